This is an optimization exercise on Yosys and OpenROAD, whose aim is small area, not a production implementation.
At most, simulation tests tie the RTL to the original design; equivalence was not proved.
The runs stand in the order in which they began. Some may have run side by side, so a run need not build on the results above it, and the first need not be the original design.
The series may have gaps, and a smaller design here may also do less where the tests do not look.
Function not checked in runs 4 to 10, 12, 13, 15, 17 and 18: the RTL went through the layout flow alone.
In runs 14 to 19 the design's own scripts or RTL, not TritonCTS, make the clock network.
No driver is modelled on the clock port, so clock power and skew are understated where the tree is cut down; a real chip needs a root buffer or a tree.

==> flow/design.v <==
`timescale 1ns / 1ps
module cam_read #(
		parameter AW = 15  
		)(
		input pclk,
		input rst,
		input vsync,
		input href,
		input [7:0] px_data,
		input init,
		output reg done,
		output reg error,
		output reg [AW-1:0] mem_px_addr,
		output reg [7:0]  mem_px_data,
		output reg px_wr
   );
reg countData;
reg [1:0]start;
reg init_old;
reg vsync_old;
reg [14:0]count;
always @(posedge pclk)begin
	if (rst)begin
		countData <= 0;
		mem_px_addr <= 15'h7fff;
		start <= 0;
		done <= 0;
		error <= 0;
		count <= 0;
		px_wr <= 0;
		init_old <= 0;
		vsync_old <= 0;
	end else begin
		if(init && !init_old)begin
			start <= 1;
			done <= 0;
		end
		if(start>0 && (!vsync && vsync_old))begin
			start <=2;
		end
		if(start == 2 && (vsync && !vsync_old))begin
			mem_px_addr <= 15'h7fff;
			px_wr <= 0;
			start <= 0;
			if(count >= 19200)begin
				done <= 1;
				error <= 0;
			end else begin
				error <= 1;
				done <= 0;
			end
		end
			if(start==2)begin
				if(href)begin
					if(countData == 0)begin
						mem_px_data[7:2] <= {px_data[7:5],px_data[2:0]} ;
						countData <= 1;
						px_wr <= 0;
					end
					if(countData == 1)begin
						mem_px_data[1:0] <= {px_data[4:3]} ;
						mem_px_addr <= mem_px_addr + 1;
						px_wr <= 1;
						countData <= 0;
						count <= count+1;
					end
				end else begin
					px_wr <= 0;
				end
			end
		init_old <= init;
		vsync_old <= vsync;
	end
end
endmodule
`timescale 1ns / 1ps
module Analyzer(
	input [7:0]data,
	input clk,
	input rst,
	input init,
	output reg [14:0]addr,
	output reg done,
	output reg [2:0]res
    );
reg init_old;
reg start;
reg [14:0]count;
reg [17:0]sumaR;
reg [17:0]sumaG;
reg [17:0]sumaB;
wire [2:0]dataR;
wire [2:0]dataG;
wire [2:0]dataB;
assign dataR = data[7:5];
assign dataG = data[4:2];
assign dataB = {data[2:0],1'b0};
always @(posedge clk)begin
	if(rst)begin
		init_old <= 0;
		start <= 0;
		addr <= 15'h7fff;
		done <= 0;
		count <= 0;
		sumaR <= 0;
		sumaG <= 0;
		sumaB <= 0;
	end else begin
		if(init && !init_old)begin
			start <= 1;
			done <= 0;
			sumaR <= 0;
			sumaG <= 0;
			sumaB <= 0;
		end
		if(start)begin
			if(count >= 19200)begin
				start <= 0;
				count <= 0;
				addr <= 15'h7fff;
				done <= 1;
				if((sumaR > sumaG) && (sumaR > sumaB))begin
					res <= 3'b100;
				end else begin
					if((sumaG > sumaR) && (sumaG > sumaB))begin
					res <= 3'b010;
					end else begin
						if((sumaB > sumaR) && (sumaB > sumaG))begin
							res <= 3'b001;
						end else begin
							res <= 3'b111;  
						end
					end
				end
			end else begin
				addr <= addr+1;
				count <= count+1;
				sumaR <= sumaR+dataR;
				sumaG <= sumaG+dataG;
				sumaB <= sumaB+dataB;
				done <= 0;
			end
		end
		init_old <= init;
	end
end
endmodule
`timescale 1ns / 1ps
module cam_color(
	input wire clk,
	input wire rst,
	input wire CAM_vsync,
	input wire CAM_href,
	input wire [7:0] CAM_px_data,
	input wire init,
	output wire error,
	output wire done_read,
	output wire done,
	output wire [2:0] res,
	output wire [14:0] wr_addr,
	output wire [7:0] wr_data,
	output wire wr_en,
	output wire [14:0] rd_addr,
	input wire [7:0] rd_data
	);
cam_read #(15) cam_read(
		.pclk(clk),
		.rst(rst),
		.vsync(CAM_vsync),
		.href(CAM_href),
		.px_data(CAM_px_data),
		.init(init),
		.done(done_read),
		.error(error),
		.mem_px_addr(wr_addr),
		.mem_px_data(wr_data),
		.px_wr(wr_en)
   );
Analyzer Analyzer(
	.data(rd_data),
	.clk(clk),
	.rst(rst),
	.init(done_read),
	.addr(rd_addr),
	.done(done),
	.res(res)
    );
endmodule
==> flow/run.sh <==
#!/bin/bash
# synth_recipe.tcl (not shown) runs the flow's synth.tcl, then flattens the netlist and writes it again
# the make line also repeats each setting of config.mk as NAME=value (left out here)
make -C /OpenROAD-flow-scripts/flow DESIGN_CONFIG=/design/flow/config.mk WORK_HOME=/design/flow/orfs CLKGATE_MAP_FILE= SYNTH_SCRIPT=/design/flow/synth_recipe.tcl finish
==> flow/config.mk <==
export PLATFORM = sky130hd
export DESIGN_NAME = cam_color
export DESIGN_NICKNAME = cam_color
export VERILOG_FILES = /design/flow/design.v
export SDC_FILE = /design/flow/constraint.sdc
export NUM_CORES = 4
export LEC_CHECK = 0
export CAP_MARGIN = 20
export CORE_MARGIN = 2
export CORE_UTILIZATION = 40
export SLEW_MARGIN = 20
==> flow/constraint.sdc <==
create_clock -name core_clock -period 6.0 [get_ports {clk}]
set_input_delay 1.2000 -clock core_clock [delete_from_list [all_inputs] [get_ports {clk}]]
set_output_delay 1.2000 -clock core_clock [all_outputs]
set_load 0.01 [all_outputs]
==> flow_summary.ini, run 1 <==
[route]
drc_errors = 0
vias = 6318
drt-total-wl_um = 17890
viasPerCell = 5.377
first_pass_iters = 6
final_antenna_net_count = 0
drt-initial-drc-count = 358
routedWlPerCell_um = 15.22

[critical_path]
required_ns = 6.34
cp_max_fo = 3
cp.depth = 10
end_kind = register
worstPathArrival_ns = 3.29
timing.critical_path.buf_inv = 2
cp_common_cell = nor2_1
cp_slowest_stage_delay_ns = 0.46
critPathLaunchType = input pin
crit_path_cell_trace = clkdlybuf4s50_1 -> ha_1 -> inv_1 -> fa_1 -> nor2b_1 -> nor2_1 -> nor2_1 -> nand3_1 -> nor3_1 -> mux2i_1
slowest_stage = clkdlybuf4s50_1
r2r_slack_ns = 3.29
worstSetupPathType = in -> reg
critPathTopFamily = simple AND/OR/NAND/NOR gates
ff2ff_path_depth = 5

[logic_synthesis]
synthesis.instances = 870
synth_edf_count = 11
ys_warn_count = 2
yosys_register_bits = 136
synth_nets = 962
syn_area_sq_mm = 0.007393
avgSynthCellArea_sq_um = 8.498
async_flop_share_pct = 0
synth_flop_cell = dfxtp_1
ys_seq_area_share_pct = 38.31
yosysUniqueCellTypes = 55

[floorplanning]
core_area_sq_mm = 0.01802
dieArea_sq_mm = 0.01959
die_y_um = 140.0
rows = 49
io_pins = 66
start_util_pct = 41.02
die_w_um = 140.0

[global_route]
first_global_vias = 5865
grt_max_degree = 55
grt.total_usage_pct = 18.60
antenna_found_initial = 0
grt_pass1_wl_um = 29860
grt_overflow_total = 0

[clock_network]
post_cts_buffers = 0
path_clk_slew_ns = 0.06
cts_tree = done
clkLatencyLatePin_ns = 0.42
cts.sinks = 136
cts_buffer_depth = 2
htree_levels = 4
cts_root_buf = clkbuf_16
hold_buffers = 0
post_cts_resized = 0
tritoncts.num_buffers = 17

[placed_design]
gp_congestion = 0.8003
place_hpwl_um = 12940
port_buffers = 65

[worst_hold_path]
hold_path.class = reg -> reg
holdPathStages = 1

[sta]
fin_skew_ns = 0.009556
worstMarginPinSlew_ns = 0.9275
timing.final.crit_share_pct = 49.15
relSlewSlack_pct = 38.02
tns_ns = 0
max_freq_mhz = 339.1
period_minus_slack_ns = 2.949
setup-violations-final = 0
hold_viol_final = 0
slew_violations = 0
rsz0062_at_grt = false

[run_status]
outcome = complete, no violations

[cells_and_area]
drive_gt1_share_pct = 5.285
syn_to_final_growth_pct = 19.78
num_antenna_cells = 0
nets = 1026

[run]
max-cap-violations = 0
registers in the layout, indices dropped and copies added (netlist names), 2 cells and up:
name                  count
Analyzer.addr            15
Analyzer.sumaR           18
cam_read.count           15
Analyzer.count           15
Analyzer.res              3
cam_read.mem_px_data      8
Analyzer.sumaB           18
Analyzer.sumaG           18
cam_read.start            2
cam_read.mem_px_addr     15
per-stage QoR:
stage	instance area (sq um)	cells	utilization (%)	hold WS, ns	setup WS (ns)
4_1_cts	8843	1174	49.06	0.4687	3.060
3_5_place_dp	8248	1143	45.76	0.4541	2.610
6_report	8856	1175	49.13	0.4572	3.051
5_1_grt	8856	1175	49.13	0.4836	2.844
3_3_place_gp	8248	1143	45.76	0.4455	2.656
2_1_floorplan	7393	870	-	0.4365	3.323
worst paths after layout:
check                 start                  to
max              rd_data[2]  Analyzer.sumaG[12]
max reg2reg  Analyzer.start  Analyzer.sumaR[11]
min reg2reg   Analyzer.done       Analyzer.done
min           Analyzer.done       Analyzer.done
layer usage:
layer / up-vias / share of wire [%] / global-route usage [%] / routed length [um]
li1: 3250 / - / - / -
met1: 2950 / 50 / 25.72 / 8979
met2: 104 / 46 / 30.19 / 8166
met3: 14 / 3.2 / 3.795 / 574
met4: 0 / 0.92 / 4.000 / 165
met5: - / 0 / 0 / 0
Yosys cell counts (11+ instances only):
| master | n | area, sq um |
|---|---|---|
| ha_1 | 68 | 850.8 |
| nor2b_1 | 11 | 68.82 |
| inv_1 | 51 | 191.4 |
| edfxtp_1 | 11 | 330.3 |
| or3_1 | 12 | 75.07 |
| xnor2_1 | 20 | 175.2 |
| a21o_1 | 16 | 120.1 |
| o31ai_1 | 22 | 165.2 |
| a21oi_1 | 44 | 220.2 |
| dfxtp_1 | 125 | 2502 |
| nand4_1 | 32 | 200.2 |
| nand3_1 | 64 | 320.3 |
| nor2_1 | 83 | 311.6 |
| and3_1 | 15 | 93.84 |
| xor2_1 | 24 | 210.2 |
| clkbuf_1 | 18 | 67.56 |
| nand2_1 | 90 | 337.8 |
| nor3_1 | 23 | 115.1 |
| o21ai_0 | 45 | 225.2 |
area by class of cell:
cell class,instances,area (sq um)
Timing Repair Buffer,70,683.2
Clock inverter,14,170.2
Inverter,52,195.2
Fill cell,1730,9169
Sequential cell,136,2833
Tap cell,229,286.5
Clock buffer,17,425.4
Multi-Input combinational cell,657,4263
cells by family after synthesis:
kind of cell               synth area share, %
xor gates and xnor gates                 5.212
buffers and inverters                    4.095
DFF                                      38.31
AOI/OAI and AO/OA                        15.23
adders and majority gates                12.46
muxes                                   0.2708
and+or+nand+nor                          24.42
cell usage in the layout, fill, tap and decap left out, types with 12 or more instances in the layout:
cell             instances
a21o_1                  16
a21oi_1                 44
and3_1                  15
clkbuf_16               17
clkdlybuf4s50_1         64
dfxtp_1                125
ha_1                    68
inv_1                   51
nand2_1                 90
nand3_1                 64
nand4_1                 32
nor2_1                  83
nor3_1                  22
o21ai_0                 45
o31ai_1                 22
or3_1                   12
xnor2_1                 20
xor2_1                  24
Power of run 1 is not shown: the default activity estimate is doubtful for this run.
==> run 2, diff against run 1 <==
==> flow/design.v (replaced) <==
`timescale 1ns / 1ps
module cam_read #(
		parameter AW = 15  
		)(
		input pclk,
		input rst,
		input vsync,
		input href,
		input [7:0] px_data,
		input init,
		output reg done,
		output reg error,
		output reg [AW-1:0] mem_px_addr,
		output reg [7:0]  mem_px_data,
		output reg px_wr
   );
reg countData;
reg armed;
reg cap;
reg init_old;
reg vsync_old;
reg [14:0]count;
wire init_rise = init & ~init_old;
wire vs_fall = ~vsync & vsync_old;
wire vs_rise = vsync & ~vsync_old;
wire fin = cap & vs_rise;            
wire second = cap & href & countData;  
wire enough = (count >= 19200);
always @(posedge pclk)begin
	if (rst)begin
		countData <= 0;
		mem_px_addr <= 15'h7fff;
		armed <= 0;
		cap <= 0;
		done <= 0;
		error <= 0;
		count <= 0;
		px_wr <= 0;
		init_old <= 0;
		vsync_old <= 0;
	end else begin
		if (fin) begin
			armed <= 0;
			cap <= 0;
		end else if ((armed | cap) & vs_fall) begin
			armed <= 0;
			cap <= 1;
		end else if (init_rise) begin
			armed <= 1;
			cap <= 0;
		end
		if (fin) begin
			done <= enough;
			error <= ~enough;
		end else if (init_rise) begin
			done <= 0;
		end
		if (second)
			mem_px_addr <= mem_px_addr + 1'b1;
		else if (fin)
			mem_px_addr <= 15'h7fff;
		if (second)
			count <= count + 1'b1;
		if (cap & href)
			countData <= ~countData;
		if (cap)
			px_wr <= href & countData;
		init_old <= init;
		vsync_old <= vsync;
	end
end
always @(posedge pclk)begin
	if (cap & ~countData)
		mem_px_data[7:2] <= {px_data[7:5],px_data[2:0]};
	if (cap)
		mem_px_data[1:0] <= px_data[4:3];
end
endmodule
`timescale 1ns / 1ps
module Analyzer(
	input [7:0]data,
	input clk,
	input rst,
	input init,
	output reg [14:0]addr,
	output reg done,
	output [2:0]res
    );
localparam [17:0] SIXN = 18'd115200;
reg init_old;
reg start;
reg [17:0]sx;
reg [17:0]sy;
reg [1:0]rq;    
wire [3:0] w = {~data[1:0], 1'b0};
wire [3:0] dx = data[7:5] + w;
wire [3:0] dy = data[4:2] + w;
wire init_rise = init & ~init_old;
wire last = start & addr[14] & ~addr[13] & addr[11] & addr[9] & (&addr[7:0]);
wire r_gt = (sx > sy) & (sx > SIXN);
wire g_gt = (sy > sx) & (sy > SIXN);
wire b_gt = (sx < SIXN) & (sy < SIXN);
assign res = {rq[1], rq[0], rq[1] ~^ rq[0]};
always @(posedge clk)begin
	if(rst)begin
		init_old <= 0;
		start <= 0;
		done <= 0;
	end else begin
		init_old <= init;
		if (last) begin
			start <= 0;
			done <= 1;
		end else if (init_rise) begin
			start <= 1;
			done <= 0;
		end
	end
end
always @(posedge clk)begin
	if (rst | ~start | last)
		addr <= 15'h7fff;
	else
		addr <= addr + 1'b1;
end
always @(posedge clk)begin
	if (start) begin
		sx <= sx + dx;
		sy <= sy + dy;
	end else begin
		sx <= 0;
		sy <= 0;
	end
end
always @(posedge clk)begin
	if (last) begin
		if (r_gt) rq <= 2'b10;
		else if (g_gt) rq <= 2'b01;
		else if (b_gt) rq <= 2'b00;
		else rq <= 2'b11;
	end
end
endmodule
`timescale 1ns / 1ps
module cam_color(
	input wire clk,
	input wire rst,
	input wire CAM_vsync,
	input wire CAM_href,
	input wire [7:0] CAM_px_data,
	input wire init,
	output wire error,
	output wire done_read,
	output wire done,
	output wire [2:0] res,
	output wire [14:0] wr_addr,
	output wire [7:0] wr_data,
	output wire wr_en,
	output wire [14:0] rd_addr,
	input wire [7:0] rd_data
	);
cam_read #(15) cam_read(
		.pclk(clk),
		.rst(rst),
		.vsync(CAM_vsync),
		.href(CAM_href),
		.px_data(CAM_px_data),
		.init(init),
		.done(done_read),
		.error(error),
		.mem_px_addr(wr_addr),
		.mem_px_data(wr_data),
		.px_wr(wr_en)
   );
Analyzer Analyzer(
	.data(rd_data),
	.clk(clk),
	.rst(rst),
	.init(done_read),
	.addr(rd_addr),
	.done(done),
	.res(res)
    );
endmodule
==> run 2 against run 1 <==
Net effect:
- still clean
- die area decreased by 30%
- first-iteration DRC count decreased by 53%
- clock skew fell by 0.0010 ns
- via count fell by 36%
- worst setup slack got worse by 0.67 ns
- non-clock buffer count decreased by 3
- routed wire length shrank 40%
- flip-flop and latch count shrank 34
- core utilization grew 0.39 points
- hold slack lost 0.028 ns
- count of clock-buffer cells in the layout decreased by 5
- synthesized cell count down 36%
- critical path type unchanged
==> flow_summary.ini, run 2 <==
[critical_path]
required_ns = 6.24
critPathLaunchType = input pin
r2r_slack_ns = 3.36
cp_max_fo = 9
worstSetupPathType = in -> reg
worstPathArrival_ns = 3.86
end_kind = register

[route]
drt-initial-drc-count = 167
drc_errors = 0
vias = 4019
final_antenna_net_count = 0
viasPerCell = 5.017
routedWlPerCell_um = 13.31
first_pass_iters = 4
drt-total-wl_um = 10660

[logic_synthesis]
synthesis.instances = 559
async_flop_share_pct = 0
yosys_register_bits = 102
yosysMostFrequentCell = dfxtp_1
yosys.area.top_type = dfxtp_1
synth_nets = 616
avgSynthCellArea_sq_um = 9.099
ys_top_cells_by_area = dfxtp_1 36%, ha_1 7.4%, edfxtp_1 5.9%
netlist.area_leader.share_pct = 36.21
synth_edf_count = 10
synth_commonest_cells = 92 x dfxtp_1, 52 x nand2_1, 48 x inv_1
ys_seq_area_share_pct = 42.12
yosysUniqueCellTypes = 49
syn_area_sq_mm = 0.005086
synth_flop_cell = dfxtp_1
ys_warn_count = 2

[cells_and_area]
drive_gt1_share_pct = 3.657
nets = 682
final_cell_mix = 92 x dfxtp_1, 65 x clkdlybuf4s50_1, 52 x nand2_1
top_regs = Analyzer.sx x18, Analyzer.sy x18
num_antenna_cells = 0
syn_to_final_growth_pct = 21.87
utilization_pct = 49.52
fill_cells = 1211
final_common_cell = dfxtp_1

[run]
max-cap-violations = 0

[global_route]
grt_max_degree = 40
grt_overflow_total = 0
first_global_vias = 3758
grt.total_usage_pct = 16.53
grt_pass1_wl_um = 17910
antenna_found_initial = 0

[placed_design]
gp_congestion = 0.7859
port_buffers = 65
place_hpwl_um = 7718

[floorplanning]
io_pins = 66
die_y_um = 116.8
die_w_um = 116.8
start_util_pct = 40.63
dieArea_sq_mm = 0.01363
rows = 41
core_area_sq_mm = 0.01252

[sta]
hold_viol_final = 0
rsz0062_at_grt = false
tns_ns = 0
setup-violations-final = 0
relSlewSlack_pct = 36.81
slew_violations = 0
worstMarginPinSlew_ns = 0.9436
max_freq_mhz = 276.1
fin_skew_ns = 0.008542
timing.final.crit_share_pct = 60.36
period_minus_slack_ns = 3.621

[clock_network]
post_cts_buffers = 0
cts_tree = done
path_clk_slew_ns = 0.07
hold_buffers = 0
cts.sinks = 102
cts_root_buf = clkbuf_16
cts_buffer_depth = 2
clkLatencyLatePin_ns = 0.35
tritoncts.num_buffers = 9
post_cts_resized = 0
htree_levels = 3

[worst_hold_path]
hold_path.class = reg -> reg

[run_status]
outcome = complete, no violations
run 2: path summary, 6_finish.rpt:
kind                                        from          endpoint  cells after the start
worst max-delay path                  rd_data[1]    Analyzer.sx[6]                      9
worst min-delay path            Analyzer.addr[0]  Analyzer.addr[0]                      1
worst max register to register    Analyzer.sy[1]   Analyzer.sy[13]                     10
worst min register to register  Analyzer.addr[0]  Analyzer.addr[0]                      1
run 2: cell families (layout without fill, tap and decap cells):
logic type               Yosys count  after routing  synth area share, %
AO/OA/AOI/OAI                     69             69                8.389
XOR/XNOR                          54             54                9.299
adder cells (fa/ha/maj)           37             37                9.939
buffers and inverters             60            130                4.551
flip-flops                       102            102                42.12
AND/OR/NAND/NOR                  237            237                25.71
run 2: metal layers:
| layer | GRT usage [%] | up-vias | wire length [um] |
|---|---|---|---|
| met5 | 0 | - | 0 |
| met2 | 27.17 | 58 | 5101 |
| met1 | 20.93 | 1900 | 4998 |
| li1 | - | 2055 | - |
| met3 | 4.463 | 6 | 477 |
| met4 | 5.882 | 0 | 82 |
run 2: final cells by class:
class / count / area, sq um / share of cell area [%]
repair buffers: 67 / 665.6 / 10.74
flip-flops and latches: 102 / 2142 / 34.56
clock buffers: 12 / 256.5 / 4.138
well taps: 172 / 215.2 / 3.472
clock inverters: 3 / 26.28 / 0.4239
inverters: 48 / 180.2 / 2.907
multi-input cells: 397 / 2713 / 43.76
run 2: stage by stage:
stage	setup WS, ns	hold slack, ns	instances	area, sq um
after floorplan	2.768	0.4357	559	5086
after global placement	2.074	0.4104	786	5916
after detailed placement	2.007	0.4148	786	5916
after CTS	2.384	0.4340	801	6198
after global routing	2.153	0.4569	801	6198
final	2.379	0.4296	801	6198
run 2: critical path, stage by stage:
cell,delay (ns)
clkdlybuf4s50_1,0.49
fa_1,0.63
inv_1,0.07
ha_1,0.28
a21o_1,0.18
a21oi_1,0.58
nor3_1,0.13
xnor2_1,0.15
and2_1,0.16
Power of run 2 is not shown: the default activity estimate is doubtful for this run.
==> run 3, diff against run 2 <==
--- a/flow/config.mk
+++ b/flow/config.mk
@@ -5,6 +5,7 @@
 export SDC_FILE = /design/flow/constraint.sdc
 export NUM_CORES = 4
 export LEC_CHECK = 0
+export ABC_AREA = 1
 export CAP_MARGIN = 20
 export CORE_MARGIN = 2
 export CORE_UTILIZATION = 40
==> run 3 against run 2 <==
Net effect:
- synthesized area is 7.9% higher
- highest routed layer unchanged
- critical path depth is 4 higher
- register-to-register slack better by 0.07 ns
- global-route usage is 1.8 points higher
- sequential share of layout area is 2.1 points lower
- die area is 7.6% higher
- final cell count is 27% higher
- maximum frequency is 1.6% higher
- hold slack better by 0.0065 ns
- clock skew is 0.0010 ns higher
==> flow_summary.ini, run 3 <==
[clock_network]
clkLatencyLatePin_ns = 0.35
post_cts_buffers = 0
tritoncts.num_buffers = 9
cts.sinks = 102
cts_tree = done
htree_levels = 3
path_clk_slew_ns = 0.07
post_cts_resized = 0
hold_buffers = 0
cts_root_buf = clkbuf_16
cts_buffer_depth = 2

[route]
drc_errors = 0
drt-initial-drc-count = 364
routedWlPerCell_um = 12.38
top_layer_used = met4
drt-total-wl_um = 12620
first_pass_iters = 5
dr_wl_met3_um = 556
final_antenna_net_count = 0
wl_met1_um = 5845
wl_met2_um = 6006
vias = 5007
viasPerCell = 4.914

[critical_path]
worstSetupPathType = in -> reg
slowest_stage = fa_1
cp_common_cell = inv_1
cp_slowest_stage_delay_ns = 0.48
critPathTopFamily = adder cells
required_ns = 6.27
timing.critical_path.buf_inv = 4
cp_max_fo = 6
worstPathArrival_ns = 3.84
critPathLaunchType = input pin
end_kind = register
r2r_slack_ns = 3.43
crit_path_cell_trace = clkdlybuf4s50_1 -> fa_1 -> inv_1 -> ha_1 -> inv_1 -> fa_1 -> inv_1 -> nand2_1 -> a21oi_4 -> nand2_1 -> nor2_1 -> nand3_1 -> a21oi_1

[run_status]
outcome = complete, no violations

[logic_synthesis]
ys_warn_count = 2
yosys_register_bits = 102
ys_top_cells_by_area = dfxtp_1 34%, nand2_1 12%, inv_1 8.8%
synth_nets = 831
synth_edf_count = 10
async_flop_share_pct = 0
netlist.area_leader.share_pct = 33.57
synth_commonest_cells = 176 x nand2_1, 129 x inv_1, 100 x nor2_1
yosysUniqueCellTypes = 38
yosys.area.top_type = dfxtp_1
yosysMostFrequentCell = nand2_1
synth_flop_cell = dfxtp_1
avgSynthCellArea_sq_um = 7.089
synthesis.instances = 774
syn_area_sq_mm = 0.005487
ys_seq_area_share_pct = 39.04

[sta]
period_minus_slack_ns = 3.566
slew_violations = 0
max_freq_mhz = 280.5
fin_skew_ns = 0.009547
rsz0062_at_grt = false
whs_ns = 0.4361
worstMarginPinSlew_ns = 0.8667
timing.final.crit_share_pct = 59.43
relSlewSlack_pct = 42.14
hold_viol_final = 0
tns_ns = 0
setup-violations-final = 0

[cells_and_area]
syn_to_final_growth_pct = 20.23
final_cell_mix = 176 x nand2_1, 129 x inv_1, 100 x nor2_1
top_regs = Analyzer.sx x18, Analyzer.sy x18
drive_gt1_share_pct = 4.152
nets = 895
num_antenna_cells = 0
fill_cells = 1346
final_common_cell = nand2_1

[floorplanning]
die_y_um = 121.1
core_area_sq_mm = 0.01330
io_pins = 66
start_util_pct = 41.27
dieArea_sq_mm = 0.01467
rows = 42
die_w_um = 121.1

[global_route]
grt.total_usage_pct = 18.28
grt_pass1_wl_um = 21760
grt_max_degree = 25
antenna_found_initial = 0
first_global_vias = 4832
grt_overflow_total = 0

[placed_design]
port_buffers = 65
gp_congestion = 0.8686
place_hpwl_um = 9551

[run]
max-cap-violations = 0

[worst_hold_path]
hold_path.class = reg -> reg
run 3: layout make-up:
class / instances / area, sq um / share of cell area [%]
Multi-Input combinational cell: 529 / 2793 / 42.34
Sequential cell: 102 / 2142 / 32.47
Timing Repair Buffer: 65 / 650.6 / 9.863
Inverter: 131 / 491.7 / 7.454
Clock buffer: 11 / 242.7 / 3.680
Tap cell: 176 / 220.2 / 3.338
Clock inverter: 5 / 56.30 / 0.8536
run 3: path summary, 6_finish.rpt:
path,start,to,depth (start not counted)
worst max-delay path,rd_data[0],Analyzer.sy[15],13
worst min register to register,Analyzer.addr[0],Analyzer.addr[0],1
worst min-delay path,Analyzer.addr[0],Analyzer.addr[0],1
worst max register to register,Analyzer.sy[1],Analyzer.sy[15],13
run 3: metrics by stage:
stage	setup WS (ns)	cell area, sq um	utilization (%)	instances
final	2.434	6596	49.61	1019
after global routing	2.229	6596	49.61	1019
after CTS	2.449	6596	49.61	1019
after detailed placement	2.096	6297	47.37	1003
after global placement	2.137	6297	47.37	1003
after floorplan	2.814	5487	-	774
run 3: routing by layer:
layer	GRT usage [%]	vias to the layer above
met3	4.887	21
li1	-	2591
met5	0	-
met1	22.82	2295
met4	5.669	0
met2	30.72	100
run 3: worst reg2reg max path, delay by kind of cell, from the launching register on:
| family | cells | cell delay (ns) |
|---|---|---|
| flops | 1 | 0.33 |
| fa+ha+maj | 3 | 0.97 |
| buf+inv | 4 | 0.26 |
| compound gates | 2 | 0.37 |
| simple gates | 4 | 0.57 |
run 3: kinds of logic (layout without fill, tap and decap cells):
group	after synthesis	after routing	share of synthesized area (%)
and+or+nand+nor	386	386	30.81
buffers and inverters	143	212	10.06
DFF	102	102	39.04
AOI/OAI and AO/OA	98	98	9.624
adders and majority gates	36	36	9.031
xor gates and xnor gates	9	9	1.437
Power of run 3 is not shown: the default activity estimate is doubtful for this run.
==> run 4, diff against run 3 <==
--- a/flow/design.v
+++ b/flow/design.v
@@ -55,12 +55,11 @@
 		end else if (init_rise) begin
 			done <= 0;
 		end
-		if (second)
-			mem_px_addr <= mem_px_addr + 1'b1;
-		else if (fin)
+		if (fin & ~second)
 			mem_px_addr <= 15'h7fff;
-		if (second)
-			count <= count + 1'b1;
+		else
+			mem_px_addr <= mem_px_addr + second;
+		count <= count + second;
 		if (cap & href)
 			countData <= ~countData;
 		if (cap)
==> flow/flow/run.sh (new file) <==
#!/bin/bash
# Standard layout, with single-drive-strength buffers on the ports.
set -euo pipefail
export BUFFER_PORTS_ARGS="-buffer_cell sky130_fd_sc_hd__buf_1"
bash standard.sh finish > standard.log 2>&1
==> flow/standard.sh (new file) <==
#!/bin/bash
# synth_recipe.tcl (not shown) runs the flow's synth.tcl, then flattens the netlist and writes it again
# the make line also repeats each setting of config.mk as NAME=value (left out here)
make -C /OpenROAD-flow-scripts/flow DESIGN_CONFIG=/design/flow/config.mk WORK_HOME=/design/flow/orfs CLKGATE_MAP_FILE= SYNTH_SCRIPT=/design/flow/synth_recipe.tcl "${@:-finish}"
--- a/flow/config.mk
+++ b/flow/config.mk
@@ -5,7 +5,6 @@
 export SDC_FILE = /design/flow/constraint.sdc
 export NUM_CORES = 4
 export LEC_CHECK = 0
-export ABC_AREA = 1
 export CAP_MARGIN = 20
 export CORE_MARGIN = 2
 export CORE_UTILIZATION = 40
removed: flow/run.sh
==> run 4 against run 3 <==
Net effect:
- register-to-register slack about the same
- synthesized cell count decreased by 32%
- maximum frequency rose by 14%
- synthesized area down 11%
- design area shrank 16%
- global-route usage fell by 2.7 points
- still clean on timing, DRC and antenna
- flip-flop and latch count did not move
- hold slack improved by 0.018 ns
- core utilization decreased by 3.0 points
- clock skew up 0.00081 ns
- critical path depth is 4 lower
==> flow_summary.ini, run 4 <==
[run_status]
outcome = complete, no violations

[cells_and_area]
final_cell_mix = 92 x dfxtp_1, 65 x buf_1, 48 x nor2_1
final_common_cell = dfxtp_1
top_regs = Analyzer.sx x18, Analyzer.sy x18
drive_gt1_share_pct = 4.858
nets = 650
utilization_pct = 46.59
final_area_sq_mm = 0.005573
num_antenna_cells = 0
syn_to_final_growth_pct = 14.12

[route]
final_antenna_net_count = 0
vias = 3766
drt-initial-drc-count = 150
routedWlPerCell_um = 13.01
drc_errors = 0
first_pass_iters = 4
drt-total-wl_um = 9683
viasPerCell = 5.062

[logic_synthesis]
synth_flop_cell = dfxtp_1
synthesis.instances = 524
netlist.area_leader.share_pct = 37.71
yosys.area.top_type = dfxtp_1
ys_top_cells_by_area = dfxtp_1 38%, ha_1 7.9%, xnor2_1 6.8%
ys_warn_count = 2
yosysUniqueCellTypes = 45
yosysMostFrequentCell = dfxtp_1
async_flop_share_pct = 0
yosys_register_bits = 102
synth_commonest_cells = 92 x dfxtp_1, 48 x nor2_1, 44 x nand2_1
syn_area_sq_mm = 0.004883
avgSynthCellArea_sq_um = 9.320
synth_edf_count = 10
synth_nets = 582
ys_seq_area_share_pct = 43.86

[floorplanning]
die_y_um = 114.5
io_pins = 66
start_util_pct = 40.83
dieArea_sq_mm = 0.01311
rows = 40
die_w_um = 114.5
core_area_sq_mm = 0.01196

[critical_path]
ff2ff_path_depth = 9
timing.rr.start = Analyzer.sy[2]
cp_max_fo = 8
critPathLaunchType = input pin
slowest_stage = a21oi_1
cp_slowest_stage_delay_ns = 0.55
r2r_end = Analyzer.sy[8]
worstPathArrival_ns = 3.33
crit_path_cell_trace = buf_1 -> fa_1 -> inv_1 -> ha_1 -> a21o_1 -> a21oi_1 -> nor3b_1 -> xnor2_1 -> nor2_1
r2r_slack_ns = 3.44
critPathTopFamily = adder cells
end_kind = register
timing.critical_path.buf_inv = 2
worstSetupPathType = in -> reg
required_ns = 6.22

[sta]
tns_ns = 0
max_freq_mhz = 321.1
worstMarginPinSlew_ns = 0.8765
setup_ws_ns = 2.885
relSlewSlack_pct = 41.25
timing.final.crit_share_pct = 51.91
period_minus_slack_ns = 3.115
fin_skew_ns = 0.01035
hold_viol_final = 0
rsz0062_at_grt = false
setup-violations-final = 0
slew_violations = 0

[placed_design]
gp_congestion = 0.8041
place_area_sq_mm = 0.005278
place_hpwl_um = 7194
port_buffers = 65
dp_slack_ns = 2.512

[clock_network]
cts_buffer_depth = 2
cts_tree = done
hold_buffers = 0
tritoncts.num_buffers = 9
clkLatencyLatePin_ns = 0.36
post_cts_buffers = 0
cts_root_buf = clkbuf_16
cts.sinks = 102
htree_levels = 3
post_cts_resized = 0
path_clk_slew_ns = 0.08

[global_route]
first_global_vias = 3659
grt_max_degree = 28
antenna_found_initial = 0
grt_overflow_total = 0
grt_pass1_wl_um = 16440
grt.total_usage_pct = 15.58

[worst_hold_path]
holdPathStages = 1
hold_path.class = reg -> reg
hold_start = Analyzer.addr[0]
min_to = Analyzer.addr[0]

[run]
max-cap-violations = 0
[run 4: cells by family after synthesis]
family / after synthesis / share of synthesized area (%)
flip-flops: 102 / 43.86
AO/OA/AOI/OAI: 49 / 5.893
AND/OR/NAND/NOR: 222 / 24.24
XOR/XNOR: 64 / 11.48
adder cells (fa/ha/maj): 38 / 10.61
buffers and inverters: 49 / 3.920
[run 4: layer usage]
metal	track usage (%)	vias up	wire (um)
met1	19.58	1782	4583
met5	0	-	0
li1	-	1911	-
met2	26.07	59	4634
met3	3.970	14	305
met4	5.203	0	160
[run 4: worst max path at each step]
stage	start	end	slack, ns	cells past startpoint
after global routing	rd_data[0]	Analyzer.sy[17]	2.75	10
after global placement	rd_data[0]	Analyzer.sy[17]	2.53	10
after CTS	rd_data[0]	Analyzer.sy[17]	2.89	10
after detailed placement	rd_data[0]	Analyzer.sy[17]	2.51	10
final	rd_data[1]	Analyzer.sy[8]	2.89	9
after floorplan	rd_data[3]	Analyzer.sy[9]	2.89	10
[run 4: cell type report]
| class | count | area [sq um] |
|---|---|---|
| clock buffers | 11 | 242.7 |
| clock inverters | 5 | 48.80 |
| fillers | 1187 | 6389 |
| inverters | 40 | 150.1 |
| multi-input cells | 373 | 2554 |
| flip-flops and latches | 102 | 2142 |
| well taps | 147 | 183.9 |
| repair buffers | 66 | 251.5 |
[run 4: stage by stage]
step                      cells  hold slack [ns]
after floorplan             524           0.4472
after global placement      728           0.4342
after detailed placement    728           0.4350
after CTS                   744           0.4554
after global routing        744           0.4822
final                       744           0.4540
[run 4: worst register-to-register path: cells and delay by family (launching register included)]
kind / cells / cell delay [ns]
adders and majority gates: 2 / 0.76
AOI/OAI and AO/OA: 2 / 0.73
DFF: 1 / 0.41
and+or+nand+nor: 2 / 0.21
xor gates and xnor gates: 1 / 0.18
buffers and inverters: 2 / 0.14
Power of run 4 is not shown: the default activity estimate is doubtful for this run.
==> run 5, diff against run 4 <==
==> flow/run.sh (new file) <==
#!/bin/bash
# synth_recipe.tcl (not shown) runs the flow's synth.tcl, then flattens the netlist and writes it again
# the make line also repeats each setting of config.mk as NAME=value (left out here)
make -C /OpenROAD-flow-scripts/flow DESIGN_CONFIG=/design/flow/config.mk WORK_HOME=/design/flow/orfs CLKGATE_MAP_FILE= SYNTH_SCRIPT=/design/flow/synth_recipe.tcl finish
--- a/flow/config.mk
+++ b/flow/config.mk
@@ -8,4 +8,6 @@
 export CAP_MARGIN = 20
 export CORE_MARGIN = 2
 export CORE_UTILIZATION = 40
+export CTS_CLUSTER_DIAMETER = 200
+export CTS_CLUSTER_SIZE = 50
 export SLEW_MARGIN = 20
removed: flow/flow/run.sh
removed: flow/standard.sh
==> run 5 against run 4 <==
Net effect:
- still clean on timing, DRC and antenna
- register-to-register slack about the same
- clock skew shrank 0.0026 ns
- synthesized area stayed put
- global-route usage is 0.36 points higher
- worst setup slack worse by 0.37 ns
- design area rose by 7.0%
- sequential share of layout area decreased by 2.5 points
- hold slack got worse by 0.0026 ns
- count of clock-buffer cells in the layout down 1
- via count shrank 1.5%
- non-clock buffer count did not move
- maximum frequency decreased by 11%
- largest cell class unchanged
==> flow_summary.ini, run 5 <==
[global_route]
antenna_found_initial = 0
first_global_vias = 3641
grt_max_degree = 28
grt_pass1_wl_um = 16830
grt.total_usage_pct = 15.95
grt_overflow_total = 0

[logic_synthesis]
synth_flop_cell = dfxtp_1
netlist.area_leader.share_pct = 37.71
synth_edf_count = 10
yosys.area.top_type = dfxtp_1
ys_top_cells_by_area = dfxtp_1 38%, ha_1 7.9%, xnor2_1 6.8%
syn_area_sq_mm = 0.004883
ys_seq_area_share_pct = 43.86
async_flop_share_pct = 0
synthesis.instances = 524
synth_nets = 582
ys_warn_count = 2
yosysMostFrequentCell = dfxtp_1
yosys_register_bits = 102
synth_commonest_cells = 92 x dfxtp_1, 48 x nor2_1, 44 x nand2_1
yosysUniqueCellTypes = 45
avgSynthCellArea_sq_um = 9.320

[sta]
period_minus_slack_ns = 3.489
fin_skew_ns = 0.007719
hold_viol_final = 0
relSlewSlack_pct = 31.20
slew_violations = 0
rsz0062_at_grt = false
timing.final.crit_share_pct = 58.15
tns_ns = 0
worstMarginPinSlew_ns = 1.032
max_freq_mhz = 286.6
setup-violations-final = 0

[cells_and_area]
final_common_cell = dfxtp_1
fill_cells = 1135
final_area_sq_mm = 0.005966
seq_area_sq_mm = 0.002142
num_antenna_cells = 0
multi_input_area_sq_mm = 0.002550
final_cell_mix = 92 x dfxtp_1, 65 x clkdlybuf4s50_1, 48 x nor2_1
top_regs = Analyzer.sx x18, Analyzer.sy x18
syn_to_final_growth_pct = 22.16
instances_no_fill = 744
drive_gt1_share_pct = 4.690
nets = 650

[route]
final_antenna_net_count = 0
routedWlPerCell_um = 13.23
vias = 3708
drt-initial-drc-count = 123
drc_errors = 0
first_pass_iters = 4
viasPerCell = 4.984
drt-total-wl_um = 9845

[floorplanning]
rows = 40
dieArea_sq_mm = 0.01311
die_y_um = 114.5
die_w_um = 114.5
io_pins = 66
core_area_sq_mm = 0.01196
start_util_pct = 40.83

[clock_network]
path_clk_slew_ns = 0.07
clkLatencyLatePin_ns = 0.35
cts_tree = done
cts_root_buf = clkbuf_16
htree_levels = 3
tritoncts.num_buffers = 9
post_cts_buffers = 0
cts.sinks = 102
cts_buffer_depth = 2
post_cts_resized = 0
hold_buffers = 0

[critical_path]
required_ns = 6.21
worstPathArrival_ns = 3.70
r2r_slack_ns = 3.43
cp_max_fo = 4
worstSetupPathType = in -> reg
critPathLaunchType = input pin
end_kind = register

[placed_design]
dp_cells = 728
gp_congestion = 0.7264
place_area_sq_mm = 0.005684
port_buffers = 65
place_hpwl_um = 7326

[run_status]
outcome = complete, no violations

[run]
max-cap-violations = 0

[worst_hold_path]
hold_path.class = reg -> reg
run 5: cell types whose count changed in the layout (fill, tap and decap cells not counted):
cell	before	now
clkbuf_8	1	0
a21oi_2	1	0
a21oi_1	22	23
inv_4	1	0
clkinvlp_4	0	1
buf_1	65	0
inv_8	3	2
clkdlybuf4s50_1	0	65
inv_6	1	2
clkinv_2	0	1
run 5: cell type report:
class	count	area share, %
multi-input cells	373	42.74
clock buffers	10	3.838
repair buffers	66	11.03
inverters	40	2.517
well taps	147	3.083
flip-flops and latches	102	35.91
clock inverters	6	0.8809
run 5: worst max-delay path, stage by stage:
cell and delay [ns]:
clkdlybuf4s50_1 0.48, fa_1 0.55, inv_1 0.04, ha_1 0.22, fa_1 0.42, a21oi_1 0.33, nor3_2 0.13, nand3_1 0.12
xor2_1 0.16, nor2_1 0.05
run 5: cell families (layout without fill, tap and decap cells):
| kind of cell | Yosys count | in the layout | synth area share [%] |
|---|---|---|---|
| AOI/OAI and AO/OA | 49 | 49 | 5.893 |
| xor gates and xnor gates | 64 | 64 | 11.48 |
| adders and majority gates | 38 | 38 | 10.61 |
| buffers and inverters | 49 | 122 | 3.920 |
| DFF | 102 | 102 | 43.86 |
| and+or+nand+nor | 222 | 222 | 24.24 |
run 5: final timing paths:
check	startpoint	to	cells past startpoint
hold reg to reg	Analyzer.addr[0]	Analyzer.addr[0]	1
setup / recovery	rd_data[0]	Analyzer.sy[17]	10
setup reg to reg	Analyzer.start	Analyzer.addr[5]	3
hold / removal	Analyzer.addr[0]	Analyzer.addr[0]	1
run 5: metrics by stage:
step	worst slack [ns]	utilization (%)	hold WS [ns]
6_report	2.511	49.87	0.4514
5_1_grt	2.282	49.87	0.5059
4_1_cts	2.498	49.87	0.4570
3_5_place_dp	2.118	47.52	0.4374
3_3_place_gp	2.159	47.52	0.4396
2_1_floorplan	2.889	-	0.4472
run 5: routing by layer:
layer | vias to the layer above | routed length (um) | GRT usage [%]
met4 | 0 | 161 | 5.691
met5 | - | 0 | 0
li1 | 1908 | - | -
met3 | 14 | 289 | 4.288
met2 | 41 | 4791 | 26.47
met1 | 1745 | 4602 | 19.92
Power of run 5 is not shown: the default activity estimate is doubtful for this run.
==> run 6, diff against run 5 <==
==> flow/flow/run.sh (new file) <==
#!/bin/bash
# Standard layout, with single-drive-strength buffers on the ports and a
# smaller clock tree (no dummy loads).
set -euo pipefail
export BUFFER_PORTS_ARGS="-buffer_cell sky130_fd_sc_hd__buf_1"
export CTS_ARGS="-sink_clustering_enable -repair_clock_nets -dont_use_dummy_load -root_buf sky130_fd_sc_hd__clkbuf_8 -buf_list sky130_fd_sc_hd__clkbuf_8 -sink_clustering_size 30 -sink_clustering_max_diameter 200"
bash standard.sh finish > standard.log 2>&1
==> flow/standard.sh (new file) <==
#!/bin/bash
# synth_recipe.tcl (not shown) runs the flow's synth.tcl, then flattens the netlist and writes it again
# the make line also repeats each setting of config.mk as NAME=value (left out here)
make -C /OpenROAD-flow-scripts/flow DESIGN_CONFIG=/design/flow/config.mk WORK_HOME=/design/flow/orfs CLKGATE_MAP_FILE= SYNTH_SCRIPT=/design/flow/synth_recipe.tcl "${@:-finish}"
--- a/flow/config.mk
+++ b/flow/config.mk
@@ -8,6 +8,4 @@
 export CAP_MARGIN = 20
 export CORE_MARGIN = 2
 export CORE_UTILIZATION = 40
-export CTS_CLUSTER_DIAMETER = 200
-export CTS_CLUSTER_SIZE = 50
 export SLEW_MARGIN = 20
removed: flow/run.sh
==> run 6 against run 5 <==
Net effect:
- global-route usage shrank 0.44 points
- synthesized cell count is the same
- routed wire length shrank 2.6%
- via count shrank 0.35%
- sequential share of layout area grew 3.7 points
- critical endpoint is now Analyzer.sy[8]
- largest cell class unchanged
==> flow_summary.ini, run 6 <==
[logic_synthesis]
avgSynthCellArea_sq_um = 9.320
ys_seq_area_share_pct = 43.86
yosysMostFrequentCell = dfxtp_1
ys_warn_count = 2
synth_commonest_cells = 92 x dfxtp_1, 48 x nor2_1, 44 x nand2_1
syn_area_sq_mm = 0.004883
ys_top_cells_by_area = dfxtp_1 38%, ha_1 7.9%, xnor2_1 6.8%
yosys_register_bits = 102
synth_flop_cell = dfxtp_1
synth_nets = 582
yosysUniqueCellTypes = 45
synth_edf_count = 10
yosys.area.top_type = dfxtp_1
async_flop_share_pct = 0
netlist.area_leader.share_pct = 37.71
synthesis.instances = 524

[global_route]
grt_max_degree = 28
antenna_found_initial = 0
grt.total_usage_pct = 15.51
grt_overflow_total = 0
grt_pass1_wl_um = 16330
first_global_vias = 3631

[clock_network]
post_cts_buffers = 0
clkLatencyLatePin_ns = 0.38
cts.sinks = 102
tritoncts.num_buffers = 9
cts_root_buf = clkbuf_8
hold_buffers = 0
post_cts_resized = 0
htree_levels = 3
cts_buffer_depth = 2
path_clk_slew_ns = 0.10
cts_tree = done

[critical_path]
required_ns = 6.22
cp_max_fo = 8
end_kind = register
worstPathArrival_ns = 3.33
worstSetupPathType = in -> reg
critPathLaunchType = input pin

[placed_design]
port_buffers = 65
dp_cells = 728
gp_congestion = 0.8041
dp_slack_ns = 2.512
place_hpwl_um = 7194

[run]
max-cap-violations = 0

[cells_and_area]
drive_gt1_share_pct = 3.898
final_cell_mix = 92 x dfxtp_1, 65 x buf_1, 48 x nor2_1
instances_no_fill = 737
top_regs = Analyzer.sx x18, Analyzer.sy x18
syn_to_final_growth_pct = 10.68
num_antenna_cells = 0
final_common_cell = dfxtp_1
nets = 650

[floorplanning]
io_pins = 66
rows = 40
dieArea_sq_mm = 0.01311
die_w_um = 114.5
core_area_sq_mm = 0.01196
start_util_pct = 40.83
die_y_um = 114.5

[sta]
fin_skew_ns = 0.03066
timing.final.crit_share_pct = 51.80
setup_ws_ns = 2.892
slew_violations = 0
setup-violations-final = 0
hold_viol_final = 0
period_minus_slack_ns = 3.108
worstMarginPinSlew_ns = 0.8845
rsz0062_at_grt = false
max_freq_mhz = 321.8
tns_ns = 0
relSlewSlack_pct = 40.71

[route]
vias = 3695
drt-total-wl_um = 9592
final_antenna_net_count = 0
drc_errors = 0
viasPerCell = 5.014
routedWlPerCell_um = 13.01
drt-initial-drc-count = 175
first_pass_iters = 4

[worst_hold_path]
hold_path.class = reg -> reg

[run_status]
outcome = complete, no violations
run 6: cell count changes in the layout (fill, tap and decap cells not counted):
cell,delta
clkbuf_1,-1
clkdlybuf4s50_1,-65
inv_6,-2
clkinvlp_4,-1
inv_8,-2
clkbuf_8,+9
clkinv_2,-1
clkbuf_16,-9
buf_1,+65
a21oi_2,+1
a21oi_1,-1
run 6: final timing paths:
path,start,to,slack [ns],depth (start not counted)
worst max-delay path,rd_data[1],Analyzer.sy[8],2.89,9
worst min-delay path,Analyzer.addr[0],Analyzer.addr[0],0.46,1
worst max register to register,Analyzer.sy[2],Analyzer.sy[8],3.44,9
worst min register to register,Analyzer.addr[0],Analyzer.addr[0],0.46,1
run 6: cell families after synthesis:
logic type	Yosys count	synth area share, %
XOR/XNOR	64	11.48
AO/OA/AOI/OAI	49	5.893
flip-flops	102	43.86
AND/OR/NAND/NOR	222	24.24
adder cells (fa/ha/maj)	38	10.61
buffers and inverters	49	3.920
run 6: layout make-up:
class	instances	area (sq um)
Inverter	40	150.1
Timing Repair Buffer	66	251.5
Sequential cell	102	2142
Tap cell	147	183.9
Multi-Input combinational cell	373	2554
Clock buffer	9	123.9
Fill cell	1207	6556
run 6: per-stage QoR:
step	utilization (%)	hold WS [ns]	instance area (sq um)
global placement	44.12	0.4342	5278
detailed placement	44.12	0.4350	5278
CTS	45.16	0.4627	5401
global route	45.19	0.4892	5405
floorplan	-	0.4472	4883
finish	45.19	0.4617	5405
run 6: worst max-delay path, stage by stage:
cell	delay, ns
buf_1	0.12
fa_1	0.54
inv_1	0.07
ha_1	0.29
a21o_1	0.18
a21oi_1	0.55
nor3b_1	0.15
xnor2_1	0.18
nor2_1	0.05
run 6: metal layers:
metal / part of all wire (%) / GRT usage, % / up-vias
met5: 0 / 0 / -
met4: 1.4 / 4.797 / 0
met3: 3.1 / 4.500 / 12
met2: 48 / 25.80 / 41
met1: 48 / 19.42 / 1738
li1: - / - / 1904
Power of run 6 is not shown: the default activity estimate is doubtful for this run.
==> run 7, diff against run 6 <==
==> flow/flow/run.sh (replaced) <==
#!/bin/bash
# Standard layout, with single-drive-strength buffers on the ports and a
# smaller clock tree (no dummy loads).
set -euo pipefail
export BUFFER_PORTS_ARGS="-buffer_cell sky130_fd_sc_hd__buf_1"
export CTS_ARGS="-repair_clock_nets -dont_use_dummy_load -root_buf sky130_fd_sc_hd__clkbuf_8 -buf_list sky130_fd_sc_hd__clkbuf_8"
bash standard.sh finish > standard.log 2>&1
==> run 7 against run 6 <==
Net effect:
- still clean
- synthesized cell count is the same
- register-to-register slack is essentially flat
- final cell count is the same
- worst setup slack is the same
- sequential share of layout area is the same
- global-route usage is the same
- first-iteration DRC count is the same
- synthesized area is the same
- highest routed layer unchanged
==> flow_summary.ini, run 7 <==
[route]
first_pass_iters = 4
drt-total-wl_um = 9592
drt-initial-drc-count = 175
final_antenna_net_count = 0
vias = 3695
viasPerCell = 5.014
routedWlPerCell_um = 13.01
drc_errors = 0

[critical_path]
r2r_slack_ns = 3.44
worstPathArrival_ns = 3.33
cp_max_fo = 8
critPathLaunchType = input pin
end_kind = register
worstSetupPathType = in -> reg
required_ns = 6.22

[cells_and_area]
nets = 650
syn_to_final_growth_pct = 10.68
final_cell_mix = 92 x dfxtp_1, 65 x buf_1, 48 x nor2_1
drive_gt1_share_pct = 3.898
final_common_cell = dfxtp_1
top_regs = Analyzer.sx x18, Analyzer.sy x18
num_antenna_cells = 0

[clock_network]
cts_tree = done
clkLatencyLatePin_ns = 0.38
cts_buffer_depth = 2
post_cts_resized = 0
hold_buffers = 0
htree_levels = 3
path_clk_slew_ns = 0.10
cts.sinks = 102
post_cts_buffers = 0
cts_root_buf = clkbuf_8
tritoncts.num_buffers = 9

[floorplanning]
die_y_um = 114.5
core_area_sq_mm = 0.01196
die_w_um = 114.5
io_pins = 66
rows = 40
dieArea_sq_mm = 0.01311
start_util_pct = 40.83

[logic_synthesis]
yosys.area.top_type = dfxtp_1
synth_edf_count = 10
ys_warn_count = 2
synthesis.instances = 524
synth_commonest_cells = 92 x dfxtp_1, 48 x nor2_1, 44 x nand2_1
yosys.area_share.simple_pct = 24.24
synth-compound-area-share_pct = 5.893
avgSynthCellArea_sq_um = 9.320
async_flop_share_pct = 0
yosysMostFrequentCell = dfxtp_1
syn_area_sq_mm = 0.004883
ys_top_cells_by_area = dfxtp_1 38%, ha_1 7.9%, xnor2_1 6.8%
ys_seq_area_share_pct = 43.86
synth_mux_area_share_pct = 0
synth_flop_cell = dfxtp_1
synth_nets = 582
synth_adder_area_share_pct = 10.61
yosys.area_share.xor_xnor_pct = 11.48
synth_top_family_by_area = simple AND/OR/NAND/NOR gates
yosys_register_bits = 102
netlist.area_leader.share_pct = 37.71
yosysUniqueCellTypes = 45

[sta]
fin_skew_ns = 0.03066
worstMarginPinSlew_ns = 0.8845
relSlewSlack_pct = 40.71
slew_violations = 0
setup-violations-final = 0
timing.final.crit_share_pct = 51.80
rsz0062_at_grt = false
max_freq_mhz = 321.8
hold_viol_final = 0
period_minus_slack_ns = 3.108
tns_ns = 0
setup_ws_ns = 2.892

[placed_design]
dp_slack_ns = 2.512
place_hpwl_um = 7194
port_buffers = 65
gp_congestion = 0.8041

[global_route]
grt_overflow_total = 0
grt_max_degree = 28
grt_pass1_wl_um = 16330
antenna_found_initial = 0
grt.total_usage_pct = 15.51
first_global_vias = 3631

[worst_hold_path]
hold_path.class = reg -> reg

[run]
max-cap-violations = 0

[run_status]
outcome = complete, no violations
## run 7: critical path, cell delays in order
cell and delay [ns]:
buf_1 0.12, fa_1 0.54, inv_1 0.07, ha_1 0.29, a21o_1 0.18, a21oi_1 0.55, nor3b_1 0.15, xnor2_1 0.18
nor2_1 0.05
## run 7: cell type report
| cell class | instances | area (sq um) |
|---|---|---|
| clock buffer | 9 | 123.9 |
| sequential | 102 | 2142 |
| fill | 1207 | 6556 |
| timing repair buffer | 66 | 251.5 |
| multi-input combinational | 373 | 2554 |
| inverter | 40 | 150.1 |
| tap | 147 | 183.9 |
## run 7: final timing paths
check / to / startpoint / cells past startpoint
worst min-delay path: Analyzer.addr[0] / Analyzer.addr[0] / 1
worst max register to register: Analyzer.sy[8] / Analyzer.sy[2] / 9
worst max-delay path: Analyzer.sy[8] / rd_data[1] / 9
worst min register to register: Analyzer.addr[0] / Analyzer.addr[0] / 1
## run 7: kinds of logic after synthesis
| family | count (synthesis) |
|---|---|
| AO/OA/AOI/OAI | 49 |
| XOR/XNOR | 64 |
| buffers and inverters | 49 |
| flip-flops | 102 |
| AND/OR/NAND/NOR | 222 |
| adder cells (fa/ha/maj) | 38 |
## run 7: routing by layer
layer	GRT usage, %	wire, um
met5	0	0
met4	4.797	133
met2	25.80	4580
met3	4.500	294
met1	19.42	4583
## run 7: stage by stage
step           std cells  utilization, %  hold WS (ns)  cell area (sq um)
6_report             737           45.19        0.4617               5405
2_1_floorplan        524               -        0.4472               4883
5_1_grt              737           45.19        0.4892               5405
3_3_place_gp         728           44.12        0.4342               5278
3_5_place_dp         728           44.12        0.4350               5278
4_1_cts              737           45.16        0.4627               5401
Power of run 7 is not shown: the default activity estimate is doubtful for this run.
==> run 8, diff against run 7 <==
==> flow/flow/run.sh (replaced) <==
#!/bin/bash
# Standard layout, with single-drive-strength buffers on the ports and a
# smaller clock tree (no dummy loads).
set -euo pipefail
export BUFFER_PORTS_ARGS="-buffer_cell sky130_fd_sc_hd__buf_1"
export CTS_ARGS="-sink_clustering_enable -repair_clock_nets -dont_use_dummy_load -root_buf sky130_fd_sc_hd__clkbuf_8 -buf_list sky130_fd_sc_hd__clkbuf_8 -sink_clustering_size 40 -sink_clustering_max_diameter 500 -sink_clustering_levels 1"
bash standard.sh finish > standard.log 2>&1
==> run 8 against run 7 <==
Net effect:
- still clean on timing, DRC and antenna
- core utilization unchanged
- first-iteration DRC count unchanged
- maximum frequency is the same
- flip-flop and latch count is the same
- sequential share of layout area is the same
- non-clock buffer count stayed put
- via count unchanged
- design area is the same
- hold slack unchanged
- clock skew did not move
- synthesized area unchanged
- largest cell class unchanged
==> flow_summary.ini, run 8 <==
[worst_hold_path]
hold_path.class = reg -> reg

[clock_network]
path_clk_slew_ns = 0.10
cts_tree = done
clkLatencyLatePin_ns = 0.38
htree_levels = 3
cts_buffer_depth = 2
post_cts_resized = 0
cts.sinks = 102
cts_root_buf = clkbuf_8
post_cts_buffers = 0
hold_buffers = 0
tritoncts.num_buffers = 9

[critical_path]
slowest_stage = a21oi_1
critPathLaunchType = input pin
crit_path_cell_trace = buf_1 -> fa_1 -> inv_1 -> ha_1 -> a21o_1 -> a21oi_1 -> nor3b_1 -> xnor2_1 -> nor2_1
cp_slowest_stage_delay_ns = 0.55
critPathTopFamily = adder cells
worstPathArrival_ns = 3.33
end_kind = register
cp_max_fo = 8
required_ns = 6.22
timing.critical_path.buf_inv = 2
worstSetupPathType = in -> reg

[sta]
whs_ns = 0.4617
setup-violations-final = 0
slew_violations = 0
period_minus_slack_ns = 3.108
hold_viol_final = 0
worstMarginPinSlew_ns = 0.8845
fin_skew_ns = 0.03066
rsz0062_at_grt = false
setup_ws_ns = 2.892
relSlewSlack_pct = 40.71
timing.final.crit_share_pct = 51.80
max_freq_mhz = 321.8
tns_ns = 0

[cells_and_area]
multi_input_area_sq_mm = 0.002554
nets = 650
fill_cells = 1207
final_cell_mix = 92 x dfxtp_1, 65 x buf_1, 48 x nor2_1
syn_to_final_growth_pct = 10.68
num_antenna_cells = 0
seq_area_sq_mm = 0.002142
final_common_cell = dfxtp_1
drive_gt1_share_pct = 3.898
utilization_pct = 45.19
top_regs = Analyzer.sx x18, Analyzer.sy x18

[route]
vias = 3695
drt-initial-drc-count = 175
viasPerCell = 5.014
drc_errors = 0
routedWlPerCell_um = 13.01
drt-total-wl_um = 9592
first_pass_iters = 4
final_antenna_net_count = 0

[logic_synthesis]
ys_top_cells_by_area = dfxtp_1 38%, ha_1 7.9%, xnor2_1 6.8%
avgSynthCellArea_sq_um = 9.320
ys_seq_area_share_pct = 43.86
synth_nets = 582
yosysUniqueCellTypes = 45
synth_commonest_cells = 92 x dfxtp_1, 48 x nor2_1, 44 x nand2_1
yosys.area_share.simple_pct = 24.24
yosys_register_bits = 102
synth_adder_area_share_pct = 10.61
yosysMostFrequentCell = dfxtp_1
synth_flop_cell = dfxtp_1
synth_mux_area_share_pct = 0
yosys.area.top_type = dfxtp_1
synthesis.instances = 524
synth_top_family_by_area = simple AND/OR/NAND/NOR gates
ys_warn_count = 2
syn_area_sq_mm = 0.004883
yosys.area_share.xor_xnor_pct = 11.48
synth-compound-area-share_pct = 5.893
netlist.area_leader.share_pct = 37.71
async_flop_share_pct = 0
synth_edf_count = 10

[run_status]
outcome = complete, no violations

[floorplanning]
rows = 40
start_util_pct = 40.83
dieArea_sq_mm = 0.01311
core_area_sq_mm = 0.01196
die_y_um = 114.5
die_w_um = 114.5
io_pins = 66

[placed_design]
dp_slack_ns = 2.512
gp_congestion = 0.8041
port_buffers = 65
place_hpwl_um = 7194

[global_route]
grt_max_degree = 28
grt_overflow_total = 0
antenna_found_initial = 0
grt.total_usage_pct = 15.51
grt_pass1_wl_um = 16330
first_global_vias = 3631

[run]
max-cap-violations = 0
run 8: cell counts after synthesis:
Identical to the previous run, type by type.
run 8: worst register-to-register path, delay by kind of cell (launching register included):
| kind | cells | cell delay (ns) |
|---|---|---|
| AOI/OAI and AO/OA | 2 | 0.73 |
| DFF | 1 | 0.41 |
| buffers and inverters | 2 | 0.14 |
| adders and majority gates | 2 | 0.76 |
| and+or+nand+nor | 2 | 0.20 |
| xor gates and xnor gates | 1 | 0.18 |
run 8: cells by family (layout without fill, tap and decap cells):
family	count (synthesis)	after routing
AO/OA/AOI/OAI	49	49
buffers and inverters	49	115
adder cells (fa/ha/maj)	38	38
flip-flops	102	102
AND/OR/NAND/NOR	222	222
XOR/XNOR	64	64
run 8: layer usage:
layer | routed length (um) | vias to the layer above | track usage (%)
met2 | 4580 | 41 | 25.80
met5 | 0 | - | 0
met4 | 133 | 0 | 4.797
met1 | 4583 | 1738 | 19.42
li1 | - | 1904 | -
met3 | 294 | 12 | 4.500
run 8: final cells by class:
type                       count  share of cell area, %
clock buffer                   9                  2.292
inverter                      40                  2.778
multi-input combinational    373                  47.25
sequential                   102                  39.63
tap                          147                  3.403
timing repair buffer          66                  4.653
run 8: final timing paths:
kind	start	endpoint	slack (ns)	cells after the start
max reg2reg	Analyzer.sy[2]	Analyzer.sy[8]	3.44	9
max	rd_data[1]	Analyzer.sy[8]	2.89	9
min reg2reg	Analyzer.addr[0]	Analyzer.addr[0]	0.46	1
min	Analyzer.addr[0]	Analyzer.addr[0]	0.46	1
run 8: stage by stage:
| stage | instance area (sq um) | std cells |
|---|---|---|
| after global placement | 5278 | 728 |
| final | 5405 | 737 |
| after detailed placement | 5278 | 728 |
| after global routing | 5405 | 737 |
| after CTS | 5401 | 737 |
| after floorplan | 4883 | 524 |
Power of run 8 is not shown: the default activity estimate is doubtful for this run.
==> run 9, diff against run 8 <==
==> flow/flow/run.sh (replaced) <==
#!/bin/bash
# Standard layout, with single-drive-strength buffers on the ports and a
# smaller clock tree (no dummy loads).
set -euo pipefail
export BUFFER_PORTS_ARGS="-buffer_cell sky130_fd_sc_hd__buf_1"
export CTS_ARGS="-sink_clustering_enable -repair_clock_nets -dont_use_dummy_load -root_buf sky130_fd_sc_hd__clkbuf_8 -buf_list sky130_fd_sc_hd__clkbuf_8 -sink_buffer_max_cap_derate 1.0"
bash standard.sh finish > standard.log 2>&1
==> run 9 against run 8 <==
Net effect:
- critical endpoint unchanged
- largest cell class unchanged
- clock skew is the same
- synthesized cell count unchanged
- final cell count stayed put
- sequential share of layout area unchanged
==> flow_summary.ini, run 9 <==
[run_status]
outcome = complete, no violations

[clock_network]
tritoncts.num_buffers = 9
cts.sinks = 102
post_cts_resized = 0
cts_buffer_depth = 2
cts_root_buf = clkbuf_8
post_cts_buffers = 0
cts_tree = done
path_clk_slew_ns = 0.10
htree_levels = 3
clkLatencyLatePin_ns = 0.38
hold_buffers = 0

[logic_synthesis]
ys_top_cells_by_area = dfxtp_1 38%, ha_1 7.9%, xnor2_1 6.8%
ys_seq_area_share_pct = 43.86
yosys_register_bits = 102
ys_warn_count = 2
syn_area_sq_mm = 0.004883
yosysMostFrequentCell = dfxtp_1
yosys.area.top_type = dfxtp_1
synth_edf_count = 10
synthesis.instances = 524
synth_flop_cell = dfxtp_1
synth_commonest_cells = 92 x dfxtp_1, 48 x nor2_1, 44 x nand2_1
netlist.area_leader.share_pct = 37.71
avgSynthCellArea_sq_um = 9.320
yosysUniqueCellTypes = 45
async_flop_share_pct = 0
synth_nets = 582

[floorplanning]
io_pins = 66
dieArea_sq_mm = 0.01311
rows = 40
die_w_um = 114.5
core_area_sq_mm = 0.01196
die_y_um = 114.5
start_util_pct = 40.83

[global_route]
grt.total_usage_pct = 15.51
grt_pass1_wl_um = 16330
grt_max_degree = 28
grt_overflow_total = 0
first_global_vias = 3631
antenna_found_initial = 0

[critical_path]
critPathLaunchType = input pin
slowest_stage = a21oi_1
ff2ff_path_depth = 9
worstSetupPathType = in -> reg
required_ns = 6.22
cp_max_fo = 8
cp_slowest_stage_delay_ns = 0.55
crit_path_cell_trace = buf_1 -> fa_1 -> inv_1 -> ha_1 -> a21o_1 -> a21oi_1 -> nor3b_1 -> xnor2_1 -> nor2_1
end_kind = register
worstPathArrival_ns = 3.33

[run]
max-cap-violations = 0

[placed_design]
place_area_sq_mm = 0.005278
port_buffers = 65
gp_congestion = 0.8041
dp_slack_ns = 2.512
place_hpwl_um = 7194

[cells_and_area]
multi_input_area_sq_mm = 0.002554
top_regs = Analyzer.sx x18, Analyzer.sy x18
fill_cells = 1207
final_common_cell = dfxtp_1
syn_to_final_growth_pct = 10.68
drive_gt1_share_pct = 3.898
num_antenna_cells = 0
seq_area_sq_mm = 0.002142
utilization_pct = 45.19
final_cell_mix = 92 x dfxtp_1, 65 x buf_1, 48 x nor2_1
final_area_sq_mm = 0.005405
nets = 650

[route]
final_antenna_net_count = 0
drc_errors = 0
vias = 3695
drt-total-wl_um = 9592
first_pass_iters = 4
drt-initial-drc-count = 175
viasPerCell = 5.014
routedWlPerCell_um = 13.01

[worst_hold_path]
holdPathStages = 1
hold_path.class = reg -> reg

[sta]
hold_viol_final = 0
max_freq_mhz = 321.8
slew_violations = 0
relSlewSlack_pct = 40.71
setup_ws_ns = 2.892
fin_skew_ns = 0.03066
timing.final.crit_share_pct = 51.80
rsz0062_at_grt = false
tns_ns = 0
worstMarginPinSlew_ns = 0.8845
period_minus_slack_ns = 3.108
setup-violations-final = 0
## run 9: cell counts in the layout (fill, tap and decap cells not counted)
Identical to the previous run, type by type.
## run 9: worst max-delay path: cells and delay by family
family	cells	cell delay [ns]
AOI/OAI and AO/OA	2	0.73
xor gates and xnor gates	1	0.18
adders and majority gates	2	0.83
buffers and inverters	2	0.19
and+or+nand+nor	2	0.20
## run 9: worst paths after layout
path                     from          endpoint  slack (ns)
max                rd_data[1]    Analyzer.sy[8]        2.89
min          Analyzer.addr[0]  Analyzer.addr[0]        0.46
max reg2reg    Analyzer.sy[2]    Analyzer.sy[8]        3.44
min reg2reg  Analyzer.addr[0]  Analyzer.addr[0]        0.46
## run 9: through the flow
step,hold slack (ns),std cells
3_3_place_gp,0.4342,728
6_report,0.4617,737
3_5_place_dp,0.4350,728
4_1_cts,0.4627,737
2_1_floorplan,0.4472,524
5_1_grt,0.4892,737
## run 9: metal layers
metal / share of wire, % / vias to the layer above / wire length (um) / track usage, %
met5: 0 / - / 0 / 0
met4: 1.4 / 0 / 133 / 4.797
met3: 3.1 / 12 / 294 / 4.500
met2: 48 / 41 / 4580 / 25.80
met1: 48 / 1738 / 4583 / 19.42
li1: - / 1904 / - / -
## run 9: cells by family (layout without fill, tap and decap cells)
group	after synthesis	count (layout)	synth area share [%]
compound gates	49	49	5.893
xor+xnor	64	64	11.48
fa+ha+maj	38	38	10.61
simple gates	222	222	24.24
buf+inv	49	115	3.920
flops	102	102	43.86
## run 9: final cells by class
class | count | share of cell area, %
tap | 147 | 3.403
inverter | 40 | 2.778
sequential | 102 | 39.63
timing repair buffer | 66 | 4.653
multi-input combinational | 373 | 47.25
clock buffer | 9 | 2.292
Power of run 9 is not shown: the default activity estimate is doubtful for this run.
==> run 10, diff against run 9 <==
==> flow/flow/run.sh (replaced) <==
#!/bin/bash
# Standard layout, with single-drive-strength buffers on the ports and a
# smaller clock tree (no dummy loads).
set -euo pipefail
export BUFFER_PORTS_ARGS="-buffer_cell sky130_fd_sc_hd__buf_1"
export CTS_ARGS="-sink_clustering_enable -repair_clock_nets -dont_use_dummy_load -root_buf sky130_fd_sc_hd__clkbuf_8 -buf_list sky130_fd_sc_hd__clkbuf_8 -sink_buffer_max_cap_derate 1.0 -sink_clustering_size 30 -sink_clustering_max_diameter 150 -wire_unit 50"
bash standard.sh finish > standard.log 2>&1
==> run 10 against run 9 <==
Net effect:
- die area unchanged
- maximum frequency up 2.2%
- hold slack better by 0.00058 ns
- synthesized cell count unchanged
- sequential share of layout area down 0.40 points
- via count up 0.41%
- core utilization up 0.46 points
==> flow_summary.ini, run 10 <==
[sta]
setup-violations-final = 0
fin_skew_ns = 0.03184
tns_ns = 0
period_minus_slack_ns = 3.042
max_freq_mhz = 328.7
whs_ns = 0.4623
rsz0062_at_grt = false
worstMarginPinSlew_ns = 0.8841
relSlewSlack_pct = 40.74
slew_violations = 0
hold_viol_final = 0
timing.final.crit_share_pct = 50.70

[critical_path]
end_kind = register
worstPathArrival_ns = 3.33
r2r_end = Analyzer.sy[8]
timing.rr.start = Analyzer.sy[2]
ff2ff_path_depth = 9
r2r_slack_ns = 3.44
required_ns = 6.29
cp_max_fo = 8
worstSetupPathType = in -> reg
critPathLaunchType = input pin

[route]
final_antenna_net_count = 0
first_pass_iters = 4
routedWlPerCell_um = 13.01
viasPerCell = 5.007
drc_errors = 0
drt-initial-drc-count = 147
vias = 3710
drt-total-wl_um = 9639

[clock_network]
cts.sinks = 102
htree_levels = 3
post_cts_resized = 0
path_clk_slew_ns = 0.10
hold_buffers = 0
post_cts_buffers = 0
cts_root_buf = clkbuf_8
cts_tree = done
clkLatencyLatePin_ns = 0.45
tritoncts.num_buffers = 13
cts_buffer_depth = 3

[logic_synthesis]
avgSynthCellArea_sq_um = 9.320
netlist.area_leader.share_pct = 37.71
async_flop_share_pct = 0
ys_top_cells_by_area = dfxtp_1 38%, ha_1 7.9%, xnor2_1 6.8%
ys_seq_area_share_pct = 43.86
synth_nets = 582
yosys.area.top_type = dfxtp_1
syn_area_sq_mm = 0.004883
synth_flop_cell = dfxtp_1
ys_warn_count = 2
synth_commonest_cells = 92 x dfxtp_1, 48 x nor2_1, 44 x nand2_1
yosys_register_bits = 102
yosysUniqueCellTypes = 45
synth_edf_count = 10
yosysMostFrequentCell = dfxtp_1
synthesis.instances = 524

[global_route]
grt.total_usage_pct = 15.26
grt_use_met3_pct = 3.441
met1_usage_pct = 19.58
grt_use_met2_pct = 25.56
grt_max_degree = 28
grt_overflow_total = 0
first_global_vias = 3652
grt_busiest_layer = met2
antenna_found_initial = 0
grt_pass1_wl_um = 16450

[cells_and_area]
nets = 654
multi_input_area_sq_mm = 0.002554
top_regs = Analyzer.sx x18, Analyzer.sy x18
fill_cells = 1200
instances_no_fill = 741
seq_area_sq_mm = 0.002142
final_common_cell = dfxtp_1
num_antenna_cells = 0
syn_to_final_growth_pct = 11.81
utilization_pct = 45.65
final_cell_mix = 92 x dfxtp_1, 65 x buf_1, 48 x nor2_1
drive_gt1_share_pct = 4.545

[floorplanning]
core_area_sq_mm = 0.01196
die_y_um = 114.5
die_w_um = 114.5
rows = 40
start_util_pct = 40.83
io_pins = 66
dieArea_sq_mm = 0.01311

[worst_hold_path]
min_to = Analyzer.addr[0]
holdPathStages = 1
hold_path.class = reg -> reg
hold_start = Analyzer.addr[0]

[placed_design]
gp_congestion = 0.8041
dp_cells = 728
port_buffers = 65
place_hpwl_um = 7194

[run]
max-cap-violations = 0

[run_status]
outcome = complete, no violations
==> run 10: kinds of logic after synthesis <==
family	synth area share (%)
AND/OR/NAND/NOR	24.24
flip-flops	43.86
XOR/XNOR	11.48
buffers and inverters	3.920
AO/OA/AOI/OAI	5.893
adder cells (fa/ha/maj)	10.61
==> run 10: how the worst max path moves through the flow <==
| stage | startpoint | end | depth (start not counted) |
|---|---|---|---|
| after global placement | rd_data[0] | Analyzer.sy[17] | 10 |
| after detailed placement | rd_data[0] | Analyzer.sy[17] | 10 |
| after floorplan | rd_data[3] | Analyzer.sy[9] | 10 |
| after global routing | rd_data[0] | Analyzer.sy[17] | 10 |
| final | rd_data[1] | Analyzer.sy[8] | 9 |
| after CTS | rd_data[0] | Analyzer.sy[17] | 10 |
==> run 10: metrics by stage <==
stage          worst slack [ns]  instance area, sq um
2_1_floorplan             2.889                  4883
3_3_place_gp              2.531                  5278
3_5_place_dp              2.512                  5278
4_1_cts                   2.975                  5456
5_1_grt                   2.837                  5460
6_report                  2.958                  5460
==> run 10: critical path, stage by stage <==
cell     delay [ns]
buf_1          0.12
fa_1           0.54
inv_1          0.07
ha_1           0.29
a21o_1         0.18
a21oi_1        0.55
nor3b_1        0.15
xnor2_1        0.18
nor2_1         0.05
==> run 10: layer usage <==
layer / share of wire (%) / vias to the layer above
met4: 1.5 / 0
met1: 48 / 1742
met2: 48 / 41
li1: - / 1912
met5: 0 / -
met3: 3.1 / 15
==> run 10: area by class of cell <==
cell class | count | share of cell area [%]
Sequential cell | 102 | 39.23
Tap cell | 147 | 3.368
Timing Repair Buffer | 66 | 4.606
Inverter | 40 | 2.750
Multi-Input combinational cell | 373 | 46.77
Clock buffer | 13 | 3.277
Power of run 10 is not shown: the default activity estimate is doubtful for this run.
==> run 11, diff against run 10 <==
--- a/flow/design.v
+++ b/flow/design.v
@@ -124,8 +124,8 @@
 end
 always @(posedge clk)begin
 	if (start) begin
-		sx <= sx + dx;
-		sy <= sy + dy;
+		sx <= sx + data[7:5] + {~data[1:0], 1'b0};
+		sy <= sy + data[4:2] + {~data[1:0], 1'b0};
 	end else begin
 		sx <= 0;
 		sy <= 0;
==> flow/flow/run.sh (replaced) <==
#!/bin/bash
# The standard layout (standard.sh), with three changes:
#  - synthesis maps the logic with an area-oriented ABC script and without
#    the full/half-adder cell mapping (registers are mapped as standard);
#  - the port buffers are buf_1;
#  - the clock tree uses clkbuf_8 only and no dummy loads.
set -euo pipefail
HERE=$(pwd)
export FLOW_SYNTH_TCL=$HERE/synth_recipe.tcl
export AREA_ABC_SCRIPT=$HERE/flow/area.abc
export BUFFER_PORTS_ARGS="-buffer_cell sky130_fd_sc_hd__buf_1"
export CTS_ARGS="-sink_clustering_enable -repair_clock_nets -dont_use_dummy_load -root_buf sky130_fd_sc_hd__clkbuf_8 -buf_list sky130_fd_sc_hd__clkbuf_8"
sed "s#SYNTH_SCRIPT=[^ ]*#SYNTH_SCRIPT=$HERE/flow/area_synth.tcl#" standard.sh > area_standard.sh
grep -q "SYNTH_SCRIPT=$HERE/flow/area_synth.tcl" area_standard.sh
bash area_standard.sh ADDER_MAP_FILE= finish > standard.log 2>&1
==> flow/flow/area.abc (new file) <==
strash
&get -n
&deepsyn -T 20
&put
dch -f
amap
topo
==> flow/flow/area_synth.tcl (new file) <==
# The standard synthesis (synth_recipe.tcl, sourced unchanged), except that
# ABC maps the logic with an area-oriented script (AREA_ABC_SCRIPT) in place
# of ORFS's speed script.
proc abc {args} {
  set i [lsearch -exact $args -script]
  if {$i >= 0} { lset args [expr {$i + 1}] $::env(AREA_ABC_SCRIPT) }
  puts "area_synth.tcl: abc with $::env(AREA_ABC_SCRIPT)"
  yosys abc {*}$args
}
source $::env(FLOW_SYNTH_TCL)
==> run 11 against run 10 <==
Net effect:
- synthesized cell count down 7.6%
- count of clock-buffer cells in the layout decreased by 4
- highest routed layer unchanged
- critical endpoint is now Analyzer.sy[16]
- critical path depth up 14
- critical path type unchanged
- flip-flop and latch count unchanged
- die area is 16% lower
- sequential share of layout area grew 7.1 points
- design area fell by 15%
- final cell count shrank 6.5%
- clock skew fell by 0.0068 ns
- maximum frequency fell by 28%
- register-to-register slack worse by 1.2 ns
- synthesized area down 17%
==> flow_summary.ini, run 11 <==
[critical_path]
timing.rr.start = Analyzer.sy[0]
r2r_slack_ns = 2.24
crit_path_cell_trace = buf_1 -> nor2b_1 -> o21ai_0 -> nand2_1 -> o21ai_0 -> a21oi_1 -> and2_0 -> nor2_1 -> nand2_1 -> o21ai_0 -> nor2_1 -> nand2_1 -> nor2_1 -> nand2_1 -> nor2_1 -> nand2_1 -> nor2_1 -> nand2_1 -> nor2_1 -> nand2_1 -> nor3_1 -> nor2_1 -> nor3_1
end_kind = register
cp_max_fo = 4
worstPathArrival_ns = 4.49
required_ns = 6.27
r2r_end = Analyzer.sy[16]
slowest_stage = nor3_1
cp_slowest_stage_delay_ns = 0.26
ff2ff_path_depth = 23
worstSetupPathType = in -> reg
critPathLaunchType = input pin

[floorplanning]
io_pins = 66
die_w_um = 104.9
core_area_sq_mm = 0.009819
dieArea_sq_mm = 0.01100
start_util_pct = 41.45
rows = 36
die_y_um = 104.9

[route]
vias = 3521
dr_wl_met3_um = 325
wl_met1_um = 3875
wl_met2_um = 3905
top_layer_used = met4
viasPerCell = 5.081
final_antenna_net_count = 0
drc_errors = 0
drt-total-wl_um = 8214
routedWlPerCell_um = 11.85
drt-initial-drc-count = 81
first_pass_iters = 4

[clock_network]
path_clk_slew_ns = 0.10
cts.sinks = 102
post_cts_buffers = 0
htree_levels = 3
cts_tree = done
post_cts_resized = 0
cts_root_buf = clkbuf_8
cts_buffer_depth = 2
clkLatencyLatePin_ns = 0.37
hold_buffers = 0
tritoncts.num_buffers = 9

[cells_and_area]
num_antenna_cells = 0
fill_cells = 1013
multi_input_area_sq_mm = 0.001767
final_common_cell = nor2_1
top_regs = Analyzer.sx x18, Analyzer.sy x18
syn_to_final_growth_pct = 13.50
drive_gt1_share_pct = 1.964
final_cell_mix = 97 x nor2_1, 92 x dfxtp_1, 65 x buf_1
seq_area_sq_mm = 0.002142
nets = 583

[logic_synthesis]
synth-compound-area-share_pct = 18.69
yosysMostFrequentCell = nor2_1
synth_top_family_by_area = simple AND/OR/NAND/NOR gates
synth_nets = 505
synth_flop_cell = dfxtp_1
synth_commonest_cells = 97 x nor2_1, 92 x dfxtp_1, 43 x clkinv_1
yosys_register_bits = 102
synthesis.instances = 484
yosys.area.top_type = dfxtp_1
async_flop_share_pct = 0
syn_area_sq_mm = 0.004070
yosys.area_share.xor_xnor_pct = 0
synth_adder_area_share_pct = 0
synth_edf_count = 10
yosysUniqueCellTypes = 31
yosys.area_share.simple_pct = 24.72
netlist.area_leader.share_pct = 45.25
ys_top_cells_by_area = dfxtp_1 45%, nor2_1 8.9%, edfxtp_1 7.4%
ys_warn_count = 2
ys_seq_area_share_pct = 52.63
avgSynthCellArea_sq_um = 8.409
synth_mux_area_share_pct = 0

[sta]
period_minus_slack_ns = 4.221
setup-violations-final = 0
timing.final.crit_share_pct = 70.36
fin_skew_ns = 0.02505
rsz0062_at_grt = false
max_freq_mhz = 236.9
relSlewSlack_pct = 47.21
slew_violations = 0
tns_ns = 0
hold_viol_final = 0
worstMarginPinSlew_ns = 0.7869

[global_route]
first_global_vias = 3159
grt_overflow_total = 0
antenna_found_initial = 0
grt_pass1_wl_um = 14270
grt_max_degree = 28
grt.total_usage_pct = 15.72

[run_status]
outcome = complete, no violations

[worst_hold_path]
holdPathStages = 1
hold_path.class = reg -> reg
min_to = Analyzer.addr[0]
hold_start = Analyzer.addr[0]

[placed_design]
port_buffers = 65
place_hpwl_um = 6047
gp_congestion = 0.8007

[run]
max-cap-violations = 0
-- run 11: cell count changes in the layout (fill, tap and decap cells not counted), moves of 13 or more --
cell      before  now
and2_0         0   15
and3_1        11   30
clkinv_1       0   43
ha_1          31    0
inv_1         40    0
nand2_1       44   27
nand3_1       39    2
nor2_1        48   97
nor3_1         8   30
o21ai_0       13   38
o21bai_1       0   13
xnor2_1       38    0
xor2_1        26    0
-- run 11: through the flow --
| step | instance area (sq um) | instances | utilization, % | worst slack (ns) | hold WS [ns] |
|---|---|---|---|---|---|
| floorplan | 4070 | 484 | - | 2.036 | 0.4162 |
| global placement | 4496 | 684 | 45.78 | 1.613 | 0.4008 |
| detailed placement | 4496 | 684 | 45.78 | 1.440 | 0.4113 |
| CTS | 4619 | 693 | 47.04 | 1.804 | 0.4364 |
| global route | 4619 | 693 | 47.04 | 1.175 | 0.4695 |
| finish | 4619 | 693 | 47.04 | 1.779 | 0.4339 |
-- run 11: kinds of logic after synthesis --
group / after synthesis
AO/OA/AOI/OAI: 123
buffers and inverters: 43
flip-flops: 102
AND/OR/NAND/NOR: 216
-- run 11: routing by layer --
layer / vias to the layer above / track usage (%)
met2: 55 / 26.21
met3: 10 / 5.677
met5: - / 0
met1: 1583 / 19.49
li1: 1873 / -
met4: 0 / 3.429
-- run 11: worst max-delay path by stage --
stage	end	from
4_1_cts	Analyzer.sy[16]	rd_data[2]
2_1_floorplan	Analyzer.sy[16]	rd_data[2]
5_1_grt	Analyzer.sy[16]	rd_data[2]
3_5_place_dp	Analyzer.sy[16]	rd_data[2]
6_report	Analyzer.sy[16]	rd_data[2]
3_3_place_gp	Analyzer.sy[16]	rd_data[2]
-- run 11: worst max-delay path, delay by kind of cell --
| kind | cells | cell delay [ns] |
|---|---|---|
| AOI/OAI and AO/OA | 4 | 0.52 |
| buffers and inverters | 1 | 0.09 |
| and+or+nand+nor | 18 | 2.70 |
-- run 11: layout make-up --
| type | instances | area share (%) |
|---|---|---|
| Sequential cell | 102 | 46.37 |
| Timing Repair Buffer | 67 | 5.607 |
| Inverter | 43 | 3.494 |
| Tap cell | 133 | 3.602 |
| Clock buffer | 9 | 2.681 |
| Multi-Input combinational cell | 339 | 38.24 |
Power of run 11 is not shown: the default activity estimate is doubtful for this run.
==> run 12, diff against run 11 <==
--- a/flow/design.v
+++ b/flow/design.v
@@ -90,16 +90,17 @@
 reg start;
 reg [17:0]sx;
 reg [17:0]sy;
-reg [1:0]rq;    
-wire [3:0] w = {~data[1:0], 1'b0};
-wire [3:0] dx = data[7:5] + w;
-wire [3:0] dy = data[4:2] + w;
 wire init_rise = init & ~init_old;
 wire last = start & addr[14] & ~addr[13] & addr[11] & addr[9] & (&addr[7:0]);
+wire clr = init_rise & ~start;
+wire en = start & ~last;
+wire [2:0] r = en ? data[7:5] : 3'd0;
+wire [2:0] g = en ? data[4:2] : 3'd0;
+wire [2:0] w = en ? {~data[1:0], 1'b0} : 3'd0;
 wire r_gt = (sx > sy) & (sx > SIXN);
 wire g_gt = (sy > sx) & (sy > SIXN);
 wire b_gt = (sx < SIXN) & (sy < SIXN);
-assign res = {rq[1], rq[0], rq[1] ~^ rq[0]};
+assign res = r_gt ? 3'b100 : g_gt ? 3'b010 : b_gt ? 3'b001 : 3'b111;
 always @(posedge clk)begin
 	if(rst)begin
 		init_old <= 0;
@@ -123,20 +124,12 @@
 		addr <= addr + 1'b1;
 end
 always @(posedge clk)begin
-	if (start) begin
-		sx <= sx + data[7:5] + {~data[1:0], 1'b0};
-		sy <= sy + data[4:2] + {~data[1:0], 1'b0};
-	end else begin
+	if (clr) begin
 		sx <= 0;
 		sy <= 0;
-	end
-end
-always @(posedge clk)begin
-	if (last) begin
-		if (r_gt) rq <= 2'b10;
-		else if (g_gt) rq <= 2'b01;
-		else if (b_gt) rq <= 2'b00;
-		else rq <= 2'b11;
+	end else begin
+		sx <= sx + r + w;
+		sy <= sy + g + w;
 	end
 end
 endmodule
==> run 12 against run 11 <==
Net effect:
- still clean on timing, DRC and antenna
- non-clock buffer count grew 1
- worst setup slack got worse by 0.49 ns
- first-iteration DRC count fell by 2.5%
- final cell count is 1.6% higher
- clock skew is 0.0011 ns lower
- routed wire length up 1.6%
- core utilization barely moved
- via count rose by 0.57%
- count of clock-buffer cells in the layout unchanged
- critical endpoint is now Analyzer.sx[17]
- highest routed layer unchanged
==> flow_summary.ini, run 12 <==
[sta]
hold_viol_final = 0
timing.final.crit_share_pct = 78.59
slew_violations = 0
worstMarginPinSlew_ns = 0.7362
period_minus_slack_ns = 4.715
max_freq_mhz = 212.1
relSlewSlack_pct = 50.74
setup-violations-final = 0
fin_skew_ns = 0.02396
rsz0062_at_grt = false
tns_ns = 0
whs_ns = 0.4341

[logic_synthesis]
synth_edf_count = 8
ys_warn_count = 2
synth_nets = 515
syn_area_sq_mm = 0.004061
netlist.area_leader.share_pct = 45.35
avgSynthCellArea_sq_um = 8.221
yosysUniqueCellTypes = 34
synthesis.instances = 494
async_flop_share_pct = 0
synth_flop_cell = dfxtp_1
yosys.area.top_type = dfxtp_1
yosys_register_bits = 100
ys_top_cells_by_area = dfxtp_1 45%, nor2_1 9.5%, edfxtp_1 5.9%
ys_seq_area_share_pct = 51.26
yosysMostFrequentCell = nor2_1
synth_commonest_cells = 103 x nor2_1, 92 x dfxtp_1, 55 x clkinv_1

[floorplanning]
dieArea_sq_mm = 0.01098
core_area_sq_mm = 0.009819
die_w_um = 104.8
io_pins = 66
rows = 36
start_util_pct = 41.36
die_y_um = 104.8

[route]
drt-total-wl_um = 8343
routedWlPerCell_um = 11.85
vias = 3541
final_antenna_net_count = 0
first_pass_iters = 5
drc_errors = 0
drt-initial-drc-count = 79
viasPerCell = 5.030

[clock_network]
cts_buffer_depth = 2
hold_buffers = 0
htree_levels = 3
cts.sinks = 100
post_cts_resized = 0
post_cts_buffers = 0
cts_tree = done
cts_root_buf = clkbuf_8
path_clk_slew_ns = 0.10
tritoncts.num_buffers = 9
clkLatencyLatePin_ns = 0.35

[critical_path]
worstSetupPathType = in -> reg
r2r_slack_ns = 1.53
worstPathArrival_ns = 4.97
timing.rr.start = Analyzer.addr[0]
cp_slowest_stage_delay_ns = 0.26
slowest_stage = nor3_1
endpoint = Analyzer.sx[17]
end_kind = register
ff2ff_path_depth = 25
cp_common_cell = nor2_1
required_ns = 6.26
r2r_end = Analyzer.sx[17]
cp_max_fo = 4
startpoint = rd_data[5]
critPathLaunchType = input pin

[cells_and_area]
top_regs = Analyzer.sx x18, Analyzer.sy x18
final_area_sq_mm = 0.004623
drive_gt1_share_pct = 2.277
syn_to_final_growth_pct = 13.83
fill_cells = 1017
final_cell_mix = 103 x nor2_1, 92 x dfxtp_1, 65 x buf_1
utilization_pct = 47.08
nets = 594
final_common_cell = nor2_1
num_antenna_cells = 0

[placed_design]
place_area_sq_mm = 0.004499
place_hpwl_um = 6336
port_buffers = 65
gp_congestion = 0.8211

[run_status]
outcome = complete, no violations

[global_route]
grt_max_degree = 28
antenna_found_initial = 0
grt.total_usage_pct = 15.94
first_global_vias = 3304
grt_overflow_total = 0
grt_pass1_wl_um = 14690

[run]
max-cap-violations = 0

[worst_hold_path]
hold_path.class = reg -> reg
-- run 12: cell types whose count changed after synthesis, moves of 3 or more --
cell	delta
o22ai_1	-6
and2_0	-5
o21ai_0	+7
nand3_1	+4
a21oi_1	-4
a21o_1	+3
and3_1	-5
nor3_1	-9
a211oi_1	+6
nor2_1	+6
clkinv_1	+12
-- run 12: cells by family (layout without fill, tap and decap cells) --
group / Yosys count / after routing / synth area share [%]
flip-flops: 100 / 100 / 51.26
AO/OA/AOI/OAI: 132 / 132 / 20.52
buffers and inverters: 55 / 132 / 5.083
AND/OR/NAND/NOR: 207 / 207 / 23.14
-- run 12: routing by layer --
| metal | GRT usage, % | vias to the layer above | part of all wire, % |
|---|---|---|---|
| li1 | - | 1882 | - |
| met1 | 20.70 | 1579 | 49 |
| met2 | 26.02 | 73 | 45 |
| met3 | 4.741 | 7 | 4.9 |
| met4 | 3.905 | 0 | 0.87 |
| met5 | 0 | - | 0 |
-- run 12: metrics by stage --
| step | worst slack (ns) | instances |
|---|---|---|
| CTS | 1.312 | 704 |
| global route | 0.4565 | 704 |
| finish | 1.285 | 704 |
| detailed placement | 0.9505 | 695 |
| floorplan | 1.566 | 494 |
| global placement | 1.222 | 695 |
-- run 12: how the worst min path moves through the flow --
stage | end | slack (ns) | from | depth (start not counted)
detailed placement | Analyzer.addr[0] | 0.41 | Analyzer.addr[0] | 1
floorplan | cam_read.count[7] | 0.42 | cam_read.count[7] | 1
global route | Analyzer.addr[0] | 0.47 | Analyzer.addr[0] | 1
finish | Analyzer.addr[0] | 0.43 | Analyzer.addr[0] | 1
global placement | Analyzer.addr[0] | 0.41 | Analyzer.addr[0] | 1
CTS | Analyzer.addr[0] | 0.44 | Analyzer.addr[0] | 1
-- run 12: critical path, delay by kind of cell --
kind,cells,cell delay [ns]
simple gates,14,2.20
buf+inv,3,0.26
compound gates,8,1.29
-- run 12: final cells by class --
| type | instances | area (sq um) | area share (%) |
|---|---|---|---|
| multi-input cells | 339 | 1778 | 38.46 |
| clock buffers | 9 | 123.9 | 2.679 |
| repair buffers | 68 | 266.5 | 5.765 |
| flip-flops and latches | 100 | 2082 | 45.03 |
| well taps | 133 | 166.4 | 3.599 |
| inverters | 55 | 206.4 | 4.465 |
Power of run 12 is not shown: the default activity estimate is doubtful for this run.
==> run 13, diff against run 12 <==
--- a/flow/design.v
+++ b/flow/design.v
@@ -89,7 +89,8 @@
 reg init_old;
 reg start;
 reg [17:0]sx;
-reg [17:0]sy;
+reg [17:0]syn;   
+wire [17:0]sy = ~syn;
 wire init_rise = init & ~init_old;
 wire last = start & addr[14] & ~addr[13] & addr[11] & addr[9] & (&addr[7:0]);
 wire clr = init_rise & ~start;
@@ -126,10 +127,10 @@
 always @(posedge clk)begin
 	if (clr) begin
 		sx <= 0;
-		sy <= 0;
+		syn <= 18'h3ffff;
 	end else begin
 		sx <= sx + r + w;
-		sy <= sy + g + w;
+		syn <= syn - g - w;
 	end
 end
 endmodule
==> run 13 against run 12 <==
Net effect:
- design area about the same
- routed wire length is 3.2% higher
- via count up 1.3%
- non-clock buffer count is the same
- sequential share of layout area about the same
- critical path type is now reg -> reg
- critical endpoint is now Analyzer.syn[17]
- highest routed layer unchanged
==> flow_summary.ini, run 13 <==
[sta]
setup-violations-final = 0
fin_skew_ns = 0.03638
max_freq_mhz = 203.3
timing.final.crit_share_pct = 81.99
hold_viol_final = 0
relSlewSlack_pct = 46.75
slew_violations = 0
worstMarginPinSlew_ns = 0.7957
period_minus_slack_ns = 4.919
tns_ns = 0
rsz0062_at_grt = false

[critical_path]
r2r_slack_ns = 1.08
worstSetupPathType = reg -> reg
critPathLaunchType = register
cp_slowest_stage_delay_ns = 0.35
worstPathArrival_ns = 5.18
end_kind = register
slowest_stage = dfxtp_1
required_ns = 6.26
cp_max_fo = 9

[global_route]
first_global_vias = 3226
antenna_found_initial = 0
grt_pass1_wl_um = 14210
grt_max_degree = 27
grt.total_usage_pct = 15.56
grt_overflow_total = 0

[placed_design]
dp_cells = 692
gp_congestion = 0.8487
place_hpwl_um = 6394
port_buffers = 65

[logic_synthesis]
syn_area_sq_mm = 0.004063
async_flop_share_pct = 0
synth_commonest_cells = 103 x nor2_1, 92 x dfxtp_1, 52 x clkinv_1
yosysUniqueCellTypes = 37
synth_nets = 512
ys_warn_count = 2
avgSynthCellArea_sq_um = 8.274
synth_flop_cell = dfxtp_1
synthesis.instances = 491
yosys.area.top_type = dfxtp_1
netlist.area_leader.share_pct = 45.33
synth_edf_count = 8
ys_top_cells_by_area = dfxtp_1 45%, nor2_1 9.5%, edfxtp_1 5.9%
yosys_register_bits = 100
yosysMostFrequentCell = nor2_1
ys_seq_area_share_pct = 51.25

[floorplanning]
core_area_sq_mm = 0.009819
io_pins = 66
dieArea_sq_mm = 0.01098
die_w_um = 104.8
start_util_pct = 41.37
die_y_um = 104.8
rows = 36

[cells_and_area]
drive_gt1_share_pct = 2.289
instances_no_fill = 701
final_cell_mix = 103 x nor2_1, 92 x dfxtp_1, 65 x buf_1
final_common_cell = nor2_1
fill_cells = 1005
num_antenna_cells = 0
nets = 591
top_regs = Analyzer.sx x18, Analyzer.syn x18
syn_to_final_growth_pct = 13.83

[run_status]
outcome = complete, no violations

[clock_network]
hold_buffers = 0
cts.sinks = 100
htree_levels = 3
cts_root_buf = clkbuf_8
tritoncts.num_buffers = 9
path_clk_slew_ns = 0.10
post_cts_buffers = 0
cts_tree = done
post_cts_resized = 0
cts_buffer_depth = 2
clkLatencyLatePin_ns = 0.36

[route]
viasPerCell = 5.118
first_pass_iters = 4
final_antenna_net_count = 0
routedWlPerCell_um = 12.28
drt-initial-drc-count = 98
drc_errors = 0
drt-total-wl_um = 8608
vias = 3588

[worst_hold_path]
hold_path.class = reg -> reg

[run]
max-cap-violations = 0
## run 13: cell count changes in the layout (fill, tap and decap cells not counted), moves of 2 or more
cell and change:
a211oi_1 -7, a21oi_1 +3, a221oi_1 +2, clkinv_1 -3
nand3_1 -4, nor2b_1 +3, nor3_1 +3, o211ai_1 +5
o21ai_0 -8, o221ai_1 -2, o22ai_1 +2, o32ai_1 +2
## run 13: worst max-delay path, delay by kind of cell, from the launching register on
kind | cells | cell delay [ns]
AO/OA/AOI/OAI | 5 | 0.96
AND/OR/NAND/NOR | 20 | 3.05
flip-flops | 1 | 0.35
buffers and inverters | 3 | 0.49
## run 13: stage by stage
| stage | utilization, % | setup WS (ns) | area [sq um] | hold slack (ns) |
|---|---|---|---|---|
| 2_1_floorplan | - | 1.572 | 4063 | 0.4216 |
| 3_3_place_gp | 45.83 | 1.188 | 4501 | 0.4034 |
| 3_5_place_dp | 45.83 | 1.051 | 4501 | 0.4080 |
| 4_1_cts | 47.09 | 1.106 | 4624 | 0.4346 |
| 5_1_grt | 47.09 | 0.5497 | 4624 | 0.4759 |
| 6_report | 47.09 | 1.081 | 4624 | 0.4271 |
## run 13: area by class of cell
class	instances	area [sq um]	share of cell area, %
repair buffers	68	266.5	5.763
flip-flops and latches	100	2082	45.02
multi-input cells	339	1790	38.72
clock buffers	9	123.9	2.679
inverters	52	195.2	4.221
well taps	133	166.4	3.598
## run 13: cell families after synthesis
logic type             Yosys count  share of synthesized area [%]
flip-flops                     100                          51.25
AND/OR/NAND/NOR                208                          23.19
AO/OA/AOI/OAI                  131                          20.76
buffers and inverters           52                          4.805
## run 13: worst paths after layout
check,from,endpoint,depth (start not counted)
min reg2reg,Analyzer.addr[0],Analyzer.addr[0],1
max reg2reg,Analyzer.addr[2],Analyzer.syn[17],28
min,Analyzer.addr[0],Analyzer.addr[0],1
max,Analyzer.addr[2],Analyzer.syn[17],28
## run 13: per-layer routing
layer  global-route usage, %  vias up  wire, um
li1                        -     1873         -
met1                   20.66     1634      4180
met2                   25.00       72      3913
met3                   4.679        9       433
met4                   3.429        0        79
met5                       0        -         0
Power of run 13 is not shown: the default activity estimate is doubtful for this run.
==> run 14, diff against run 13 <==
--- a/flow/design.v
+++ b/flow/design.v
@@ -89,19 +89,17 @@
 reg init_old;
 reg start;
 reg [17:0]sx;
-reg [17:0]syn;   
-wire [17:0]sy = ~syn;
+reg [17:0]sy;
+reg [1:0]rq;    
+wire [3:0] w = {~data[1:0], 1'b0};
+wire [3:0] dx = data[7:5] + w;
+wire [3:0] dy = data[4:2] + w;
 wire init_rise = init & ~init_old;
 wire last = start & addr[14] & ~addr[13] & addr[11] & addr[9] & (&addr[7:0]);
-wire clr = init_rise & ~start;
-wire en = start & ~last;
-wire [2:0] r = en ? data[7:5] : 3'd0;
-wire [2:0] g = en ? data[4:2] : 3'd0;
-wire [2:0] w = en ? {~data[1:0], 1'b0} : 3'd0;
 wire r_gt = (sx > sy) & (sx > SIXN);
 wire g_gt = (sy > sx) & (sy > SIXN);
 wire b_gt = (sx < SIXN) & (sy < SIXN);
-assign res = r_gt ? 3'b100 : g_gt ? 3'b010 : b_gt ? 3'b001 : 3'b111;
+assign res = {rq[1], rq[0], rq[1] ~^ rq[0]};
 always @(posedge clk)begin
 	if(rst)begin
 		init_old <= 0;
@@ -125,12 +123,20 @@
 		addr <= addr + 1'b1;
 end
 always @(posedge clk)begin
-	if (clr) begin
+	if (start) begin
+		sx <= sx + data[7:5] + {~data[1:0], 1'b0};
+		sy <= sy + data[4:2] + {~data[1:0], 1'b0};
+	end else begin
 		sx <= 0;
-		syn <= 18'h3ffff;
-	end else begin
-		sx <= sx + r + w;
-		syn <= syn - g - w;
+		sy <= 0;
+	end
+end
+always @(posedge clk)begin
+	if (last) begin
+		if (r_gt) rq <= 2'b10;
+		else if (g_gt) rq <= 2'b01;
+		else if (b_gt) rq <= 2'b00;
+		else rq <= 2'b11;
 	end
 end
 endmodule
==> flow/flow/run.sh (replaced) <==
#!/bin/bash
# The standard layout (standard.sh), with three changes:
#  - synthesis maps the logic with an area-oriented ABC script and without
#    the full/half-adder cell mapping (registers are mapped as standard);
#  - the port buffers are buf_1;
#  - the clock tree is one level of MY_CTS_NBUF clock buffers (manual_cts.tcl).
set -euo pipefail
HERE=$(pwd)
export FLOW_SYNTH_TCL=$HERE/synth_recipe.tcl
export AREA_ABC_SCRIPT=$HERE/flow/area.abc
export BUFFER_PORTS_ARGS="-buffer_cell sky130_fd_sc_hd__buf_1"
export PRE_CTS_TCL=$HERE/flow/manual_cts.tcl
export MY_CTS_NET=clk
export MY_CTS_NBUF=${MY_CTS_NBUF:-3}
export MY_CTS_CELL=${MY_CTS_CELL:-sky130_fd_sc_hd__clkbuf_16}
sed "s#SYNTH_SCRIPT=[^ ]*#SYNTH_SCRIPT=$HERE/flow/area_synth.tcl#" standard.sh > area_standard.sh
grep -q "SYNTH_SCRIPT=$HERE/flow/area_synth.tcl" area_standard.sh
bash area_standard.sh ADDER_MAP_FILE= finish > standard.log 2>&1
==> flow/flow/manual_cts.tcl (new file) <==
# PRE_CTS hook: replaces clock_tree_synthesis with a one-level clock tree.
# The sinks of the clock net are split into MY_CTS_NBUF groups by k-means on
# their placed locations (started from strips along x), each group holding at most ceil(n / MY_CTS_NBUF)
# sinks; each group gets one MY_CTS_CELL clock buffer at its
# centre, driven straight from the clock port. All groups are alike (one
# buffer between the port and every register).
proc clock_tree_synthesis {args} {
  set nbuf $::env(MY_CTS_NBUF)
  set cell $::env(MY_CTS_CELL)
  set db [ord::get_db]
  set block [ord::get_db_block]
  set clknet [$block findNet $::env(MY_CTS_NET)]
  set master [$db findMaster $cell]
  set sinks {}
  set xs {}
  set ys {}
  foreach it [$clknet getITerms] {
    set inst [$it getInst]
    set bb [$inst getBBox]
    lappend sinks $it
    lappend xs [expr {([$bb xMin] + [$bb xMax]) / 2.0}]
    lappend ys [expr {([$bb yMin] + [$bb yMax]) / 2.0}]
  }
  set n [llength $sinks]
  puts "manual_cts: $n sinks, $nbuf x $cell"
  # initial groups: strips of equal count along x; then k-means (Lloyd)
  set order {}
  for {set i 0} {$i < $n} {incr i} { lappend order [list $i [lindex $xs $i]] }
  set order [lsort -real -index 1 $order]
  set assign [lrepeat $n 0]
  for {set k 0} {$k < $n} {incr k} {
    lset assign [lindex $order $k 0] [expr {($k * $nbuf) / $n}]
  }
  for {set iter 0} {$iter < 50} {incr iter} {
    set sx [lrepeat $nbuf 0.0]; set sy [lrepeat $nbuf 0.0]; set sc [lrepeat $nbuf 0]
    for {set i 0} {$i < $n} {incr i} {
      set g [lindex $assign $i]
      lset sx $g [expr {[lindex $sx $g] + [lindex $xs $i]}]
      lset sy $g [expr {[lindex $sy $g] + [lindex $ys $i]}]
      lset sc $g [expr {[lindex $sc $g] + 1}]
    }
    set gx {}; set gy {}
    for {set g 0} {$g < $nbuf} {incr g} {
      set c [expr {max(1, [lindex $sc $g])}]
      lappend gx [expr {[lindex $sx $g] / $c}]
      lappend gy [expr {[lindex $sy $g] / $c}]
    }
    # balanced assignment: sinks with the most to lose go first, each to the
    # nearest centre that still has room (at most ceil(n / nbuf) sinks each)
    set cap [expr {($n + $nbuf - 1) / $nbuf}]
    set regret {}
    for {set i 0} {$i < $n} {incr i} {
      set ds {}
      for {set g 0} {$g < $nbuf} {incr g} {
        set dx [expr {[lindex $xs $i] - [lindex $gx $g]}]
        set dy [expr {[lindex $ys $i] - [lindex $gy $g]}]
        lappend ds [list $g [expr {sqrt($dx * $dx + $dy * $dy)}]]
      }
      set ds [lsort -real -index 1 $ds]
      set r [expr {$nbuf > 1 ? [lindex $ds 1 1] - [lindex $ds 0 1] : 0}]
      lappend regret [list $i $r $ds]
    }
    set regret [lsort -real -decreasing -index 1 $regret]
    set new [lrepeat $n 0]
    set cnt [lrepeat $nbuf 0]
    foreach e $regret {
      lassign $e i r ds
      foreach d $ds {
        set g [lindex $d 0]
        if {[lindex $cnt $g] < $cap} {
          lset new $i $g
          lset cnt $g [expr {[lindex $cnt $g] + 1}]
          break
        }
      }
    }
    if {$new eq $assign} break
    set assign $new
  }
  for {set g 0} {$g < $nbuf} {incr g} {
    set inst [odb::dbInst_create $block $master "clkbuf_manual_$g"]
    set net [odb::dbNet_create $block "clknet_manual_$g"]
    $net setSigType CLOCK
    [$inst findITerm A] connect $clknet
    [$inst findITerm X] connect $net
    set w [$master getWidth]; set h [$master getHeight]
    $inst setLocation [expr {int([lindex $gx $g] - $w / 2)}] [expr {int([lindex $gy $g] - $h / 2)}]
    $inst setPlacementStatus PLACED
    set members 0
    for {set i 0} {$i < $n} {incr i} {
      if {[lindex $assign $i] != $g} continue
      set it [lindex $sinks $i]
      $it disconnect
      $it connect $net
      incr members
    }
    puts "manual_cts: clkbuf_manual_$g at ([lindex $gx $g], [lindex $gy $g]) drives $members sinks"
  }
  $clknet setSigType CLOCK
  set_propagated_clock [all_clocks]
}
--- a/flow/config.mk
+++ b/flow/config.mk
@@ -7,5 +7,6 @@
 export LEC_CHECK = 0
 export CAP_MARGIN = 20
 export CORE_MARGIN = 2
-export CORE_UTILIZATION = 40
+export CORE_UTILIZATION = 60
+export PLACE_DENSITY = 0.75
 export SLEW_MARGIN = 20
==> run 14 against run 13 <==
Net effect:
- still clean
- register-to-register slack improved by 1.2 ns
- sequential share of layout area rose by 2.5 points
- routed wire length fell by 12%
- critical path depth fell by 4
- critical path type is now in -> reg
- critical endpoint is now Analyzer.sy[16]
- largest cell class unchanged
==> flow_summary.ini, run 14 <==
[run_status]
outcome = complete, no violations

[logic_synthesis]
synthesis.instances = 484
syn_area_sq_mm = 0.004070
ys_seq_area_share_pct = 52.63
yosysUniqueCellTypes = 31
netlist.area_leader.share_pct = 45.25
yosys.area.top_type = dfxtp_1
yosys_register_bits = 102
synth_commonest_cells = 97 x nor2_1, 92 x dfxtp_1, 43 x clkinv_1
synth_nets = 505
avgSynthCellArea_sq_um = 8.409
ys_top_cells_by_area = dfxtp_1 45%, nor2_1 8.9%, edfxtp_1 7.4%
synth_edf_count = 10
synth_flop_cell = dfxtp_1
ys_warn_count = 2
async_flop_share_pct = 0
yosysMostFrequentCell = nor2_1

[sta]
rsz0062_at_grt = false
relSlewSlack_pct = 48.24
max_freq_mhz = 227.8
worstMarginPinSlew_ns = 0.7716
period_minus_slack_ns = 4.390
hold_viol_final = 0
timing.final.crit_share_pct = 73.16
slew_violations = 0
tns_ns = 0
fin_skew_ns = 0.007382
setup-violations-final = 0

[cells_and_area]
drive_gt1_share_pct = 0.9025
multi_input_area_sq_mm = 0.001767
seq_area_sq_mm = 0.002142
nets = 577
num_antenna_cells = 0
fill_cells = 588
top_regs = Analyzer.sx x18, Analyzer.sy x18
syn_to_final_growth_pct = 10.67
final_common_cell = nor2_1
final_cell_mix = 97 x nor2_1, 92 x dfxtp_1, 65 x buf_1

[clock_network]
clkLatencyLatePin_ns = 0.18
post_cts_resized = 0
post_cts_buffers = 0
path_clk_slew_ns = 0.12
hold_buffers = 0

[critical_path]
cp_max_fo = 4
worstSetupPathType = in -> reg
slowest_stage = nor3_1
cp_common_cell = nand2_1
worstPathArrival_ns = 4.49
critPathLaunchType = input pin
critPathTopFamily = simple AND/OR/NAND/NOR gates
end_kind = register
timing.rr.start = Analyzer.sy[0]
crit_path_cell_trace = buf_1 -> nor2b_1 -> nand2_1 -> o21ai_0 -> nand2_1 -> o21ai_0 -> a21oi_1 -> and2_0 -> nor2_1 -> nand2_1 -> o21ai_0 -> nor2_1 -> nand2_1 -> nor2_1 -> nand2_1 -> nor2_1 -> nand2_1 -> nor2_1 -> nand2_1 -> nor2_1 -> nand2_1 -> nor3_1 -> nor2_1 -> nor3_1
r2r_slack_ns = 2.25
r2r_end = Analyzer.sy[16]
required_ns = 6.10
ff2ff_path_depth = 23
timing.critical_path.buf_inv = 1
cp_slowest_stage_delay_ns = 0.25

[route]
vias = 3475
drt-total-wl_um = 7570
wl_met2_um = 3538
first_pass_iters = 4
drt-initial-drc-count = 134
final_antenna_net_count = 0
viasPerCell = 5.481
wl_met1_um = 3697
routedWlPerCell_um = 11.94
dr_wl_met3_um = 226
top_layer_used = met4
drc_errors = 0

[floorplanning]
die_w_um = 86.36
rows = 30
core_area_sq_mm = 0.006681
start_util_pct = 60.92
dieArea_sq_mm = 0.007458
die_y_um = 86.36
io_pins = 66

[global_route]
grt_pass1_wl_um = 12800
grt.total_usage_pct = 19.79
grt_max_degree = 35
first_global_vias = 3062
antenna_found_initial = 0
grt_overflow_total = 0

[worst_hold_path]
min_to = Analyzer.addr[0]
hold_path.class = reg -> reg
holdPathStages = 1
hold_start = Analyzer.addr[0]

[placed_design]
gp_congestion = 0.8545
place_hpwl_um = 5731
port_buffers = 65

[run]
max-cap-violations = 0
[run 14: cell count changes in the layout (fill, tap and decap cells not counted), moves of 3 or more]
cell       delta
clkbuf_16     +3
clkbuf_8      -9
nor2_1        -6
o32ai_1       -3
nor3_1        +7
a22oi_1       +3
clkinv_1      -9
and2_0        +4
o211ai_1      -6
a21o_1        -3
o22ai_1       +4
and3_1        +6
[run 14: stage by stage]
| stage | instance area (sq um) | cells | hold WS (ns) | worst slack (ns) | utilization (%) |
|---|---|---|---|---|---|
| after floorplan | 4070 | 484 | 0.4162 | 2.036 | - |
| after global placement | 4429 | 631 | 0.4044 | 1.760 | 66.29 |
| after detailed placement | 4429 | 631 | 0.4136 | 1.510 | 66.29 |
| after CTS | 4504 | 634 | 0.4407 | 1.694 | 67.42 |
| after global routing | 4504 | 634 | 0.4612 | 1.037 | 67.42 |
| final | 4504 | 634 | 0.4404 | 1.610 | 67.42 |
[run 14: cell families (layout without fill, tap and decap cells)]
kind of cell	after synthesis	after routing	synth area share, %
flip-flops	102	102	52.63
buffers and inverters	43	113	3.965
AND/OR/NAND/NOR	216	216	24.72
AO/OA/AOI/OAI	123	123	18.69
[run 14: final cells by class]
cell class / instances / share of cell area [%]
tap: 80 / 2.222
buffer: 3 / 1.667
inverter: 43 / 3.583
timing repair buffer: 67 / 5.750
multi-input combinational: 339 / 39.22
sequential: 102 / 47.56
[run 14: layer usage]
metal / global-route usage (%) / vias up
li1: - / 1855
met4: 2.415 / 0
met3: 1.524 / 9
met1: 26.93 / 1555
met2: 35.59 / 56
met5: 0 / -
[run 14: how the worst max path moves through the flow]
stage / startpoint / end / slack, ns / cells past startpoint
final: rd_data[2] / Analyzer.sy[16] / 1.61 / 24
after global routing: rd_data[2] / Analyzer.sy[16] / 1.04 / 23
after CTS: rd_data[2] / Analyzer.sy[16] / 1.69 / 24
after detailed placement: rd_data[2] / Analyzer.sy[16] / 1.51 / 24
after global placement: rd_data[2] / Analyzer.sy[16] / 1.76 / 24
after floorplan: rd_data[2] / Analyzer.sy[16] / 2.04 / 23
[run 14: worst register-to-register path, stage by stage (launching register included)]
cell,delay [ns]
dfxtp_1,0.39
clkinv_1,0.11
nor2b_1,0.20
o21ai_0,0.14
nand2_1,0.10
o21ai_0,0.08
a21oi_1,0.19
and2_0,0.17
nor2_1,0.06
nand2_1,0.08
o21ai_0,0.12
nor2_1,0.22
nand2_1,0.11
nor2_1,0.20
nand2_1,0.10
nor2_1,0.20
nand2_1,0.10
nor2_1,0.21
nand2_1,0.12
nor2_1,0.21
nand2_1,0.15
nor3_1,0.25
nor2_1,0.07
nor3_1,0.11
Power of run 14 is not shown: the default activity estimate is doubtful for this run.
==> run 15, diff against run 14 <==
--- a/flow/design.v
+++ b/flow/design.v
@@ -89,7 +89,8 @@
 reg init_old;
 reg start;
 reg [17:0]sx;
-reg [17:0]sy;
+reg [17:0]syn;   
+wire [17:0]sy = ~syn;
 reg [1:0]rq;    
 wire [3:0] w = {~data[1:0], 1'b0};
 wire [3:0] dx = data[7:5] + w;
@@ -125,10 +126,10 @@
 always @(posedge clk)begin
 	if (start) begin
 		sx <= sx + data[7:5] + {~data[1:0], 1'b0};
-		sy <= sy + data[4:2] + {~data[1:0], 1'b0};
+		syn <= syn - data[4:2] - {~data[1:0], 1'b0};
 	end else begin
 		sx <= 0;
-		sy <= 0;
+		syn <= 18'h3ffff;
 	end
 end
 always @(posedge clk)begin
==> run 15 against run 14 <==
Net effect:
- via count down 0.69%
- critical path depth down 3
- clock skew fell by 0.00067 ns
- sequential share of layout area rose by 0.20 points
- maximum frequency is 5.3% lower
- final cell count fell by 1.1%
- largest cell class unchanged
==> flow_summary.ini, run 15 <==
[sta]
tns_ns = 0
setup-violations-final = 0
hold_viol_final = 0
rsz0062_at_grt = false
period_minus_slack_ns = 4.637
slew_violations = 0
timing.final.crit_share_pct = 77.28
worstMarginPinSlew_ns = 0.7794
max_freq_mhz = 215.7
relSlewSlack_pct = 47.72
fin_skew_ns = 0.006712

[route]
drt-initial-drc-count = 195
vias = 3451
routedWlPerCell_um = 12.51
first_pass_iters = 4
final_antenna_net_count = 0
viasPerCell = 5.504
drt-total-wl_um = 7841
drc_errors = 0

[floorplanning]
start_util_pct = 62.79
io_pins = 66
dieArea_sq_mm = 0.007432
die_w_um = 86.21
core_area_sq_mm = 0.006459
rows = 29
die_y_um = 86.21

[logic_synthesis]
ys_warn_count = 2
synth_flop_cell = dfxtp_1
yosys_register_bits = 102
yosys.area.top_type = dfxtp_1
netlist.area_leader.share_pct = 45.42
syn_area_sq_mm = 0.004055
synth_edf_count = 10
ys_top_cells_by_area = dfxtp_1 45%, nor2_1 8.9%, edfxtp_1 7.4%
yosysMostFrequentCell = nor2_1
synthesis.instances = 480
async_flop_share_pct = 0
ys_seq_area_share_pct = 52.82
avgSynthCellArea_sq_um = 8.448
synth_nets = 501
yosysUniqueCellTypes = 32
synth_commonest_cells = 96 x nor2_1, 92 x dfxtp_1, 42 x clkinv_1

[run]
max-cap-violations = 0

[critical_path]
critPathLaunchType = input pin
cp_max_fo = 5
required_ns = 6.10
worstPathArrival_ns = 4.73
end_kind = register
worstSetupPathType = in -> reg

[global_route]
first_global_vias = 3216
grt_overflow_total = 0
grt_use_met3_pct = 1.048
grt_busiest_layer = met2
antenna_found_initial = 0
grt_pass1_wl_um = 13680
grt_use_met2_pct = 38.76
met1_usage_pct = 29.31
grt_max_degree = 35
grt.total_usage_pct = 21.30

[cells_and_area]
syn_to_final_growth_pct = 10.61
final_cell_mix = 96 x nor2_1, 92 x dfxtp_1, 65 x buf_1
drive_gt1_share_pct = 0.9091
top_regs = Analyzer.sx x18, Analyzer.syn x18
final_common_cell = nor2_1
num_antenna_cells = 0
nets = 573

[clock_network]
hold_buffers = 0
clkLatencyLatePin_ns = 0.18
post_cts_resized = 0
path_clk_slew_ns = 0.12
post_cts_buffers = 0

[placed_design]
port_buffers = 65
gp_congestion = 0.8793
place_hpwl_um = 5911

[run_status]
outcome = complete, no violations

[worst_hold_path]
hold_path.class = reg -> reg
## run 15: cell types whose count changed in the layout (fill, tap and decap cells not counted), sizes merged, moves of 3 or more
cell,before,now
o22ai,12,7
a211oi,11,7
a21oi,27,21
nand2,27,31
a211o,0,5
o21ai,38,41
and3,30,27
o211ai,0,8
## run 15: logic make-up (layout without fill, tap and decap cells)
kind of cell	Yosys count	after routing	synth area share, %
and+or+nand+nor	215	215	24.47
buffers and inverters	42	112	3.888
AOI/OAI and AO/OA	121	121	18.82
DFF	102	102	52.82
## run 15: worst paths after layout
check,from,to,slack [ns],depth (start not counted)
max,rd_data[0],Analyzer.sx[16],1.36,21
max reg2reg,Analyzer.syn[0],Analyzer.syn[16],2.09,24
min reg2reg,Analyzer.addr[0],Analyzer.addr[0],0.43,1
min,Analyzer.addr[0],Analyzer.addr[0],0.43,1
## run 15: critical path, cell delays in order
cell	delay, ns
buf_1	0.17
clkinv_1	0.13
o22ai_1	0.19
nor2_1	0.08
a211oi_1	0.24
a31oi_1	0.11
a21oi_1	0.19
o21ai_0	0.14
o21ai_0	0.23
and2_0	0.23
and3_1	0.23
and2_0	0.19
and3_1	0.22
nand2_1	0.08
nor2_1	0.20
nand2_1	0.11
nor2_1	0.15
clkinv_1	0.15
nor3_1	0.25
nor2_1	0.07
nor3_1	0.15
## run 15: final cells by class
cell class / instances / area (sq um)
flip-flops and latches: 102 / 2142
repair buffers: 67 / 259.0
fillers: 542 / 1973
plain buffers: 3 / 75.07
inverters: 42 / 157.7
well taps: 77 / 96.34
multi-input cells: 336 / 1755
## run 15: stage by stage
step / hold WS [ns] / util [%] / setup WS, ns / instances / instance area [sq um]
after floorplan: 0.4216 / - / 1.794 / 480 / 4055
after global placement: 0.4026 / 68.29 / 1.366 / 624 / 4410
after detailed placement: 0.4048 / 68.29 / 1.220 / 624 / 4410
after CTS: 0.4341 / 69.45 / 1.404 / 627 / 4486
after global routing: 0.4657 / 69.45 / 0.8539 / 627 / 4486
final: 0.4316 / 69.45 / 1.363 / 627 / 4486
## run 15: layer usage
metal	share of wire, %	up-vias
li1	-	1834
met4	0.78	0
met2	48	65
met1	48	1545
met5	0	-
met3	3.1	7
Power of run 15 is not shown: the default activity estimate is doubtful for this run.
==> run 16, diff against run 15 <==
--- a/flow/design.v
+++ b/flow/design.v
@@ -71,7 +71,7 @@
 always @(posedge pclk)begin
 	if (cap & ~countData)
 		mem_px_data[7:2] <= {px_data[7:5],px_data[2:0]};
-	if (cap)
+	if (second)
 		mem_px_data[1:0] <= px_data[4:3];
 end
 endmodule
@@ -89,8 +89,7 @@
 reg init_old;
 reg start;
 reg [17:0]sx;
-reg [17:0]syn;   
-wire [17:0]sy = ~syn;
+reg [17:0]sy;
 reg [1:0]rq;    
 wire [3:0] w = {~data[1:0], 1'b0};
 wire [3:0] dx = data[7:5] + w;
@@ -126,10 +125,10 @@
 always @(posedge clk)begin
 	if (start) begin
 		sx <= sx + data[7:5] + {~data[1:0], 1'b0};
-		syn <= syn - data[4:2] - {~data[1:0], 1'b0};
+		sy <= sy + data[4:2] + {~data[1:0], 1'b0};
 	end else begin
 		sx <= 0;
-		syn <= 18'h3ffff;
+		sy <= 0;
 	end
 end
 always @(posedge clk)begin
==> run 16 against run 15 <==
Net effect:
- still clean
- sequential share of layout area up 0.053 points
- synthesized cell count shrank 0.63%
- hold slack improved by 0.0067 ns
- critical path depth is 2 higher
- worst setup slack better by 0.20 ns
- first-iteration DRC count down 6.7%
- critical path type unchanged
- highest routed layer unchanged
==> flow_summary.ini, run 16 <==
[sta]
hold_viol_final = 0
timing.final.crit_share_pct = 73.98
relSlewSlack_pct = 42.81
rsz0062_at_grt = false
setup-violations-final = 0
worstMarginPinSlew_ns = 0.8526
slew_violations = 0
period_minus_slack_ns = 4.439
fin_skew_ns = 0.01180
max_freq_mhz = 225.3
tns_ns = 0

[logic_synthesis]
yosys.area.top_type = dfxtp_1
async_flop_share_pct = 0
avgSynthCellArea_sq_um = 8.491
synth_commonest_cells = 95 x nor2_1, 92 x dfxtp_1, 41 x clkinv_1
ys_seq_area_share_pct = 52.89
synthesis.instances = 477
yosysUniqueCellTypes = 30
yosysMostFrequentCell = nor2_1
synth_edf_count = 10
yosys_register_bits = 102
synth_flop_cell = dfxtp_1
netlist.area_leader.share_pct = 45.47
synth_nets = 498
ys_warn_count = 2
syn_area_sq_mm = 0.004050
ys_top_cells_by_area = dfxtp_1 45%, nor2_1 8.8%, edfxtp_1 7.4%

[global_route]
grt_max_degree = 35
grt_overflow_total = 0
grt.total_usage_pct = 20.40
antenna_found_initial = 0
first_global_vias = 3113
grt_pass1_wl_um = 13140

[critical_path]
end_kind = register
timing.rr.start = Analyzer.sy[0]
r2r_end = Analyzer.sy[16]
crit_path_cell_trace = buf_1 -> nor2b_1 -> o21ai_0 -> nor2_1 -> or2_0 -> and2_0 -> nor2_1 -> nor2_1 -> a21oi_1 -> nor2_1 -> nand2_1 -> nor2_1 -> nand2_1 -> nor2_1 -> nand2_1 -> nor2_1 -> nand2_1 -> nor2_1 -> nand2_1 -> clkinv_1 -> and3_1 -> nor2_1 -> nor3_1
cp_max_fo = 4
slowest_stage = nor2_1
worstSetupPathType = in -> reg
ff2ff_path_depth = 23
r2r_slack_ns = 2.20
worstPathArrival_ns = 4.52
critPathLaunchType = input pin
cp.depth = 23
required_ns = 6.09
timing.critical_path.buf_inv = 2
critPathTopFamily = simple AND/OR/NAND/NOR gates
cp_common_cell = nor2_1
cp_slowest_stage_delay_ns = 0.23

[floorplanning]
rows = 29
core_area_sq_mm = 0.006422
io_pins = 66
die_y_um = 86.16
start_util_pct = 63.06
dieArea_sq_mm = 0.007424
die_w_um = 86.16

[cells_and_area]
final_cell_mix = 95 x nor2_1, 92 x dfxtp_1, 65 x buf_1
nets = 570
final_common_cell = nor2_1
top_regs = Analyzer.sx x18, Analyzer.sy x18
num_antenna_cells = 0
drive_gt1_share_pct = 0.9141
syn_to_final_growth_pct = 10.63

[route]
viasPerCell = 5.587
vias = 3486
drt-initial-drc-count = 182
final_antenna_net_count = 0
first_pass_iters = 4
routedWlPerCell_um = 12.33
drc_errors = 0
drt-total-wl_um = 7695

[run]
max-cap-violations = 0

[clock_network]
clkLatencyLatePin_ns = 0.18
post_cts_buffers = 0
path_clk_slew_ns = 0.12
post_cts_resized = 0
hold_buffers = 0

[worst_hold_path]
hold_path.class = reg -> reg
hold_start = Analyzer.addr[0]
holdPathStages = 1
min_to = Analyzer.addr[0]

[placed_design]
gp_congestion = 0.8148
port_buffers = 65
place_hpwl_um = 5699

[run_status]
outcome = complete, no violations
[run 16: worst max-delay path by stage]
stage | from | endpoint | slack, ns
3_5_place_dp | rd_data[5] | Analyzer.sx[17] | 1.46
2_1_floorplan | rd_data[5] | Analyzer.sx[16] | 2.06
5_1_grt | rd_data[5] | Analyzer.sx[17] | 1.10
4_1_cts | rd_data[5] | Analyzer.sx[17] | 1.66
6_report | rd_data[2] | Analyzer.sy[16] | 1.56
3_3_place_gp | rd_data[5] | Analyzer.sx[17] | 1.64
[run 16: worst register-to-register path, stage by stage, from the launching register on]
cell and delay, ns:
dfxtp_1 0.38, clkinv_1 0.12, nor2b_1 0.21, o21ai_0 0.13, nor2_1 0.15, or2_0 0.19, and2_0 0.18, nor2_1 0.06
nor2_1 0.13, a21oi_1 0.08, nor2_1 0.23, nand2_1 0.12, nor2_1 0.22, nand2_1 0.11, nor2_1 0.22, nand2_1 0.13
nor2_1 0.20, nand2_1 0.10, nor2_1 0.16, nand2_1 0.11, clkinv_1 0.08, and3_1 0.18, nor2_1 0.05, nor3_1 0.17
[run 16: metrics by stage]
step                      setup WS, ns  utilization [%]  hold WS (ns)  instances  area (sq um)
after floorplan                  2.060                -        0.4162        477          4050
after detailed placement         1.462            68.60        0.4115        621          4405
after CTS                        1.657            69.76        0.4407        624          4481
after global placement           1.642            68.60        0.4052        621          4405
final                            1.561            69.76        0.4383        624          4481
after global routing             1.099            69.76        0.4600        624          4481
[run 16: cell type report]
| cell class | count | area (sq um) |
|---|---|---|
| Buffer | 3 | 75.07 |
| Fill cell | 534 | 1942 |
| Inverter | 41 | 153.9 |
| Multi-Input combinational cell | 334 | 1754 |
| Sequential cell | 102 | 2142 |
| Tap cell | 77 | 96.34 |
| Timing Repair Buffer | 67 | 259.0 |
[run 16: routing by layer]
metal / GRT usage [%] / share of wire (%) / vias up
li1: - / - / 1838
met1: 28.40 / 49 / 1588
met2: 36.72 / 47 / 56
met3: 1.251 / 3.9 / 4
met4: 1.154 / 0.64 / 0
met5: 0 / 0 / -
[run 16: logic make-up after synthesis]
kind of cell / Yosys count / share of synthesized area, %
AO/OA/AOI/OAI: 117 / 18.17
buffers and inverters: 41 / 3.800
flip-flops: 102 / 52.89
AND/OR/NAND/NOR: 217 / 25.15
Power of run 16 is not shown: the default activity estimate is doubtful for this run.
==> run 17, diff against run 16 <==
--- a/flow/design.v
+++ b/flow/design.v
@@ -89,7 +89,8 @@
 reg init_old;
 reg start;
 reg [17:0]sx;
-reg [17:0]sy;
+reg [17:0]syn;   
+wire [17:0]sy = ~syn;
 reg [1:0]rq;    
 wire [3:0] w = {~data[1:0], 1'b0};
 wire [3:0] dx = data[7:5] + w;
@@ -125,10 +126,10 @@
 always @(posedge clk)begin
 	if (start) begin
 		sx <= sx + data[7:5] + {~data[1:0], 1'b0};
-		sy <= sy + data[4:2] + {~data[1:0], 1'b0};
+		syn <= syn - data[4:2] - {~data[1:0], 1'b0};
 	end else begin
 		sx <= 0;
-		sy <= 0;
+		syn <= 18'h3ffff;
 	end
 end
 always @(posedge clk)begin
==> run 17 against run 16 <==
Net effect:
- still clean on timing, DRC and antenna
- core utilization fell by 2.1 points
- hold slack improved by 0.017 ns
- die area rose by 0.77%
==> flow_summary.ini, run 17 <==
[global_route]
first_global_vias = 3187
grt_pass1_wl_um = 13470
grt_max_degree = 35
grt_overflow_total = 0
antenna_found_initial = 0
grt.total_usage_pct = 20.92

[sta]
worstMarginPinSlew_ns = 0.9771
slew_violations = 0
hold_viol_final = 0
timing.final.crit_share_pct = 79.00
rsz0062_at_grt = false
period_minus_slack_ns = 4.740
fin_skew_ns = 0.01079
relSlewSlack_pct = 34.26
tns_ns = 0
whs_ns = 0.4557
setup-violations-final = 0
max_freq_mhz = 211.0

[worst_hold_path]
hold_path.class = reg -> reg

[logic_synthesis]
yosysUniqueCellTypes = 34
yosys.area_share.xor_xnor_pct = 0
avgSynthCellArea_sq_um = 8.332
netlist.area_leader.share_pct = 45.11
synth_adder_area_share_pct = 0
synthesis.instances = 490
yosys.area_share.simple_pct = 24.82
synth_mux_area_share_pct = 0
yosys_register_bits = 102
async_flop_share_pct = 0
syn_area_sq_mm = 0.004083
yosys.area.top_type = dfxtp_1
synth_nets = 511
ys_warn_count = 2
yosysMostFrequentCell = nor2_1
ys_seq_area_share_pct = 52.47
synth_edf_count = 10
synth-compound-area-share_pct = 18.39
synth_commonest_cells = 102 x nor2_1, 92 x dfxtp_1, 47 x clkinv_1
ys_top_cells_by_area = dfxtp_1 45%, nor2_1 9.4%, edfxtp_1 7.4%
synth_flop_cell = dfxtp_1
synth_top_family_by_area = simple AND/OR/NAND/NOR gates

[route]
drt-initial-drc-count = 119
final_antenna_net_count = 0
viasPerCell = 5.506
routedWlPerCell_um = 12.09
vias = 3524
first_pass_iters = 4
drc_errors = 0
drt-total-wl_um = 7737

[floorplanning]
rows = 30
dieArea_sq_mm = 0.007481
io_pins = 66
die_y_um = 86.49
start_util_pct = 61.10
core_area_sq_mm = 0.006681
die_w_um = 86.49

[cells_and_area]
num_antenna_cells = 0
nets = 583
multi_input_area_sq_mm = 0.001764
seq_area_sq_mm = 0.002142
final_area_sq_mm = 0.004521
final_common_cell = nor2_1
instances_no_fill = 640
final_cell_mix = 102 x nor2_1, 92 x dfxtp_1, 65 x buf_1
drive_gt1_share_pct = 0.8929
syn_to_final_growth_pct = 10.73
top_regs = Analyzer.sx x18, Analyzer.syn x18
fill_cells = 568

[run]
max-cap-violations = 0

[clock_network]
post_cts_buffers = 0
path_clk_slew_ns = 0.12
hold_buffers = 0
post_cts_resized = 0
clkLatencyLatePin_ns = 0.18

[critical_path]
worstSetupPathType = in -> reg
worstPathArrival_ns = 4.79
cp_max_fo = 5
required_ns = 6.05
critPathLaunchType = input pin
end_kind = register

[placed_design]
place_hpwl_um = 5864
place_area_sq_mm = 0.004434
port_buffers = 65
dp_cells = 636
gp_congestion = 0.8026

[run_status]
outcome = complete, no violations
## run 17: cell types whose count changed after synthesis, moves of 2 or more
cell      delta
or4_1        -3
nand3_1      +2
o211ai_1     +7
nor3_1       +5
and3_1       -6
nor2_1       +7
a211oi_1    -11
nand2_1      +3
o221ai_1     -3
a22oi_1      +2
a211o_1      +5
nor4_1       -2
clkinv_1     +6
## run 17: final timing paths
kind / startpoint / endpoint / slack [ns] / cells after the start
worst min-delay path: Analyzer.addr[0] / Analyzer.addr[0] / 0.46 / 1
worst max-delay path: rd_data[0] / Analyzer.syn[16] / 1.26 / 25
worst max register to register: Analyzer.syn[0] / Analyzer.syn[16] / 1.89 / 26
worst min register to register: Analyzer.addr[0] / Analyzer.addr[0] / 0.46 / 1
## run 17: critical path, stage by stage
cell      delay, ns
buf_1          0.12
clkinv_1       0.14
nor2_1         0.17
a21oi_1        0.07
and2_0         0.15
nor2_1         0.08
nor2_1         0.06
a31oi_1        0.23
a21oi_1        0.16
nor2_1         0.11
a21oi_1        0.06
nand2_1        0.10
o21ai_0        0.12
nor2_1         0.20
nand2_1        0.13
nor2_1         0.19
nand2_1        0.12
nor2_1         0.20
nand2_1        0.12
nor2_1         0.18
nand2_1        0.12
nor2_1         0.19
nand2_1        0.14
nor3_1         0.31
o211ai_1       0.13
## run 17: cell type report
| class | instances | share of cell area, % |
|---|---|---|
| Tap cell | 80 | 2.214 |
| Buffer | 3 | 1.661 |
| Multi-Input combinational cell | 341 | 39.03 |
| Timing Repair Buffer | 67 | 5.812 |
| Sequential cell | 102 | 47.38 |
| Inverter | 47 | 3.903 |
## run 17: per-stage QoR
step	utilization, %	setup WS (ns)
2_1_floorplan	-	1.863
3_3_place_gp	66.37	1.382
3_5_place_dp	66.37	1.154
4_1_cts	67.49	1.323
5_1_grt	67.66	0.7259
6_report	67.66	1.260
## run 17: logic make-up after synthesis
| logic type | after synthesis |
|---|---|
| AND/OR/NAND/NOR | 222 |
| AO/OA/AOI/OAI | 119 |
| flip-flops | 102 |
| buffers and inverters | 47 |
## run 17: per-layer routing
metal  vias to the layer above  share of wire [%]  GRT usage, %
li1                       1851                  -             -
met2                        61                 49         38.46
met5                         -                  0             0
met4                         0               0.62         1.278
met3                         4                3.6         1.524
met1                      1608                 47         28.34
Power of run 17 is not shown: the default activity estimate is doubtful for this run.
==> run 18, diff against run 17 <==
--- a/flow/config.mk
+++ b/flow/config.mk
@@ -5,8 +5,8 @@
 export SDC_FILE = /design/flow/constraint.sdc
 export NUM_CORES = 4
 export LEC_CHECK = 0
-export CAP_MARGIN = 20
+export CAP_MARGIN = 0
 export CORE_MARGIN = 2
 export CORE_UTILIZATION = 60
 export PLACE_DENSITY = 0.75
-export SLEW_MARGIN = 20
+export SLEW_MARGIN = 0
==> run 18 against run 17 <==
Net effect:
- synthesized cell count is the same
- routed wire length down 0.47%
- worst setup slack better by 0.0090 ns
- critical path depth stayed put
- clock skew hardly changed
- largest cell class unchanged
==> flow_summary.ini, run 18 <==
[run_status]
outcome = complete, no violations

[sta]
period_minus_slack_ns = 4.731
slew_violations = 0
max_freq_mhz = 211.4
relSlewSlack_pct = 28.03
timing.final.crit_share_pct = 78.85
setup-violations-final = 0
rsz0062_at_grt = false
fin_skew_ns = 0.01112
tns_ns = 0
hold_viol_final = 0
worstMarginPinSlew_ns = 1.080

[floorplanning]
start_util_pct = 61.10
die_w_um = 86.49
rows = 30
core_area_sq_mm = 0.006681
die_y_um = 86.49
io_pins = 66
dieArea_sq_mm = 0.007481

[critical_path]
startpoint = rd_data[0]
r2r_slack_ns = 1.90
timing.rr.start = Analyzer.syn[0]
end_kind = register
critPathLaunchType = input pin
required_ns = 6.05
worstPathArrival_ns = 4.78
ff2ff_path_depth = 26
worstSetupPathType = in -> reg
r2r_end = Analyzer.syn[16]
cp_max_fo = 5
endpoint = Analyzer.syn[16]

[route]
viasPerCell = 5.495
drt-initial-drc-count = 115
routedWlPerCell_um = 12.05
final_antenna_net_count = 0
drt-total-wl_um = 7701
vias = 3511
first_pass_iters = 4
drc_errors = 0

[global_route]
grt_max_degree = 35
grt_pass1_wl_um = 13470
grt.total_usage_pct = 20.92
antenna_found_initial = 0
first_global_vias = 3187
grt_overflow_total = 0

[cells_and_area]
nets = 582
final_common_cell = nor2_1
syn_to_final_growth_pct = 10.45
num_antenna_cells = 0
instances_no_fill = 639
top_regs = Analyzer.sx x18, Analyzer.syn x18
multi_input_area_sq_mm = 0.001764
seq_area_sq_mm = 0.002142
final_cell_mix = 102 x nor2_1, 92 x dfxtp_1, 65 x buf_1
fill_cells = 570
drive_gt1_share_pct = 0.7156

[logic_synthesis]
synth_nets = 511
yosys.area.top_type = dfxtp_1
async_flop_share_pct = 0
yosysMostFrequentCell = nor2_1
synth_commonest_cells = 102 x nor2_1, 92 x dfxtp_1, 47 x clkinv_1
synth_flop_cell = dfxtp_1
avgSynthCellArea_sq_um = 8.332
yosys_register_bits = 102
syn_area_sq_mm = 0.004083
ys_top_cells_by_area = dfxtp_1 45%, nor2_1 9.4%, edfxtp_1 7.4%
synthesis.instances = 490
yosysUniqueCellTypes = 34
ys_seq_area_share_pct = 52.47
ys_warn_count = 2
netlist.area_leader.share_pct = 45.11
synth_edf_count = 10

[clock_network]
hold_buffers = 0
post_cts_buffers = 0
path_clk_slew_ns = 0.12
post_cts_resized = 0
clkLatencyLatePin_ns = 0.18

[worst_hold_path]
hold_path.class = reg -> reg

[placed_design]
dp_cells = 636
port_buffers = 65
gp_congestion = 0.8026
place_hpwl_um = 5864

[run]
max-cap-violations = 0
-- run 18: cell counts after synthesis --
Identical to the previous run, type by type.
-- run 18: worst min-delay path by stage --
stage / from / to / cells after the start
floorplan: cam_read.count[7] / cam_read.count[7] / 1
finish: Analyzer.addr[0] / Analyzer.addr[0] / 1
CTS: Analyzer.addr[0] / Analyzer.addr[0] / 1
global route: cam_read.count[7] / cam_read.count[7] / 1
detailed placement: Analyzer.addr[0] / Analyzer.addr[0] / 1
global placement: Analyzer.addr[0] / Analyzer.addr[0] / 1
-- run 18: cells by family (layout without fill, tap and decap cells) --
family                 Yosys count  after routing  share of synthesized area (%)
AOI/OAI and AO/OA              119            119                          18.39
buffers and inverters           47            116                          4.321
and+or+nand+nor                222            222                          24.82
DFF                            102            102                          52.47
-- run 18: critical path, stage by stage --
cell and delay, ns:
buf_1 0.12, clkinv_1 0.14, nor2_1 0.17, a21oi_1 0.07
and2_0 0.15, nor2_1 0.08, nor2_1 0.06, a31oi_1 0.23
a21oi_1 0.16, nor2_1 0.11, a21oi_1 0.06, nand2_1 0.10
o21ai_0 0.12, nor2_1 0.21, nand2_1 0.13, nor2_1 0.19
nand2_1 0.12, nor2_1 0.19, nand2_1 0.12, nor2_1 0.18
nand2_1 0.12, nor2_1 0.19, nand2_1 0.14, nor3_1 0.31
o211ai_1 0.13
-- run 18: cell type report --
cell class,instances,area share [%]
flip-flops and latches,102,47.50
multi-input cells,341,39.12
repair buffers,66,5.577
inverters,47,3.912
well taps,80,2.220
plain buffers,3,1.665
-- run 18: metal layers --
layer  vias up  GRT usage [%]  part of all wire (%)
met1      1603          28.34                    47
met2        56          38.46                    49
met3         4          1.524                   3.4
met5         -              0                     0
li1       1848              -                     -
met4         0          1.278                  0.62
-- run 18: metrics by stage --
step / worst slack, ns / cell area (sq um) / utilization, % / hold WS (ns)
after floorplan: 1.863 / 4083 / - / 0.4216
after global placement: 1.382 / 4434 / 66.37 / 0.4045
after detailed placement: 1.154 / 4434 / 66.37 / 0.4278
after CTS: 1.323 / 4509 / 67.49 / 0.4568
after global routing: 0.7259 / 4509 / 67.49 / 0.4747
final: 1.269 / 4509 / 67.49 / 0.4558
Power of run 18 is not shown: the default activity estimate is doubtful for this run.
==> run 19, diff against run 18 <==
--- a/flow/design.v
+++ b/flow/design.v
@@ -89,8 +89,7 @@
 reg init_old;
 reg start;
 reg [17:0]sx;
-reg [17:0]syn;   
-wire [17:0]sy = ~syn;
+reg [17:0]sy;
 reg [1:0]rq;    
 wire [3:0] w = {~data[1:0], 1'b0};
 wire [3:0] dx = data[7:5] + w;
@@ -126,10 +125,10 @@
 always @(posedge clk)begin
 	if (start) begin
 		sx <= sx + data[7:5] + {~data[1:0], 1'b0};
-		syn <= syn - data[4:2] - {~data[1:0], 1'b0};
+		sy <= sy + data[4:2] + {~data[1:0], 1'b0};
 	end else begin
 		sx <= 0;
-		syn <= 18'h3ffff;
+		sy <= 0;
 	end
 end
 always @(posedge clk)begin
==> flow/flow/area.abc (replaced) <==
strash
&get -n
&deepsyn -I 4 -J 50
&put
dch -f
amap
topo
==> run 19 against run 18 <==
Net effect:
- highest routed layer unchanged
- critical path type unchanged
- maximum frequency up 6.6%
- sequential share of layout area up 0.31 points
- critical path depth down 2
- largest cell class unchanged
- final cell count down 2.3%
==> flow_summary.ini, run 19 <==
[clock_network]
post_cts_resized = 0
path_clk_slew_ns = 0.12
hold_buffers = 0
post_cts_buffers = 0
clkLatencyLatePin_ns = 0.18

[route]
vias = 3486
drt-initial-drc-count = 182
final_antenna_net_count = 0
routedWlPerCell_um = 12.33
first_pass_iters = 4
viasPerCell = 5.587
drt-total-wl_um = 7695
drc_errors = 0

[global_route]
grt.total_usage_pct = 20.40
grt_overflow_total = 0
grt_max_degree = 35
first_global_vias = 3113
grt_busiest_layer = met2
grt_pass1_wl_um = 13140
grt_use_met3_pct = 1.251
grt_use_met2_pct = 36.72
met1_usage_pct = 28.40
antenna_found_initial = 0

[logic_synthesis]
syn_area_sq_mm = 0.004050
ys_top_cells_by_area = dfxtp_1 45%, nor2_1 8.8%, edfxtp_1 7.4%
yosysMostFrequentCell = nor2_1
synth_nets = 498
synth_commonest_cells = 95 x nor2_1, 92 x dfxtp_1, 41 x clkinv_1
async_flop_share_pct = 0
avgSynthCellArea_sq_um = 8.491
yosys.area.top_type = dfxtp_1
yosysUniqueCellTypes = 30
synth_flop_cell = dfxtp_1
synth_edf_count = 10
netlist.area_leader.share_pct = 45.47
yosys_register_bits = 102
ys_seq_area_share_pct = 52.89
synthesis.instances = 477
ys_warn_count = 2

[critical_path]
worstSetupPathType = in -> reg
required_ns = 6.09
crit_path_cell_trace = buf_1 -> nor2b_1 -> o21ai_0 -> nor2_1 -> or2_0 -> and2_0 -> nor2_1 -> nor2_1 -> a21oi_1 -> nor2_1 -> nand2_1 -> nor2_1 -> nand2_1 -> nor2_1 -> nand2_1 -> nor2_1 -> nand2_1 -> nor2_1 -> nand2_1 -> clkinv_1 -> and3_1 -> nor2_1 -> nor3_1
critPathLaunchType = input pin
cp_slowest_stage_delay_ns = 0.23
worstPathArrival_ns = 4.52
end_kind = register
cp_max_fo = 4
cp_common_cell = nor2_1
slowest_stage = nor2_1

[sta]
fin_skew_ns = 0.01180
hold_viol_final = 0
timing.final.crit_share_pct = 73.98
rsz0062_at_grt = false
period_minus_slack_ns = 4.439
relSlewSlack_pct = 42.81
max_freq_mhz = 225.3
setup-violations-final = 0
tns_ns = 0
slew_violations = 0
worstMarginPinSlew_ns = 0.8526

[cells_and_area]
final_common_cell = nor2_1
num_antenna_cells = 0
final_cell_mix = 95 x nor2_1, 92 x dfxtp_1, 65 x buf_1
top_regs = Analyzer.sx x18, Analyzer.sy x18
drive_gt1_share_pct = 0.9141
syn_to_final_growth_pct = 10.63
nets = 570

[floorplanning]
dieArea_sq_mm = 0.007424
die_y_um = 86.16
die_w_um = 86.16
start_util_pct = 63.06
io_pins = 66
rows = 29
core_area_sq_mm = 0.006422

[run]
max-cap-violations = 0

[run_status]
outcome = complete, no violations

[placed_design]
place_hpwl_um = 5699
gp_congestion = 0.8148
port_buffers = 65

[worst_hold_path]
hold_path.class = reg -> reg
run 19: per-stage QoR:
step	hold slack [ns]	instance area (sq um)	std cells	util (%)	setup WS, ns
after floorplan	0.4162	4050	477	-	2.060
after global placement	0.4052	4405	621	68.60	1.642
after detailed placement	0.4115	4405	621	68.60	1.462
after CTS	0.4407	4481	624	69.76	1.657
after global routing	0.4600	4481	624	69.76	1.099
final	0.4383	4481	624	69.76	1.561
run 19: layout make-up:
type                    count  area, sq um
flip-flops and latches    102         2142
fillers                   534         1942
multi-input cells         334         1754
repair buffers             67        259.0
inverters                  41        153.9
well taps                  77        96.34
plain buffers               3        75.07
run 19: final timing paths:
path | from | endpoint | slack, ns | cells past startpoint
worst max-delay path | rd_data[2] | Analyzer.sy[16] | 1.56 | 23
worst min-delay path | Analyzer.addr[0] | Analyzer.addr[0] | 0.44 | 1
worst max register to register | Analyzer.sy[0] | Analyzer.sy[16] | 2.20 | 23
worst min register to register | Analyzer.addr[0] | Analyzer.addr[0] | 0.44 | 1
run 19: worst max-delay path: cells and delay by family:
family	cells	cell delay [ns]
buf+inv	2	0.18
simple gates	19	2.91
compound gates	2	0.21
run 19: cells by family (layout without fill, tap and decap cells):
| logic type | after synthesis | after routing | share of synthesized area [%] |
|---|---|---|---|
| AND/OR/NAND/NOR | 217 | 217 | 25.15 |
| AO/OA/AOI/OAI | 117 | 117 | 18.17 |
| flip-flops | 102 | 102 | 52.89 |
| buffers and inverters | 41 | 111 | 3.800 |
run 19: per-layer routing:
layer / routed length, um / part of all wire (%)
met5: 0 / 0
met4: 49 / 0.64
met3: 299 / 3.9
met2: 3597 / 47
met1: 3748 / 49
Power of run 19 is not shown: the default activity estimate is doubtful for this run.

-- afterwards: timing with drivers on the ports --
In the flow no input, the clock included, has a driving cell. The finished layouts below were timed again as built, in two steps.
Step 1: set_driving_cell puts a clkbuf_16 on clk and a buf_2 on each other input, an assumption about the parent block.
Step 2 times the ports against the registers' clock, not the clock port: input delays grow and output delays shrink by t, the midpoint of the rising clock arrivals with the driver on.
Slacks: no drivers / after step 1 / after step 2; pairs: no drivers / after step 1.
run	shift t [ns]	setup WS [ns]	hold slack, ns	worst slew at a driven data input, ns
run 1	0.459	3.051 / 3.067 / 2.608	0.457 / 0.457 / 0.457	0.04
run 2	0.387	2.379 / 2.390 / 2.003	0.430 / 0.430 / 0.430	0.04
run 3	0.388	2.434 / 2.455 / 2.067	0.436 / 0.436 / 0.436	0.03
run 4	0.391	2.885 / 2.901 / 2.510	0.454 / 0.454 / 0.454	0.03
run 5	0.385	2.511 / 2.528 / 2.143	0.451 / 0.451 / 0.451	0.04
run 6	0.394	2.892 / 2.904 / 2.510	0.462 / 0.462 / 0.462	0.04
run 7	0.394	2.892 / 2.904 / 2.510	0.462 / 0.462 / 0.462	0.04
run 8	0.394	2.892 / 2.904 / 2.510	0.462 / 0.462 / 0.462	0.04
run 9	0.394	2.892 / 2.904 / 2.510	0.462 / 0.462 / 0.462	0.04
run 10	0.464	2.958 / 2.971 / 2.508	0.462 / 0.462 / 0.462	0.03
run 11	0.391	1.779 / 1.783 / 1.392	0.434 / 0.434 / 0.434	0.03
run 12	0.373	1.285 / 1.295 / 0.922	0.434 / 0.434 / 0.434	0.06
run 13	0.372	1.081 / 1.081 / 1.033	0.427 / 0.427 / 0.427	0.04
run 14	0.235	1.610 / 1.654 / 1.418	0.440 / 0.440 / 0.440	0.04
run 15	0.236	1.363 / 1.402 / 1.165	0.432 / 0.432 / 0.432	0.03
run 16	0.234	1.561 / 1.598 / 1.364	0.438 / 0.438 / 0.438	0.03
run 17	0.238	1.260 / 1.298 / 1.060	0.456 / 0.456 / 0.456	0.03
run 18	0.238	1.269 / 1.307 / 1.069	0.456 / 0.456 / 0.456	0.03
run 19	0.234	1.561 / 1.598 / 1.364	0.438 / 0.438 / 0.438	0.03
After both steps every run listed still meets setup and hold. The setup slack of run 10, which loses most, moves by +0.013 ns with the drivers and by -0.450 ns with both steps.
